From an optimization exercise on the open Yosys and OpenROAD flow, aimed at small area, a short achievable clock period and few clock cycles; shortcuts taken in it are not production practice.
RTL that was checked went through simulation tests only; none was proved equivalent to the original.
Order is by start time. A run may have started before the one above it ended, and the first run may already hold edits.
Not every run is shown, and edits may drop behaviour that the tests do not exercise.
No functional check of the RTL was part of runs 9, 10, 12 to 18, 24 and 29.

===== design/flow/run.sh =====
#!/bin/bash
# synth_recipe.tcl (not shown) runs the flow's synth.tcl, then flattens the netlist and writes it again
# the make line also repeats each setting of config.mk as NAME=value (left out here)
make -C /OpenROAD-flow-scripts/flow DESIGN_CONFIG=/design/flow/config.mk WORK_HOME=/design/flow/orfs CLKGATE_MAP_FILE= SYNTH_SCRIPT=/design/flow/synth_recipe.tcl finish

===== design/flow/config.mk =====
export PLATFORM = sky130hd
export DESIGN_NAME = huffman
export DESIGN_NICKNAME = huffman
export VERILOG_FILES = /design/flow/design.v
export SDC_FILE = /design/flow/constraint.sdc
export NUM_CORES = 4
export LEC_CHECK = 0
export CAP_MARGIN = 20
export CORE_MARGIN = 2
export CORE_UTILIZATION = 30
export SLEW_MARGIN = 20

===== design/flow/constraint.sdc =====
create_clock -name core_clock -period 7.0 [get_ports {clk}]
set_input_delay 1.4000 -clock core_clock [delete_from_list [all_inputs] [get_ports {clk}]]
set_output_delay 1.4000 -clock core_clock [all_outputs]
set_load 0.01 [all_outputs]

===== design/flow/design.v =====
module huffman(clk, reset, sram_a, sram_d, sram_wen, sram_q, finish);
input            clk;
input            reset;
output reg [9:0] sram_a;
output reg [7:0] sram_d;
output reg       sram_wen;
input  [7:0]     sram_q;
output reg       finish;
reg [7:0] sram_a_r;
wire [9:0] sram_a_w;
wire [7:0] sram_d_w;
wire sram_wen_w;
wire finish_w;
reg [6:0] CNT [0:5];  
reg [6:0] n_CNT [0:5];
reg [5:0] index_value [0:5]; 
reg [5:0] n_index_value [0:5];
reg [2:0] CNT_size;
wire [2:0] CNT_size_w;
wire [12:0] insert_value_w;
wire [5:0] sort_w, insert_w;
reg [4:0] HC [0:5];  
reg [4:0] n_HC [0:5];
reg [4:0] M [0:5];  
reg [4:0] n_M [0:5];
integer i, j;
assign sram_a_w = sram_a_r == 10'd100 ? 8'd128 :
                  sram_a_r == 10'd133 ? 8'd123 :
                  sram_a_r == 10'd127 ? 8'd134 : sram_a_r + 8'd1;
assign sram_d_w = sram_a_r[4:0] == 5'd0 ? {1'd0, n_CNT[0]} :
                  sram_a_r[4:0] == 5'd6 ? {3'd0, n_HC[0]} :
                  sram_a_r[4:0] < 5'd6 ? {1'd0, CNT[sram_a_r[2:0]]} :
                  sram_a_r[4:0] >= 5'd6 && sram_a_r[4:0] < 5'd12 ? {3'd0, HC[sram_a_r[3:0] - 4'd6]} :
                  {3'd0, M[sram_a_r[4:0] - 5'd12]};
assign sram_wen_w = ~sram_a_r[7];
assign finish_w = (sram_a_r == 10'd146);
assign insert_w[0] = sort_w[0];
generate
genvar g;
    for(g = 0; g < 6; g = g +1) assign sort_w[g] = CNT[g] < insert_value_w[12:6];
    for(g = 1; g < 6; g = g +1) assign  insert_w[g] = sort_w[g] && ~sort_w[g-1] && g <= CNT_size;
endgenerate
assign insert_value_w = sram_a_r[7] || sram_a_r == 8'd123 ? {CNT[CNT_size], index_value[CNT_size]} : {CNT[CNT_size] + CNT[CNT_size + 3'd1], index_value[CNT_size] | index_value[CNT_size + 3'd1]};
assign CNT_size_w = (sram_a_r > 128 && sram_a_r <= 133) ? CNT_size + 3'd1 : 
                    (sram_a_r[7:4] == 4'b0111) ? CNT_size - 3'd1 : 
                    CNT_size;
always @(*) begin
    for(i = 0; i < 6; i = i+1)
        n_CNT[i] = CNT[i];
    for(i = 0; i < 6; i = i+1)
        n_index_value[i] = index_value[i];
    if(CNT_size != 3'd0) begin
        for(i = 0; i < 6; i = i+1) begin
            if(i < CNT_size) begin
                if(insert_w[i]) begin
                    n_CNT[i] = insert_value_w[12:6];
                    n_index_value[i] = insert_value_w[5:0];
                end
                else if (sort_w[i]) begin
                    n_CNT[i] = CNT[i-1];
                    n_index_value[i] = index_value[i-1];
                end
            end else if (i == CNT_size && i != 0) begin
                n_CNT[i] = sort_w[i-1] ? CNT[i-1] : insert_value_w[12:6];
                n_index_value[i] = sort_w[i-1] ? index_value[i-1] : insert_value_w[5:0];
            end
        end
    end else begin
        if((sram_a_r < 8'd101 && sram_a_r > 8'd1) || sram_a_r == 8'd128) begin
            for(i = 0; i < 6; i = i+1)n_CNT[i] = sram_q[2:0] == i+1 ? CNT[i] + 7'd1 : CNT[i];
        end
    end
end
always @(*) begin
    for(i = 0; i < 6; i = i+1)n_HC[i] = HC[i];
    for(i = 0; i < 6; i = i+1)n_M[i]  =  M[i];
    if(sram_a_r[7:2] == 6'b011111 || sram_a_r == 8'd134) begin 
        for(i = 0; i < 6; i = i+1)begin
            if(index_value[CNT_size][i] || index_value[CNT_size + 3'd1][i]) n_M[i] = {M[i][3:0], 1'd1};
            if(index_value[CNT_size + 3'd1][i]) begin
                if(M[i][0] ==1) begin
                    n_HC[i][0] = HC[i][0];
                end else begin
                    n_HC[i][0] = 1'b1;
                end
                for(j = 1; j < 5; j = j+1)
                    if(~M[i][j] & M[i][j-1]) begin
                        n_HC[i][j] = 1'b1;
                    end else begin
                        n_HC[i][j] = HC[i][j];
                    end 
            end
        end
    end
end
always @(posedge clk) begin
    if(reset) begin
        sram_a <= 10'h0;
        sram_a_r <= 8'd1;
        sram_d <= 8'd0;
        sram_wen <= 1'd1;
        finish <= 1'd0;
        for (i = 0; i < 6; i = i+1) begin
            CNT[i] <= 7'd0;
            index_value[i] <= 1 << i;
            HC[i] <= 5'd0;
            M[i] <= 5'd0;
        end
        CNT_size <= 3'd0;
    end else begin
        sram_a <= {2'd0, sram_a_r};
        sram_a_r <= sram_a_w;
        sram_d <= sram_d_w;
        sram_wen <= sram_wen_w;
        finish <= finish_w;
        for (i = 0; i < 6; i = i+1) begin
            CNT[i] <= n_CNT[i];
            index_value[i] <= n_index_value[i];
            HC[i] <= n_HC[i];
            M[i] <= n_M[i];
        end
        CNT_size <= CNT_size_w;
    end
end
endmodule

==> results.cfg, run 1 <==
[run_status]
run_status = timing/DRC/antenna clean

[setup_path]
r2r_start = CNT_size[2]$_SDFFE_PP0P_
worstRegToRegCells = 23
sort_of_element_at_the_end_of_the_critical_path = register
worst_r2r_endpoint = sram_d[4]$_SDFF_PP0_
crit_fanout = 20
critical_path_class = reg2reg
crit_path_start_kind = register
critPathRequiredTime_ps = 7300
ff2ff_setup_slack_ps = 750
arrival_ps = 6550

[layout]
finalNetCount = 1534
antenna-diode-count = 0
layout_common_cells = sky130_fd_sc_hd__nor2_1 (210), sky130_fd_sc_hd__dfxtp_1 (165), sky130_fd_sc_hd__nand2_1 (118)
final_layout_size_suffix_gt1_share_pct = 9.60
areaGrowthSynthToFinish_pct = 10.8
final_cells = 1997
leading_cell_type_in_the_layout_fill_and_taps_excluded = sky130_fd_sc_hd__nor2_1

[sta]
setup_viol = 0
worst-slew-pin-transition_ps = 1040
timing.final.crit_period_ps = 6250
clock.fmax_mhz = 160
grt_setup_unrepaired = no
finClkSkew_ps = 18.1
worst_slack_ps = 752
fin_crit_sh_pct = 89.3
hold_slack_ps = 480
slew_violations = 0
finalHoldViolCount = 0
setup_total_negative_slack_ps = 0
slew_headroom_pct = 29.7

[die]
die_h_um = 201
floorplan.io_pins = 30
floorplan.die_area_um2 = 40400
die_x_um = 201
placementRows = 72
effective_utilization_at_floorplan_pct = 30.3
coreArea_um2 = 38500

[grt]
first_pass_grt_wire_length_mm = 63.8
overflow = 0
grt_antenna_before_repair = 0
grt_pass1_vias = 11300
grt_start_max_net_pins = 77
grt_use_total_pct = 19.8

[place]
detailedPlace.worstSlack_ps = 828
dpl.cell_count = 1965
routabilityCongestion = 1.00
place_hpwl_mm = 29.6
number_of_buffers_inserted_by_port_buffering = 21

[synth]
postSynth.asyncResetShare_pct = 0
ys.flop_type = sky130_fd_sc_hd__dfxtp_1
synth_enable_flop_cells = 0
synth.avg_cell_area_um2 = 7.78
post_synth_num_cell_types = 96
synth-seq-cells = 166
synth_seq_area_share_pct = 28.5
synth-warning-count = 11
synth.cell_area_um2 = 11600
postSynthCellCount = 1497

[flow_run]
drv_cap = 0

[min_path]
hold_path.startpoint = HC[1][4]$_SDFFE_PP0P_
min_path_cells = 2
min-delay-path-class = reg2reg
whs_endpoint = HC[1][4]$_SDFFE_PP0P_

[drt]
drt_pass1_iterations = 12
post-route-drc-count = 0
post_drt_wl_per_cell_um = 20.6
route.antenna.remaining_nets = 0
first_iter_violations = 1560
avgViaCountPerCell = 5.97
route.vias.total = 11900
total_length_of_routed_wires_mm = 41.1

[clock_network]
cts_buffer_depth = 2
cts_buffers = 17
numClockSinks = 166
cts-hold-fix-buffers = 0
cts-htree-levels = 4
clock-root-buffer = sky130_fd_sc_hd__clkbuf_16
cts_tree = yes
cts_post_setup_buffers_inserted = 0
clk_pin_slew_worst_paths_ps = 70
worstSkewPairLatency_ps = 450
cts-resized-gates = 0
-- worst max-delay path by stage --
stage	start	end	depth (start not counted)
detailed placement	CNT_size[2]$_SDFFE_PP0P_	sram_d[4]$_SDFF_PP0_	23
finish	CNT_size[2]$_SDFFE_PP0P_	sram_d[4]$_SDFF_PP0_	23
global route	CNT_size[2]$_SDFFE_PP0P_	sram_d[4]$_SDFF_PP0_	23
CTS	CNT_size[2]$_SDFFE_PP0P_	sram_d[4]$_SDFF_PP0_	23
global placement	CNT_size[2]$_SDFFE_PP0P_	sram_d[4]$_SDFF_PP0_	23
floorplan	CNT_size[1]$_SDFFE_PP0P_	sram_d[3]$_SDFF_PP0_	26
-- state kept, by name, indices dropped and copies added (netlist names), 3 cells and up --
name / cells
CNT: 42
index_value: 36
HC: 30
M: 30
sram_a: 8
sram_a_r: 8
sram_d: 7
CNT_size: 3
-- per-layer routing --
layer / wire (um) / up-vias / track usage [%]
met1: 17400 / 5696 / 25.9
li1: - / 5468 / -
met4: 1460 / 0 / 8.73
met2: 18300 / 655 / 31.6
met5: 0 / - / 0
met3: 3820 / 102 / 3.94
-- worst max-delay path: stages (launching register included) --
cell and delay [ps]:
sky130_fd_sc_hd__dfxtp_2 620, sky130_fd_sc_hd__inv_1 120, sky130_fd_sc_hd__ha_1 410, sky130_fd_sc_hd__inv_1 180, sky130_fd_sc_hd__nand2_1 130, sky130_fd_sc_hd__o21ai_0 500
sky130_fd_sc_hd__inv_1 100, sky130_fd_sc_hd__ha_1 330, sky130_fd_sc_hd__a21o_1 160, sky130_fd_sc_hd__a21oi_1 170, sky130_fd_sc_hd__xnor2_1 140, sky130_fd_sc_hd__mux2_2 280
sky130_fd_sc_hd__inv_1 80, sky130_fd_sc_hd__ha_1 300, sky130_fd_sc_hd__o211ai_1 120, sky130_fd_sc_hd__nor2_1 80, sky130_fd_sc_hd__a211oi_1 180, sky130_fd_sc_hd__o21ai_1 120
sky130_fd_sc_hd__maj3_2 330, sky130_fd_sc_hd__maj3_2 320, sky130_fd_sc_hd__maj3_4 460, sky130_fd_sc_hd__or2_0 480, sky130_fd_sc_hd__a31oi_1 360, sky130_fd_sc_hd__a211oi_1 120
-- through the flow --
stage | utilization (%) | cell area (um2)
floorplan | - | 11600
global placement | 31.9 | 12300
detailed placement | 31.9 | 12300
CTS | 33.5 | 12900
global route | 33.5 | 12900
finish | 33.5 | 12900
-- synthesized netlist by cell type (5+ instances only) --
| cell type | instances | share of area (%) |
|---|---|---|
| sky130_fd_sc_hd__a22o_1 | 7 | 0.53 |
| sky130_fd_sc_hd__o32ai_1 | 5 | 0.38 |
| sky130_fd_sc_hd__mux2_2 | 18 | 1.7 |
| sky130_fd_sc_hd__o2111ai_1 | 19 | 1.4 |
| sky130_fd_sc_hd__a31oi_1 | 19 | 1.0 |
| sky130_fd_sc_hd__inv_1 | 47 | 1.5 |
| sky130_fd_sc_hd__maj3_2 | 6 | 0.58 |
| sky130_fd_sc_hd__nand3_1 | 49 | 2.1 |
| sky130_fd_sc_hd__o21ai_0 | 77 | 3.3 |
| sky130_fd_sc_hd__dfxtp_1 | 166 | 29 |
| sky130_fd_sc_hd__buf_2 | 11 | 0.47 |
| sky130_fd_sc_hd__a211o_1 | 5 | 0.38 |
| sky130_fd_sc_hd__a221oi_1 | 14 | 1.1 |
| sky130_fd_sc_hd__nand2_1 | 118 | 3.8 |
| sky130_fd_sc_hd__buf_4 | 6 | 0.39 |
| sky130_fd_sc_hd__o221ai_1 | 12 | 0.90 |
| sky130_fd_sc_hd__or2_1 | 5 | 0.27 |
| sky130_fd_sc_hd__nand4_1 | 10 | 0.54 |
| sky130_fd_sc_hd__a222oi_1 | 21 | 1.8 |
| sky130_fd_sc_hd__a211oi_1 | 34 | 2.2 |
| sky130_fd_sc_hd__o21a_1 | 5 | 0.32 |
| sky130_fd_sc_hd__o22ai_1 | 16 | 0.86 |
| sky130_fd_sc_hd__a21o_1 | 13 | 0.84 |
| sky130_fd_sc_hd__o21ai_1 | 14 | 0.60 |
| sky130_fd_sc_hd__and2_1 | 10 | 0.54 |
| sky130_fd_sc_hd__nor2_1 | 211 | 6.8 |
| sky130_fd_sc_hd__and3_1 | 10 | 0.54 |
| sky130_fd_sc_hd__o31ai_1 | 6 | 0.39 |
| sky130_fd_sc_hd__a22oi_1 | 23 | 1.5 |
| sky130_fd_sc_hd__xnor2_1 | 11 | 0.83 |
| sky130_fd_sc_hd__or2_2 | 13 | 0.70 |
| sky130_fd_sc_hd__a21oi_1 | 111 | 4.8 |
| sky130_fd_sc_hd__nor3_1 | 22 | 0.95 |
| sky130_fd_sc_hd__buf_6 | 10 | 0.97 |
| sky130_fd_sc_hd__or3_1 | 6 | 0.32 |
| sky130_fd_sc_hd__nor3b_1 | 22 | 1.4 |
| sky130_fd_sc_hd__clkbuf_1 | 78 | 2.5 |
| sky130_fd_sc_hd__nor4_1 | 7 | 0.38 |
| sky130_fd_sc_hd__ha_1 | 57 | 6.1 |
| sky130_fd_sc_hd__buf_1 | 9 | 0.29 |
| sky130_fd_sc_hd__nand2b_1 | 9 | 0.48 |
| sky130_fd_sc_hd__o211ai_1 | 22 | 1.4 |
| sky130_fd_sc_hd__mux2i_1 | 60 | 5.2 |
| sky130_fd_sc_hd__nor2b_1 | 12 | 0.64 |
-- layout make-up --
cell class / count / area, um2
Fill cell: 4075 / 25600
Multi-Input combinational cell: 1170 / 7630
Sequential cell: 166 / 3320
Tap cell: 518 / 648
Timing Repair Buffer: 62 / 515
Clock buffer: 19 / 443
Inverter: 49 / 184
Clock inverter: 13 / 161
-- cell families after synthesis --
kind of cell | synth area share (%)
and+or+nand+nor | 21.5
AOI/OAI and AO/OA | 28.2
DFF | 28.5
buffers and inverters | 6.21
muxes | 7.19
adders and majority gates | 7.08
xor gates and xnor gates | 1.19
other | 0.0322
Testbench counts, summed over its fixed seeds: cycles 8,000.
Power of run 1 is not shown: the default activity estimate is doubtful for this run.
==> run 2: changes to the inputs <==
==> design/flow/design.v (replaced) <==
module huffman(clk, reset, sram_a, sram_d, sram_wen, sram_q, finish);
input            clk;
input            reset;
output     [9:0] sram_a;
output     [7:0] sram_d;
output reg       sram_wen;
input      [7:0] sram_q;
output reg       finish;
localparam RD = 2'd0, LF = 2'd1, MG = 2'd2, WR = 2'd3;
reg [7:0] a;           
reg [6:0] X;           
reg [1:0] ph;
reg [2:0] k;           
reg       hm;          
reg       v;           
reg [6:0] cnt [0:5];
reg [2:0] rk  [0:5];
reg [4:0] HC  [0:5];
reg [4:0] M   [0:5];
assign sram_a = {2'b00, a};
assign sram_d = {1'b0, X};
integer s, r;
reg [6:0] n_cnt [0:5];
reg [4:0] n_HC  [0:5];
reg [5:0] lt;
reg [5:0] T;
reg [2:0] Kl, Km;
reg [6:0] selA, selB, selL;
reg [4:0] selH, selM;
always @(*) begin
    for (s = 0; s < 6; s = s + 1) begin
        n_cnt[s] = cnt[s] + {6'd0, v && ph == RD && sram_q[2:0] == s + 1};
        lt[s] = cnt[s] < X;
        for (r = 0; r < 5; r = r + 1)
            n_HC[s][r] = HC[s][r] | (rk[s] == 3'd0 && (r == 0 || M[s][r-1]) && !M[s][r]);
    end
    for (r = 0; r < 6; r = r + 1) begin
        T[r] = 1'b0;
        for (s = 0; s < 6; s = s + 1)
            if (rk[s] == r && lt[s] && (ph != LF || s < k)) T[r] = 1'b1;
    end
    Kl = T[4] ? 3'd5 : T[3] ? 3'd4 : T[2] ? 3'd3 : T[1] ? 3'd2 : T[0] ? 3'd1 : 3'd0;
    Km = T[5] ? 3'd4 : T[4] ? 3'd3 : T[3] ? 3'd2 : T[2] ? 3'd1 : 3'd0;
    selA = 7'd0; selB = 7'd0; selL = 7'd0; selH = 5'd0; selM = 5'd0;
    for (s = 0; s < 6; s = s + 1) begin
        if (rk[s] == 3'd0) selB = selB | cnt[s];
        if (rk[s] == 3'd1) selA = selA | cnt[s];
        if (k == (s + 5) % 6) selL = selL | cnt[s];
        if (k == s) selH = selH | HC[s];
        if (k == s) selM = selM | M[s];
    end
end
always @(posedge clk) begin
    if (reset) begin
        a <= 8'd0;
        sram_wen <= 1'b1;
        finish <= 1'b0;
        ph <= RD;
        v <= 1'b0;
        for (s = 0; s < 6; s = s + 1) begin
            cnt[s] <= 7'd0;
            HC[s] <= 5'd0;
            M[s] <= 5'd0;
        end
    end else begin
        case (ph)
        RD: begin
            v <= 1'b1;
            for (s = 0; s < 6; s = s + 1) cnt[s] <= n_cnt[s];
            if (a == 8'd100) begin
                ph <= LF;
                k <= 3'd1;
                a <= 8'd129;
                sram_wen <= 1'b0;
                X <= n_cnt[1];
                rk[0] <= 3'd0;
            end else begin
                a <= a + 8'd1;
            end
        end
        LF: begin
            for (s = 0; s < 6; s = s + 1) begin
                if (s < k) rk[s] <= rk[s] + {2'd0, !lt[s]};
                else if (s == k) rk[s] <= Kl;
            end
            X <= selL;
            if (k == 3'd5) begin
                ph <= MG;
                k <= 3'd0;
                hm <= 1'b0;
                a <= 8'd128;
            end else begin
                k <= k + 3'd1;
                a <= a + 8'd1;
            end
        end
        MG: begin
            sram_wen <= 1'b1;
            if (!hm) begin
                X <= selA + selB;
                hm <= 1'b1;
            end else begin
                for (s = 0; s < 6; s = s + 1) begin
                    if (rk[s][2:1] == 2'd0) begin
                        cnt[s] <= X;
                        rk[s] <= Km;
                        M[s] <= {M[s][3:0], 1'b1};
                        HC[s] <= n_HC[s];
                    end else begin
                        rk[s] <= rk[s] - (lt[s] ? 3'd2 : 3'd1);
                    end
                end
                if (k == 3'd4) begin
                    ph <= WR;
                    X <= {2'd0, n_HC[0]};
                    a <= 8'd134;
                    sram_wen <= 1'b0;
                    k <= 3'd1;
                    hm <= 1'b0;
                end else begin
                    k <= k + 3'd1;
                    hm <= (k == 3'd3);
                end
            end
        end
        WR: begin
            X <= {2'd0, hm ? selM : selH};
            a <= a + 8'd1;
            if (k == 3'd5) begin
                k <= 3'd0;
                hm <= 1'b1;
            end else begin
                k <= k + 3'd1;
            end
            if (a == 8'd145) finish <= 1'b1;
        end
        endcase
    end
end
endmodule
==> run 2 against run 1 <==
Worst setup slack gained 2400 ps. Final cell count shrank 8.6%. Clock skew shrank 6.6 ps. Flip-flop and latch count shrank 22. Critical endpoint is now X[4]$_DFFE_PP_. Register-to-register slack gained 2400 ps. Sequential share of layout area grew 0.88 points. Final area shrank 7.7%. Via count shrank 12%. Still clean on timing, DRC and antenna. Largest cell class unchanged.
==> results.cfg, run 2 <==
[sta]
fin_crit_sh_pct = 54.6
timing.final.crit_period_ps = 3820
grt_setup_unrepaired = no
clock.fmax_mhz = 262
setup_viol = 0
finalHoldViolCount = 0
worst-slew-pin-transition_ps = 1220
slew_headroom_pct = 18.1
setup_total_negative_slack_ps = 0
hold_slack_ps = 467
slew_violations = 0
finClkSkew_ps = 11.5

[setup_path]
sort_of_element_at_the_end_of_the_critical_path = register
critPathRequiredTime_ps = 7150
crit_fanout = 7
crit_path_start_kind = register
worstRegToRegCells = 15
arrival_ps = 3970
worst_r2r_endpoint = X[4]$_DFFE_PP_
r2r_start = rk[4][0]$_DFFE_PP_
ff2ff_setup_slack_ps = 3180
critical_path_class = reg2reg

[drt]
route.antenna.remaining_nets = 0
first_iter_violations = 971
drt_pass1_iterations = 8
avgViaCountPerCell = 5.77
post-route-drc-count = 0
route.vias.total = 10500
total_length_of_routed_wires_mm = 37.0
post_drt_wl_per_cell_um = 20.3

[synth]
synth.cell_area_um2 = 10600
yosysTopAreaCellShare_pct = 21.6
post_synth_num_cell_types = 77
synth-warning-count = 13
synth-seq-cells = 144
synth_enable_flop_cells = 29
ys.flop_type = sky130_fd_sc_hd__dfxtp_1
ys_top_cells_by_area = sky130_fd_sc_hd__dfxtp_1 (22%), sky130_fd_sc_hd__ha_1 (10%), sky130_fd_sc_hd__edfxtp_1 (8.2%)
synth.avg_cell_area_um2 = 7.78
most_instantiated_cells_after_synthesis = sky130_fd_sc_hd__a21oi_1 (150), sky130_fd_sc_hd__nand2_1 (150), sky130_fd_sc_hd__nor2_1 (141), sky130_fd_sc_hd__dfxtp_1 (115), sky130_fd_sc_hd__o21ai_0 (96)
synth_seq_area_share_pct = 29.8
postSynthCellCount = 1369
postSynth.asyncResetShare_pct = 0
synth.largest_area_cell = sky130_fd_sc_hd__dfxtp_1

[grt]
first_pass_grt_wire_length_mm = 57.6
overflow = 0
grt_pass1_vias = 9843
grt_antenna_before_repair = 0
grt_start_max_net_pins = 87
grt_use_total_pct = 20.3

[layout]
antenna-diode-count = 0
final_cells = 1826
final_core_utilization_pct = 34.3
layout_common_cells = sky130_fd_sc_hd__nand2_1 (150), sky130_fd_sc_hd__a21oi_1 (150), sky130_fd_sc_hd__nor2_1 (141)
finalNetCount = 1460
registers.top_by_ff_count = cnt
areaGrowthSynthToFinish_pct = 11.9
layout_top_registers = cnt x42, HC x30, M x30
largest_register_ff_count = 42
final_layout_size_suffix_gt1_share_pct = 7.59

[die]
effective_utilization_at_floorplan_pct = 30.7
die_x_um = 192
die_h_um = 192
coreArea_um2 = 34700
floorplan.die_area_um2 = 37000
placementRows = 68
floorplan.io_pins = 30

[clock_network]
clock-root-buffer = sky130_fd_sc_hd__clkbuf_16
cts_buffer_depth = 2
cts_post_setup_buffers_inserted = 0
numClockSinks = 144
worstSkewPairLatency_ps = 440
cts_buffers = 17
clk_pin_slew_worst_paths_ps = 70
cts-hold-fix-buffers = 0
cts-htree-levels = 4
cts-resized-gates = 0
cts_tree = yes

[place]
number_of_buffers_inserted_by_port_buffering = 21
dpl.cell_count = 1794
routabilityCongestion = 0.975
place_hpwl_mm = 26.3

[flow_run]
drv_cap = 0

[min_path]
hold_path.startpoint = HC[4][2]$_SDFFE_PP0P_
min_path_cells = 2
whs_endpoint = HC[4][2]$_SDFFE_PP0P_
min-delay-path-class = reg2reg

[run_status]
run_status = timing/DRC/antenna clean
run 2: changes by cell type after synthesis, sizes merged, moves of 18 or more:
cell	change
a21oi	+40
a22oi	+33
a31oi	+18
buf	-21
dfxtp	-51
edfxtp	+29
ha	+28
inv	+24
mux2i	-29
nand2	+32
nor2	-70
o2111ai	-19
o211ai	-19
run 2: worst max-delay path, cell delays in order, from the launching register on:
cell	delay [ps]
sky130_fd_sc_hd__edfxtp_1	550
sky130_fd_sc_hd__inv_1	150
sky130_fd_sc_hd__nor3_1	310
sky130_fd_sc_hd__buf_4	260
sky130_fd_sc_hd__a22oi_1	90
sky130_fd_sc_hd__nand3_1	100
sky130_fd_sc_hd__ha_1	180
sky130_fd_sc_hd__inv_1	70
sky130_fd_sc_hd__fa_1	410
sky130_fd_sc_hd__inv_1	70
sky130_fd_sc_hd__a21oi_1	60
sky130_fd_sc_hd__o21bai_1	220
sky130_fd_sc_hd__xnor2_1	160
sky130_fd_sc_hd__o21ai_0	120
sky130_fd_sc_hd__a2111oi_0	690
sky130_fd_sc_hd__a21oi_1	100
run 2: final cells by class:
class                           instances  area, um2
Tap cell                              455        569
Multi-Input combinational cell       1074       6890
Clock buffer                           22        495
Clock inverter                         10        100
Sequential cell                       144       3170
Inverter                               73        274
Timing Repair Buffer                   48        410
Fill cell                            3686      22800
run 2: stage by stage:
step / instance area (um2) / worst slack, ps
final: 11900 / 3180
after CTS: 11900 / 3320
after global placement: 11300 / 3020
after detailed placement: 11300 / 2950
after floorplan: 10700 / 3760
after global routing: 11900 / 2900
run 2: cells by family after synthesis:
logic type,Yosys count,share of synthesized area (%)
XOR/XNOR,23,1.89
AND/OR/NAND/NOR,468,20.6
other,1,0.0352
adder cells (fa/ha/maj),92,11.3
buffers and inverters,153,5.70
flip-flops,144,29.8
multiplexers,51,5.03
AO/OA/AOI/OAI,437,25.6
run 2: per-layer routing:
| layer | vias up | GRT usage (%) | routed length [um] |
|---|---|---|---|
| met3 | 107 | 3.84 | 2880 |
| met2 | 497 | 31.4 | 16400 |
| met5 | - | 0 | 0 |
| li1 | 4953 | - | - |
| met1 | 4988 | 27.2 | 16100 |
| met4 | 0 | 9.69 | 1580 |
run 2: how the worst max path moves through the flow:
| stage | startpoint | end | cells past startpoint | slack [ps] |
|---|---|---|---|---|
| 2_1_floorplan | rk[0][1]$_DFFE_PP_ | X[4]$_DFFE_PP_ | 14 | 3760 |
| 3_3_place_gp | sram_q[2] | cnt[1][6]$_SDFFE_PP0P_ | 11 | 3020 |
| 3_5_place_dp | sram_q[1] | cnt[1][6]$_SDFFE_PP0P_ | 11 | 2950 |
| 4_1_cts | rk[4][0]$_DFFE_PP_ | X[4]$_DFFE_PP_ | 15 | 3320 |
| 5_1_grt | rk[4][0]$_DFFE_PP_ | X[4]$_DFFE_PP_ | 15 | 2900 |
| 6_report | rk[4][0]$_DFFE_PP_ | X[4]$_DFFE_PP_ | 15 | 3180 |
Testbench counts for the RTL of run 2, summed over its fixed seeds: cycles 8,192.
Power of run 2 is not shown: the default activity estimate is doubtful for this run.
==> run 3: changes to the inputs <==
--- a/design/flow/config.mk
+++ b/design/flow/config.mk
@@ -6,6 +6,8 @@
 export NUM_CORES = 4
 export LEC_CHECK = 0
+export ABC_CLOCK_PERIOD_IN_PS = 3000
 export CAP_MARGIN = 20
 export CORE_MARGIN = 2
 export CORE_UTILIZATION = 30
+export SETUP_SLACK_MARGIN = 4.0
 export SLEW_MARGIN = 20
==> run 3 against run 2 <==
Synthesized cell count did not move. Highest routed layer unchanged. Clock-buffer cell count fell by 4. Worst setup slack improved by 710 ps. First-iteration DRC count rose by 33%. Still clean on timing, DRC and antenna.
==> results.cfg, run 3 <==
[run_status]
run_status = timing/DRC/antenna clean

[synth]
synth.largest_area_cell = sky130_fd_sc_hd__dfxtp_1
synth-seq-cells = 144
synth.cell_area_um2 = 10600
postSynth.asyncResetShare_pct = 0
synth_enable_flop_cells = 29
most_instantiated_cells_after_synthesis = sky130_fd_sc_hd__a21oi_1 (150), sky130_fd_sc_hd__nand2_1 (150), sky130_fd_sc_hd__nor2_1 (141), sky130_fd_sc_hd__dfxtp_1 (115), sky130_fd_sc_hd__o21ai_0 (96)
ys.flop_type = sky130_fd_sc_hd__dfxtp_1
yosysTopAreaCellShare_pct = 21.6
synth-warning-count = 13
synth.avg_cell_area_um2 = 7.78
postSynthCellCount = 1369
ys_top_cells_by_area = sky130_fd_sc_hd__dfxtp_1 (22%), sky130_fd_sc_hd__ha_1 (10%), sky130_fd_sc_hd__edfxtp_1 (8.2%)
synth_seq_area_share_pct = 29.8
post_synth_num_cell_types = 77

[layout]
registers.top_by_ff_count = cnt
layout_common_cells = sky130_fd_sc_hd__nand2_1 (150), sky130_fd_sc_hd__nor2_1 (135), sky130_fd_sc_hd__a21oi_1 (133)
final_layout_size_suffix_gt1_share_pct = 20.3
multi_input_area_um2 = 7460
layout_top_registers = cnt x42, HC x30, M x30
n_fill_cell = 3585
finalNetCount = 1555
leading_cell_type_in_the_layout_fill_and_taps_excluded = sky130_fd_sc_hd__nand2_1
largest_register_ff_count = 42
antenna-diode-count = 0
register_area_um2 = 3180
areaGrowthSynthToFinish_pct = 25.0

[setup_path]
worstRegToRegCells = 13
timing.critical_path.cells = nor3_4 -> a22oi_1 -> nand3_1 -> ha_2 -> inv_2 -> fa_2 -> inv_2 -> a21oi_2 -> o21bai_1 -> xnor2_1 -> o21ai_1 -> a2111oi_2 -> a21oi_1
arrival_ps = 3270
cp.buffers_inverters = 2
crit_fanout = 4
cp_slowest_cell = sky130_fd_sc_hd__edfxtp_1
critical_path_class = reg2reg
ff2ff_setup_slack_ps = 3880
sort_of_element_at_the_end_of_the_critical_path = register
critPathTopFamily = compound AO/OA/AOI/OAI gates
crit_path_start_kind = register
slowest_delay_ps = 510
critPathRequiredTime_ps = 7160
r2r_start = rk[1][1]$_DFFE_PP_
critPathMostFrequentCell = sky130_fd_sc_hd__inv_2
worst_r2r_endpoint = X[4]$_DFFE_PP_

[grt]
grt_start_max_net_pins = 82
overflow = 0
first_pass_grt_wire_length_mm = 58.9
grt_pass1_vias = 10300
grt_use_total_pct = 20.7
grt_antenna_before_repair = 0

[drt]
drt_pass1_iterations = 6
post_drt_wl_per_cell_um = 20.3
first_iter_violations = 1287
total_length_of_routed_wires_mm = 39.0
post-route-drc-count = 0
route.vias.total = 11200
avgViaCountPerCell = 5.82
route.antenna.remaining_nets = 0

[sta]
grt_setup_unrepaired = yes
setup_total_negative_slack_ps = 0
worst-slew-pin-transition_ps = 945
hold_slack_ps = 470
finalHoldViolCount = 0
slew_headroom_pct = 37.0
fin_crit_sh_pct = 44.5
finClkSkew_ps = 19.3
timing.final.crit_period_ps = 3120
slew_violations = 0
setup_viol = 0
clock.fmax_mhz = 321

[die]
placementRows = 68
floorplan.io_pins = 30
die_h_um = 192
coreArea_um2 = 34700
die_x_um = 192
effective_utilization_at_floorplan_pct = 30.7
floorplan.die_area_um2 = 37000

[min_path]
min-delay-path-class = reg2reg
whs_endpoint = HC[2][4]$_SDFFE_PP0P_
hold_path.startpoint = HC[2][4]$_SDFFE_PP0P_
min_path_cells = 2

[place]
number_of_buffers_inserted_by_port_buffering = 21
place_hpwl_mm = 25.8
routabilityCongestion = 0.985

[clock_network]
cts_tree = yes
cts_buffers = 17
clock-root-buffer = sky130_fd_sc_hd__clkbuf_16
cts-htree-levels = 4
numClockSinks = 144
clk_pin_slew_worst_paths_ps = 70
cts_buffer_depth = 2
worstSkewPairLatency_ps = 440

[flow_run]
drv_cap = 0
-- run 3: cell counts after synthesis --
No cell type changed its count.
-- run 3: worst max path at each step --
stage / from / to / slack [ps] / cells after the start
floorplan: rk[0][1]$_DFFE_PP_ / X[4]$_DFFE_PP_ / 4030 / 14
global placement: sram_q[2] / cnt[1][6]$_SDFFE_PP0P_ / 3030 / 11
detailed placement: sram_q[2] / cnt[1][6]$_SDFFE_PP0P_ / 3020 / 11
CTS: rk[5][0]$_DFFE_PP_ / X[4]$_DFFE_PP_ / 3940 / 14
global route: rk[0][0]$_DFFE_PP_ / X[5]$_DFFE_PP_ / 3760 / 13
finish: rk[1][1]$_DFFE_PP_ / X[4]$_DFFE_PP_ / 3880 / 13
-- run 3: area by class of cell --
cell class | count | share of cell area, %
sequential | 144 | 23.9
inverter | 73 | 2.19
multi-input combinational | 1074 | 56.1
timing repair buffer | 143 | 8.81
tap | 455 | 4.28
clock inverter | 14 | 1.35
clock buffer | 18 | 3.39
-- run 3: cells by family (layout without fill, tap and decap cells) --
group / Yosys count / in the layout / share of synthesized area (%)
other: 1 / 3 / 0.0352
AND/OR/NAND/NOR: 468 / 468 / 20.6
multiplexers: 51 / 51 / 5.03
flip-flops: 144 / 144 / 29.8
XOR/XNOR: 23 / 23 / 1.89
buffers and inverters: 153 / 248 / 5.70
adder cells (fa/ha/maj): 92 / 92 / 11.3
AO/OA/AOI/OAI: 437 / 437 / 25.6
-- run 3: routing by layer --
| metal | wire length, um | part of all wire [%] | vias up | global-route usage (%) |
|---|---|---|---|---|
| met2 | 17700 | 45 | 586 | 32.8 |
| met3 | 3610 | 9.2 | 125 | 4.16 |
| met1 | 16200 | 42 | 5292 | 27.4 |
| met4 | 1530 | 3.9 | 0 | 8.63 |
| met5 | 0 | 0 | - | 0 |
| li1 | - | - | 5168 | - |
-- run 3: metrics by stage --
| step | setup slack, ps | util, % | instances | instance area, um2 |
|---|---|---|---|---|
| 2_1_floorplan | 4030 | - | 1371 | 10700 |
| 5_1_grt | 3760 | 38.3 | 1921 | 13300 |
| 6_report | 3880 | 38.3 | 1921 | 13300 |
| 4_1_cts | 3940 | 36.2 | 1867 | 12600 |
| 3_5_place_dp | 3020 | 32.6 | 1785 | 11300 |
| 3_3_place_gp | 3030 | 32.6 | 1785 | 11300 |
-- run 3: worst reg2reg max path, stage by stage, from the launching register on --
cell and delay [ps]:
sky130_fd_sc_hd__edfxtp_1 510, sky130_fd_sc_hd__nor3_4 360, sky130_fd_sc_hd__a22oi_1 140, sky130_fd_sc_hd__nand3_1 110, sky130_fd_sc_hd__ha_2 190, sky130_fd_sc_hd__inv_2 40, sky130_fd_sc_hd__fa_2 370, sky130_fd_sc_hd__inv_2 70
sky130_fd_sc_hd__a21oi_2 50, sky130_fd_sc_hd__o21bai_1 220, sky130_fd_sc_hd__xnor2_1 170, sky130_fd_sc_hd__o21ai_1 120, sky130_fd_sc_hd__a2111oi_2 440, sky130_fd_sc_hd__a21oi_1 80
-- run 3: repair_timing --
item                       in CTS  in global routing
pin swaps                      21                 46
buffers inserted               50                 54
gates cloned                    0                  0
resized for setup              66                 74
setup endpoints to repair      41                 43
hold buffers                    0                  0
Power of run 3 is not shown: the default activity estimate is doubtful for this run.
==> run 4: changes to the inputs <==
==> design/flow/design.v (replaced) <==
module huffman(clk, reset, sram_a, sram_d, sram_wen, sram_q, finish);
input            clk;
input            reset;
output     [9:0] sram_a;
output     [7:0] sram_d;
output reg       sram_wen;
input      [7:0] sram_q;
output reg       finish;
localparam RD = 2'd0, LF = 2'd1, MG = 2'd2, WR = 2'd3;
reg [7:0] a;           
reg [6:0] X;           
reg [1:0] ph;
reg [2:0] k;           
reg       hm;          
reg       v;           
reg [6:0] cnt [0:5];
reg [2:0] rk  [0:5];
reg [5:0] Q   [0:5];
assign sram_a = {2'b00, a};
assign sram_d = {1'b0, X};
integer s, j;
function ge3(input [2:0] x, input integer c);
    begin
        case (c)
        0: ge3 = 1'b1;
        1: ge3 = |x;
        2: ge3 = x[2] | x[1];
        3: ge3 = x[2] | (x[1] & x[0]);
        4: ge3 = x[2];
        5: ge3 = x[2] & (x[1] | x[0]);
        6: ge3 = x[2] & x[1];
        7: ge3 = &x;
        default: ge3 = 1'b0;
        endcase
    end
endfunction
function lt7(input [6:0] x, input [6:0] y);
    integer i;
    begin
        lt7 = 1'b0;
        for (i = 0; i < 7; i = i + 1)
            lt7 = (~x[i] & y[i]) | (~(x[i] & ~y[i]) & lt7);
    end
endfunction
reg [6:0] n_cnt [0:5];
reg [5:0] lt;
reg [5:0] tl, tm;
reg [2:0] Kl, Km;
reg [6:0] selA, selB, selL;
reg [5:0] selQ, W;
reg [4:0] Mo, Ho;
wire      S2 = ph == MG && hm;
always @(*) begin
    for (s = 0; s < 6; s = s + 1) begin
        n_cnt[s] = cnt[s] + {6'd0, v && ph == RD && sram_q[2:0] == s + 1};
        lt[s] = lt7(cnt[s], X);
    end
    for (j = 0; j < 6; j = j + 1) begin
        tl[j] = 1'b0;
        tm[j] = 1'b0;
        for (s = 0; s < 6; s = s + 1) begin
            if (lt[s] && ge3(k, s + 1) && ge3(rk[s], j)) tl[j] = 1'b1;
            if (lt[s] && ge3(rk[s], j + 2)) tm[j] = 1'b1;
        end
    end
    Kl = {tl[3], tl[1] & ~tl[3], (tl[0] & ~tl[1]) | (tl[2] & ~tl[3]) | tl[4]};
    Km = {tm[3], tm[1] & ~tm[3], (tm[0] & ~tm[1]) | (tm[2] & ~tm[3])};
    selA = 7'd0; selB = 7'd0; selL = 7'd0; selQ = 6'd0;
    for (s = 0; s < 6; s = s + 1) begin
        if (rk[s] == 3'd0) selB = selB | cnt[s];
        if (rk[s] == 3'd1) selA = selA | cnt[s];
        if (k == (s + 5) % 6) selL = selL | cnt[s];
        if (k == s) selQ = selQ | Q[s];
    end
    W = ph == MG ? {Q[0][4:0], rk[0] == 3'd0} : selQ;
    for (j = 0; j < 5; j = j + 1) begin
        Mo[j] = |(W >> (j + 1));
        Ho[j] = 1'b0;
        for (s = j + 1; s < 6; s = s + 1)
            if (W[s] && !(|(W >> (s + 1))) && W[s - 1 - j]) Ho[j] = 1'b1;
    end
end
always @(posedge clk) begin
    for (s = 0; s < 6; s = s + 1) begin
        if (reset) cnt[s] <= 7'd0;
        else if (S2 && rk[s][2:1] == 2'd0) cnt[s] <= X;
        else cnt[s] <= n_cnt[s];
        if (reset) Q[s] <= 6'd1;
        else if (S2 && rk[s][2:1] == 2'd0) Q[s] <= {Q[s][4:0], rk[s] == 3'd0};
        if (ph == MG) begin
            if (!hm) rk[s] <= rk[s];
            else if (rk[s][2:1] == 2'd0) rk[s] <= Km;
            else rk[s] <= rk[s] - (lt[s] ? 3'd2 : 3'd1);
        end else begin
            if (ge3(k, s + 1)) rk[s] <= rk[s] + {2'd0, !lt[s]};
            else rk[s] <= Kl;
        end
    end
    if (reset) begin
        a <= 8'd0;
        sram_wen <= 1'b1;
        finish <= 1'b0;
        ph <= RD;
        v <= 1'b0;
        k <= 3'd0;
    end else begin
        case (ph)
        RD: begin
            v <= 1'b1;
            X <= n_cnt[1];
            if (a == 8'd100) begin
                ph <= LF;
                k <= 3'd1;
                a <= 8'd129;
                sram_wen <= 1'b0;
            end else begin
                a <= a + 8'd1;
            end
        end
        LF: begin
            X <= selL;
            if (k == 3'd5) begin
                ph <= MG;
                k <= 3'd0;
                hm <= 1'b0;
                a <= 8'd128;
            end else begin
                k <= k + 3'd1;
                a <= a + 8'd1;
            end
        end
        MG: begin
            sram_wen <= 1'b1;
            a <= 8'd134;
            if (!hm) begin
                X <= selA + selB;
                hm <= 1'b1;
            end else begin
                X <= {2'd0, Ho};
                if (k == 3'd4) begin
                    ph <= WR;
                    sram_wen <= 1'b0;
                    k <= 3'd1;
                    hm <= 1'b0;
                end else begin
                    k <= k + 3'd1;
                    hm <= (k == 3'd3);
                end
            end
        end
        WR: begin
            X <= {2'd0, hm ? Mo : Ho};
            a <= a + 8'd1;
            if (k == 3'd5) begin
                k <= 3'd0;
                hm <= 1'b1;
            end else begin
                k <= k + 3'd1;
            end
            if (a == 8'd145) finish <= 1'b1;
        end
        endcase
    end
end
endmodule
--- a/design/flow/config.mk
+++ b/design/flow/config.mk
@@ -6,8 +6,6 @@
 export NUM_CORES = 4
 export LEC_CHECK = 0
-export ABC_CLOCK_PERIOD_IN_PS = 3000
 export CAP_MARGIN = 20
 export CORE_MARGIN = 2
 export CORE_UTILIZATION = 30
-export SETUP_SLACK_MARGIN = 4.0
 export SLEW_MARGIN = 20
==> run 4 against run 3 <==
Still clean on timing, DRC and antenna. Clock skew is 11 ps lower. Critical path depth is 4 lower. Synthesized cell count fell by 17%. Critical endpoint is now rk[2][0]$_DFFE_PP_. Highest routed layer unchanged.
==> results.cfg, run 4 <==
[grt]
overflow = 0
grt_pass1_vias = 8330
first_pass_grt_wire_length_mm = 47.7
grt_antenna_before_repair = 0
grt_use_total_pct = 19.9
grt_start_max_net_pins = 67

[sta]
hold_slack_ps = 455
worst_slack_ps = 3010
finClkSkew_ps = 8.67
finalHoldViolCount = 0
fin_crit_sh_pct = 57.0
setup_viol = 0
worst-slew-pin-transition_ps = 1110
clock.fmax_mhz = 251
grt_setup_unrepaired = no
slew_headroom_pct = 25.5
slew_violations = 0
setup_total_negative_slack_ps = 0
timing.final.crit_period_ps = 3990

[layout]
n_fill_cell = 3098
layout_top_registers = cnt x42, Q x36, rk x18
largest_register_ff_count = 42
layout_common_cells = sky130_fd_sc_hd__nand2_1 (165), sky130_fd_sc_hd__nor2_1 (104), sky130_fd_sc_hd__dfxtp_1 (94)
registers.top_by_ff_count = cnt
leading_cell_type_in_the_layout_fill_and_taps_excluded = sky130_fd_sc_hd__nand2_1
areaGrowthSynthToFinish_pct = 12.4
antenna-diode-count = 0
fin_area_um2 = 9920
final_layout_size_suffix_gt1_share_pct = 6.33
finalNetCount = 1175

[clock_network]
cts-htree-levels = 4
cts_post_setup_buffers_inserted = 0
cts_tree = yes
clk_pin_slew_worst_paths_ps = 60
cts-resized-gates = 0
numClockSinks = 120
clock-root-buffer = sky130_fd_sc_hd__clkbuf_16
worstSkewPairLatency_ps = 440
cts_buffer_depth = 2
cts_buffers = 17
cts-hold-fix-buffers = 0

[setup_path]
critPathRequiredTime_ps = 7150
slowest_delay_ps = 630
critPathTopFamily = compound AO/OA/AOI/OAI gates
crit_path_start_kind = register
critical_path_class = reg2reg
critPathMostFrequentCell = sky130_fd_sc_hd__a31oi_1
cp.buffers_inverters = 1
crit_fanout = 12
arrival_ps = 4140
sort_of_element_at_the_end_of_the_critical_path = register
cp_slowest_cell = sky130_fd_sc_hd__edfxtp_1
timing.critical_path.cells = clkinv_1 -> a221o_1 -> a31oi_1 -> nand3_1 -> o211ai_1 -> a211o_1 -> a31oi_1 -> a2111oi_4 -> a222oi_1

[drt]
post_drt_wl_per_cell_um = 20.2
detailroute.wirelength.met3_mm = 2.51
dr.max_layer_used = met4
post-route-drc-count = 0
first_iter_violations = 1104
detailroute.wirelength.met2_mm = 13.8
route.antenna.remaining_nets = 0
total_length_of_routed_wires_mm = 30.3
route.vias.total = 8555
avgViaCountPerCell = 5.68
detail_route.wirelength.met1_mm = 12.9
drt_pass1_iterations = 8

[synth]
ys.flop_type = sky130_fd_sc_hd__dfxtp_1
synth-warning-count = 5
synth.cell_area_um2 = 8830
synth-seq-cells = 120
ys_top_cells_by_area = sky130_fd_sc_hd__dfxtp_1 (21%), sky130_fd_sc_hd__edfxtp_1 (8.8%), sky130_fd_sc_hd__ha_1 (7.1%)
yosysTopAreaCellShare_pct = 21.3
synth.avg_cell_area_um2 = 7.81
synth_seq_area_share_pct = 30.2
synth_enable_flop_cells = 26
postSynthCellCount = 1131
postSynth.asyncResetShare_pct = 0
post_synth_num_cell_types = 73
most_instantiated_cells_after_synthesis = sky130_fd_sc_hd__nand2_1 (165), sky130_fd_sc_hd__nor2_1 (104), sky130_fd_sc_hd__dfxtp_1 (94), sky130_fd_sc_hd__a21oi_1 (88)
synth.largest_area_cell = sky130_fd_sc_hd__dfxtp_1
yosys.cell_count.top_type = sky130_fd_sc_hd__nand2_1

[place]
number_of_buffers_inserted_by_port_buffering = 21
detailedPlace.worstSlack_ps = 3130
place_hpwl_mm = 21.0
routabilityCongestion = 0.945
detailed_place.area_um2 = 9310

[die]
die_x_um = 176
effective_utilization_at_floorplan_pct = 30.6
floorplan.die_area_um2 = 30800
placementRows = 62
floorplan.io_pins = 30
die_h_um = 176
coreArea_um2 = 28900

[run_status]
run_status = timing/DRC/antenna clean

[flow_run]
drv_cap = 0

[min_path]
min-delay-path-class = reg2reg
[run 4: cell types whose count changed after synthesis, sizes merged, moves of 21 or more]
cell / delta
mux2i: -23
dfxtp: -21
ha: -35
a31oi: -33
nor2: -37
o21ai: -57
a21oi: -64
nor3: -24
[run 4: metal layers]
metal	GRT usage [%]	vias to the layer above
met4	8.71	0
met5	0	-
met2	32.0	377
li1	-	4041
met3	3.16	92
met1	26.4	4045
[run 4: path summary, 6_finish.rpt]
kind | start | endpoint | slack (ps) | cells after the start
setup / recovery | X[4]$_DFFE_PN_ | rk[2][0]$_DFFE_PP_ | 3010 | 9
hold / removal | Q[5][5]$_SDFFE_PP0P_ | Q[5][5]$_SDFFE_PP0P_ | 450 | 2
setup reg to reg | X[4]$_DFFE_PN_ | rk[2][0]$_DFFE_PP_ | 3010 | 9
hold reg to reg | Q[5][5]$_SDFFE_PP0P_ | Q[5][5]$_SDFFE_PP0P_ | 450 | 2
[run 4: cell type report]
| class | count | area [um2] | area share, % |
|---|---|---|---|
| clock buffer | 23 | 509 | 5.13 |
| multi-input combinational | 870 | 5620 | 56.6 |
| timing repair buffer | 34 | 303 | 3.05 |
| tap | 384 | 480 | 4.84 |
| inverter | 65 | 244 | 2.46 |
| sequential | 120 | 2660 | 26.8 |
| clock inverter | 9 | 109 | 1.10 |
[run 4: worst reg2reg max path: cells and delay by family (launching register included)]
kind | cells | cell delay [ps]
AO/OA/AOI/OAI | 7 | 2410
AND/OR/NAND/NOR | 1 | 180
buffers and inverters | 1 | 500
flip-flops | 1 | 630
[run 4: cells by family after synthesis]
family          synth area share, %
simple gates                   20.4
other cells                  0.0425
buf+inv                        6.40
mux                            1.80
flops                          30.2
xor+xnor                       4.76
fa+ha+maj                      9.63
compound gates                 26.8
[run 4: per-stage QoR]
step / util (%) / instances
2_1_floorplan: - / 1133
3_3_place_gp: 32.2 / 1473
3_5_place_dp: 32.2 / 1473
4_1_cts: 34.4 / 1505
5_1_grt: 34.4 / 1505
6_report: 34.4 / 1505
Testbench counts for the RTL of run 4, summed over its fixed seeds: cycles 8,192.
Power of run 4 is not shown: the default activity estimate is doubtful for this run.
==> run 5: changes to the inputs <==
--- a/design/flow/config.mk
+++ b/design/flow/config.mk
@@ -9,3 +9,4 @@
 export CORE_MARGIN = 2
 export CORE_UTILIZATION = 30
+export SETUP_SLACK_MARGIN = 4.5
 export SLEW_MARGIN = 20
==> run 5 against run 4 <==
Still clean on timing, DRC and antenna. Flip-flop and latch count is the same. Maximum frequency is 26% higher. Final area is 25% higher. Via count grew 13%. Critical path depth stayed put.
==> results.cfg, run 5 <==
[layout]
layout_common_cells = sky130_fd_sc_hd__nand2_1 (156), sky130_fd_sc_hd__buf_4 (142), sky130_fd_sc_hd__dfxtp_1 (81), sky130_fd_sc_hd__a21oi_1 (81), sky130_fd_sc_hd__nor2_1 (76)
registers.top_by_ff_count = cnt
leading_cell_type_in_the_layout_fill_and_taps_excluded = sky130_fd_sc_hd__nand2_1
antenna-diode-count = 0
final_layout_size_suffix_gt1_share_pct = 33.2
largest_register_ff_count = 42
finalNetCount = 1341
areaGrowthSynthToFinish_pct = 40.3
layout_top_registers = cnt x42, Q x36, rk x18

[drt]
post-route-drc-count = 0
total_length_of_routed_wires_mm = 35.2
route.antenna.remaining_nets = 0
route.vias.total = 9708
avgViaCountPerCell = 5.81
first_iter_violations = 1270
post_drt_wl_per_cell_um = 21.1
drt_pass1_iterations = 9

[synth]
most_instantiated_cells_after_synthesis = sky130_fd_sc_hd__nand2_1 (165), sky130_fd_sc_hd__nor2_1 (104), sky130_fd_sc_hd__dfxtp_1 (94), sky130_fd_sc_hd__a21oi_1 (88)
synth_simple_gate_area_share_pct = 20.4
yosysTopAreaCellShare_pct = 21.3
dominant_combinational_cell_family_by_area_after_synthesis = compound AO/OA/AOI/OAI gates
synth.largest_area_cell = sky130_fd_sc_hd__dfxtp_1
ys.flop_type = sky130_fd_sc_hd__dfxtp_1
ys_top_cells_by_area = sky130_fd_sc_hd__dfxtp_1 (21%), sky130_fd_sc_hd__edfxtp_1 (8.8%), sky130_fd_sc_hd__ha_1 (7.1%)
postSynth.asyncResetShare_pct = 0
synth-seq-cells = 120
synth_seq_area_share_pct = 30.2
synth_enable_flop_cells = 26
synth.cell_area_um2 = 8830
synth-compound-area-share_pct = 26.8
synth.avg_cell_area_um2 = 7.81
postSynthCellCount = 1131
synth_xor_xnor_area_share_pct = 4.76
synth_mux_area_share_pct = 1.80
post_synth_num_cell_types = 73
synth-warning-count = 5
yosys.cell_count.top_type = sky130_fd_sc_hd__nand2_1
synth_fa_ha_area_share_pct = 9.63

[run_status]
run_status = timing/DRC/antenna clean

[die]
die_h_um = 176
die_x_um = 176
floorplan.die_area_um2 = 30800
placementRows = 62
effective_utilization_at_floorplan_pct = 30.6
coreArea_um2 = 28900
floorplan.io_pins = 30

[min_path]
whs_endpoint = Q[4][5]$_SDFFE_PP0P_
hold_path.startpoint = Q[4][5]$_SDFFE_PP0P_
min-delay-path-class = reg2reg
min_path_cells = 2

[setup_path]
critical_path_class = reg2reg
worstRegToRegCells = 9
critPathRequiredTime_ps = 7290
sort_of_element_at_the_end_of_the_critical_path = register
crit_path_start_kind = register
r2r_start = X[4]$_DFFE_PN_
worst_r2r_endpoint = rk[4][0]$_DFFE_PP_
ff2ff_setup_slack_ps = 3830
crit_fanout = 6
arrival_ps = 3460

[sta]
grt_setup_unrepaired = yes
slew_violations = 0
fin_crit_sh_pct = 45.4
finClkSkew_ps = 8.94
worst-slew-pin-transition_ps = 963
finalHoldViolCount = 0
setup_total_negative_slack_ps = 0
timing.final.crit_period_ps = 3170
clock.fmax_mhz = 315
setup_viol = 0
slew_headroom_pct = 35.8

[place]
place_hpwl_mm = 21.2
routabilityCongestion = 0.941
number_of_buffers_inserted_by_port_buffering = 21

[clock_network]
cts_buffers = 17
cts-htree-levels = 4
cts_tree = yes
clk_pin_slew_worst_paths_ps = 60
clock-root-buffer = sky130_fd_sc_hd__clkbuf_16
cts_buffer_depth = 2
worstSkewPairLatency_ps = 440
numClockSinks = 120

[flow_run]
drv_cap = 0

[grt]
grt_start_max_net_pins = 84
grt_use_total_pct = 22.5
grt_antenna_before_repair = 0
overflow = 0
grt_pass1_vias = 9267
first_pass_grt_wire_length_mm = 53.6
## run 5: logic make-up after synthesis
group,Yosys count
buffers and inverters,143
adders and majority gates,65
AOI/OAI and AO/OA,338
and+or+nand+nor,401
muxes,15
DFF,120
other,1
xor gates and xnor gates,48
## run 5: routing by layer
| layer | track usage (%) | routed length [um] |
|---|---|---|
| met5 | 0 | 0 |
| met1 | 28.8 | 13800 |
| met4 | 11.1 | 1860 |
| met3 | 5.22 | 3590 |
| met2 | 35.6 | 15900 |
## run 5: stage by stage
step | hold WS [ps] | area [um2] | setup slack [ps] | std cells | utilization (%)
2_1_floorplan | 433 | 9180 | 4130 | 1133 | -
3_3_place_gp | 444 | 9590 | 2990 | 1470 | 33.2
3_5_place_dp | 446 | 9590 | 3010 | 1470 | 33.2
4_1_cts | 454 | 11800 | 3950 | 1638 | 40.9
5_1_grt | 479 | 12400 | 3770 | 1671 | 42.9
6_report | 454 | 12400 | 3830 | 1671 | 42.9
## run 5: cell type report
cell class                 instances  area (um2)
tap                              384         480
sequential                       120        2690
fill                            2821       16500
timing repair inverter             3        20.0
timing repair buffer             197        1710
multi-input combinational        870        6640
clock buffer                      18         450
inverter                          65         272
clock inverter                    14         138
## run 5: what timing repair did
action | 4_1_cts | 5_1_grt
buffers inserted | 132 | 33
resized for setup | 210 | 83
setup endpoints to repair | 122 | 93
gates cloned | 4 | 0
hold buffers | 0 | 0
pin swaps | 52 | 74
## run 5: worst max path at each step
stage                   start                 end  slack, ps  cells past startpoint
6_report       X[4]$_DFFE_PN_  rk[4][0]$_DFFE_PP_       3830                      9
5_1_grt        X[4]$_DFFE_PN_  rk[1][2]$_DFFE_PP_       3770                     10
4_1_cts        X[4]$_DFFE_PN_  rk[2][0]$_DFFE_PP_       3950                     10
3_5_place_dp   X[2]$_DFFE_PN_  rk[2][0]$_DFFE_PP_       3010                      9
3_3_place_gp   X[3]$_DFFE_PN_  rk[2][0]$_DFFE_PP_       2990                      9
2_1_floorplan  X[4]$_DFFE_PN_  rk[5][0]$_DFFE_PP_       4130                     11
## run 5: worst max-delay path, cell delays in order, from the launching register on
cell and delay (ps):
sky130_fd_sc_hd__edfxtp_1 530, sky130_fd_sc_hd__nor2b_4 190, sky130_fd_sc_hd__maj3_2 310, sky130_fd_sc_hd__maj3_2 370, sky130_fd_sc_hd__o21ai_2 200, sky130_fd_sc_hd__o22ai_1 120
sky130_fd_sc_hd__or4_4 610, sky130_fd_sc_hd__o221a_4 350, sky130_fd_sc_hd__a22o_1 240, sky130_fd_sc_hd__a21oi_2 110
Power of run 5 is not shown: the default activity estimate is doubtful for this run.
==> run 6: changes to the inputs <==
--- a/design/flow/design.v
+++ b/design/flow/design.v
@@ -36,9 +36,15 @@
 endfunction
 function lt7(input [6:0] x, input [6:0] y);
-    integer i;
+    reg [6:0] l, g;
+    reg l10, g10, l32, g32, l54, g54, l30, g30, l64, g64;
     begin
-        lt7 = 1'b0;
-        for (i = 0; i < 7; i = i + 1)
-            lt7 = (~x[i] & y[i]) | (~(x[i] & ~y[i]) & lt7);
+        l = ~x & y;
+        g = x & ~y;
+        l10 = l[1] | (~g[1] & l[0]);  g10 = g[1] | (~l[1] & g[0]);
+        l32 = l[3] | (~g[3] & l[2]);  g32 = g[3] | (~l[3] & g[2]);
+        l54 = l[5] | (~g[5] & l[4]);  g54 = g[5] | (~l[5] & g[4]);
+        l30 = l32 | (~g32 & l10);     g30 = g32 | (~l32 & g10);
+        l64 = l[6] | (~g[6] & l54);   g64 = g[6] | (~l[6] & g54);
+        lt7 = l64 | (~g64 & l30);
     end
 endfunction
@@ -50,4 +56,5 @@
 reg [5:0] selQ, W;
 reg [4:0] Mo, Ho;
+reg [6:0] nX;
 wire      S2 = ph == MG && hm;
 always @(*) begin
@@ -80,6 +87,15 @@
             if (W[s] && !(|(W >> (s + 1))) && W[s - 1 - j]) Ho[j] = 1'b1;
     end
+    case (ph)
+    RD: nX = n_cnt[1];
+    LF: nX = selL;
+    MG: nX = hm ? {2'd0, Ho} : selA + selB;
+    default: nX = {2'd0, hm ? Mo : Ho};
+    endcase
 end
 always @(posedge clk) begin
+    X <= nX;
+    sram_wen <= reset || (ph == RD && a != 8'd100) || (ph == MG && !(hm && k == 3'd4));
+    finish <= !reset && ph == WR && a == 8'd145;
     for (s = 0; s < 6; s = s + 1) begin
         if (reset) cnt[s] <= 7'd0;
@@ -99,6 +115,4 @@
     if (reset) begin
         a <= 8'd0;
-        sram_wen <= 1'b1;
-        finish <= 1'b0;
         ph <= RD;
         v <= 1'b0;
@@ -108,10 +122,8 @@
         RD: begin
             v <= 1'b1;
-            X <= n_cnt[1];
             if (a == 8'd100) begin
                 ph <= LF;
                 k <= 3'd1;
                 a <= 8'd129;
-                sram_wen <= 1'b0;
             end else begin
                 a <= a + 8'd1;
@@ -119,5 +131,4 @@
         end
         LF: begin
-            X <= selL;
             if (k == 3'd5) begin
                 ph <= MG;
@@ -131,24 +142,17 @@
         end
         MG: begin
-            sram_wen <= 1'b1;
             a <= 8'd134;
             if (!hm) begin
-                X <= selA + selB;
                 hm <= 1'b1;
+            end else if (k == 3'd4) begin
+                ph <= WR;
+                k <= 3'd1;
+                hm <= 1'b0;
             end else begin
-                X <= {2'd0, Ho};
-                if (k == 3'd4) begin
-                    ph <= WR;
-                    sram_wen <= 1'b0;
-                    k <= 3'd1;
-                    hm <= 1'b0;
-                end else begin
-                    k <= k + 3'd1;
-                    hm <= (k == 3'd3);
-                end
+                k <= k + 3'd1;
+                hm <= (k == 3'd3);
             end
         end
         WR: begin
-            X <= {2'd0, hm ? Mo : Ho};
             a <= a + 8'd1;
             if (k == 3'd5) begin
@@ -158,5 +162,4 @@
                 k <= k + 3'd1;
             end
-            if (a == 8'd145) finish <= 1'b1;
         end
         endcase
--- a/design/flow/config.mk
+++ b/design/flow/config.mk
@@ -9,4 +9,4 @@
 export CORE_MARGIN = 2
 export CORE_UTILIZATION = 30
-export SETUP_SLACK_MARGIN = 4.5
+export SETUP_SLACK_MARGIN = 3.5
 export SLEW_MARGIN = 20
==> run 6 against run 5 <==
Still clean on timing, DRC and antenna. Worst setup slack lost 280 ps. Final area is 14% lower. Via count is 3.9% lower. First-iteration DRC count rose by 1.8%. Critical path depth rose by 2. Synthesized cell count increased by 5.4%. Hold slack improved by 1.6 ps. Critical endpoint is now rk[3][0]$_DFFE_PP_.
==> results.cfg, run 6 <==
[setup_path]
crit_path_start_kind = register
ff2ff_setup_slack_ps = 3540
crit_fanout = 17
slowest_delay_ps = 470
cp_slowest_cell = sky130_fd_sc_hd__a2111oi_0
sort_of_element_at_the_end_of_the_critical_path = register
timing.critical_path.cells = inv_4 -> a222oi_1 -> o2bb2ai_1 -> a221oi_4 -> buf_4 -> buf_4 -> nor2_1 -> a2111oi_0 -> a211oi_2 -> nor3_4 -> a222oi_1
worst_r2r_endpoint = rk[3][0]$_DFFE_PP_
arrival_ps = 3600
worstRegToRegCells = 11
critPathRequiredTime_ps = 7140
r2r_start = X[2]$_DFF_P_
critical_path_class = reg2reg

[place]
routabilityCongestion = 0.900
number_of_buffers_inserted_by_port_buffering = 21
place_hpwl_mm = 21.9

[synth]
synth.avg_cell_area_um2 = 7.83
synth.cell_area_um2 = 9330
synth.largest_area_cell = sky130_fd_sc_hd__dfxtp_1
synth-warning-count = 5
ys_top_cells_by_area = sky130_fd_sc_hd__dfxtp_1 (22%), sky130_fd_sc_hd__ha_1 (6.7%), sky130_fd_sc_hd__nand2_1 (6.6%)
synth_seq_area_share_pct = 27.8
postSynth.asyncResetShare_pct = 0
ys.flop_type = sky130_fd_sc_hd__dfxtp_1
post_synth_num_cell_types = 95
synth_enable_flop_cells = 19
postSynthCellCount = 1192
yosysTopAreaCellShare_pct = 21.7
most_instantiated_cells_after_synthesis = sky130_fd_sc_hd__nand2_1 (165), sky130_fd_sc_hd__nor2_1 (116), sky130_fd_sc_hd__a21oi_1 (103), sky130_fd_sc_hd__dfxtp_1 (101), sky130_fd_sc_hd__clkbuf_1 (60)
yosys.cell_count.top_type = sky130_fd_sc_hd__nand2_1
synth-seq-cells = 120

[clock_network]
cts_buffer_depth = 2
cts-htree-levels = 4
cts_buffers = 17
worstSkewPairLatency_ps = 430
cts-hold-fix-buffers = 0
numClockSinks = 120
cts_tree = yes
clk_pin_slew_worst_paths_ps = 70
clock-root-buffer = sky130_fd_sc_hd__clkbuf_16

[min_path]
min_path_cells = 2
whs_endpoint = Q[0][5]$_SDFFE_PP0P_
hold_path.startpoint = Q[0][5]$_SDFFE_PP0P_
min-delay-path-class = reg2reg

[drt]
post-route-drc-count = 0
first_iter_violations = 1293
post_drt_wl_per_cell_um = 20.2
drt_pass1_iterations = 9
route.vias.total = 9327
route.antenna.remaining_nets = 0
total_length_of_routed_wires_mm = 32.4
avgViaCountPerCell = 5.82

[sta]
slew_headroom_pct = 34.8
grt_setup_unrepaired = yes
finalHoldViolCount = 0
worst-slew-pin-transition_ps = 977
finClkSkew_ps = 15.3
hold_slack_ps = 455
setup_total_negative_slack_ps = 0
setup_viol = 0
slew_violations = 0
fin_crit_sh_pct = 49.4
clock.fmax_mhz = 289
timing.final.crit_period_ps = 3460

[layout]
multi_input_area_um2 = 6110
areaGrowthSynthToFinish_pct = 13.7
antenna-diode-count = 0
largest_register_ff_count = 42
registers.top_by_ff_count = cnt
final_layout_size_suffix_gt1_share_pct = 13.6
register_area_um2 = 2600
finalNetCount = 1261
layout_common_cells = sky130_fd_sc_hd__nand2_1 (165), sky130_fd_sc_hd__nor2_1 (106), sky130_fd_sc_hd__a21oi_1 (103)
leading_cell_type_in_the_layout_fill_and_taps_excluded = sky130_fd_sc_hd__nand2_1
n_fill_cell = 3185
layout_top_registers = cnt x42, Q x36, rk x18

[grt]
grt_pass1_vias = 8499
grt_use_total_pct = 19.1
overflow = 0
first_pass_grt_wire_length_mm = 49.2
grt_start_max_net_pins = 54
grt_antenna_before_repair = 0

[die]
placementRows = 64
coreArea_um2 = 30600
effective_utilization_at_floorplan_pct = 30.5
floorplan.io_pins = 30
die_h_um = 180
floorplan.die_area_um2 = 32500
die_x_um = 180

[run_status]
run_status = timing/DRC/antenna clean

[flow_run]
drv_cap = 0
==> run 6: metrics by stage <==
step	cells	setup WS [ps]	cell area (um2)	utilization [%]
after detailed placement	1533	3100	9640	31.5
after global routing	1603	3460	10600	34.7
after floorplan	1194	3910	9340	-
after CTS	1572	3520	10300	33.7
after global placement	1533	3070	9640	31.5
final	1603	3540	10600	34.7
==> run 6: how the worst max path moves through the flow <==
stage	from	to	slack (ps)	cells after the start
finish	X[2]$_DFF_P_	rk[3][0]$_DFFE_PP_	3540	11
floorplan	rk[5][2]$_DFFE_PP_	X[6]$_DFF_P_	3910	17
global placement	X[3]$_DFF_P_	rk[5][0]$_DFFE_PP_	3070	9
detailed placement	X[3]$_DFF_P_	rk[3][0]$_DFFE_PP_	3100	9
global route	rk[4][2]$_DFFE_PP_	X[6]$_DFF_P_	3460	15
CTS	X[5]$_DFF_P_	rk[3][0]$_DFFE_PP_	3520	9
==> run 6: timing repair <==
item                                    CTS  global route
endpoints found under the setup margin   15            23
resized for setup                        14            15
gates cloned                              0             1
buffers inserted                          7            30
pin swaps                                 2             5
==> run 6: critical path: cells and delay by family, from the launching register on <==
kind                   cells  cell delay, ps
flip-flops                 1             440
AND/OR/NAND/NOR            2             500
AO/OA/AOI/OAI              6            1630
buffers and inverters      3             560
==> run 6: final cells by class <==
cell class	instances	area share, %
timing repair buffer	73	5.62
tap	396	4.67
clock inverter	14	1.32
sequential	120	24.5
multi-input combinational	921	57.6
inverter	61	2.25
clock buffer	18	4.05
==> run 6: cell families after synthesis <==
logic type / synth area share, %
and+or+nand+nor: 19.7
buffers and inverters: 8.06
AOI/OAI and AO/OA: 29.2
DFF: 27.8
xor gates and xnor gates: 4.51
adders and majority gates: 8.53
other: 0.0402
muxes: 2.11
==> run 6: per-layer routing <==
layer	wire, um	global-route usage, %	part of all wire (%)	vias up
li1	-	-	-	4317
met1	14300	26.1	44	4417
met2	14000	29.0	43	490
met3	2640	3.07	8.1	103
met4	1540	9.42	4.7	0
met5	0	0	0	-
Testbench counts for the RTL of run 6, summed over its fixed seeds: cycles 8,192.
Power of run 6 is not shown: the default activity estimate is doubtful for this run.
==> run 7: changes to the inputs <==
--- a/design/flow/config.mk
+++ b/design/flow/config.mk
@@ -9,4 +9,4 @@
 export CORE_MARGIN = 2
 export CORE_UTILIZATION = 30
-export SETUP_SLACK_MARGIN = 3.5
+export SETUP_SLACK_MARGIN = 4.0
 export SLEW_MARGIN = 20
==> run 7 against run 6 <==
Largest cell class unchanged. Core utilization increased by 2.8 points. Clock-buffer cell count decreased by 1. Final cell count increased by 3.5%. Maximum frequency increased by 11%. Flip-flop and latch count unchanged. Routed wire length increased by 7.0%. Sequential share of layout area decreased by 1.6 points. Via count increased by 4.8%. Die area unchanged.
==> results.cfg, run 7 <==
[grt]
grt_antenna_before_repair = 0
grt_start_max_net_pins = 92
first_pass_grt_wire_length_mm = 52.1
overflow = 0
grt_use_total_pct = 20.3
grt_pass1_vias = 8898

[synth]
ys_top_cells_by_area = sky130_fd_sc_hd__dfxtp_1 (22%), sky130_fd_sc_hd__ha_1 (6.7%), sky130_fd_sc_hd__nand2_1 (6.6%)
most_instantiated_cells_after_synthesis = sky130_fd_sc_hd__nand2_1 (165), sky130_fd_sc_hd__nor2_1 (116), sky130_fd_sc_hd__a21oi_1 (103), sky130_fd_sc_hd__dfxtp_1 (101), sky130_fd_sc_hd__clkbuf_1 (60)
yosys.cell_count.top_type = sky130_fd_sc_hd__nand2_1
yosysTopAreaCellShare_pct = 21.7
post_synth_num_cell_types = 95
synth.avg_cell_area_um2 = 7.83
postSynth.asyncResetShare_pct = 0
postSynthCellCount = 1192
synth.largest_area_cell = sky130_fd_sc_hd__dfxtp_1
ys.flop_type = sky130_fd_sc_hd__dfxtp_1
synth_seq_area_share_pct = 27.8
synth_enable_flop_cells = 19
synth.cell_area_um2 = 9330
synth-seq-cells = 120
synth-warning-count = 5

[clock_network]
clock-root-buffer = sky130_fd_sc_hd__clkbuf_16
cts-htree-levels = 4
numClockSinks = 120
worstSkewPairLatency_ps = 430
cts_tree = yes
cts_buffers = 17
clk_pin_slew_worst_paths_ps = 60
cts-hold-fix-buffers = 0
cts_buffer_depth = 2

[layout]
finalNetCount = 1317
registers.top_by_ff_count = cnt
antenna-diode-count = 0
final_layout_size_suffix_gt1_share_pct = 23.3
leading_cell_type_in_the_layout_fill_and_taps_excluded = sky130_fd_sc_hd__nand2_1
layout_top_registers = cnt x42, Q x36, rk x18
layout_common_cells = sky130_fd_sc_hd__nand2_1 (158), sky130_fd_sc_hd__a21oi_1 (101), sky130_fd_sc_hd__nor2_1 (98)
largest_register_ff_count = 42
areaGrowthSynthToFinish_pct = 23.0

[setup_path]
r2r_start = X[3]$_DFF_P_
crit_path_start_kind = register
critPathRequiredTime_ps = 7140
slowest_delay_ps = 480
timing.critical_path.cells = buf_4 -> nor2_1 -> a21o_1 -> a211oi_2 -> a211oi_4 -> o22ai_1 -> a2111oi_0 -> o221ai_1 -> a211oi_4 -> buf_4 -> a221oi_1
worstRegToRegCells = 11
crit_fanout = 6
ff2ff_setup_slack_ps = 3890
critical_path_class = reg2reg
cp.buffers_inverters = 2
sort_of_element_at_the_end_of_the_critical_path = register
worst_setup_path_startpoint = X[3]$_DFF_P_
critPathTopFamily = compound AO/OA/AOI/OAI gates
arrival_ps = 3260
worst_r2r_endpoint = rk[1][0]$_DFFE_PP_
cp_slowest_cell = sky130_fd_sc_hd__a211oi_4

[die]
floorplan.die_area_um2 = 32500
placementRows = 64
floorplan.io_pins = 30
die_h_um = 180
effective_utilization_at_floorplan_pct = 30.5
coreArea_um2 = 30600
die_x_um = 180

[sta]
timing.final.crit_period_ps = 3110
slew_headroom_pct = 31.4
fin_crit_sh_pct = 44.5
slew_violations = 0
worst-slew-pin-transition_ps = 1030
setup_total_negative_slack_ps = 0
grt_setup_unrepaired = yes
clock.fmax_mhz = 321
hold_slack_ps = 465
setup_viol = 0
finClkSkew_ps = 9.29
finalHoldViolCount = 0

[place]
routabilityCongestion = 0.910
number_of_buffers_inserted_by_port_buffering = 21
place_hpwl_mm = 21.8

[drt]
total_length_of_routed_wires_mm = 34.7
route.vias.total = 9778
route.antenna.remaining_nets = 0
avgViaCountPerCell = 5.89
drt_pass1_iterations = 6
post-route-drc-count = 0
post_drt_wl_per_cell_um = 20.9
first_iter_violations = 1136

[run_status]
run_status = timing/DRC/antenna clean

[min_path]
min-delay-path-class = reg2reg
whs_endpoint = Q[4][5]$_SDFFE_PP0P_
hold_path.startpoint = Q[4][5]$_SDFFE_PP0P_
min_path_cells = 2

[flow_run]
drv_cap = 0
==> run 7: metal layers <==
metal  track usage, %  part of all wire [%]  up-vias
li1                 -                     -     4416
met1             27.1                    41     4669
met2             30.9                    43      543
met3             3.98                   9.2      150
met4             10.5                   6.1        0
met5                0                     0        -
==> run 7: final cells by class <==
type	count	area, um2
multi-input combinational	920	6430
sequential	120	2630
tap	396	495
clock inverter	15	153
fill	3095	19100
timing repair inverter	1	7.51
clock buffer	17	425
inverter	61	249
timing repair buffer	129	1090
==> run 7: cell families (layout without fill, tap and decap cells) <==
logic type	count (synthesis)	count (layout)	share of synthesized area [%]
buf+inv	154	223	8.06
simple gates	405	405	19.7
mux	18	18	2.11
xor+xnor	48	48	4.51
flops	120	120	27.8
other cells	1	3	0.0402
compound gates	386	386	29.2
fa+ha+maj	60	60	8.53
==> run 7: worst max path at each step <==
stage / endpoint / slack [ps] / cells after the start
floorplan: X[6]$_DFF_P_ / 3980 / 17
global placement: rk[2][0]$_DFFE_PP_ / 3050 / 9
detailed placement: rk[3][0]$_DFFE_PP_ / 3140 / 9
CTS: rk[2][0]$_DFFE_PP_ / 3990 / 10
global route: X[6]$_DFF_P_ / 3790 / 16
finish: rk[1][0]$_DFFE_PP_ / 3890 / 11
==> run 7: metrics by stage <==
stage          cell area [um2]  worst slack (ps)  std cells  utilization, %
2_1_floorplan             9350              3980       1194               -
3_3_place_gp              9630              3050       1531            31.5
3_5_place_dp              9640              3140       1531            31.5
4_1_cts                  11100              3990       1636            36.1
5_1_grt                  11500              3790       1659            37.5
6_report                 11500              3890       1659            37.5
==> run 7: worst register-to-register path: stages, from the launching register on <==
cell and delay (ps):
sky130_fd_sc_hd__dfxtp_4 380, sky130_fd_sc_hd__buf_4 140, sky130_fd_sc_hd__nor2_1 160, sky130_fd_sc_hd__a21o_1 160, sky130_fd_sc_hd__a211oi_2 130, sky130_fd_sc_hd__a211oi_4 480
sky130_fd_sc_hd__o22ai_1 160, sky130_fd_sc_hd__a2111oi_0 420, sky130_fd_sc_hd__o221ai_1 270, sky130_fd_sc_hd__a211oi_4 260, sky130_fd_sc_hd__buf_4 200, sky130_fd_sc_hd__a221oi_1 90
==> run 7: timing repair <==
action	CTS	global route
endpoints found under the setup margin	88	86
pin swaps	23	18
setup buffers	72	22
gates cloned	1	1
resized for setup	75	74
Power of run 7 is not shown: the default activity estimate is doubtful for this run.
==> run 8: changes to the inputs <==
==> design/flow/flow/run.sh (new file) <==
#!/bin/bash
# Own layout flow: the standard synthesis, then the combinational logic
# re-mapped by ABC with its default (area-recovering) script, keeping every
# register instance of the standard synthesis as it is; then the standard
# layout from floorplan to finish on the re-mapped netlist.
set -euo pipefail
W=$(pwd)
YOSYS=${FLOW_HOME}/../tools/install/yosys/bin/yosys
R=$W/orfs/results/${FLOW_PLATFORM}/huffman/base

bash standard.sh synth > $W/flow_synth.log 2>&1
cp $R/1_2_yosys.v $W/std_synth.v
cd $W
$YOSYS -s $W/flow/remap.ys > $W/flow_remap.log 2>&1
cp $W/remapped.v $R/1_2_yosys.v
rm -f $R/1_synth.odb
bash standard.sh finish > $W/flow_finish.log 2>&1
==> design/flow/flow/remap.ys (new file) <==
read_liberty -ignore_miss_func /OpenROAD-flow-scripts/flow/platforms/sky130hd/lib/sky130_fd_sc_hd__tt_025C_1v80.lib
read_verilog std_synth.v
hierarchy -top huffman
setattr -mod -set keep_hierarchy 1 sky130_fd_sc_hd__df* sky130_fd_sc_hd__edf* sky130_fd_sc_hd__conb_1
flatten
opt_clean
abc -liberty /OpenROAD-flow-scripts/flow/platforms/sky130hd/lib/sky130_fd_sc_hd__tt_025C_1v80.lib -dont_use *lpflow* -dont_use *probe*
opt_clean -purge
setundef -zero
hilomap -singleton -hicell sky130_fd_sc_hd__conb_1 HI -locell sky130_fd_sc_hd__conb_1 LO
splitnets
insbuf -buf sky130_fd_sc_hd__buf_4 A X
opt_clean -purge
select huffman
stat -liberty /OpenROAD-flow-scripts/flow/platforms/sky130hd/lib/sky130_fd_sc_hd__tt_025C_1v80.lib
write_verilog -noattr -selected remapped.v
==> design/flow/standard.sh (new file) <==
#!/bin/bash
# synth_recipe.tcl (not shown) runs the flow's synth.tcl, then flattens the netlist and writes it again
# the make line also repeats each setting of config.mk as NAME=value (left out here)
make -C /OpenROAD-flow-scripts/flow DESIGN_CONFIG=/design/flow/config.mk WORK_HOME=/design/flow/orfs CLKGATE_MAP_FILE= SYNTH_SCRIPT=/design/flow/synth_recipe.tcl "${@:-finish}"
--- a/design/flow/config.mk
+++ b/design/flow/config.mk
@@ -9,4 +9,3 @@
 export CORE_MARGIN = 2
 export CORE_UTILIZATION = 30
-export SETUP_SLACK_MARGIN = 4.0
 export SLEW_MARGIN = 20
removed: design/flow/run.sh
==> run 8 against run 7 <==
Via count down 15%. Worst setup slack worse by 1400 ps. Final area is 21% lower. Clock-buffer cell count grew 4. Flip-flop and latch count unchanged. Hold slack lost 4.1 ps. Critical path depth shrank 1. Sequential share of layout area rose by 5.6 points. Die area shrank 16%.
==> results.cfg, run 8 <==
[clock_network]
clk_pin_slew_worst_paths_ps = 70
numClockSinks = 120
cts_post_setup_buffers_inserted = 0
cts_tree = yes
cts_buffers = 17
cts_buffer_depth = 2
cts-hold-fix-buffers = 0
cts-htree-levels = 4
cts-resized-gates = 0
clock-root-buffer = sky130_fd_sc_hd__clkbuf_16
worstSkewPairLatency_ps = 440

[place]
routabilityCongestion = 0.958
number_of_buffers_inserted_by_port_buffering = 21
place_hpwl_mm = 20.0

[drt]
post-route-drc-count = 0
total_length_of_routed_wires_mm = 28.7
route.antenna.remaining_nets = 0
post_drt_wl_per_cell_um = 20.5
drt_pass1_iterations = 9
detailroute.wirelength.met3_mm = 2.48
dr.max_layer_used = met4
first_iter_violations = 1108
route.vias.total = 8352
detail_route.wirelength.met1_mm = 12.6
avgViaCountPerCell = 5.96
detailroute.wirelength.met2_mm = 12.1

[layout]
layout_common_cells = sky130_fd_sc_hd__nand2_1 (146), sky130_fd_sc_hd__nor2_1 (123), sky130_fd_sc_hd__dfxtp_1 (101)
layout_top_registers = cnt x42, Q x36, rk x18
final_layout_size_suffix_gt1_share_pct = 5.79
finalNetCount = 1068
leading_cell_type_in_the_layout_fill_and_taps_excluded = sky130_fd_sc_hd__nand2_1
multi_input_area_um2 = 4940
largest_register_ff_count = 42
register_area_um2 = 2590
areaGrowthSynthToFinish_pct = 16.9
n_fill_cell = 2716
registers.top_by_ff_count = cnt
antenna-diode-count = 0

[die]
floorplan.die_area_um2 = 27200
die_h_um = 165
floorplan.io_pins = 30
effective_utilization_at_floorplan_pct = 30.7
die_x_um = 165
coreArea_um2 = 25300
placementRows = 58

[grt]
grt_antenna_before_repair = 0
overflow = 0
grt_pass1_vias = 7827
grt_start_max_net_pins = 73
grt_use_total_pct = 21.9
first_pass_grt_wire_length_mm = 45.3

[sta]
setup_viol = 0
clock.fmax_mhz = 221
finalHoldViolCount = 0
slew_violations = 0
slew_headroom_pct = 32.1
timing.final.crit_period_ps = 4520
fin_crit_sh_pct = 64.6
worst-slew-pin-transition_ps = 1010
grt_setup_unrepaired = no
setup_total_negative_slack_ps = 0
finClkSkew_ps = 13.2

[setup_path]
sort_of_element_at_the_end_of_the_critical_path = register
arrival_ps = 4780
crit_path_start_kind = register
critPathRequiredTime_ps = 7260
crit_fanout = 13
critical_path_class = reg2reg

[synth]
synth-warning-count = 5
postSynthCellCount = 1006
synth.cell_area_um2 = 7760
synth.avg_cell_area_um2 = 7.71

[run_status]
run_status = timing/DRC/antenna clean

[min_path]
min-delay-path-class = reg2reg

[flow_run]
drv_cap = 0
-- run 8: cell type report --
type	instances	area share, %
Clock inverter	11	1.08
Tap cell	330	4.55
Sequential cell	120	28.6
Inverter	28	1.16
Timing Repair Buffer	49	4.61
Clock buffer	21	5.55
Multi-Input combinational cell	842	54.5
-- run 8: worst max-delay path: stages, from the launching register on --
cell,delay [ps]
sky130_fd_sc_hd__dfxtp_1,460
sky130_fd_sc_hd__nor2b_1,210
sky130_fd_sc_hd__maj3_1,390
sky130_fd_sc_hd__a21o_1,220
sky130_fd_sc_hd__a31oi_1,720
sky130_fd_sc_hd__or2_0,360
sky130_fd_sc_hd__o2111ai_1,220
sky130_fd_sc_hd__a211oi_1,780
sky130_fd_sc_hd__nand2_1,430
sky130_fd_sc_hd__a32o_1,370
sky130_fd_sc_hd__a211oi_1,170
-- run 8: layer usage --
metal / vias up / global-route usage (%)
met4: 0 / 11.1
met1: 3928 / 29.3
li1: 3923 / -
met2: 405 / 32.6
met5: - / 0
met3: 96 / 5.35
-- run 8: stage by stage --
step                cell area, um2  setup slack [ps]  utilization, %  hold slack, ps  cells
floorplan                     7770              3720               -             430   1008
global placement              8460              2750            33.5             448   1369
detailed placement            8460              2760            33.5             450   1369
CTS                           9060              2720            35.9             459   1401
global route                  9070              2360            35.9             490   1401
finish                        9070              2480            35.9             461   1401
-- run 8: worst paths after layout --
kind	slack [ps]	endpoint	depth (start not counted)	start
setup / recovery	2480	rk[5][1]$_DFFE_PP_	10	X[0]$_DFF_P_
hold / removal	460	Q[1][5]$_SDFFE_PP0P_	2	Q[1][5]$_SDFFE_PP0P_
setup reg to reg	2480	rk[5][1]$_DFFE_PP_	10	X[0]$_DFF_P_
hold reg to reg	460	Q[1][5]$_SDFFE_PP0P_	2	Q[1][5]$_SDFFE_PP0P_
Power of run 8 is not shown: the default activity estimate is doubtful for this run.
==> run 9: changes to the inputs <==
--- a/design/flow/design.v
+++ b/design/flow/design.v
@@ -15,24 +15,9 @@
 reg       v;           
 reg [6:0] cnt [0:5];
-reg [2:0] rk  [0:5];
+reg [4:0] R   [0:5];
 reg [5:0] Q   [0:5];
 assign sram_a = {2'b00, a};
 assign sram_d = {1'b0, X};
 integer s, j;
-function ge3(input [2:0] x, input integer c);
-    begin
-        case (c)
-        0: ge3 = 1'b1;
-        1: ge3 = |x;
-        2: ge3 = x[2] | x[1];
-        3: ge3 = x[2] | (x[1] & x[0]);
-        4: ge3 = x[2];
-        5: ge3 = x[2] & (x[1] | x[0]);
-        6: ge3 = x[2] & x[1];
-        7: ge3 = &x;
-        default: ge3 = 1'b0;
-        endcase
-    end
-endfunction
 function lt7(input [6:0] x, input [6:0] y);
     reg [6:0] l, g;
@@ -51,6 +36,5 @@
 reg [6:0] n_cnt [0:5];
 reg [5:0] lt;
-reg [5:0] tl, tm;
-reg [2:0] Kl, Km;
+reg [4:0] tl, tm;
 reg [6:0] selA, selB, selL;
 reg [5:0] selQ, W;
@@ -63,22 +47,20 @@
         lt[s] = lt7(cnt[s], X);
     end
-    for (j = 0; j < 6; j = j + 1) begin
+    for (j = 0; j < 5; j = j + 1) begin
         tl[j] = 1'b0;
         tm[j] = 1'b0;
         for (s = 0; s < 6; s = s + 1) begin
-            if (lt[s] && ge3(k, s + 1) && ge3(rk[s], j)) tl[j] = 1'b1;
-            if (lt[s] && ge3(rk[s], j + 2)) tm[j] = 1'b1;
+            if (lt[s] && s < k && (j == 0 || R[s][j - 1])) tl[j] = 1'b1;
+            if (lt[s] && j < 4 && R[s][j + 1]) tm[j] = 1'b1;
         end
     end
-    Kl = {tl[3], tl[1] & ~tl[3], (tl[0] & ~tl[1]) | (tl[2] & ~tl[3]) | tl[4]};
-    Km = {tm[3], tm[1] & ~tm[3], (tm[0] & ~tm[1]) | (tm[2] & ~tm[3])};
     selA = 7'd0; selB = 7'd0; selL = 7'd0; selQ = 6'd0;
     for (s = 0; s < 6; s = s + 1) begin
-        if (rk[s] == 3'd0) selB = selB | cnt[s];
-        if (rk[s] == 3'd1) selA = selA | cnt[s];
+        if (!R[s][0]) selB = selB | cnt[s];
+        if (R[s][0] && !R[s][1]) selA = selA | cnt[s];
         if (k == (s + 5) % 6) selL = selL | cnt[s];
         if (k == s) selQ = selQ | Q[s];
     end
-    W = ph == MG ? {Q[0][4:0], rk[0] == 3'd0} : selQ;
+    W = ph == MG ? {Q[0][4:0], !R[0][0]} : selQ;
     for (j = 0; j < 5; j = j + 1) begin
         Mo[j] = |(W >> (j + 1));
@@ -100,15 +82,15 @@
     for (s = 0; s < 6; s = s + 1) begin
         if (reset) cnt[s] <= 7'd0;
-        else if (S2 && rk[s][2:1] == 2'd0) cnt[s] <= X;
+        else if (S2 && !R[s][1]) cnt[s] <= X;
         else cnt[s] <= n_cnt[s];
         if (reset) Q[s] <= 6'd1;
-        else if (S2 && rk[s][2:1] == 2'd0) Q[s] <= {Q[s][4:0], rk[s] == 3'd0};
+        else if (S2 && !R[s][1]) Q[s] <= {Q[s][4:0], !R[s][0]};
         if (ph == MG) begin
-            if (!hm) rk[s] <= rk[s];
-            else if (rk[s][2:1] == 2'd0) rk[s] <= Km;
-            else rk[s] <= rk[s] - (lt[s] ? 3'd2 : 3'd1);
+            if (!hm) R[s] <= R[s];
+            else if (!R[s][1]) R[s] <= tm;
+            else R[s] <= lt[s] ? {2'b00, R[s][4:2]} : {1'b0, R[s][4:1]};
         end else begin
-            if (ge3(k, s + 1)) rk[s] <= rk[s] + {2'd0, !lt[s]};
-            else rk[s] <= Kl;
+            if (s < k) R[s] <= lt[s] ? R[s] : {R[s][3:0], 1'b1};
+            else R[s] <= tl;
         end
     end
==> design/flow/run.sh (new file) <==
#!/bin/bash
# synth_recipe.tcl (not shown) runs the flow's synth.tcl, then flattens the netlist and writes it again
# the make line also repeats each setting of config.mk as NAME=value (left out here)
make -C /OpenROAD-flow-scripts/flow DESIGN_CONFIG=/design/flow/config.mk WORK_HOME=/design/flow/orfs CLKGATE_MAP_FILE= SYNTH_SCRIPT=/design/flow/synth_recipe.tcl finish
--- a/design/flow/config.mk
+++ b/design/flow/config.mk
@@ -9,3 +9,4 @@
 export CORE_MARGIN = 2
 export CORE_UTILIZATION = 30
+export SETUP_SLACK_MARGIN = 4.0
 export SLEW_MARGIN = 20
removed: design/flow/flow/run.sh
removed: design/flow/flow/remap.ys
removed: design/flow/standard.sh
==> run 9 against run 8 <==
Flip-flop and latch count increased by 12. Largest cell class unchanged. Synthesized cell count increased by 18%. Via count increased by 12%. Sequential share of layout area decreased by 1.2 points. Clock skew decreased by 3.2 ps. Core utilization increased by 0.65 points. Global-route usage decreased by 1.2 points. Critical path depth decreased by 9. Area after synthesis increased by 18%. Final cell count increased by 15%. Critical endpoint is now sram_d[0].
==> results.cfg, run 9 <==
[run_status]
run_status = timing/DRC/antenna clean

[sta]
setup_total_negative_slack_ps = 0
fin_crit_sh_pct = 42.0
worst_slack_ps = 4060
clock.fmax_mhz = 340
grt_setup_unrepaired = yes
slew_violations = 0
setup_viol = 0
slew_headroom_pct = 29.4
finalHoldViolCount = 0
timing.final.crit_period_ps = 2940
finClkSkew_ps = 9.94
worst-slew-pin-transition_ps = 1060

[die]
effective_utilization_at_floorplan_pct = 30.7
die_x_um = 178
floorplan.io_pins = 30
coreArea_um2 = 29800
die_h_um = 178
placementRows = 63
floorplan.die_area_um2 = 31900

[clock_network]
numClockSinks = 132
cts_buffers = 17
cts-htree-levels = 4
cts_buffer_depth = 2
cts-hold-fix-buffers = 0
worstSkewPairLatency_ps = 430
clock-root-buffer = sky130_fd_sc_hd__clkbuf_16
cts_tree = yes
clk_pin_slew_worst_paths_ps = 60

[synth]
synth_enable_flop_cells = 31
post_synth_num_cell_types = 71
synth.largest_area_cell = sky130_fd_sc_hd__dfxtp_1
ys_top_cells_by_area = sky130_fd_sc_hd__dfxtp_1 (22%), sky130_fd_sc_hd__edfxtp_1 (10%), sky130_fd_sc_hd__nand2_1 (6.7%)
synth-warning-count = 17
synth-seq-cells = 132
yosys.cell_count.top_type = sky130_fd_sc_hd__nand2_1
synth.cell_area_um2 = 9130
ys.flop_type = sky130_fd_sc_hd__dfxtp_1
yosysTopAreaCellShare_pct = 22.1
postSynth.asyncResetShare_pct = 0
most_instantiated_cells_after_synthesis = sky130_fd_sc_hd__nand2_1 (162), sky130_fd_sc_hd__a21oi_1 (113), sky130_fd_sc_hd__nor2_1 (110), sky130_fd_sc_hd__dfxtp_1 (101), sky130_fd_sc_hd__clkbuf_1 (71)
postSynthCellCount = 1190
synth.avg_cell_area_um2 = 7.68
synth_seq_area_share_pct = 32.3

[drt]
route.vias.total = 9387
first_iter_violations = 1165
avgViaCountPerCell = 5.82
post-route-drc-count = 0
drt_pass1_iterations = 7
total_length_of_routed_wires_mm = 33.4
post_drt_wl_per_cell_um = 20.7
route.antenna.remaining_nets = 0

[grt]
overflow = 0
grt_start_max_net_pins = 93
grt_pass1_vias = 8483
grt_antenna_before_repair = 0
first_pass_grt_wire_length_mm = 50.4
grt_use_total_pct = 20.7

[setup_path]
critPathTopFamily = buffers and inverters
crit_cells = 1
slowest_delay_ps = 600
crit_fanout = 14
cp_slowest_cell = sky130_fd_sc_hd__clkdlybuf4s50_1
critical_path_class = reg2out
timing.critical_path.cells = clkdlybuf4s50_1
cp.buffers_inverters = 1
crit_path_start_kind = register
arrival_ps = 1540
worstRegToRegCells = 11
sort_of_element_at_the_end_of_the_critical_path = output pin
critPathRequiredTime_ps = 5600

[layout]
areaGrowthSynthToFinish_pct = 19.3
registers.top_by_ff_count = cnt
layout_common_cells = sky130_fd_sc_hd__nand2_1 (161), sky130_fd_sc_hd__a21oi_1 (108), sky130_fd_sc_hd__nor2_1 (95)
antenna-diode-count = 0
finalNetCount = 1249
largest_register_ff_count = 42
layout_top_registers = cnt x42, Q x36, R x30
leading_cell_type_in_the_layout_fill_and_taps_excluded = sky130_fd_sc_hd__nand2_1
final_layout_size_suffix_gt1_share_pct = 15.2

[min_path]
min_path_cells = 2
min-delay-path-class = reg2reg

[place]
routabilityCongestion = 0.984
number_of_buffers_inserted_by_port_buffering = 21
detailedPlace.worstSlack_ps = 3120
place_hpwl_mm = 22.5

[flow_run]
drv_cap = 0
==> run 9: worst paths after layout <==
| path | startpoint | to | slack [ps] |
|---|---|---|---|
| worst max-delay path | X[0]$_DFF_P_ | sram_d[0] | 4060 |
| worst min-delay path | Q[5][5]$_SDFFE_PP0P_ | Q[5][5]$_SDFFE_PP0P_ | 450 |
| worst max register to register | X[0]$_DFF_P_ | R[1][0]$_DFFE_PP_ | 4090 |
| worst min register to register | Q[5][5]$_SDFFE_PP0P_ | Q[5][5]$_SDFFE_PP0P_ | 450 |
==> run 9: area by class of cell <==
| type | instances | area [um2] |
|---|---|---|
| clock buffer | 19 | 464 |
| clock inverter | 13 | 148 |
| fill | 3075 | 18900 |
| inverter | 69 | 284 |
| multi-input combinational | 902 | 5820 |
| sequential | 132 | 2980 |
| tap | 390 | 488 |
| timing repair buffer | 87 | 708 |
==> run 9: metal layers <==
layer / vias to the layer above / global-route usage [%] / wire [um]
met1: 4433 / 26.9 / 14100
met3: 99 / 4.24 / 2970
met2: 503 / 33.2 / 14900
met5: - / 0 / 0
li1: 4352 / - / -
met4: 0 / 9.04 / 1480
==> run 9: stage by stage <==
step           std cells  area [um2]  hold WS (ps)  utilization (%)
4_1_cts             1573       10400           457             35.0
5_1_grt             1612       10900           480             36.6
3_5_place_dp        1526        9570           449             32.1
3_3_place_gp        1526        9570           444             32.1
6_report            1612       10900           454             36.6
2_1_floorplan       1192        9140           436                -
==> run 9: cells by family (layout without fill, tap and decap cells) <==
logic type,after synthesis,count (layout),share of synthesized area (%)
AO/OA/AOI/OAI,369,369,28.1
other,1,3,0.0411
buffers and inverters,158,188,6.75
AND/OR/NAND/NOR,427,427,21.2
XOR/XNOR,42,42,4.03
flip-flops,132,132,32.3
multiplexers,23,23,2.53
adder cells (fa/ha/maj),38,38,5.07
==> run 9: timing repair <==
item	in CTS	in global routing
buffers inserted	15	39
endpoints found under the setup margin	53	81
hold endpoints to repair	0	0
pin swaps	7	21
resized for setup	52	44
Power of run 9 is not shown: the default activity estimate is doubtful for this run.
==> run 10: changes to the inputs <==
==> design/flow/flow/run.sh (new file) <==
#!/bin/bash
# Own layout flow: the standard synthesis, then the combinational logic
# re-mapped by ABC with its default (area-recovering) script, keeping every
# register instance of the standard synthesis as it is; then the standard
# layout from floorplan to finish on the re-mapped netlist.
set -euo pipefail
W=$(pwd)
YOSYS=${FLOW_HOME}/../tools/install/yosys/bin/yosys
R=$W/orfs/results/${FLOW_PLATFORM}/huffman/base

bash standard.sh synth > $W/flow_synth.log 2>&1
cp $R/1_2_yosys.v $W/std_synth.v
cd $W
$YOSYS -s $W/flow/remap.ys > $W/flow_remap.log 2>&1
cp $W/remapped.v $R/1_2_yosys.v
rm -f $R/1_synth.odb
bash standard.sh finish > $W/flow_finish.log 2>&1
==> design/flow/flow/remap.ys (new file) <==
read_liberty -ignore_miss_func /OpenROAD-flow-scripts/flow/platforms/sky130hd/lib/sky130_fd_sc_hd__tt_025C_1v80.lib
read_verilog std_synth.v
hierarchy -top huffman
setattr -mod -set keep_hierarchy 1 sky130_fd_sc_hd__df* sky130_fd_sc_hd__edf* sky130_fd_sc_hd__conb_1
flatten
opt_clean
abc -liberty /OpenROAD-flow-scripts/flow/platforms/sky130hd/lib/sky130_fd_sc_hd__tt_025C_1v80.lib -dont_use *lpflow* -dont_use *probe*
opt_clean -purge
setundef -zero
hilomap -singleton -hicell sky130_fd_sc_hd__conb_1 HI -locell sky130_fd_sc_hd__conb_1 LO
splitnets
insbuf -buf sky130_fd_sc_hd__buf_4 A X
opt_clean -purge
select huffman
stat -liberty /OpenROAD-flow-scripts/flow/platforms/sky130hd/lib/sky130_fd_sc_hd__tt_025C_1v80.lib
write_verilog -noattr -selected remapped.v
==> design/flow/standard.sh (new file) <==
#!/bin/bash
# synth_recipe.tcl (not shown) runs the flow's synth.tcl, then flattens the netlist and writes it again
# the make line also repeats each setting of config.mk as NAME=value (left out here)
make -C /OpenROAD-flow-scripts/flow DESIGN_CONFIG=/design/flow/config.mk WORK_HOME=/design/flow/orfs CLKGATE_MAP_FILE= SYNTH_SCRIPT=/design/flow/synth_recipe.tcl "${@:-finish}"
removed: design/flow/run.sh
==> run 10 against run 9 <==
Hold slack improved by 13 ps. Highest routed layer unchanged. Critical path type is now reg2reg. Via count fell by 8.9%. Core utilization barely moved. Sequential share of layout area rose by 3.0 points. Register-to-register slack got worse by 70 ps. Final area fell by 10%. Final cell count fell by 10%. First-iteration DRC count rose by 0.60%. Die area fell by 11%. Flip-flop and latch count did not move. Routed wire length fell by 12%. Synthesized cell count fell by 14%.
==> results.cfg, run 10 <==
[setup_path]
crit_fanout = 35
timing.critical_path.cells = nor2b_2 -> buf_4 -> nand2_1 -> nor2_1 -> a21oi_1 -> a211oi_1
worst_setup_path_startpoint = ph[1]$_SDFFE_PP0P_
arrival_ps = 3320
critPathRequiredTime_ps = 7340
sort_of_element_at_the_end_of_the_critical_path = register
slowest_delay_ps = 950
critical_path_class = reg2reg
r2r_start = ph[1]$_SDFFE_PP0P_
cp_slowest_cell = sky130_fd_sc_hd__nor2_1
crit_path_start_kind = register

[sta]
timing.final.crit_period_ps = 2980
grt_setup_unrepaired = yes
clock.fmax_mhz = 336
slew_violations = 0
finalHoldViolCount = 0
finClkSkew_ps = 11.9
worst_slack_ps = 4020
fin_crit_sh_pct = 42.6
setup_total_negative_slack_ps = 0
slew_headroom_pct = 27.0
setup_viol = 0
worst-slew-pin-transition_ps = 1080

[run_status]
run_status = timing/DRC/antenna clean

[grt]
overflow = 0
first_pass_grt_wire_length_mm = 45.4
grt_start_max_net_pins = 93
grt_antenna_before_repair = 0
grt_pass1_vias = 7804
grt_use_total_pct = 20.4

[clock_network]
clk_pin_slew_worst_paths_ps = 60
cts-hold-fix-buffers = 0
clock-root-buffer = sky130_fd_sc_hd__clkbuf_16
cts_tree = yes
cts_buffers = 17
cts-htree-levels = 4
numClockSinks = 132
worstSkewPairLatency_ps = 430
cts_buffer_depth = 2

[drt]
total_length_of_routed_wires_mm = 29.4
route.antenna.remaining_nets = 0
drt_pass1_iterations = 7
first_iter_violations = 1172
post-route-drc-count = 0
post_drt_wl_per_cell_um = 20.3
route.vias.total = 8551
avgViaCountPerCell = 5.91

[place]
number_of_buffers_inserted_by_port_buffering = 21
routabilityCongestion = 0.919
place_hpwl_mm = 20.2
detailedPlace.worstSlack_ps = 3140

[die]
placementRows = 60
floorplan.io_pins = 30
floorplan.die_area_um2 = 28400
coreArea_um2 = 26700
effective_utilization_at_floorplan_pct = 30.4
die_x_um = 168
die_h_um = 168

[synth]
synth.cell_area_um2 = 8110
synth.avg_cell_area_um2 = 7.92
postSynthCellCount = 1025
synth-warning-count = 17

[layout]
antenna-diode-count = 0
largest_register_ff_count = 42
final_layout_size_suffix_gt1_share_pct = 12.8
finalNetCount = 1103
areaGrowthSynthToFinish_pct = 20.5
registers.top_by_ff_count = cnt
layout_top_registers = cnt x42, Q x36, R x30
layout_common_cells = sky130_fd_sc_hd__nand2_1 (156), sky130_fd_sc_hd__nor2_1 (92), sky130_fd_sc_hd__dfxtp_1 (90)
leading_cell_type_in_the_layout_fill_and_taps_excluded = sky130_fd_sc_hd__nand2_1

[flow_run]
drv_cap = 0

[min_path]
min-delay-path-class = reg2reg
hold_path.startpoint = Q[2][4]$_SDFFE_PP0P_
run 10: layout make-up:
type | count | area [um2]
well taps | 341 | 427
inverters | 48 | 206
clock inverters | 13 | 95.1
repair buffers | 65 | 549
fillers | 2762 | 16900
flip-flops and latches | 132 | 2970
multi-input cells | 829 | 5070
clock buffers | 19 | 464
run 10: critical path, delay by kind of cell, from the launching register on:
family                 cells  cell delay (ps)
buffers and inverters      1              350
AND/OR/NAND/NOR            3             1570
flip-flops                 1              650
AO/OA/AOI/OAI              2              320
run 10: final timing paths:
check                         end  slack (ps)  cells past startpoint
max reg2reg  cnt[5][4]$_SDFF_PP0_        4020                      6
min reg2reg  Q[2][5]$_SDFFE_PP0P_         470                      2
min          Q[2][5]$_SDFFE_PP0P_         470                      2
max          cnt[5][4]$_SDFF_PP0_        4020                      6
run 10: metal layers:
layer,global-route usage (%),wire (um),vias to the layer above
met5,0,0,-
met4,7.61,890,0
met3,4.75,2200,51
met2,31.9,13200,417
met1,27.4,13100,4043
li1,-,-,4040
run 10: what timing repair did:
| item | 4_1_cts | 5_1_grt |
|---|---|---|
| endpoints found under the setup margin | 78 | 68 |
| resized for setup | 48 | 45 |
| pin swaps | 11 | 16 |
| setup buffers | 10 | 24 |
run 10: stage by stage:
step	hold slack, ps	cell area (um2)	cells	util [%]
after global placement	450	8700	1381	32.5
after global routing	482	9780	1447	36.6
after floorplan	430	8120	1027	-
final	467	9780	1447	36.6
after CTS	466	9460	1423	35.4
after detailed placement	456	8700	1381	32.6
Power of run 10 is not shown: the default activity estimate is doubtful for this run.
==> run 11: changes to the inputs <==
==> design/flow/design.v: back to that of run 6 <==
==> run 11 against run 10 <==
Critical path depth increased by 4. Flip-flop and latch count decreased by 12. Global-route usage increased by 2.4 points. Clock-buffer cell count unchanged. First-iteration DRC count increased by 4.0%. Hold slack got worse by 7.8 ps. Register-to-register slack got worse by 20 ps. Sequential share of layout area decreased by 4.4 points. Die area decreased by 4.3%. Clock skew decreased by 0.70 ps. Final cell count increased by 2.1%. Largest cell class unchanged.
==> results.cfg, run 11 <==
[setup_path]
slowest_delay_ps = 490
worstRegToRegCells = 10
cp.buffers_inverters = 0
r2r_start = rk[5][1]$_DFFE_PP_
arrival_ps = 3310
sort_of_element_at_the_end_of_the_critical_path = register
timing.critical_path.cells = nor3b_4 -> a222oi_1 -> nand2_1 -> xnor2_2 -> o31ai_2 -> maj3_2 -> maj3_2 -> maj3_2 -> xnor2_1 -> o22a_1
crit_fanout = 7
ff2ff_setup_slack_ps = 4000
crit_path_start_kind = register
worst_r2r_endpoint = X[6]$_DFF_P_
cp_slowest_cell = sky130_fd_sc_hd__edfxtp_1
critPathTopFamily = adder cells
critPathRequiredTime_ps = 7310
critPathMostFrequentCell = sky130_fd_sc_hd__maj3_2
critical_path_class = reg2reg

[sta]
finClkSkew_ps = 11.2
clock.fmax_mhz = 333
fin_crit_sh_pct = 42.8
grt_setup_unrepaired = yes
setup_viol = 0
setup_total_negative_slack_ps = 0
timing.final.crit_period_ps = 3000
slew_headroom_pct = 37.0
slew_violations = 0
finalHoldViolCount = 0
worst-slew-pin-transition_ps = 945

[layout]
register_area_um2 = 2630
registers.top_by_ff_count = cnt
final_layout_size_suffix_gt1_share_pct = 20.5
finalNetCount = 1144
leading_cell_type_in_the_layout_fill_and_taps_excluded = sky130_fd_sc_hd__nand2_1
areaGrowthSynthToFinish_pct = 30.7
antenna-diode-count = 0
layout_top_registers = cnt x42, Q x36, rk x18
multi_input_area_um2 = 5410
n_fill_cell = 2604
largest_register_ff_count = 42
layout_common_cells = sky130_fd_sc_hd__nand2_1 (143), sky130_fd_sc_hd__nor2_1 (111), sky130_fd_sc_hd__buf_4 (99)

[grt]
grt_antenna_before_repair = 0
grt_pass1_vias = 7955
grt_start_max_net_pins = 50
first_pass_grt_wire_length_mm = 47.0
overflow = 0
grt_use_total_pct = 22.7

[synth]
synth.cell_area_um2 = 7760
postSynthCellCount = 1006
synth-warning-count = 5
synth.avg_cell_area_um2 = 7.71

[die]
die_x_um = 165
floorplan.die_area_um2 = 27200
placementRows = 58
coreArea_um2 = 25300
floorplan.io_pins = 30
die_h_um = 165
effective_utilization_at_floorplan_pct = 30.7

[drt]
first_iter_violations = 1219
route.antenna.remaining_nets = 0
post_drt_wl_per_cell_um = 21.1
total_length_of_routed_wires_mm = 31.1
drt_pass1_iterations = 11
avgViaCountPerCell = 5.95
route.vias.total = 8790
post-route-drc-count = 0

[clock_network]
cts-hold-fix-buffers = 0
cts-htree-levels = 4
clock-root-buffer = sky130_fd_sc_hd__clkbuf_16
worstSkewPairLatency_ps = 430
cts_buffer_depth = 2
cts_buffers = 17
numClockSinks = 120
clk_pin_slew_worst_paths_ps = 60
cts_tree = yes

[place]
number_of_buffers_inserted_by_port_buffering = 21
routabilityCongestion = 0.935
place_hpwl_mm = 20.0

[min_path]
min-delay-path-class = reg2reg
whs_endpoint = Q[4][5]$_SDFFE_PP0P_
hold_path.startpoint = Q[4][5]$_SDFFE_PP0P_
min_path_cells = 2

[run_status]
run_status = timing/DRC/antenna clean

[flow_run]
drv_cap = 0
run 11: per-layer routing:
layer  part of all wire (%)  up-vias  global-route usage (%)
met2                     44      470                    34.7
met1                     42     4132                    30.1
li1                       -     4079                       -
met4                    5.1        0                    11.5
met3                    9.4      109                    5.10
met5                      0        -                       0
run 11: worst max-delay path by stage:
stage / startpoint / endpoint / cells after the start
CTS: X[4]$_DFF_P_ / rk[5][1]$_DFFE_PP_ / 9
global route: rk[2][0]$_DFFE_PP_ / X[6]$_DFF_P_ / 10
detailed placement: X[0]$_DFF_P_ / rk[5][1]$_DFFE_PP_ / 10
finish: rk[5][1]$_DFFE_PP_ / X[6]$_DFF_P_ / 10
global placement: X[0]$_DFF_P_ / rk[5][1]$_DFFE_PP_ / 10
floorplan: k[2]$_SDFFE_PP0P_ / X[0]$_DFF_P_ / 9
run 11: metrics by stage:
step	hold slack (ps)	utilization (%)	setup slack (ps)	cell area, um2	std cells
after floorplan	430	-	4020	7900	1008
after global placement	448	33.7	2640	8510	1357
after detailed placement	452	33.7	2590	8520	1358
after CTS	459	39.0	3960	9840	1457
after global routing	476	40.2	3950	10100	1477
final	459	40.2	4000	10100	1477
run 11: worst register-to-register path: cells and delay by family, from the launching register on:
family                     cells  cell delay, ps
AOI/OAI and AO/OA              3             500
xor gates and xnor gates       2             290
adders and majority gates      3             970
DFF                            1             490
and+or+nand+nor                2             640
run 11: cell type report:
| class | instances | share of cell area [%] |
|---|---|---|
| multi-input combinational | 842 | 53.3 |
| timing repair buffer | 125 | 9.82 |
| clock buffer | 19 | 4.58 |
| sequential | 120 | 25.9 |
| tap | 330 | 4.07 |
| clock inverter | 13 | 1.07 |
| inverter | 28 | 1.21 |
run 11: repair_timing:
action	CTS	global route
gates resized for setup	75	48
pin swaps	26	29
setup buffers	67	20
endpoints found under the setup margin	44	30
endpoints found under the hold margin	0	0
Testbench counts for the RTL of run 11, summed over its fixed seeds: cycles 8,192.
Power of run 11 is not shown: the default activity estimate is doubtful for this run.
==> run 12: changes to the inputs <==
==> design/flow/design.v: back to that of run 9 <==
--- a/design/flow/flow/remap.ys
+++ b/design/flow/flow/remap.ys
@@ -5,5 +5,5 @@
 flatten
 opt_clean
-abc -liberty /OpenROAD-flow-scripts/flow/platforms/sky130hd/lib/sky130_fd_sc_hd__tt_025C_1v80.lib -dont_use *lpflow* -dont_use *probe*
+abc -liberty /OpenROAD-flow-scripts/flow/platforms/sky130hd/lib/sky130_fd_sc_hd__tt_025C_1v80.lib -dont_use *lpflow* -dont_use *probe* -script +strash;dch,-f;map,-a;buffer,-c;upsize,-c;dnsize,-c
 opt_clean -purge
 setundef -zero
==> run 12 against run 11 <==
Core utilization shrank 3.3 points. Still clean on timing, DRC and antenna. Clock-buffer cell count is 2 lower. Non-clock buffer count is 40 lower. Die area rose by 12%. Flip-flop and latch count rose by 12. Sequential share of layout area up 2.2 points. Via count grew 7.6%. Highest routed layer unchanged. Critical path type unchanged. Largest cell class unchanged. Synthesized cell count grew 21%. Worst setup slack better by 40 ps. Register-to-register slack improved by 40 ps. Critical endpoint is now R[5][3]$_DFFE_PP_.
==> results.cfg, run 12 <==
[synth]
synth-warning-count = 17
synth.cell_area_um2 = 8690
synth.avg_cell_area_um2 = 7.15
postSynthCellCount = 1216

[clock_network]
cts_tree = yes
cts_buffers = 17
cts-hold-fix-buffers = 0
cts_buffer_depth = 2
cts-htree-levels = 4
numClockSinks = 132
worstSkewPairLatency_ps = 450
clock-root-buffer = sky130_fd_sc_hd__clkbuf_16
clk_pin_slew_worst_paths_ps = 80

[sta]
setup_viol = 0
finalHoldViolCount = 0
grt_setup_unrepaired = yes
timing.final.crit_period_ps = 2960
setup_total_negative_slack_ps = 0
worst_slack_ps = 4040
slew_headroom_pct = 41.8
finClkSkew_ps = 13.9
slew_violations = 0
fin_crit_sh_pct = 42.3
clock.fmax_mhz = 338
worst-slew-pin-transition_ps = 865

[layout]
largest_register_ff_count = 42
registers.top_by_ff_count = cnt
layout_common_cells = sky130_fd_sc_hd__nor2_1 (159), sky130_fd_sc_hd__inv_1 (155), sky130_fd_sc_hd__nand2_1 (126)
final_layout_size_suffix_gt1_share_pct = 17.8
leading_cell_type_in_the_layout_fill_and_taps_excluded = sky130_fd_sc_hd__nor2_1
fin_area_um2 = 10600
areaGrowthSynthToFinish_pct = 21.4
finalNetCount = 1284
layout_top_registers = cnt x42, Q x36, R x30
n_fill_cell = 3010
antenna-diode-count = 0

[grt]
grt_pass1_vias = 8640
grt_use_total_pct = 23.5
overflow = 0
first_pass_grt_wire_length_mm = 54.1
grt_antenna_before_repair = 0
grt_start_max_net_pins = 57

[flow_run]
drv_cap = 0

[drt]
route.antenna.remaining_nets = 0
avgViaCountPerCell = 5.66
post-route-drc-count = 0
total_length_of_routed_wires_mm = 36.3
post_drt_wl_per_cell_um = 21.7
first_iter_violations = 1121
route.vias.total = 9455
drt_pass1_iterations = 6

[die]
placementRows = 62
die_h_um = 174
floorplan.die_area_um2 = 30400
die_x_um = 174
floorplan.io_pins = 30
effective_utilization_at_floorplan_pct = 30.4
coreArea_um2 = 28600

[run_status]
run_status = timing/DRC/antenna clean

[place]
routabilityCongestion = 0.991
detailedPlace.worstSlack_ps = 3070
number_of_buffers_inserted_by_port_buffering = 21
detailed_place.area_um2 = 9240
place_hpwl_mm = 25.6

[setup_path]
sort_of_element_at_the_end_of_the_critical_path = register
crit_path_start_kind = register
arrival_ps = 3160
critPathRequiredTime_ps = 7200
critical_path_class = reg2reg
crit_fanout = 11

[min_path]
min-delay-path-class = reg2reg
[run 12: worst max-delay path, cell delays in order (launching register included)]
cell and delay, ps:
sky130_fd_sc_hd__dfxtp_1 310, sky130_fd_sc_hd__buf_4 200, sky130_fd_sc_hd__clkinvlp_4 190, sky130_fd_sc_hd__buf_4 130, sky130_fd_sc_hd__a21oi_1 80, sky130_fd_sc_hd__o311ai_2 410, sky130_fd_sc_hd__nand2_2 180, sky130_fd_sc_hd__inv_2 130
sky130_fd_sc_hd__nor2_1 70, sky130_fd_sc_hd__a21oi_1 110, sky130_fd_sc_hd__nand3_1 100, sky130_fd_sc_hd__nor2_1 280, sky130_fd_sc_hd__inv_1 220, sky130_fd_sc_hd__o221a_2 270
[run 12: final cells by class]
type | count | area, um2 | area share [%]
multi-input combinational | 844 | 4940 | 46.8
sequential | 132 | 2970 | 28.2
inverter | 193 | 810 | 7.67
timing repair buffer | 85 | 762 | 7.22
tap | 384 | 480 | 4.55
clock buffer | 17 | 425 | 4.03
clock inverter | 15 | 156 | 1.48
timing repair inverter | 1 | 5.00 | 0.0474
[run 12: metrics by stage]
stage | hold WS [ps] | std cells | utilization [%]
3_5_place_dp | 447 | 1591 | 32.3
3_3_place_gp | 443 | 1590 | 32.2
5_1_grt | 490 | 1671 | 36.9
2_1_floorplan | 429 | 1218 | -
6_report | 458 | 1671 | 36.9
4_1_cts | 458 | 1646 | 35.5
[run 12: what timing repair did]
item,4_1_cts,5_1_grt
gates cloned,0,1
pin swaps,7,11
endpoints found under the hold margin,0,0
gates resized for setup,55,52
buffers inserted,23,24
endpoints found under the setup margin,70,60
[run 12: layer usage]
metal	vias up	track usage [%]	routed length, um
li1	4376	-	-
met4	0	8.82	1300
met2	512	36.4	15900
met5	-	0	0
met3	94	4.22	3190
met1	4473	32.6	15800
[run 12: path summary, 6_finish.rpt]
path                        startpoint                   end  slack (ps)  depth (start not counted)
setup / recovery          X[4]$_DFF_P_     R[5][3]$_DFFE_PP_        4040                         13
hold reg to reg   Q[4][5]$_SDFFE_PP0P_  Q[4][5]$_SDFFE_PP0P_         460                          2
hold / removal    Q[4][5]$_SDFFE_PP0P_  Q[4][5]$_SDFFE_PP0P_         460                          2
setup reg to reg          X[4]$_DFF_P_     R[5][3]$_DFFE_PP_        4040                         13
Power of run 12 is not shown: the default activity estimate is doubtful for this run.
==> run 13: changes to the inputs <==
--- a/design/flow/flow/run.sh
+++ b/design/flow/flow/run.sh
@@ -13,4 +13,5 @@
 cd $W
 $YOSYS -s $W/flow/remap.ys > $W/flow_remap.log 2>&1
+python3 $W/flow/fixports.py $W/remapped0.v $W/remapped.v > $W/flow_fixports.log 2>&1
 cp $W/remapped.v $R/1_2_yosys.v
 rm -f $R/1_synth.odb
==> design/flow/flow/fixports.py (new file) <==
#!/usr/bin/env python3
"""Rewrite 'assign <port bits> = <nets>;' in a flat Yosys netlist so that the
nets take the port names: each net named on the right of such an assign is
renamed to the port bit it drives. A net that drives two ports keeps one and
gets a buffer to the other."""
import re, sys

src, dst = sys.argv[1], sys.argv[2]
text = open(src).read()

def split_concat(s):
    s = s.strip()
    if s.startswith('{'):
        return [x.strip() for x in s[1:-1].split(',')]
    return [s]

def expand(items, widths):
    out = []
    for it in items:
        m = re.fullmatch(r'([A-Za-z_][A-Za-z0-9_$]*)\[(\d+):(\d+)\]', it)
        if m:
            n, hi, lo = m.group(1), int(m.group(2)), int(m.group(3))
            step = -1 if hi >= lo else 1
            out += ['%s[%d]' % (n, i) for i in range(hi, lo + step, step)]
        elif it in widths and widths[it] > 1:
            out += ['%s[%d]' % (it, i) for i in range(widths[it] - 1, -1, -1)]
        else:
            out.append(it)
    return out

widths = {}
for m in re.finditer(r'^\s*(?:wire|input|output)\s*\[(\d+):(\d+)\]\s*([A-Za-z_][A-Za-z0-9_$]*)\s*;', text, re.M):
    widths[m.group(3)] = int(m.group(1)) - int(m.group(2)) + 1

ren = {}
bufs = []
keep = []
for m in re.finditer(r'^\s*assign\s+(.*?)\s*=\s*(.*?)\s*;\s*$', text, re.M):
    lhs = expand(split_concat(m.group(1)), widths)
    rhs = expand(split_concat(m.group(2)), widths)
    assert len(lhs) == len(rhs), m.group(0)
    for l, r in zip(lhs, rhs):
        if re.fullmatch(r'_\d+_', r) and r not in ren:
            ren[r] = l
        else:
            bufs.append((r if r not in ren else ren[r], l))
text = re.sub(r'^\s*assign\s+.*?;\s*$\n', '', text, flags=re.M)
for net in ren:
    text = re.sub(r'^\s*wire\s+%s\s*;\s*$\n' % re.escape(net), '', text, flags=re.M)
def sub(m):
    return ren.get(m.group(0), m.group(0))
text = re.sub(r'\b_\d+_\b', sub, text)
extra = ''
for i, (a, b) in enumerate(bufs):
    extra += '  sky130_fd_sc_hd__buf_2 fixport_%d (\n    .A(%s),\n    .X(%s)\n  );\n' % (i, a, b)
text = text.replace('endmodule', extra + 'endmodule', 1)
open(dst, 'w').write(text)
print('renamed', len(ren), 'nets; buffered', len(bufs))
==> design/flow/flow/remap.ys (replaced) <==
read_liberty -ignore_miss_func /OpenROAD-flow-scripts/flow/platforms/sky130hd/lib/sky130_fd_sc_hd__tt_025C_1v80.lib
read_verilog std_synth.v
hierarchy -top huffman
setattr -mod -set keep_hierarchy 1 sky130_fd_sc_hd__df* sky130_fd_sc_hd__edf* sky130_fd_sc_hd__conb_1
flatten
rename -hide w:*.*
opt_clean
abc -liberty /OpenROAD-flow-scripts/flow/platforms/sky130hd/lib/sky130_fd_sc_hd__tt_025C_1v80.lib -dont_use *lpflow* -dont_use *probe*
opt_clean -purge
setundef -zero
hilomap -hicell sky130_fd_sc_hd__conb_1 HI -locell sky130_fd_sc_hd__conb_1 LO
splitnets
opt_clean -purge
select huffman
stat -liberty /OpenROAD-flow-scripts/flow/platforms/sky130hd/lib/sky130_fd_sc_hd__tt_025C_1v80.lib
write_verilog -noattr -selected remapped0.v
==> run 13 against run 12 <==
Final cell count fell by 14%. Worst setup slack got worse by 31 ps. Clock skew increased by 0.92 ps. Hold slack got worse by 5.2 ps. Flip-flop and latch count stayed put. Core utilization rose by 0.58 points. Non-clock buffer count is 27 lower. Routed wire length down 19%. Sequential share of layout area increased by 2.2 points.
==> results.cfg, run 13 <==
[drt]
route.antenna.remaining_nets = 0
route.vias.total = 8567
total_length_of_routed_wires_mm = 29.5
avgViaCountPerCell = 5.97
first_iter_violations = 1230
drt_pass1_iterations = 19
post-route-drc-count = 0
post_drt_wl_per_cell_um = 20.5

[grt]
grt_start_max_net_pins = 65
grt_antenna_before_repair = 0
grt_use_total_pct = 20.9
first_pass_grt_wire_length_mm = 46.2
overflow = 0
grt_pass1_vias = 7978

[clock_network]
clock-root-buffer = sky130_fd_sc_hd__clkbuf_16
numClockSinks = 132
cts_buffers = 17
clk_pin_slew_worst_paths_ps = 70
cts_tree = yes
cts-htree-levels = 4
cts_buffer_depth = 2
worstSkewPairLatency_ps = 440

[synth]
postSynthCellCount = 1009
synth-warning-count = 17
synth.avg_cell_area_um2 = 7.92
synth.cell_area_um2 = 7990

[layout]
final_layout_size_suffix_gt1_share_pct = 12.5
antenna-diode-count = 0
registers.top_by_ff_count = cnt
areaGrowthSynthToFinish_pct = 22.5
layout_top_registers = cnt x42, Q x36, R x30
largest_register_ff_count = 42
finalNetCount = 1096
leading_cell_type_in_the_layout_fill_and_taps_excluded = sky130_fd_sc_hd__nand2_1
layout_common_cells = sky130_fd_sc_hd__nand2_1 (157), sky130_fd_sc_hd__nor2_1 (89), sky130_fd_sc_hd__dfxtp_1 (88)

[setup_path]
crit_fanout = 13
arrival_ps = 1590
crit_path_start_kind = register
cp_slowest_cell = sky130_fd_sc_hd__clkdlybuf4s50_1
slowest_delay_ps = 610
critPathTopFamily = buffers and inverters
sort_of_element_at_the_end_of_the_critical_path = output pin
cp.buffers_inverters = 1
timing.critical_path.cells = clkdlybuf4s50_1
critPathRequiredTime_ps = 5600
critical_path_class = reg2out

[die]
floorplan.die_area_um2 = 28000
placementRows = 59
coreArea_um2 = 26100
effective_utilization_at_floorplan_pct = 30.6
die_h_um = 167
die_x_um = 167
floorplan.io_pins = 30

[sta]
clock.fmax_mhz = 334
timing.final.crit_period_ps = 2990
finalHoldViolCount = 0
finClkSkew_ps = 14.9
grt_setup_unrepaired = yes
worst-slew-pin-transition_ps = 998
setup_total_negative_slack_ps = 0
hold_slack_ps = 453
setup_viol = 0
slew_headroom_pct = 32.8
slew_violations = 0
fin_crit_sh_pct = 42.7

[place]
number_of_buffers_inserted_by_port_buffering = 21
routabilityCongestion = 0.942
place_hpwl_mm = 20.5

[run_status]
run_status = timing/DRC/antenna clean

[min_path]
min-delay-path-class = reg2reg

[flow_run]
drv_cap = 0
run 13: layer usage:
metal | vias to the layer above | GRT usage (%) | wire length, um
met5 | - | 0 | 0
met4 | 0 | 7.18 | 846
met3 | 75 | 3.97 | 2190
met2 | 400 | 32.6 | 13300
met1 | 4076 | 28.9 | 13100
li1 | 4016 | - | -
run 13: cell type report:
| class | instances | area (um2) |
|---|---|---|
| inverters | 48 | 200 |
| clock inverters | 13 | 116 |
| repair buffers | 58 | 494 |
| flip-flops and latches | 132 | 2980 |
| clock buffers | 19 | 464 |
| well taps | 335 | 419 |
| multi-input cells | 829 | 5110 |
| fillers | 2747 | 16300 |
run 13: stage by stage:
| step | utilization (%) | std cells | setup slack, ps | instance area, um2 |
|---|---|---|---|---|
| after floorplan | - | 1011 | 4080 | 8000 |
| after global placement | 33.3 | 1376 | 3220 | 8700 |
| after detailed placement | 33.3 | 1377 | 3200 | 8710 |
| after CTS | 36.4 | 1421 | 3970 | 9520 |
| after global routing | 37.4 | 1434 | 3890 | 9780 |
| final | 37.4 | 1434 | 4010 | 9780 |
run 13: worst register-to-register path, delay by kind of cell (launching register included):
kind	cells	cell delay (ps)
simple gates	4	990
flops	1	610
compound gates	6	1260
run 13: repair_timing:
item	4_1_cts	5_1_grt
buffers inserted	12	12
pin swaps	4	12
hold buffers	0	0
setup endpoints to repair	77	67
gates resized for setup	47	49
run 13: worst paths after layout:
check	cells after the start	to	from	slack, ps
setup / recovery	1	sram_d[5]	X[5]$_DFF_P_	4010
hold / removal	2	Q[3][2]$_SDFFE_PP0P_	Q[3][1]$_SDFFE_PP0P_	450
setup reg to reg	10	X[6]$_DFF_P_	R[4][1]$_DFFE_PP_	4050
hold reg to reg	2	Q[3][2]$_SDFFE_PP0P_	Q[3][1]$_SDFFE_PP0P_	450
Power of run 13 is not shown: the default activity estimate is doubtful for this run.
==> run 14: changes to the inputs <==
--- a/design/flow/config.mk
+++ b/design/flow/config.mk
@@ -9,4 +9,6 @@
 export CORE_MARGIN = 2
 export CORE_UTILIZATION = 30
+export CTS_BUF_LIST = sky130_fd_sc_hd__clkbuf_4 sky130_fd_sc_hd__clkbuf_8
+export CTS_CLUSTER_SIZE = 30
 export SETUP_SLACK_MARGIN = 4.0
 export SLEW_MARGIN = 20
==> run 14 against run 13 <==
Flip-flop and latch count unchanged. Core utilization down 0.84 points. First-iteration DRC count shrank 1.2%. Sequential share of layout area grew 0.74 points. Final area decreased by 2.3%. Final cell count unchanged. Global-route usage is essentially flat. Clock skew up 1.3 ps. Routed wire length up 0.14%. Via count hardly changed. Worst setup slack improved by 0.92 ps.
==> results.cfg, run 14 <==
[sta]
clock.fmax_mhz = 335
timing.final.crit_period_ps = 2990
setup_viol = 0
finalHoldViolCount = 0
grt_setup_unrepaired = yes
worst-slew-pin-transition_ps = 973
setup_total_negative_slack_ps = 0
finClkSkew_ps = 16.2
slew_violations = 0
fin_crit_sh_pct = 42.7
slew_headroom_pct = 34.5

[setup_path]
r2r_start = X[1]$_DFF_P_
worst_r2r_endpoint = R[4][3]$_DFFE_PP_
crit_fanout = 10
critical_path_class = reg2reg
sort_of_element_at_the_end_of_the_critical_path = register
critPathRequiredTime_ps = 7290
arrival_ps = 3280
crit_path_start_kind = register
ff2ff_setup_slack_ps = 4010
worstRegToRegCells = 10

[drt]
drt_pass1_iterations = 19
first_iter_violations = 1215
route.vias.total = 8573
avgViaCountPerCell = 5.98
post-route-drc-count = 0
total_length_of_routed_wires_mm = 29.5
post_drt_wl_per_cell_um = 20.6
route.antenna.remaining_nets = 0

[grt]
use_met3_pct = 3.50
grt_start_max_net_pins = 65
grt_antenna_before_repair = 0
most_congested_layer_reported_by_global_routing = met2
grtUsageMet1_pct = 29.1
first_pass_grt_wire_length_mm = 46.1
overflow = 0
grt_pass1_vias = 7967
grt_use_total_pct = 20.8
use_met2_pct = 32.8

[flow_run]
drv_cap = 0

[clock_network]
clock-root-buffer = sky130_fd_sc_hd__clkbuf_8
numClockSinks = 132
clk_pin_slew_worst_paths_ps = 90
cts_buffer_depth = 2
worstSkewPairLatency_ps = 470
cts_tree = yes
cts_buffers = 17
cts-htree-levels = 4

[place]
routabilityCongestion = 0.942
place_hpwl_mm = 20.5
number_of_buffers_inserted_by_port_buffering = 21
detailed_place.area_um2 = 8710

[layout]
layout_top_registers = cnt x42, Q x36, R x30
layout_common_cells = sky130_fd_sc_hd__nand2_1 (157), sky130_fd_sc_hd__a21oi_1 (88), sky130_fd_sc_hd__nor2_1 (88)
areaGrowthSynthToFinish_pct = 19.7
fin_area_um2 = 9560
largest_register_ff_count = 42
antenna-diode-count = 0
final_layout_size_suffix_gt1_share_pct = 12.0
finalNetCount = 1096
leading_cell_type_in_the_layout_fill_and_taps_excluded = sky130_fd_sc_hd__nand2_1
n_fill_cell = 2764
registers.top_by_ff_count = cnt

[min_path]
min-delay-path-class = reg2reg
min_path_cells = 2
hold_path.startpoint = Q[3][1]$_SDFFE_PP0P_
whs_endpoint = Q[3][2]$_SDFFE_PP0P_

[synth]
synth-warning-count = 17
synth.cell_area_um2 = 7990
postSynthCellCount = 1009
synth.avg_cell_area_um2 = 7.92

[run_status]
run_status = timing/DRC/antenna clean

[die]
die_h_um = 167
floorplan.io_pins = 30
coreArea_um2 = 26100
floorplan.die_area_um2 = 28000
die_x_um = 167
effective_utilization_at_floorplan_pct = 30.6
placementRows = 59
-- run 14: worst max-delay path: stages (launching register included) --
cell and delay [ps]:
sky130_fd_sc_hd__dfxtp_2 490, sky130_fd_sc_hd__clkinv_2 190, sky130_fd_sc_hd__maj3_1 390, sky130_fd_sc_hd__o221ai_1 230, sky130_fd_sc_hd__a22o_2 320, sky130_fd_sc_hd__and2_1 310
sky130_fd_sc_hd__a22oi_1 130, sky130_fd_sc_hd__o21ai_0 150, sky130_fd_sc_hd__o21bai_2 250, sky130_fd_sc_hd__a21oi_1 110, sky130_fd_sc_hd__a311oi_1 250
-- run 14: layout make-up --
cell class,count,area [um2],area share [%]
sequential,132,2980,31.2
tap,335,419,4.38
timing repair buffer,58,498,5.21
clock buffer,18,248,2.59
inverter,48,193,2.01
clock inverter,14,146,1.53
multi-input combinational,829,5080,53.1
-- run 14: repair_timing --
action,in CTS,in global routing
buffers inserted,11,13
hold endpoints to repair,0,0
hold buffers,0,0
resized for setup,47,41
endpoints found under the setup margin,77,70
pin swaps,4,8
-- run 14: routing by layer --
metal	part of all wire [%]	vias up	wire [um]
met5	0	-	0
met4	2.4	0	695
met3	7.7	69	2270
met2	45	420	13300
met1	45	4067	13200
li1	-	4017	-
-- run 14: through the flow --
step	instances	util (%)	hold slack (ps)	worst slack, ps
6_report	1434	36.6	453	4010
5_1_grt	1434	36.6	481	3850
4_1_cts	1420	35.6	454	3990
3_5_place_dp	1377	33.3	451	3200
3_3_place_gp	1376	33.3	447	3220
2_1_floorplan	1011	-	430	4080
-- run 14: worst max path at each step --
stage	start	endpoint	slack, ps	depth (start not counted)
2_1_floorplan	sram_q[0]	cnt[5][6]$_SDFF_PP0_	4080	6
3_3_place_gp	sram_q[0]	cnt[5][6]$_SDFF_PP0_	3220	7
3_5_place_dp	sram_q[0]	cnt[5][6]$_SDFF_PP0_	3200	7
4_1_cts	sram_q[2]	cnt[4][6]$_SDFF_PP0_	3990	7
5_1_grt	X[1]$_DFF_P_	R[4][3]$_DFFE_PP_	3850	10
6_report	X[1]$_DFF_P_	R[4][3]$_DFFE_PP_	4010	10
Power of run 14 is not shown: the default activity estimate is doubtful for this run.
==> run 15: changes to the inputs <==
--- a/design/flow/design.v
+++ b/design/flow/design.v
@@ -7,8 +7,8 @@
 input      [7:0] sram_q;
 output reg       finish;
-localparam RD = 2'd0, LF = 2'd1, MG = 2'd2, WR = 2'd3;
 reg [7:0] a;           
 reg [6:0] X;           
-reg [1:0] ph;
+reg       rd, lf, mg, wr;   
+reg       s2;          
 reg [2:0] k;           
 reg       hm;          
@@ -41,8 +41,7 @@
 reg [4:0] Mo, Ho;
 reg [6:0] nX;
-wire      S2 = ph == MG && hm;
 always @(*) begin
     for (s = 0; s < 6; s = s + 1) begin
-        n_cnt[s] = cnt[s] + {6'd0, v && ph == RD && sram_q[2:0] == s + 1};
+        n_cnt[s] = cnt[s] + {6'd0, v && rd && sram_q[2:0] == s + 1};
         lt[s] = lt7(cnt[s], X);
     end
@@ -62,5 +61,5 @@
         if (k == s) selQ = selQ | Q[s];
     end
-    W = ph == MG ? {Q[0][4:0], !R[0][0]} : selQ;
+    W = mg ? {Q[0][4:0], !R[0][0]} : selQ;
     for (j = 0; j < 5; j = j + 1) begin
         Mo[j] = |(W >> (j + 1));
@@ -69,23 +68,21 @@
             if (W[s] && !(|(W >> (s + 1))) && W[s - 1 - j]) Ho[j] = 1'b1;
     end
-    case (ph)
-    RD: nX = n_cnt[1];
-    LF: nX = selL;
-    MG: nX = hm ? {2'd0, Ho} : selA + selB;
-    default: nX = {2'd0, hm ? Mo : Ho};
-    endcase
+    if (rd) nX = n_cnt[1];
+    else if (lf) nX = selL;
+    else if (mg) nX = hm ? {2'd0, Ho} : selA + selB;
+    else nX = {2'd0, hm ? Mo : Ho};
 end
 always @(posedge clk) begin
     X <= nX;
-    sram_wen <= reset || (ph == RD && a != 8'd100) || (ph == MG && !(hm && k == 3'd4));
-    finish <= !reset && ph == WR && a == 8'd145;
+    sram_wen <= reset || (rd && a != 8'd100) || (mg && !(hm && k == 3'd4));
+    finish <= !reset && wr && a == 8'd145;
     for (s = 0; s < 6; s = s + 1) begin
         if (reset) cnt[s] <= 7'd0;
-        else if (S2 && !R[s][1]) cnt[s] <= X;
+        else if (s2 && !R[s][1]) cnt[s] <= X;
         else cnt[s] <= n_cnt[s];
         if (reset) Q[s] <= 6'd1;
-        else if (S2 && !R[s][1]) Q[s] <= {Q[s][4:0], !R[s][0]};
-        if (ph == MG) begin
-            if (!hm) R[s] <= R[s];
+        else if (s2 && !R[s][1]) Q[s] <= {Q[s][4:0], !R[s][0]};
+        if (mg) begin
+            if (!s2) R[s] <= R[s];
             else if (!R[s][1]) R[s] <= tm;
             else R[s] <= lt[s] ? {2'b00, R[s][4:2]} : {1'b0, R[s][4:1]};
@@ -97,13 +94,15 @@
     if (reset) begin
         a <= 8'd0;
-        ph <= RD;
+        {rd, lf, mg, wr} <= 4'b1000;
+        s2 <= 1'b0;
         v <= 1'b0;
         k <= 3'd0;
     end else begin
-        case (ph)
-        RD: begin
+        s2 <= mg && (!hm || k == 3'd3);
+        if (rd) begin
             v <= 1'b1;
             if (a == 8'd100) begin
-                ph <= LF;
+                rd <= 1'b0;
+                lf <= 1'b1;
                 k <= 3'd1;
                 a <= 8'd129;
@@ -112,7 +111,8 @@
             end
         end
-        LF: begin
+        if (lf) begin
             if (k == 3'd5) begin
-                ph <= MG;
+                lf <= 1'b0;
+                mg <= 1'b1;
                 k <= 3'd0;
                 hm <= 1'b0;
@@ -123,10 +123,11 @@
             end
         end
-        MG: begin
+        if (mg) begin
             a <= 8'd134;
             if (!hm) begin
                 hm <= 1'b1;
             end else if (k == 3'd4) begin
-                ph <= WR;
+                mg <= 1'b0;
+                wr <= 1'b1;
                 k <= 3'd1;
                 hm <= 1'b0;
@@ -136,5 +137,5 @@
             end
         end
-        WR: begin
+        if (wr) begin
             a <= a + 8'd1;
             if (k == 3'd5) begin
@@ -145,5 +146,4 @@
             end
         end
-        endcase
     end
 end
--- a/design/flow/config.mk
+++ b/design/flow/config.mk
@@ -9,6 +9,4 @@
 export CORE_MARGIN = 2
 export CORE_UTILIZATION = 30
-export CTS_BUF_LIST = sky130_fd_sc_hd__clkbuf_4 sky130_fd_sc_hd__clkbuf_8
-export CTS_CLUSTER_SIZE = 30
 export SETUP_SLACK_MARGIN = 4.0
 export SLEW_MARGIN = 20
==> run 15 against run 14 <==
Final area rose by 5.5%. Routed wire length increased by 3.1%. Still clean. Register-to-register slack got worse by 30 ps. Largest cell class unchanged. Critical endpoint is now X[6]$_DFF_P_. Sequential share of layout area decreased by 1.0 points. Clock-buffer cell count unchanged. Highest routed layer unchanged. Critical path depth is the same. First-iteration DRC count increased by 8.5%. Via count is 3.0% higher. Maximum frequency down 0.96%. Global-route usage is 0.44 points higher.
==> results.cfg, run 15 <==
[run_status]
run_status = timing/DRC/antenna clean

[die]
coreArea_um2 = 26700
floorplan.die_area_um2 = 28200
floorplan.io_pins = 30
die_x_um = 168
die_h_um = 168
placementRows = 60
effective_utilization_at_floorplan_pct = 30.3

[synth]
synth-warning-count = 17
synth.avg_cell_area_um2 = 7.85
synth.cell_area_um2 = 8060
postSynthCellCount = 1027

[grt]
grt_pass1_vias = 7798
grt_antenna_before_repair = 1
most_congested_layer_reported_by_global_routing = met2
first_pass_grt_wire_length_mm = 46.8
overflow = 0
grt_start_max_net_pins = 72
grtUsageMet1_pct = 30.4
use_met2_pct = 32.0
use_met3_pct = 3.29
grt_use_total_pct = 21.3

[layout]
registers.top_by_ff_count = cnt
layout_common_cells = sky130_fd_sc_hd__nor2_1 (133), sky130_fd_sc_hd__o21ai_0 (114), sky130_fd_sc_hd__a21oi_1 (94)
layout_top_registers = cnt x42, Q x36, R x30
leading_cell_type_in_the_layout_fill_and_taps_excluded = sky130_fd_sc_hd__nor2_1
largest_register_ff_count = 42
finalNetCount = 1131
areaGrowthSynthToFinish_pct = 25.1
final_core_utilization_pct = 37.9
final_layout_size_suffix_gt1_share_pct = 15.6
antenna-diode-count = 0
n_fill_cell = 2732

[sta]
worst_slack_ps = 3980
setup_total_negative_slack_ps = 0
hold_slack_ps = 492
finClkSkew_ps = 10.4
finalHoldViolCount = 0
grt_setup_unrepaired = yes
slew_headroom_pct = 40.7
worst-slew-pin-transition_ps = 889
fin_crit_sh_pct = 43.1
setup_viol = 0
clock.fmax_mhz = 331
timing.final.crit_period_ps = 3020
slew_violations = 0

[drt]
post-route-drc-count = 0
drt_pass1_iterations = 7
route.vias.total = 8826
post_drt_wl_per_cell_um = 20.6
total_length_of_routed_wires_mm = 30.4
first_iter_violations = 1318
avgViaCountPerCell = 5.98
route.antenna.remaining_nets = 0

[setup_path]
critPathTopFamily = adder cells
cp.buffers_inverters = 0
timing.critical_path.cells = nor2b_4 -> a222oi_1 -> nand2_1 -> xor2_2 -> a32oi_2 -> maj3_2 -> maj3_2 -> maj3_2 -> xnor2_2 -> o21ai_1
slowest_delay_ps = 480
critPathMostFrequentCell = sky130_fd_sc_hd__maj3_2
critPathRequiredTime_ps = 7370
critical_path_class = reg2reg
worst_setup_path_startpoint = R[4][0]$_DFFE_PP_
cp_slowest_cell = sky130_fd_sc_hd__edfxtp_1
r2r_start = R[4][0]$_DFFE_PP_
crit_path_start_kind = register
sort_of_element_at_the_end_of_the_critical_path = register
arrival_ps = 3380
crit_fanout = 7

[place]
number_of_buffers_inserted_by_port_buffering = 21
routabilityCongestion = 0.929
place_hpwl_mm = 20.5
detailedPlace.worstSlack_ps = 3350

[clock_network]
cts_buffer_depth = 2
clock-root-buffer = sky130_fd_sc_hd__clkbuf_16
cts_tree = yes
cts-htree-levels = 4
cts_buffers = 17
clk_pin_slew_worst_paths_ps = 70
worstSkewPairLatency_ps = 450
numClockSinks = 135

[flow_run]
drv_cap = 0

[min_path]
hold_path.startpoint = Q[2][5]$_SDFFE_PP0P_
min-delay-path-class = reg2reg
-- run 15: stage by stage --
step                cells  area, um2
floorplan            1029       8080
global route         1475      10100
global placement     1403       8810
CTS                  1453       9700
detailed placement   1403       8810
finish               1475      10100
-- run 15: worst min-delay path, cell delays in order, from the launching register on --
cell and delay [ps]:
sky130_fd_sc_hd__dfxtp_1 330, sky130_fd_sc_hd__nor2_1 50, sky130_fd_sc_hd__nor2_1 80
-- run 15: area by class of cell --
class	count	area, um2	area share (%)
Clock inverter	14	129	1.28
Inverter	42	175	1.74
Timing Repair Buffer	75	637	6.31
Tap cell	341	427	4.23
Sequential cell	135	3040	30.2
Clock buffer	18	439	4.35
Multi-Input combinational cell	850	5240	51.9
-- run 15: layer usage --
metal / vias to the layer above / routed length [um]
met4: 0 / 1160
met2: 497 / 13200
met1: 4169 / 13600
li1: 4081 / -
met3: 79 / 2490
met5: - / 0
-- run 15: worst paths after layout --
check                              end  slack, ps  cells past startpoint
setup / recovery          X[6]$_DFF_P_       3980                     10
setup reg to reg          X[6]$_DFF_P_       3980                     10
hold / removal    Q[2][5]$_SDFFE_PP0P_        490                      2
hold reg to reg   Q[2][5]$_SDFFE_PP0P_        490                      2
-- run 15: repair_timing --
| item | CTS | global route |
|---|---|---|
| pin swaps | 9 | 30 |
| resized for setup | 60 | 74 |
| setup buffers | 18 | 22 |
| hold buffers | 0 | 0 |
| endpoints found under the setup margin | 48 | 55 |
Power of run 15 is not shown: the default activity estimate is doubtful for this run.
==> run 16: changes to the inputs <==
--- a/design/flow/design.v
+++ b/design/flow/design.v
@@ -13,5 +13,4 @@
 reg [2:0] k;           
 reg       hm;          
-reg       v;           
 reg [6:0] cnt [0:5];
 reg [4:0] R   [0:5];
@@ -43,5 +42,5 @@
 always @(*) begin
     for (s = 0; s < 6; s = s + 1) begin
-        n_cnt[s] = cnt[s] + {6'd0, v && rd && sram_q[2:0] == s + 1};
+        n_cnt[s] = cnt[s] + {6'd0, rd && a != 8'd0 && sram_q[2:0] == s + 1};
         lt[s] = lt7(cnt[s], X);
     end
@@ -96,10 +95,8 @@
         {rd, lf, mg, wr} <= 4'b1000;
         s2 <= 1'b0;
-        v <= 1'b0;
         k <= 3'd0;
     end else begin
         s2 <= mg && (!hm || k == 3'd3);
         if (rd) begin
-            v <= 1'b1;
             if (a == 8'd100) begin
                 rd <= 1'b0;
--- a/design/flow/config.mk
+++ b/design/flow/config.mk
@@ -9,4 +9,6 @@
 export CORE_MARGIN = 2
 export CORE_UTILIZATION = 30
+export CTS_BUF_LIST = sky130_fd_sc_hd__clkbuf_4 sky130_fd_sc_hd__clkbuf_8
+export CTS_CLUSTER_SIZE = 30
 export SETUP_SLACK_MARGIN = 4.0
 export SLEW_MARGIN = 20
==> run 16 against run 15 <==
Maximum frequency fell by 1.1%. Hold slack got worse by 2.5 ps. Non-clock buffer count fell by 10. Synthesized cell count fell by 3.9%. Die area fell by 1.7%. Sequential share of layout area rose by 1.1 points. Area after synthesis fell by 1.7%. Critical path depth did not move. Critical path type unchanged. Largest cell class unchanged. Highest routed layer unchanged.
==> results.cfg, run 16 <==
[layout]
final_layout_size_suffix_gt1_share_pct = 14.5
largest_register_ff_count = 42
leading_cell_type_in_the_layout_fill_and_taps_excluded = sky130_fd_sc_hd__a21oi_1
final_core_utilization_pct = 37.2
fin_area_um2 = 9660
n_fill_cell = 2716
multi_input_area_um2 = 5090
register_area_um2 = 3010
antenna-diode-count = 0
finalNetCount = 1081
areaGrowthSynthToFinish_pct = 21.9
layout_common_cells = sky130_fd_sc_hd__a21oi_1 (115), sky130_fd_sc_hd__o21ai_0 (111), sky130_fd_sc_hd__nor2_1 (96)
registers.top_by_ff_count = cnt
layout_top_registers = cnt x42, Q x36, R x30

[drt]
post-route-drc-count = 0
drt_pass1_iterations = 12
avgViaCountPerCell = 6.06
post_drt_wl_per_cell_um = 21.5
route.vias.total = 8595
first_iter_violations = 1313
total_length_of_routed_wires_mm = 30.5
route.antenna.remaining_nets = 0

[flow_run]
drv_cap = 0

[setup_path]
worstRegToRegCells = 10
critical_path_class = reg2reg
sort_of_element_at_the_end_of_the_critical_path = register
crit_path_start_kind = register
r2r_start = R[4][0]$_DFFE_PP_
crit_fanout = 7
arrival_ps = 3430
slowest_delay_ps = 500
cp_slowest_cell = sky130_fd_sc_hd__edfxtp_1
ff2ff_setup_slack_ps = 3950
worst_setup_path_startpoint = R[4][0]$_DFFE_PP_
critPathRequiredTime_ps = 7380
timing.critical_path.cells = clkinv_4 -> a222oi_1 -> nand2_1 -> xnor2_4 -> a31oi_4 -> maj3_2 -> maj3_2 -> maj3_2 -> xnor2_2 -> o31ai_2
capture_point_of_the_critical_path = X[6]$_DFF_P_
critPathMostFrequentCell = sky130_fd_sc_hd__maj3_2
worst_r2r_endpoint = X[6]$_DFF_P_

[grt]
first_pass_grt_wire_length_mm = 46.2
most_congested_layer_reported_by_global_routing = met2
overflow = 0
grt_antenna_before_repair = 0
grt_use_total_pct = 21.2
grt_start_max_net_pins = 55
grtUsageMet1_pct = 29.5
use_met3_pct = 4.66
grt_pass1_vias = 7830
use_met2_pct = 31.8

[sta]
setup_total_negative_slack_ps = 0
worst-slew-pin-transition_ps = 1130
worst_slack_ps = 3950
clock.fmax_mhz = 328
grt_setup_unrepaired = yes
slew_violations = 0
slew_headroom_pct = 24.5
finalHoldViolCount = 0
finClkSkew_ps = 21.6
setup_viol = 0
timing.final.crit_period_ps = 3050
fin_crit_sh_pct = 43.6

[clock_network]
cts_buffers = 17
cts_buffer_depth = 2
clock-root-buffer = sky130_fd_sc_hd__clkbuf_8
numClockSinks = 134
cts-htree-levels = 4
clk_pin_slew_worst_paths_ps = 100
cts_tree = yes
worstSkewPairLatency_ps = 490

[place]
detailedPlace.worstSlack_ps = 3130
number_of_buffers_inserted_by_port_buffering = 21
routabilityCongestion = 0.946
detailed_place.area_um2 = 8660
place_hpwl_mm = 20.0

[die]
placementRows = 59
floorplan.io_pins = 30
die_x_um = 167
effective_utilization_at_floorplan_pct = 30.5
die_h_um = 167
floorplan.die_area_um2 = 27700
coreArea_um2 = 26000

[min_path]
min_path_cells = 2
min-delay-path-class = reg2reg

[synth]
synth.cell_area_um2 = 7930
postSynthCellCount = 987
synth-warning-count = 17
synth.avg_cell_area_um2 = 8.03

[run_status]
run_status = timing/DRC/antenna clean
[run 16: stage by stage]
step                cells  hold WS (ps)
floorplan             989           434
global placement     1354           458
detailed placement   1354           460
CTS                  1406           487
global route         1419           507
finish               1419           489
[run 16: cell type report]
class                           count  area share [%]
Clock buffer                       17            2.42
Clock inverter                     15            1.68
Inverter                           39            1.92
Multi-Input combinational cell    814            52.8
Sequential cell                   134            31.2
Tap cell                          335            4.34
Timing Repair Buffer               65            5.66
[run 16: critical path, delay by kind of cell (launching register included)]
family                     cells  cell delay (ps)
adders and majority gates      3             1000
AOI/OAI and AO/OA              3              730
DFF                            1              500
xor gates and xnor gates       2              350
and+or+nand+nor                1              210
buffers and inverters          1              150
[run 16: timing repair]
item,4_1_cts,5_1_grt
setup buffers,20,13
gates resized for setup,66,42
hold buffers,0,0
pin swaps,11,20
endpoints found under the setup margin,94,39
[run 16: worst min path at each step]
stage | to | startpoint
global route | Q[0][5]$_SDFFE_PP0P_ | Q[0][5]$_SDFFE_PP0P_
floorplan | Q[1][4]$_SDFFE_PP0P_ | Q[1][3]$_SDFFE_PP0P_
finish | Q[1][3]$_SDFFE_PP0P_ | Q[1][3]$_SDFFE_PP0P_
global placement | Q[1][3]$_SDFFE_PP0P_ | Q[1][3]$_SDFFE_PP0P_
detailed placement | Q[1][3]$_SDFFE_PP0P_ | Q[1][3]$_SDFFE_PP0P_
CTS | Q[1][3]$_SDFFE_PP0P_ | Q[1][3]$_SDFFE_PP0P_
[run 16: routing by layer]
metal,up-vias,share of wire (%)
li1,3976,-
met4,0,3.2
met2,510,43
met1,4016,44
met5,-,0
met3,93,9.4
Power of run 16 is not shown: the default activity estimate is doubtful for this run.
==> run 17: changes to the inputs <==
--- a/design/flow/flow/run.sh
+++ b/design/flow/flow/run.sh
@@ -3,5 +3,7 @@
 # re-mapped by ABC with its default (area-recovering) script, keeping every
 # register instance of the standard synthesis as it is; then the standard
-# layout from floorplan to finish on the re-mapped netlist.
+# layout from floorplan to finish on the re-mapped netlist, with every input
+# and output port buffered by a plain buffer (sky130_fd_sc_hd__buf_2) rather
+# than the delay cell buffer_ports picks by default.
 set -euo pipefail
 W=$(pwd)
@@ -16,3 +18,3 @@
 cp $W/remapped.v $R/1_2_yosys.v
 rm -f $R/1_synth.odb
-bash standard.sh finish > $W/flow_finish.log 2>&1
+BUFFER_PORTS_ARGS='-buffer_cell sky130_fd_sc_hd__buf_2' bash standard.sh finish > $W/flow_finish.log 2>&1
--- a/design/flow/config.mk
+++ b/design/flow/config.mk
@@ -11,4 +11,4 @@
 export CTS_BUF_LIST = sky130_fd_sc_hd__clkbuf_4 sky130_fd_sc_hd__clkbuf_8
 export CTS_CLUSTER_SIZE = 30
-export SETUP_SLACK_MARGIN = 4.0
+export SETUP_SLACK_MARGIN = 4.3
 export SLEW_MARGIN = 20
==> run 17 against run 16 <==
Still clean on timing, DRC and antenna. Hold slack lost 19 ps. Flip-flop and latch count did not move. Worst setup slack better by 0.71 ps. Area after synthesis stayed put. Final area grew 2.5%. Critical path type unchanged. Largest cell class unchanged.
==> results.cfg, run 17 <==
[clock_network]
numClockSinks = 134
clk_pin_slew_worst_paths_ps = 90
cts-hold-fix-buffers = 0
worstSkewPairLatency_ps = 490
cts_buffer_depth = 2
cts_tree = yes
clock-root-buffer = sky130_fd_sc_hd__clkbuf_8
cts-htree-levels = 4
cts_buffers = 17

[sta]
finalHoldViolCount = 0
hold_slack_ps = 470
fin_crit_sh_pct = 43.6
worst-slew-pin-transition_ps = 1160
setup_total_negative_slack_ps = 0
timing.final.crit_period_ps = 3050
grt_setup_unrepaired = yes
finClkSkew_ps = 23.3
slew_headroom_pct = 22.7
setup_viol = 0
slew_violations = 0
clock.fmax_mhz = 328

[drt]
first_iter_violations = 1426
avgViaCountPerCell = 6.18
total_length_of_routed_wires_mm = 30.7
post-route-drc-count = 0
route.vias.total = 8854
drt_pass1_iterations = 8
post_drt_wl_per_cell_um = 21.4
route.antenna.remaining_nets = 0

[layout]
register_area_um2 = 3060
largest_register_ff_count = 42
registers.top_by_ff_count = cnt
layout_common_cells = sky130_fd_sc_hd__a21oi_1 (112), sky130_fd_sc_hd__o21ai_0 (99), sky130_fd_sc_hd__nor2_1 (95)
antenna-diode-count = 0
multi_input_area_um2 = 5260
finalNetCount = 1094
layout_top_registers = cnt x42, Q x36, R x30
leading_cell_type_in_the_layout_fill_and_taps_excluded = sky130_fd_sc_hd__a21oi_1
areaGrowthSynthToFinish_pct = 24.9
n_fill_cell = 2649
final_layout_size_suffix_gt1_share_pct = 21.2
final_cells = 1432

[synth]
postSynthCellCount = 987
synth.cell_area_um2 = 7930
synth.avg_cell_area_um2 = 8.03
synth-warning-count = 17

[setup_path]
crit_fanout = 3
slowest_delay_ps = 520
crit_path_start_kind = register
sort_of_element_at_the_end_of_the_critical_path = register
cp_slowest_cell = sky130_fd_sc_hd__edfxtp_1
arrival_ps = 3430
critical_path_class = reg2reg
timing.critical_path.cells = clkinv_4 -> a222oi_1 -> nand2_1 -> xnor2_4 -> a31oi_4 -> maj3_2 -> maj3_2 -> maj3_2 -> xnor2_2 -> o31ai_2
critPathRequiredTime_ps = 7380
critPathMostFrequentCell = sky130_fd_sc_hd__maj3_2
ff2ff_setup_slack_ps = 3950

[die]
die_h_um = 167
die_x_um = 167
placementRows = 59
floorplan.io_pins = 30
floorplan.die_area_um2 = 27700
coreArea_um2 = 26000
effective_utilization_at_floorplan_pct = 30.5

[place]
place_hpwl_mm = 19.7
number_of_buffers_inserted_by_port_buffering = 21
routabilityCongestion = 0.919
dpl.cell_count = 1349

[grt]
use_met2_pct = 32.8
use_met3_pct = 4.68
grt_start_max_net_pins = 72
first_pass_grt_wire_length_mm = 47.0
overflow = 0
grtUsageMet1_pct = 29.2
most_congested_layer_reported_by_global_routing = met2
grt_pass1_vias = 7996
grt_use_total_pct = 21.4
grt_antenna_before_repair = 0

[min_path]
min-delay-path-class = reg2reg

[run_status]
run_status = timing/DRC/antenna clean

[flow_run]
drv_cap = 0
run 17: repair_timing:
item / 4_1_cts / 5_1_grt
buffers inserted: 34 / 17
setup endpoints to repair: 138 / 38
pin swaps: 22 / 39
resized for setup: 94 / 71
run 17: worst paths after layout:
kind / startpoint / endpoint / depth (start not counted)
min: Q[1][3]$_SDFFE_PP0P_ / Q[1][3]$_SDFFE_PP0P_ / 2
max reg2reg: R[3][0]$_DFFE_PP_ / X[6]$_DFF_P_ / 10
min reg2reg: Q[1][3]$_SDFFE_PP0P_ / Q[1][3]$_SDFFE_PP0P_ / 2
max: R[3][0]$_DFFE_PP_ / X[6]$_DFF_P_ / 10
run 17: layout make-up:
type,instances,area share (%)
tap,335,4.23
clock buffer,18,2.44
sequential,134,30.9
clock inverter,14,1.40
multi-input combinational,814,53.1
timing repair buffer,78,5.80
inverter,39,2.16
run 17: worst max-delay path, delay by kind of cell, from the launching register on:
kind	cells	cell delay, ps
AOI/OAI and AO/OA	3	740
buffers and inverters	1	120
DFF	1	520
adders and majority gates	3	980
and+or+nand+nor	1	220
xor gates and xnor gates	2	380
run 17: stage by stage:
step	setup slack (ps)	util, %	cell area, um2
global route	3870	38.1	9900
global placement	3500	33.2	8630
floorplan	4310	-	8070
detailed placement	3470	33.2	8640
CTS	4030	36.7	9550
finish	3950	38.1	9900
run 17: per-layer routing:
| metal | routed length [um] | up-vias | share of wire [%] |
|---|---|---|---|
| li1 | - | 4002 | - |
| met1 | 12900 | 4188 | 42 |
| met2 | 13300 | 556 | 43 |
| met3 | 3220 | 108 | 10 |
| met4 | 1260 | 0 | 4.1 |
| met5 | 0 | - | 0 |
Power of run 17 is not shown: the default activity estimate is doubtful for this run.
==> run 18: changes to the inputs <==
--- a/design/flow/design.v
+++ b/design/flow/design.v
@@ -9,6 +9,6 @@
 reg [7:0] a;           
 reg [6:0] X;           
-reg       rd, lf, mg, wr;   
-reg       s2;          
+reg       rd, lf, wr;  
+reg       s1, s2, sf;  
 reg [2:0] k;           
 reg       hm;          
@@ -34,6 +34,6 @@
 endfunction
 reg [6:0] n_cnt [0:5];
-reg [5:0] lt;
-reg [4:0] tl, tm;
+reg [5:0] lt, in, nw;
+reg [4:0] T;
 reg [6:0] selA, selB, selL;
 reg [5:0] selQ, W;
@@ -44,12 +44,11 @@
         n_cnt[s] = cnt[s] + {6'd0, rd && a != 8'd0 && sram_q[2:0] == s + 1};
         lt[s] = lt7(cnt[s], X);
+        in[s] = (rd || lf) ? s < k : !R[s][3];
+        nw[s] = (rd || lf) ? s == k : R[s][3];
     end
     for (j = 0; j < 5; j = j + 1) begin
-        tl[j] = 1'b0;
-        tm[j] = 1'b0;
-        for (s = 0; s < 6; s = s + 1) begin
-            if (lt[s] && s < k && (j == 0 || R[s][j - 1])) tl[j] = 1'b1;
-            if (lt[s] && j < 4 && R[s][j + 1]) tm[j] = 1'b1;
-        end
+        T[j] = 1'b0;
+        for (s = 0; s < 6; s = s + 1)
+            if (in[s] && lt[s] && (j == 0 || R[s][j - 1])) T[j] = 1'b1;
     end
     selA = 7'd0; selB = 7'd0; selL = 7'd0; selQ = 6'd0;
@@ -60,5 +59,5 @@
         if (k == s) selQ = selQ | Q[s];
     end
-    W = mg ? {Q[0][4:0], !R[0][0]} : selQ;
+    W = sf ? {Q[0][4:0], !R[0][0]} : selQ;
     for (j = 0; j < 5; j = j + 1) begin
         Mo[j] = |(W >> (j + 1));
@@ -69,33 +68,34 @@
     if (rd) nX = n_cnt[1];
     else if (lf) nX = selL;
-    else if (mg) nX = hm ? {2'd0, Ho} : selA + selB;
-    else nX = {2'd0, hm ? Mo : Ho};
+    else if (s1) nX = selA + selB;
+    else nX = {2'd0, (wr && hm) ? Mo : Ho};
 end
 always @(posedge clk) begin
     X <= nX;
-    sram_wen <= reset || (rd && a != 8'd100) || (mg && !(hm && k == 3'd4));
+    sram_wen <= reset || (rd && a != 8'd100) || s1 || s2;
     finish <= !reset && wr && a == 8'd145;
     for (s = 0; s < 6; s = s + 1) begin
         if (reset) cnt[s] <= 7'd0;
-        else if (s2 && !R[s][1]) cnt[s] <= X;
+        else if (s2 && R[s][3]) cnt[s] <= X;
         else cnt[s] <= n_cnt[s];
         if (reset) Q[s] <= 6'd1;
-        else if (s2 && !R[s][1]) Q[s] <= {Q[s][4:0], !R[s][0]};
-        if (mg) begin
-            if (!s2) R[s] <= R[s];
-            else if (!R[s][1]) R[s] <= tm;
-            else R[s] <= lt[s] ? {2'b00, R[s][4:2]} : {1'b0, R[s][4:1]};
+        else if (s2 && R[s][3]) Q[s] <= {Q[s][4:0], R[s][4]};
+        else if (sf) Q[s] <= {Q[s][4:0], !R[s][0]};
+        if (s1) begin
+            if (!R[s][1]) R[s] <= {!R[s][0], 4'b1111};
+            else R[s] <= {2'b00, R[s][4:2]};
         end else begin
-            if (s < k) R[s] <= lt[s] ? R[s] : {R[s][3:0], 1'b1};
-            else R[s] <= tl;
+            if (nw[s]) R[s] <= T;
+            else if (!lt[s]) R[s] <= {R[s][3:0], 1'b1};
         end
     end
     if (reset) begin
         a <= 8'd0;
-        {rd, lf, mg, wr} <= 4'b1000;
-        s2 <= 1'b0;
+        {rd, lf, wr, s1, s2, sf} <= 6'b100000;
         k <= 3'd0;
     end else begin
-        s2 <= mg && (!hm || k == 3'd3);
+        s2 <= s1;
+        sf <= s2 && k == 3'd3;
+        s1 <= (lf && k == 3'd5) || (s2 && k != 3'd3);
         if (rd) begin
             if (a == 8'd100) begin
@@ -111,7 +111,5 @@
             if (k == 3'd5) begin
                 lf <= 1'b0;
-                mg <= 1'b1;
                 k <= 3'd0;
-                hm <= 1'b0;
                 a <= 8'd128;
             end else begin
@@ -120,17 +118,11 @@
             end
         end
-        if (mg) begin
+        if (s1 || s2) a <= 8'd134;
+        if (s2) k <= k + 3'd1;
+        if (sf) begin
+            wr <= 1'b1;
+            k <= 3'd1;
+            hm <= 1'b0;
             a <= 8'd134;
-            if (!hm) begin
-                hm <= 1'b1;
-            end else if (k == 3'd4) begin
-                mg <= 1'b0;
-                wr <= 1'b1;
-                k <= 3'd1;
-                hm <= 1'b0;
-            end else begin
-                k <= k + 3'd1;
-                hm <= (k == 3'd3);
-            end
         end
         if (wr) begin
==> run 18 against run 17 <==
Still clean on timing, DRC and antenna. Routed wire length decreased by 4.3%. Area after synthesis shrank 2.2%. Final cell count down 1.7%. Flip-flop and latch count grew 1. Highest routed layer unchanged. Via count decreased by 5.5%. Critical path type unchanged. Worst setup slack improved by 130 ps. Synthesized cell count is 5.0% lower. Final area shrank 0.58%.
==> results.cfg, run 18 <==
[drt]
total_length_of_routed_wires_mm = 29.4
drt_pass1_iterations = 6
post-route-drc-count = 0
route.antenna.remaining_nets = 0
route.vias.total = 8368
avgViaCountPerCell = 5.95
post_drt_wl_per_cell_um = 20.9
first_iter_violations = 1007

[layout]
areaGrowthSynthToFinish_pct = 27.0
multi_input_area_um2 = 4970
n_fill_cell = 2595
final_layout_size_suffix_gt1_share_pct = 22.7
largest_register_ff_count = 42
leading_cell_type_in_the_layout_fill_and_taps_excluded = sky130_fd_sc_hd__nand2_1
registers.top_by_ff_count = cnt
register_area_um2 = 3060
antenna-diode-count = 0
finalNetCount = 1074
layout_common_cells = sky130_fd_sc_hd__nand2_1 (91), sky130_fd_sc_hd__nor2_1 (89), sky130_fd_sc_hd__dfxtp_1 (83)
layout_top_registers = cnt x42, Q x36, R x30

[sta]
timing.final.crit_period_ps = 2920
finalHoldViolCount = 0
fin_crit_sh_pct = 41.7
clock.fmax_mhz = 343
finClkSkew_ps = 20.2
worst-slew-pin-transition_ps = 844
setup_total_negative_slack_ps = 0
slew_violations = 0
slew_headroom_pct = 43.2
grt_setup_unrepaired = yes
setup_viol = 0

[place]
number_of_buffers_inserted_by_port_buffering = 21
routabilityCongestion = 0.955
place_hpwl_mm = 19.3

[clock_network]
cts_buffers = 17
numClockSinks = 135
worstSkewPairLatency_ps = 490
cts_buffer_depth = 2
cts-htree-levels = 4
clk_pin_slew_worst_paths_ps = 90
cts_tree = yes
cts-hold-fix-buffers = 0
clock-root-buffer = sky130_fd_sc_hd__clkbuf_8

[setup_path]
ff2ff_setup_slack_ps = 4080
sort_of_element_at_the_end_of_the_critical_path = register
crit_path_start_kind = register
critPathRequiredTime_ps = 7230
crit_fanout = 6
arrival_ps = 3150
critical_path_class = reg2reg

[die]
effective_utilization_at_floorplan_pct = 30.7
placementRows = 58
coreArea_um2 = 25300
die_x_um = 165
floorplan.die_area_um2 = 27100
die_h_um = 165
floorplan.io_pins = 30

[grt]
first_pass_grt_wire_length_mm = 44.8
grt_antenna_before_repair = 0
overflow = 0
grt_use_total_pct = 21.7
grt_start_max_net_pins = 50
grt_pass1_vias = 7698

[min_path]
min-delay-path-class = reg2reg

[synth]
postSynthCellCount = 938
synth-warning-count = 11
synth.cell_area_um2 = 7750
synth.avg_cell_area_um2 = 8.26

[flow_run]
drv_cap = 0

[run_status]
run_status = timing/DRC/antenna clean
## run 18: changes by cell type in the layout (fill, tap and decap cells not counted), moves of 11 or more
cell,before,now
sky130_fd_sc_hd__o21ai_0,99,81
sky130_fd_sc_hd__buf_4,47,77
sky130_fd_sc_hd__clkinv_1,24,35
sky130_fd_sc_hd__mux2i_1,2,31
sky130_fd_sc_hd__a21oi_1,112,80
sky130_fd_sc_hd__o211ai_1,16,2
## run 18: area by class of cell
cell class | count | area share, %
clock buffer | 19 | 2.59
clock inverter | 13 | 1.58
inverter | 45 | 2.02
multi-input combinational | 758 | 50.5
sequential | 135 | 31.1
tap | 330 | 4.20
timing repair buffer | 107 | 8.00
## run 18: path summary, 6_finish.rpt
path / from / endpoint / cells after the start
min reg2reg: Q[0][5]$_SDFFE_PP0P_ / Q[0][5]$_SDFFE_PP0P_ / 2
min: Q[0][5]$_SDFFE_PP0P_ / Q[0][5]$_SDFFE_PP0P_ / 2
max reg2reg: cnt[2][0]$_SDFF_PP0_ / R[5][1]$_DFFE_PP_ / 12
max: cnt[2][0]$_SDFF_PP0_ / R[5][1]$_DFFE_PP_ / 12
## run 18: critical path, cell delays in order (launching register included)
cell                       delay [ps]
sky130_fd_sc_hd__dfxtp_4          380
sky130_fd_sc_hd__nand2b_4         120
sky130_fd_sc_hd__o221ai_2         100
sky130_fd_sc_hd__a222oi_1         360
sky130_fd_sc_hd__o22ai_1          190
sky130_fd_sc_hd__maj3_2           390
sky130_fd_sc_hd__o211a_1          170
sky130_fd_sc_hd__buf_6            130
sky130_fd_sc_hd__a222oi_1         280
sky130_fd_sc_hd__nand2_1          170
sky130_fd_sc_hd__a21oi_4          200
sky130_fd_sc_hd__buf_6            140
sky130_fd_sc_hd__a21oi_2           50
## run 18: per-stage QoR
| step | worst slack (ps) | std cells | util, % | hold slack (ps) | instance area, um2 |
|---|---|---|---|---|---|
| after floorplan | 4270 | 940 | - | 451 | 7840 |
| after global placement | 3070 | 1297 | 33.3 | 480 | 8400 |
| after detailed placement | 3110 | 1297 | 33.3 | 486 | 8400 |
| after CTS | 4130 | 1389 | 37.6 | 508 | 9500 |
| after global routing | 3950 | 1407 | 39.0 | 535 | 9840 |
| final | 4080 | 1407 | 39.0 | 504 | 9840 |
## run 18: repair_timing
action                                  4_1_cts  5_1_grt
pin swaps                                    31       21
endpoints found under the setup margin       87       81
setup buffers                                60       18
cloned                                        0        0
resized for setup                            75       63
## run 18: metal layers
metal  GRT usage [%]  vias up  wire, um
met5               0        -         0
li1                -     3838         -
met2            33.5      482     13200
met1            29.5     3934     11900
met4            9.53        0      1220
met3            4.34      114      3030
Power of run 18 is not shown: the default activity estimate is doubtful for this run.
==> run 19: changes to the inputs <==
--- a/design/flow/design.v
+++ b/design/flow/design.v
@@ -87,5 +87,5 @@
         end else begin
             if (nw[s]) R[s] <= T;
-            else if (!lt[s]) R[s] <= {R[s][3:0], 1'b1};
+            else R[s] <= R[s] | ({R[s][3:0], 1'b1} & {5{!lt[s]}});
         end
     end
--- a/design/flow/config.mk
+++ b/design/flow/config.mk
@@ -8,7 +8,7 @@
 export CAP_MARGIN = 20
 export CORE_MARGIN = 2
-export CORE_UTILIZATION = 30
+export CORE_UTILIZATION = 50
 export CTS_BUF_LIST = sky130_fd_sc_hd__clkbuf_4 sky130_fd_sc_hd__clkbuf_8
 export CTS_CLUSTER_SIZE = 30
-export SETUP_SLACK_MARGIN = 4.3
+export SETUP_SLACK_MARGIN = 4.0
 export SLEW_MARGIN = 20
==> run 19 against run 18 <==
Still clean on timing, DRC and antenna. First-iteration DRC count rose by 14%. Critical path depth fell by 3. Sequential share of layout area fell by 0.32 points. Flip-flop and latch count did not move. Maximum frequency fell by 1.4%. Die area fell by 40%. Core utilization rose by 20 points. Clock skew fell by 4.5 ps. Non-clock buffer count fell by 58. Critical path type unchanged.
==> results.cfg, run 19 <==
[die]
placementRows = 45
floorplan.die_area_um2 = 16400
floorplan.io_pins = 30
die_x_um = 128
effective_utilization_at_floorplan_pct = 50.9
die_h_um = 128
coreArea_um2 = 15100

[layout]
registers.top_by_ff_count = cnt
register_area_um2 = 2750
layout_top_registers = cnt x42, Q x36, R x30
largest_register_ff_count = 42
final_layout_size_suffix_gt1_share_pct = 12.4
multi_input_area_um2 = 5040
areaGrowthSynthToFinish_pct = 15.7
n_fill_cell = 1407
leading_cell_type_in_the_layout_fill_and_taps_excluded = sky130_fd_sc_hd__dfxtp_1
antenna-diode-count = 0
final_core_utilization_pct = 58.8
finalNetCount = 1049
layout_common_cells = sky130_fd_sc_hd__dfxtp_1 (119), sky130_fd_sc_hd__a21oi_1 (104), sky130_fd_sc_hd__nor2_1 (102)

[sta]
fin_crit_sh_pct = 42.3
finClkSkew_ps = 15.7
finalHoldViolCount = 0
worst-slew-pin-transition_ps = 958
slew_violations = 0
slew_headroom_pct = 36.1
timing.final.crit_period_ps = 2960
grt_setup_unrepaired = yes
setup_viol = 0
hold_slack_ps = 469
setup_total_negative_slack_ps = 0
clock.fmax_mhz = 338

[drt]
route.antenna.remaining_nets = 0
route.vias.total = 8341
post_drt_wl_per_cell_um = 21.6
dr.max_layer_used = met4
detailroute.wirelength.met3_mm = 2.45
drt_pass1_iterations = 8
detail_route.wirelength.met1_mm = 11.1
first_iter_violations = 1146
avgViaCountPerCell = 6.73
detailroute.wirelength.met2_mm = 12.0
total_length_of_routed_wires_mm = 26.7
post-route-drc-count = 0

[flow_run]
drv_cap = 0

[grt]
grt_use_total_pct = 32.6
grt_antenna_before_repair = 0
first_pass_grt_wire_length_mm = 41.6
grt_start_max_net_pins = 58
grt_pass1_vias = 7570
overflow = 0

[setup_path]
arrival_ps = 3300
crit_fanout = 20
sort_of_element_at_the_end_of_the_critical_path = register
critPathRequiredTime_ps = 7340
crit_path_start_kind = register
critical_path_class = reg2reg

[clock_network]
numClockSinks = 135
cts_tree = yes
cts_buffer_depth = 2
cts-hold-fix-buffers = 0
worstSkewPairLatency_ps = 480
cts_buffers = 17
cts-htree-levels = 4
clk_pin_slew_worst_paths_ps = 90
clock-root-buffer = sky130_fd_sc_hd__clkbuf_8

[place]
routabilityCongestion = 0.942
number_of_buffers_inserted_by_port_buffering = 21
place_hpwl_mm = 18.5

[synth]
synth-warning-count = 11
synth.avg_cell_area_um2 = 7.93
synth.cell_area_um2 = 7700
postSynthCellCount = 971

[min_path]
min-delay-path-class = reg2reg

[run_status]
run_status = timing/DRC/antenna clean
==> run 19: cell types whose count changed in the layout (fill, tap and decap cells not counted), moves of 8 or more <==
cell | previous run | this run
sky130_fd_sc_hd__nand2b_1 | 7 | 23
sky130_fd_sc_hd__a2111oi_0 | 0 | 9
sky130_fd_sc_hd__nor2_1 | 89 | 102
sky130_fd_sc_hd__a22o_1 | 3 | 14
sky130_fd_sc_hd__edfxtp_1 | 31 | 1
sky130_fd_sc_hd__nor2b_1 | 6 | 14
sky130_fd_sc_hd__a211oi_1 | 4 | 14
sky130_fd_sc_hd__a21oi_1 | 80 | 104
sky130_fd_sc_hd__nand3_1 | 22 | 14
sky130_fd_sc_hd__dfxtp_1 | 83 | 119
sky130_fd_sc_hd__buf_4 | 77 | 27
==> run 19: repair_timing <==
action / CTS / global route
gates cloned: 0 / 0
buffers inserted: 9 / 4
endpoints found under the setup margin: 35 / 29
pin swaps: 1 / 4
resized for setup: 40 / 30
==> run 19: area by class of cell <==
class                      instances  share of cell area, %
tap                              188                   2.64
clock buffer                      17                   2.63
multi-input combinational        794                   56.6
clock inverter                    15                   1.91
sequential                       135                   30.8
timing repair buffer              49                   3.58
inverter                          42                   1.84
==> run 19: final timing paths <==
kind	start	end	slack, ps	depth (start not counted)
min reg2reg	Q[2][4]$_SDFFE_PP0P_	Q[2][4]$_SDFFE_PP0P_	470	2
max	lf$_SDFF_PP0_	R[5][0]$_DFF_P_	4040	9
min	Q[2][4]$_SDFFE_PP0P_	Q[2][4]$_SDFFE_PP0P_	470	2
max reg2reg	lf$_SDFF_PP0_	R[5][0]$_DFF_P_	4040	9
==> run 19: worst max-delay path: stages (launching register included) <==
cell and delay, ps:
sky130_fd_sc_hd__dfxtp_2 540, sky130_fd_sc_hd__nor2_1 200, sky130_fd_sc_hd__buf_4 270, sky130_fd_sc_hd__nor2_1 430, sky130_fd_sc_hd__a2111oi_0 140, sky130_fd_sc_hd__buf_4 180, sky130_fd_sc_hd__or4_1 530, sky130_fd_sc_hd__nor3_4 280
sky130_fd_sc_hd__buf_4 190, sky130_fd_sc_hd__a21oi_1 70
==> run 19: metrics by stage <==
| step | std cells | cell area [um2] | worst slack [ps] |
|---|---|---|---|
| finish | 1240 | 8910 | 4040 |
| CTS | 1236 | 8750 | 4010 |
| detailed placement | 1195 | 8150 | 3160 |
| global placement | 1195 | 8150 | 3190 |
| global route | 1240 | 8910 | 3950 |
| floorplan | 973 | 7710 | 4100 |
==> run 19: layer usage <==
layer	up-vias	GRT usage (%)
met5	-	0
met2	443	50.6
met3	85	6.51
li1	3866	-
met1	3947	43.6
met4	0	15.7
Testbench counts for the RTL of run 19, summed over its fixed seeds: cycles 8,192.
Power of run 19 is not shown: the default activity estimate is doubtful for this run.
==> run 20: changes to the inputs <==
--- a/design/flow/design.v
+++ b/design/flow/design.v
@@ -33,4 +33,15 @@
     end
 endfunction
+function [6:0] inc7(input [6:0] x, input e);
+    integer i;
+    reg p;
+    begin
+        p = 1'b1;
+        for (i = 0; i < 7; i = i + 1) begin
+            inc7[i] = x[i] ^ (e & p);
+            p = p & x[i];
+        end
+    end
+endfunction
 reg [6:0] n_cnt [0:5];
 reg [5:0] lt, in, nw;
@@ -42,5 +53,5 @@
 always @(*) begin
     for (s = 0; s < 6; s = s + 1) begin
-        n_cnt[s] = cnt[s] + {6'd0, rd && a != 8'd0 && sram_q[2:0] == s + 1};
+        n_cnt[s] = inc7(cnt[s], rd && a != 8'd0 && sram_q[2:0] == s + 1);
         lt[s] = lt7(cnt[s], X);
         in[s] = (rd || lf) ? s < k : !R[s][3];
--- a/design/flow/flow/remap.ys
+++ b/design/flow/flow/remap.ys
@@ -6,5 +6,5 @@
 rename -hide w:*.*
 opt_clean
-abc -liberty /OpenROAD-flow-scripts/flow/platforms/sky130hd/lib/sky130_fd_sc_hd__tt_025C_1v80.lib -dont_use *lpflow* -dont_use *probe*
+abc -liberty /OpenROAD-flow-scripts/flow/platforms/sky130hd/lib/sky130_fd_sc_hd__tt_025C_1v80.lib -dont_use *lpflow* -dont_use *probe* -script +strash;dch,-f;map,-D,2500;topo
 opt_clean -purge
 setundef -zero
--- a/design/flow/config.mk
+++ b/design/flow/config.mk
@@ -8,5 +8,5 @@
 export CAP_MARGIN = 20
 export CORE_MARGIN = 2
-export CORE_UTILIZATION = 50
+export CORE_UTILIZATION = 30
 export CTS_BUF_LIST = sky130_fd_sc_hd__clkbuf_4 sky130_fd_sc_hd__clkbuf_8
 export CTS_CLUSTER_SIZE = 30
==> run 20 against run 19 <==
Still clean. Final area increased by 3.2%. Largest cell class unchanged. Worst setup slack improved by 12 ps. First-iteration DRC count decreased by 18%. Area after synthesis increased by 0.73%. Die area increased by 66%. Flip-flop and latch count unchanged.
==> results.cfg, run 20 <==
[setup_path]
worstRegToRegCells = 11
crit_fanout = 12
ff2ff_setup_slack_ps = 4050
cp.buffers_inverters = 3
worst_r2r_endpoint = R[1][2]$_DFF_P_
critical_path_class = reg2reg
r2r_start = X[3]$_DFF_P_
slowest_delay_ps = 560
critPathRequiredTime_ps = 7380
cp_slowest_cell = sky130_fd_sc_hd__dfxtp_2
crit_path_start_kind = register
critPathTopFamily = compound AO/OA/AOI/OAI gates
arrival_ps = 3330
sort_of_element_at_the_end_of_the_critical_path = register
timing.critical_path.cells = clkinv_2 -> a22oi_1 -> nand2_1 -> a211o_2 -> o21ai_1 -> nand2_1 -> clkinv_1 -> a21oi_1 -> nand3_1 -> clkinv_1 -> a221oi_1

[sta]
slew_violations = 0
finalHoldViolCount = 0
finClkSkew_ps = 16.6
setup_viol = 0
fin_crit_sh_pct = 42.1
worst-slew-pin-transition_ps = 732
timing.final.crit_period_ps = 2950
grt_setup_unrepaired = yes
setup_total_negative_slack_ps = 0
slew_headroom_pct = 51.0
clock.fmax_mhz = 339

[run_status]
run_status = timing/DRC/antenna clean

[drt]
drt_pass1_iterations = 5
route.antenna.remaining_nets = 0
route.vias.total = 8910
avgViaCountPerCell = 5.72
post_drt_wl_per_cell_um = 19.2
first_iter_violations = 935
post-route-drc-count = 0
total_length_of_routed_wires_mm = 29.9

[grt]
grt_antenna_before_repair = 0
overflow = 0
first_pass_grt_wire_length_mm = 46.0
grt_use_total_pct = 22.2
grt_pass1_vias = 8111
grt_start_max_net_pins = 39

[place]
routabilityCongestion = 0.978
place_hpwl_mm = 21.6
number_of_buffers_inserted_by_port_buffering = 21

[layout]
largest_register_ff_count = 42
final_core_utilization_pct = 36.4
layout_common_cells = sky130_fd_sc_hd__clkinv_1 (162), sky130_fd_sc_hd__nor2_1 (145), sky130_fd_sc_hd__a21oi_1 (133)
finalNetCount = 1226
registers.top_by_ff_count = cnt
final_layout_size_suffix_gt1_share_pct = 15.1
leading_cell_type_in_the_layout_fill_and_taps_excluded = sky130_fd_sc_hd__clkinv_1
layout_top_registers = cnt x42, Q x36, R x30
areaGrowthSynthToFinish_pct = 18.5
antenna-diode-count = 0

[synth]
synth.avg_cell_area_um2 = 6.74
synth.cell_area_um2 = 7760
postSynthCellCount = 1151
synth-warning-count = 11

[clock_network]
cts-htree-levels = 4
cts_tree = yes
cts_buffers = 17
clk_pin_slew_worst_paths_ps = 90
cts-hold-fix-buffers = 0
numClockSinks = 135
cts_buffer_depth = 2
clock-root-buffer = sky130_fd_sc_hd__clkbuf_8
worstSkewPairLatency_ps = 480

[die]
coreArea_um2 = 25300
die_x_um = 165
placementRows = 58
effective_utilization_at_floorplan_pct = 30.7
floorplan.die_area_um2 = 27200
die_h_um = 165
floorplan.io_pins = 30

[flow_run]
drv_cap = 0

[min_path]
whs_endpoint = Q[5][2]$_SDFFE_PP0P_
min_path_cells = 2
hold_path.startpoint = Q[5][1]$_SDFFE_PP0P_
min-delay-path-class = reg2reg
-- run 20: through the flow --
| stage | cells | setup slack (ps) | cell area (um2) | hold slack (ps) |
|---|---|---|---|---|
| 6_report | 1559 | 4050 | 9200 | 462 |
| 2_1_floorplan | 1153 | 3950 | 7790 | 431 |
| 3_5_place_dp | 1513 | 3090 | 8380 | 444 |
| 4_1_cts | 1545 | 3890 | 8940 | 465 |
| 3_3_place_gp | 1513 | 3120 | 8380 | 447 |
| 5_1_grt | 1559 | 3950 | 9200 | 479 |
-- run 20: worst max-delay path by stage --
stage	slack (ps)	from	depth (start not counted)	to
after global placement	3120	k[2]$_SDFFE_PP0P_	14	X[2]$_DFF_P_
final	4050	X[3]$_DFF_P_	11	R[1][2]$_DFF_P_
after detailed placement	3090	k[2]$_SDFFE_PP0P_	14	X[2]$_DFF_P_
after global routing	3950	X[6]$_DFF_P_	12	R[1][2]$_DFF_P_
after CTS	3890	k[2]$_SDFFE_PP0P_	14	X[2]$_DFF_P_
after floorplan	3950	sram_q[2]	14	cnt[0][6]$_SDFF_PP0_
-- run 20: final cells by class --
class,instances,area (um2)
clock buffers,17,234
repair buffers,46,293
fillers,2779,16100
inverters,199,787
well taps,330,413
flip-flops and latches,135,2760
multi-input cells,817,4530
clock inverters,15,185
-- run 20: per-layer routing --
| layer | track usage [%] | vias to the layer above | part of all wire (%) |
|---|---|---|---|
| met2 | 34.7 | 388 | 44 |
| met4 | 8.42 | 0 | 3.7 |
| met3 | 5.22 | 82 | 8.6 |
| met5 | 0 | - | 0 |
| li1 | - | 4261 | - |
| met1 | 29.6 | 4179 | 43 |
-- run 20: what timing repair did --
action                                  CTS  global route
resized for setup                        63            62
endpoints found under the setup margin   45            42
pin swaps                                 0             7
setup buffers                             0            14
hold endpoints to repair                  0             0
-- run 20: worst register-to-register path, cell delays in order, from the launching register on --
cell,delay [ps]
sky130_fd_sc_hd__dfxtp_2,560
sky130_fd_sc_hd__clkinv_2,290
sky130_fd_sc_hd__a22oi_1,220
sky130_fd_sc_hd__nand2_1,120
sky130_fd_sc_hd__a211o_2,330
sky130_fd_sc_hd__o21ai_1,240
sky130_fd_sc_hd__nand2_1,200
sky130_fd_sc_hd__clkinv_1,120
sky130_fd_sc_hd__a21oi_1,70
sky130_fd_sc_hd__nand3_1,120
sky130_fd_sc_hd__clkinv_1,250
sky130_fd_sc_hd__a221oi_1,330
Testbench counts for the RTL of run 20, summed over its fixed seeds: cycles 8,192.
Power of run 20 is not shown: the default activity estimate is doubtful for this run.
==> run 21: changes to the inputs <==
--- a/design/flow/config.mk
+++ b/design/flow/config.mk
@@ -8,5 +8,5 @@
 export CAP_MARGIN = 20
 export CORE_MARGIN = 2
-export CORE_UTILIZATION = 30
+export CORE_UTILIZATION = 50
 export CTS_BUF_LIST = sky130_fd_sc_hd__clkbuf_4 sky130_fd_sc_hd__clkbuf_8
 export CTS_CLUSTER_SIZE = 30
==> run 21 against run 20 <==
Final cell count fell by 8.9%. Core utilization is 23 points higher. Clock skew barely moved. Die area fell by 39%. Routed wire length shrank 5.3%. First-iteration DRC count grew 5.9%. Final area down 1.5%.
==> results.cfg, run 21 <==
[setup_path]
crit_cells = 10
worstRegToRegCells = 10
critPathTopFamily = compound AO/OA/AOI/OAI gates
crit_path_start_kind = register
timing.critical_path.cells = clkinv_2 -> a22oi_1 -> o211ai_1 -> nand3_1 -> clkinv_1 -> a211oi_4 -> nand2_1 -> nand3_1 -> clkinv_1 -> a221oi_1
sort_of_element_at_the_end_of_the_critical_path = register
critical_path_class = reg2reg
arrival_ps = 3290
crit_fanout = 12
slowest_delay_ps = 490
cp_slowest_cell = sky130_fd_sc_hd__dfxtp_2
cp.buffers_inverters = 3
critPathRequiredTime_ps = 7370

[grt]
first_pass_grt_wire_length_mm = 43.3
grt_antenna_before_repair = 0
grt_pass1_vias = 7947
overflow = 0
grt_start_max_net_pins = 39
grt_use_total_pct = 34.3

[sta]
finClkSkew_ps = 16.6
worst-slew-pin-transition_ps = 732
slew_violations = 0
slew_headroom_pct = 50.0
setup_total_negative_slack_ps = 0
clock.fmax_mhz = 343
setup_viol = 0
hold_slack_ps = 472
fin_crit_sh_pct = 41.7
finalHoldViolCount = 0
timing.final.crit_period_ps = 2920
grt_setup_unrepaired = no

[clock_network]
cts_buffer_depth = 2
cts_tree = yes
worstSkewPairLatency_ps = 460
clk_pin_slew_worst_paths_ps = 90
cts_buffers = 17
cts-htree-levels = 4
numClockSinks = 135
clock-root-buffer = sky130_fd_sc_hd__clkbuf_8

[layout]
layout_common_cells = sky130_fd_sc_hd__clkinv_1 (165), sky130_fd_sc_hd__nor2_1 (143), sky130_fd_sc_hd__a21oi_1 (133)
registers.top_by_ff_count = cnt
areaGrowthSynthToFinish_pct = 16.8
largest_register_ff_count = 42
multi_input_area_um2 = 4530
final_layout_size_suffix_gt1_share_pct = 15.0
leading_cell_type_in_the_layout_fill_and_taps_excluded = sky130_fd_sc_hd__clkinv_1
layout_top_registers = cnt x42, Q x36, R x30
antenna-diode-count = 0
register_area_um2 = 2750
n_fill_cell = 1481
finalNetCount = 1230

[die]
effective_utilization_at_floorplan_pct = 51.0
floorplan.die_area_um2 = 16500
floorplan.io_pins = 30
die_x_um = 129
placementRows = 45
die_h_um = 129
coreArea_um2 = 15200

[drt]
first_iter_violations = 990
route.antenna.remaining_nets = 0
drt_pass1_iterations = 5
post_drt_wl_per_cell_um = 19.9
post-route-drc-count = 0
avgViaCountPerCell = 6.26
total_length_of_routed_wires_mm = 28.3
route.vias.total = 8896

[run_status]
run_status = timing/DRC/antenna clean

[synth]
synth-warning-count = 11
postSynthCellCount = 1151
synth.cell_area_um2 = 7760
synth.avg_cell_area_um2 = 6.74

[place]
number_of_buffers_inserted_by_port_buffering = 21
place_hpwl_mm = 20.8
routabilityCongestion = 0.972

[min_path]
min-delay-path-class = reg2reg
min_path_cells = 2

[flow_run]
drv_cap = 0
run 21: through the flow:
stage,area (um2),util [%],setup WS (ps),cells
finish,9060,59.6,4080,1421
global route,9060,59.6,3940,1421
CTS,8800,57.9,3950,1405
detailed placement,8210,54.0,2970,1372
global placement,8210,54.0,2960,1372
floorplan,7790,-,3950,1153
run 21: layout make-up:
cell class / count / area share (%)
tap: 188 / 2.59
multi-input combinational: 817 / 50.0
clock buffer: 19 / 2.88
clock inverter: 13 / 1.78
inverter: 199 / 8.81
sequential: 135 / 30.3
timing repair buffer: 50 / 3.60
run 21: tightest hold or removal path: stages (launching register included):
cell,delay (ps)
sky130_fd_sc_hd__dfxtp_1,310
sky130_fd_sc_hd__clkinv_1,60
sky130_fd_sc_hd__a21oi_1,60
run 21: path summary, 6_finish.rpt:
kind	from	end	slack (ps)
setup / recovery	X[5]$_DFF_P_	R[1][2]$_DFF_P_	4080
hold / removal	Q[3][3]$_SDFFE_PP0P_	Q[3][4]$_SDFFE_PP0P_	470
setup reg to reg	X[5]$_DFF_P_	R[1][2]$_DFF_P_	4080
hold reg to reg	Q[3][3]$_SDFFE_PP0P_	Q[3][4]$_SDFFE_PP0P_	470
run 21: what timing repair did:
item	4_1_cts	5_1_grt
endpoints found under the setup margin	43	42
pin swaps	0	9
gates resized for setup	64	55
buffers inserted	1	16
hold buffers	0	0
run 21: metal layers:
metal | part of all wire, % | up-vias | GRT usage, %
met4 | 3.9 | 0 | 14.0
met1 | 43 | 4057 | 46.6
li1 | - | 4260 | -
met5 | 0 | - | 0
met2 | 43 | 486 | 53.8
met3 | 10 | 93 | 6.53
Power of run 21 is not shown: the default activity estimate is doubtful for this run.
==> run 22: changes to the inputs <==
--- a/design/flow/design.v
+++ b/design/flow/design.v
@@ -33,15 +33,4 @@
     end
 endfunction
-function [6:0] inc7(input [6:0] x, input e);
-    integer i;
-    reg p;
-    begin
-        p = 1'b1;
-        for (i = 0; i < 7; i = i + 1) begin
-            inc7[i] = x[i] ^ (e & p);
-            p = p & x[i];
-        end
-    end
-endfunction
 reg [6:0] n_cnt [0:5];
 reg [5:0] lt, in, nw;
@@ -53,5 +42,5 @@
 always @(*) begin
     for (s = 0; s < 6; s = s + 1) begin
-        n_cnt[s] = inc7(cnt[s], rd && a != 8'd0 && sram_q[2:0] == s + 1);
+        n_cnt[s] = cnt[s] + {6'd0, rd && a != 8'd0 && sram_q[2:0] == s + 1};
         lt[s] = lt7(cnt[s], X);
         in[s] = (rd || lf) ? s < k : !R[s][3];
--- a/design/flow/flow/remap.ys
+++ b/design/flow/flow/remap.ys
@@ -6,5 +6,5 @@
 rename -hide w:*.*
 opt_clean
-abc -liberty /OpenROAD-flow-scripts/flow/platforms/sky130hd/lib/sky130_fd_sc_hd__tt_025C_1v80.lib -dont_use *lpflow* -dont_use *probe* -script +strash;dch,-f;map,-D,2500;topo
+abc -liberty /OpenROAD-flow-scripts/flow/platforms/sky130hd/lib/sky130_fd_sc_hd__tt_025C_1v80.lib -dont_use *lpflow* -dont_use *probe*
 opt_clean -purge
 setundef -zero
--- a/design/flow/config.mk
+++ b/design/flow/config.mk
@@ -11,4 +11,4 @@
 export CTS_BUF_LIST = sky130_fd_sc_hd__clkbuf_4 sky130_fd_sc_hd__clkbuf_8
 export CTS_CLUSTER_SIZE = 30
-export SETUP_SLACK_MARGIN = 4.0
+export SETUP_SLACK_MARGIN = 4.5
 export SLEW_MARGIN = 20
==> run 22 against run 21 <==
Routed wire length is 6.4% higher. Worst setup slack improved by 200 ps. Core utilization is 8.4 points higher. Critical endpoint is now X[6]$_DFF_P_. Highest routed layer unchanged.
==> results.cfg, run 22 <==
[drt]
post-route-drc-count = 0
detail_route.wirelength.met1_mm = 11.7
post_drt_wl_per_cell_um = 23.0
total_length_of_routed_wires_mm = 30.2
avgViaCountPerCell = 6.86
route.vias.total = 8986
detailroute.wirelength.met2_mm = 13.7
detailroute.wirelength.met3_mm = 3.04
dr.max_layer_used = met4
drt_pass1_iterations = 9
first_iter_violations = 1251
route.antenna.remaining_nets = 0

[layout]
leading_cell_type_in_the_layout_fill_and_taps_excluded = sky130_fd_sc_hd__a21oi_1
largest_register_ff_count = 42
finalNetCount = 1118
antenna-diode-count = 0
layout_top_registers = cnt x42, Q x36, R x30
areaGrowthSynthToFinish_pct = 33.7
n_fill_cell = 1230
final_layout_size_suffix_gt1_share_pct = 29.2
registers.top_by_ff_count = cnt
layout_common_cells = sky130_fd_sc_hd__a21oi_1 (93), sky130_fd_sc_hd__dfxtp_1 (92), sky130_fd_sc_hd__nor2_1 (92)

[die]
effective_utilization_at_floorplan_pct = 50.9
die_x_um = 128
die_h_um = 128
floorplan.die_area_um2 = 16400
placementRows = 45
coreArea_um2 = 15100
floorplan.io_pins = 30

[grt]
grt_pass1_vias = 8288
overflow = 0
first_pass_grt_wire_length_mm = 46.0
grt_use_total_pct = 36.4
grt_antenna_before_repair = 0
grt_start_max_net_pins = 58

[place]
number_of_buffers_inserted_by_port_buffering = 21
detailedPlace.worstSlack_ps = 3640
place_hpwl_mm = 19.1
routabilityCongestion = 0.966

[setup_path]
timing.critical_path.cells = nor2b_4 -> buf_6 -> a222oi_1 -> and2_1 -> nand4_1 -> a31oi_4 -> maj3_2 -> maj3_2 -> maj3_2 -> xnor2_2 -> o21ai_1
sort_of_element_at_the_end_of_the_critical_path = register
slowest_delay_ps = 370
critical_path_class = reg2reg
critPathRequiredTime_ps = 7400
worstRegToRegCells = 11
crit_fanout = 4
cp_slowest_cell = sky130_fd_sc_hd__dfxtp_4
critPathMostFrequentCell = sky130_fd_sc_hd__maj3_2
crit_path_start_kind = register
arrival_ps = 3110

[sta]
grt_setup_unrepaired = yes
slew_headroom_pct = 39.7
finClkSkew_ps = 13.7
finalHoldViolCount = 0
fin_crit_sh_pct = 38.8
slew_violations = 0
timing.final.crit_period_ps = 2710
setup_total_negative_slack_ps = 0
clock.fmax_mhz = 368
worst_slack_ps = 4290
setup_viol = 0
worst-slew-pin-transition_ps = 901

[clock_network]
cts_buffers = 17
numClockSinks = 135
worstSkewPairLatency_ps = 480
clk_pin_slew_worst_paths_ps = 100
cts_tree = yes
cts_buffer_depth = 2
cts-htree-levels = 4
clock-root-buffer = sky130_fd_sc_hd__clkbuf_8

[flow_run]
drv_cap = 0

[synth]
synth.cell_area_um2 = 7700
synth-warning-count = 11
synth.avg_cell_area_um2 = 7.93
postSynthCellCount = 971

[run_status]
run_status = timing/DRC/antenna clean

[min_path]
min-delay-path-class = reg2reg
min_path_cells = 2
-- run 22: timing repair --
item                       in CTS  in global routing
gates cloned                    1                  0
setup endpoints to repair      83                 75
pin swaps                      40                 56
buffers inserted               52                 35
resized for setup             126                108
hold buffers                    0                  0
-- run 22: critical path, delay by kind of cell (launching register included) --
kind,cells,cell delay (ps)
buf+inv,1,140
simple gates,3,650
fa+ha+maj,3,1020
xor+xnor,1,140
compound gates,3,320
flops,1,370
-- run 22: path summary, 6_finish.rpt --
check	endpoint	slack, ps	start
setup reg to reg	X[6]$_DFF_P_	4290	R[4][0]$_DFF_P_
hold / removal	Q[2][4]$_SDFFE_PP0P_	480	Q[2][4]$_SDFFE_PP0P_
setup / recovery	X[6]$_DFF_P_	4290	R[4][0]$_DFF_P_
hold reg to reg	Q[2][4]$_SDFFE_PP0P_	480	Q[2][4]$_SDFFE_PP0P_
-- run 22: cell type report --
type	instances	area, um2	area share, %
sequential	135	2830	27.4
tap	188	235	2.28
clock buffer	18	248	2.41
inverter	42	178	1.73
timing repair buffer	118	992	9.64
multi-input combinational	794	5640	54.7
clock inverter	14	183	1.77
-- run 22: through the flow --
stage               hold slack, ps  util, %  std cells  area [um2]
floorplan                      434        -        973        7890
global placement               455     54.7       1189        8290
detailed placement             457     54.7       1189        8290
CTS                            473     63.3       1274        9590
global route                   516     68.0       1309       10300
finish                         480     68.0       1309       10300
-- run 22: layer usage --
| layer | GRT usage [%] | vias up |
|---|---|---|
| li1 | - | 4010 |
| met3 | 9.39 | 153 |
| met2 | 57.4 | 590 |
| met4 | 18.9 | 0 |
| met5 | 0 | - |
| met1 | 45.8 | 4233 |
Testbench counts for the RTL of run 22, summed over its fixed seeds: cycles 8,192.
Power of run 22 is not shown: the default activity estimate is doubtful for this run.
==> run 23: changes to the inputs <==
--- a/design/flow/design.v
+++ b/design/flow/design.v
@@ -33,4 +33,15 @@
     end
 endfunction
+function [6:0] inc7(input [6:0] x, input e);
+    integer i;
+    reg p;
+    begin
+        p = 1'b1;
+        for (i = 0; i < 7; i = i + 1) begin
+            inc7[i] = x[i] ^ (e & p);
+            p = p & x[i];
+        end
+    end
+endfunction
 reg [6:0] n_cnt [0:5];
 reg [5:0] lt, in, nw;
@@ -42,5 +53,5 @@
 always @(*) begin
     for (s = 0; s < 6; s = s + 1) begin
-        n_cnt[s] = cnt[s] + {6'd0, rd && a != 8'd0 && sram_q[2:0] == s + 1};
+        n_cnt[s] = inc7(cnt[s], rd && a != 8'd0 && sram_q[2:0] == s + 1);
         lt[s] = lt7(cnt[s], X);
         in[s] = (rd || lf) ? s < k : !R[s][3];
==> run 23 against run 22 <==
Critical path depth unchanged. Die area decreased by 2.4%. Maximum frequency decreased by 0.69%. Area after synthesis decreased by 2.5%. Sequential share of layout area increased by 1.1 points. Still clean. Highest routed layer unchanged. Worst setup slack got worse by 19 ps. Final area decreased by 4.7%. Global-route usage decreased by 2.0 points. Non-clock buffer count decreased by 9. Final cell count decreased by 5.2%.
==> results.cfg, run 23 <==
[run_status]
run_status = timing/DRC/antenna clean

[layout]
largest_register_ff_count = 42
register_area_um2 = 2800
multi_input_area_um2 = 5320
n_fill_cell = 1212
layout_common_cells = sky130_fd_sc_hd__dfxtp_1 (97), sky130_fd_sc_hd__a21oi_1 (87), sky130_fd_sc_hd__nor2_1 (78)
final_layout_size_suffix_gt1_share_pct = 28.9
layout_top_registers = cnt x42, Q x36, R x30
leading_cell_type_in_the_layout_fill_and_taps_excluded = sky130_fd_sc_hd__dfxtp_1
registers.top_by_ff_count = cnt
areaGrowthSynthToFinish_pct = 30.6
antenna-diode-count = 0
finalNetCount = 1054

[drt]
post-route-drc-count = 0
first_iter_violations = 1046
post_drt_wl_per_cell_um = 22.9
drt_pass1_iterations = 9
avgViaCountPerCell = 6.82
route.antenna.remaining_nets = 0
route.vias.total = 8465
total_length_of_routed_wires_mm = 28.4

[setup_path]
crit_fanout = 6
worst_setup_path_startpoint = R[4][0]$_DFF_P_
arrival_ps = 3100
sort_of_element_at_the_end_of_the_critical_path = register
ff2ff_setup_slack_ps = 4270
worstRegToRegCells = 11
crit_path_start_kind = register
capture_point_of_the_critical_path = X[6]$_DFF_P_
critical_path_class = reg2reg
worst_r2r_endpoint = X[6]$_DFF_P_
r2r_start = R[4][0]$_DFF_P_
critPathRequiredTime_ps = 7370

[sta]
worst-slew-pin-transition_ps = 744
slew_headroom_pct = 49.1
setup_total_negative_slack_ps = 0
timing.final.crit_period_ps = 2730
finalHoldViolCount = 0
finClkSkew_ps = 19.1
hold_slack_ps = 513
fin_crit_sh_pct = 39.0
setup_viol = 0
clock.fmax_mhz = 366
slew_violations = 0
grt_setup_unrepaired = yes

[clock_network]
cts-htree-levels = 4
cts_buffers = 17
clock-root-buffer = sky130_fd_sc_hd__clkbuf_8
cts_tree = yes
cts-hold-fix-buffers = 0
cts_buffer_depth = 2
clk_pin_slew_worst_paths_ps = 80
numClockSinks = 135
worstSkewPairLatency_ps = 470

[die]
placementRows = 44
coreArea_um2 = 14600
die_h_um = 127
floorplan.die_area_um2 = 16000
floorplan.io_pins = 30
die_x_um = 127
effective_utilization_at_floorplan_pct = 51.5

[synth]
postSynthCellCount = 916
synth.avg_cell_area_um2 = 8.20
synth-warning-count = 11
synth.cell_area_um2 = 7510

[grt]
overflow = 0
grt_start_max_net_pins = 52
grt_use_total_pct = 34.4
grt_pass1_vias = 7794
grt_antenna_before_repair = 0
first_pass_grt_wire_length_mm = 43.5

[place]
number_of_buffers_inserted_by_port_buffering = 21
routabilityCongestion = 0.989
place_hpwl_mm = 18.4

[min_path]
min-delay-path-class = reg2reg
min_path_cells = 2

[flow_run]
drv_cap = 0
[run 23: final cells by class]
cell class / count / share of cell area [%]
clock inverters: 13 / 1.47
clock buffers: 19 / 2.54
repair buffers: 109 / 9.00
well taps: 184 / 2.35
flip-flops and latches: 135 / 28.5
inverters: 38 / 1.94
multi-input cells: 743 / 54.2
[run 23: per-stage QoR]
step           instance area (um2)  setup WS (ps)  cells  util (%)
6_report                      9810           4270   1241      67.3
5_1_grt                       9810           4200   1241      67.3
4_1_cts                       9330           4280   1207      63.9
3_5_place_dp                  8090           3330   1129      55.5
3_3_place_gp                  8090           3460   1129      55.5
2_1_floorplan                 7710           4260    918         -
[run 23: per-layer routing]
layer,up-vias,share of wire (%),track usage (%)
li1,3829,-,-
met4,0,2.4,9.89
met2,499,47,54.2
met1,4065,41,47.3
met3,72,10,7.80
met5,-,0,0
[run 23: repair_timing]
item / in CTS / in global routing
setup endpoints to repair: 57 / 90
setup buffers: 46 / 34
cloned: 0 / 0
pin swaps: 53 / 51
resized for setup: 130 / 67
[run 23: worst min-delay path by stage]
| stage | start | to |
|---|---|---|
| after CTS | Q[4][5]$_SDFFE_PP0P_ | Q[4][5]$_SDFFE_PP0P_ |
| after detailed placement | Q[4][5]$_SDFFE_PP0P_ | Q[4][5]$_SDFFE_PP0P_ |
| after floorplan | R[0][4]$_DFF_P_ | Q[0][0]$_SDFFE_PP1P_ |
| final | Q[1][5]$_SDFFE_PP0P_ | Q[1][5]$_SDFFE_PP0P_ |
| after global placement | Q[5][5]$_SDFFE_PP0P_ | Q[5][5]$_SDFFE_PP0P_ |
| after global routing | R[3][1]$_DFF_P_ | R[3][4]$_DFF_P_ |
[run 23: worst max-delay path: stages, from the launching register on]
cell	delay [ps]
sky130_fd_sc_hd__dfxtp_4	380
sky130_fd_sc_hd__nor2b_4	160
sky130_fd_sc_hd__a222oi_1	340
sky130_fd_sc_hd__and2_4	230
sky130_fd_sc_hd__nor3_2	60
sky130_fd_sc_hd__o211ai_1	220
sky130_fd_sc_hd__a21o_1	190
sky130_fd_sc_hd__nand2_2	60
sky130_fd_sc_hd__maj3_2	320
sky130_fd_sc_hd__maj3_2	340
sky130_fd_sc_hd__xnor2_1	130
sky130_fd_sc_hd__o31ai_1	200
Testbench counts for the RTL of run 23, summed over its fixed seeds: cycles 8,192.
Power of run 23 is not shown: the default activity estimate is doubtful for this run.
==> run 24: changes to the inputs <==
--- a/design/flow/design.v
+++ b/design/flow/design.v
@@ -13,4 +13,5 @@
 reg [2:0] k;           
 reg       hm;          
+reg [2:0] qr;          
 reg [6:0] cnt [0:5];
 reg [4:0] R   [0:5];
@@ -53,5 +54,5 @@
 always @(*) begin
     for (s = 0; s < 6; s = s + 1) begin
-        n_cnt[s] = inc7(cnt[s], rd && a != 8'd0 && sram_q[2:0] == s + 1);
+        n_cnt[s] = inc7(cnt[s], rd && a[7:1] != 7'd0 && qr == s + 1);
         lt[s] = lt7(cnt[s], X);
         in[s] = (rd || lf) ? s < k : !R[s][3];
@@ -83,6 +84,7 @@
 end
 always @(posedge clk) begin
+    qr <= sram_q[2:0];
     X <= nX;
-    sram_wen <= reset || (rd && a != 8'd100) || s1 || s2;
+    sram_wen <= reset || (rd && a != 8'd101) || s1 || s2;
     finish <= !reset && wr && a == 8'd145;
     for (s = 0; s < 6; s = s + 1) begin
@@ -110,5 +112,5 @@
         s1 <= (lf && k == 3'd5) || (s2 && k != 3'd3);
         if (rd) begin
-            if (a == 8'd100) begin
+            if (a == 8'd101) begin
                 rd <= 1'b0;
                 lf <= 1'b1;
--- a/design/flow/config.mk
+++ b/design/flow/config.mk
@@ -11,4 +11,4 @@
 export CTS_BUF_LIST = sky130_fd_sc_hd__clkbuf_4 sky130_fd_sc_hd__clkbuf_8
 export CTS_CLUSTER_SIZE = 30
-export SETUP_SLACK_MARGIN = 4.5
+export SETUP_SLACK_MARGIN = 4.6
 export SLEW_MARGIN = 20
==> run 24 against run 23 <==
Non-clock buffer count increased by 7. Maximum frequency shrank 7.8%. Via count grew 3.8%. Critical path depth rose by 1. Highest routed layer unchanged. Still clean. Routed wire length rose by 7.2%. Register-to-register slack worse by 230 ps. Hold slack got worse by 5.3 ps. Critical endpoint is now R[5][1]$_DFF_P_. Final cell count is 3.8% higher. Critical path type unchanged.
==> results.cfg, run 24 <==
[layout]
antenna-diode-count = 0
registers.top_by_ff_count = cnt
leading_cell_type_in_the_layout_fill_and_taps_excluded = sky130_fd_sc_hd__dfxtp_1
largest_register_ff_count = 42
register_area_um2 = 2860
areaGrowthSynthToFinish_pct = 34.7
n_fill_cell = 1203
final_layout_size_suffix_gt1_share_pct = 30.8
multi_input_area_um2 = 5550
layout_top_registers = cnt x42, Q x36, R x30
layout_common_cells = sky130_fd_sc_hd__dfxtp_1 (101), sky130_fd_sc_hd__a21oi_1 (95), sky130_fd_sc_hd__nor2_1 (94)
finalNetCount = 1097

[die]
floorplan.die_area_um2 = 16300
coreArea_um2 = 15100
floorplan.io_pins = 30
die_h_um = 128
effective_utilization_at_floorplan_pct = 50.7
placementRows = 45
die_x_um = 128

[sta]
slew_violations = 0
setup_total_negative_slack_ps = 0
clock.fmax_mhz = 337
fin_crit_sh_pct = 42.3
worst-slew-pin-transition_ps = 680
finalHoldViolCount = 0
finClkSkew_ps = 10.1
setup_viol = 0
hold_slack_ps = 508
timing.final.crit_period_ps = 2960
grt_setup_unrepaired = yes
slew_headroom_pct = 54.2

[drt]
total_length_of_routed_wires_mm = 30.4
post-route-drc-count = 0
first_iter_violations = 1283
route.antenna.remaining_nets = 0
avgViaCountPerCell = 6.82
drt_pass1_iterations = 10
post_drt_wl_per_cell_um = 23.6
route.vias.total = 8790

[grt]
grt_start_max_net_pins = 51
grt_antenna_before_repair = 0
grt_use_total_pct = 36.3
first_pass_grt_wire_length_mm = 45.6
overflow = 0
grt_pass1_vias = 8056

[place]
routabilityCongestion = 0.926
number_of_buffers_inserted_by_port_buffering = 21
place_hpwl_mm = 19.3

[setup_path]
arrival_ps = 3350
worst_r2r_endpoint = R[5][1]$_DFF_P_
critPathMostFrequentCell = sky130_fd_sc_hd__maj3_2
timing.critical_path.cells = nand2b_4 -> maj3_2 -> maj3_2 -> maj3_2 -> maj3_2 -> a21oi_4 -> o22ai_4 -> a211oi_4 -> buf_4 -> a222oi_1 -> and2_4 -> a211oi_2
sort_of_element_at_the_end_of_the_critical_path = register
r2r_start = X[0]$_DFF_P_
crit_fanout = 7
ff2ff_setup_slack_ps = 4040
critical_path_class = reg2reg
cp_slowest_cell = sky130_fd_sc_hd__dfxtp_4
crit_path_start_kind = register
critPathRequiredTime_ps = 7380
slowest_delay_ps = 430
worstRegToRegCells = 12

[clock_network]
numClockSinks = 138
cts_buffers = 17
worstSkewPairLatency_ps = 470
clock-root-buffer = sky130_fd_sc_hd__clkbuf_8
clk_pin_slew_worst_paths_ps = 90
cts_tree = yes
cts-htree-levels = 4
cts_buffer_depth = 2

[synth]
synth.avg_cell_area_um2 = 8.05
postSynthCellCount = 951
synth-warning-count = 11
synth.cell_area_um2 = 7650

[min_path]
whs_endpoint = Q[0][5]$_SDFFE_PP0P_
hold_path.startpoint = Q[0][5]$_SDFFE_PP0P_
min-delay-path-class = reg2reg
min_path_cells = 2

[flow_run]
drv_cap = 0

[run_status]
run_status = timing/DRC/antenna clean
run 24: cell types whose count changed in the layout (fill, tap and decap cells not counted), sizes merged, moves of 6 or more:
cell,before,now
a21oi,113,127
nand2,79,72
a221oi,21,10
o21ai,81,95
a22oi,20,4
clkinv,38,44
buf,109,116
o22ai,16,22
nor2,87,103
run 24: how the worst max path moves through the flow:
stage,endpoint,start,slack (ps),cells after the start
final,R[5][1]$_DFF_P_,X[0]$_DFF_P_,4040,12
after global routing,R[2][3]$_DFF_P_,cnt[3][0]$_SDFF_PP0_,3960,11
after CTS,R[2][3]$_DFF_P_,cnt[3][0]$_SDFF_PP0_,4110,11
after detailed placement,R[2][0]$_DFF_P_,cnt[5][1]$_SDFF_PP0_,3280,11
after global placement,R[2][0]$_DFF_P_,cnt[1][1]$_SDFF_PP0_,3350,9
after floorplan,R[2][3]$_DFF_P_,X[1]$_DFF_P_,4210,11
run 24: final cells by class:
type                       count  area share (%)
inverter                      42            1.99
tap                          188            2.28
multi-input combinational    771            53.9
timing repair buffer         116            9.54
clock inverter                15            2.19
clock buffer                  17            2.27
timing repair inverter         1          0.0850
sequential                   138            27.8
run 24: metal layers:
layer / GRT usage, % / part of all wire (%) / vias up
met5: 0 / 0 / -
met4: 17.3 / 4.4 / 0
met3: 7.10 / 10 / 108
met2: 56.5 / 46 / 564
met1: 48.6 / 40 / 4171
li1: - / - / 3947
run 24: metrics by stage:
step | cell area (um2) | std cells | util, % | setup WS [ps]
floorplan | 7760 | 953 | - | 4210
global placement | 8150 | 1168 | 54.0 | 3350
detailed placement | 8150 | 1168 | 54.0 | 3280
CTS | 9780 | 1270 | 64.8 | 4110
global route | 10300 | 1288 | 68.3 | 3960
finish | 10300 | 1288 | 68.3 | 4040
run 24: what timing repair did:
action	4_1_cts	5_1_grt
setup endpoints to repair	78	83
setup buffers	69	18
gates cloned	1	0
resized for setup	185	86
pin swaps	53	38
hold buffers	0	0
run 24: worst max-delay path, delay by kind of cell, from the launching register on:
kind | cells | cell delay (ps)
AO/OA/AOI/OAI | 5 | 740
flip-flops | 1 | 430
AND/OR/NAND/NOR | 2 | 300
buffers and inverters | 1 | 170
adder cells (fa/ha/maj) | 4 | 1250
Power of run 24 is not shown: the default activity estimate is doubtful for this run.
==> run 25: changes to the inputs <==
--- a/design/flow/design.v
+++ b/design/flow/design.v
@@ -13,5 +13,4 @@
 reg [2:0] k;           
 reg       hm;          
-reg [2:0] qr;          
 reg [6:0] cnt [0:5];
 reg [4:0] R   [0:5];
@@ -34,15 +33,4 @@
     end
 endfunction
-function [6:0] inc7(input [6:0] x, input e);
-    integer i;
-    reg p;
-    begin
-        p = 1'b1;
-        for (i = 0; i < 7; i = i + 1) begin
-            inc7[i] = x[i] ^ (e & p);
-            p = p & x[i];
-        end
-    end
-endfunction
 reg [6:0] n_cnt [0:5];
 reg [5:0] lt, in, nw;
@@ -54,5 +42,5 @@
 always @(*) begin
     for (s = 0; s < 6; s = s + 1) begin
-        n_cnt[s] = inc7(cnt[s], rd && a[7:1] != 7'd0 && qr == s + 1);
+        n_cnt[s] = cnt[s] + {6'd0, rd && a != 8'd0 && sram_q[2:0] == s + 1};
         lt[s] = lt7(cnt[s], X);
         in[s] = (rd || lf) ? s < k : !R[s][3];
@@ -84,7 +72,6 @@
 end
 always @(posedge clk) begin
-    qr <= sram_q[2:0];
     X <= nX;
-    sram_wen <= reset || (rd && a != 8'd101) || s1 || s2;
+    sram_wen <= reset || (rd && a != 8'd100) || s1 || s2;
     finish <= !reset && wr && a == 8'd145;
     for (s = 0; s < 6; s = s + 1) begin
@@ -112,5 +99,5 @@
         s1 <= (lf && k == 3'd5) || (s2 && k != 3'd3);
         if (rd) begin
-            if (a == 8'd101) begin
+            if (a == 8'd100) begin
                 rd <= 1'b0;
                 lf <= 1'b1;
--- a/design/flow/config.mk
+++ b/design/flow/config.mk
@@ -8,7 +8,7 @@
 export CAP_MARGIN = 20
 export CORE_MARGIN = 2
-export CORE_UTILIZATION = 50
+export CORE_UTILIZATION = 30
 export CTS_BUF_LIST = sky130_fd_sc_hd__clkbuf_4 sky130_fd_sc_hd__clkbuf_8
 export CTS_CLUSTER_SIZE = 30
-export SETUP_SLACK_MARGIN = 4.6
+export SETUP_SLACK_MARGIN = 4.3
 export SLEW_MARGIN = 20
==> run 25 against run 24 <==
Non-clock buffer count down 36. Worst setup slack better by 300 ps. Core utilization down 30 points. Area after synthesis up 0.69%. Hold slack worse by 39 ps. Sequential share of layout area up 1.3 points. Routed wire length down 7.5%. Via count down 4.5%. Critical endpoint is now R[0][2]$_DFF_P_.
==> results.cfg, run 25 <==
[grt]
overflow = 0
grt_antenna_before_repair = 0
grtUsageMet1_pct = 27.6
grt_start_max_net_pins = 58
grt_pass1_vias = 7599
use_met3_pct = 6.06
grt_use_total_pct = 20.6
use_met2_pct = 31.5
first_pass_grt_wire_length_mm = 43.2
most_congested_layer_reported_by_global_routing = met2

[sta]
setup_viol = 0
finalHoldViolCount = 0
grt_setup_unrepaired = yes
worst-slew-pin-transition_ps = 1020
slew_violations = 0
finClkSkew_ps = 11.3
clock.fmax_mhz = 376
fin_crit_sh_pct = 38.0
slew_headroom_pct = 32.1
setup_total_negative_slack_ps = 0
timing.final.crit_period_ps = 2660

[die]
die_x_um = 164
die_h_um = 164
floorplan.die_area_um2 = 27000
effective_utilization_at_floorplan_pct = 30.6
floorplan.io_pins = 30
coreArea_um2 = 25200
placementRows = 58

[synth]
synth-warning-count = 11
postSynthCellCount = 971
synth.avg_cell_area_um2 = 7.93
synth.cell_area_um2 = 7700

[layout]
largest_register_ff_count = 42
antenna-diode-count = 0
finalNetCount = 1080
register_area_um2 = 2790
multi_input_area_um2 = 5300
final_layout_size_suffix_gt1_share_pct = 20.5
layout_common_cells = sky130_fd_sc_hd__a21oi_1 (103), sky130_fd_sc_hd__dfxtp_1 (101), sky130_fd_sc_hd__nor2_1 (95)
leading_cell_type_in_the_layout_fill_and_taps_excluded = sky130_fd_sc_hd__a21oi_1
registers.top_by_ff_count = cnt
layout_top_registers = cnt x42, Q x36, R x30
n_fill_cell = 2573
areaGrowthSynthToFinish_pct = 24.6

[min_path]
min-delay-path-class = reg2reg
hold_path.startpoint = Q[2][4]$_SDFFE_PP0P_
min_path_cells = 2

[clock_network]
clock-root-buffer = sky130_fd_sc_hd__clkbuf_8
cts_tree = yes
numClockSinks = 135
clk_pin_slew_worst_paths_ps = 90
worstSkewPairLatency_ps = 460
cts-htree-levels = 4
cts_buffers = 17
cts-hold-fix-buffers = 0
cts_buffer_depth = 2

[drt]
total_length_of_routed_wires_mm = 28.1
drt_pass1_iterations = 8
route.vias.total = 8391
avgViaCountPerCell = 5.94
post-route-drc-count = 0
route.antenna.remaining_nets = 0
post_drt_wl_per_cell_um = 19.9
first_iter_violations = 1167

[setup_path]
arrival_ps = 3010
crit_path_start_kind = register
critPathRequiredTime_ps = 7350
crit_fanout = 16
r2r_start = lf$_SDFF_PP0_
critical_path_class = reg2reg
sort_of_element_at_the_end_of_the_critical_path = register
worst_setup_path_startpoint = lf$_SDFF_PP0_
worstRegToRegCells = 10

[place]
routabilityCongestion = 0.921
number_of_buffers_inserted_by_port_buffering = 21
place_hpwl_mm = 18.5

[flow_run]
drv_cap = 0

[run_status]
run_status = timing/DRC/antenna clean
-- run 25: cell count changes in the layout (fill, tap and decap cells not counted), moves of 9 or more --
cell / change
sky130_fd_sc_hd__nor3_1: +13
sky130_fd_sc_hd__nand2b_1: +13
sky130_fd_sc_hd__nor2b_1: +9
sky130_fd_sc_hd__a22o_1: +13
sky130_fd_sc_hd__o21ai_0: -13
sky130_fd_sc_hd__buf_6: -30
sky130_fd_sc_hd__buf_4: -12
sky130_fd_sc_hd__a21oi_2: -28
sky130_fd_sc_hd__xnor2_1: +14
sky130_fd_sc_hd__xnor2_2: -13
sky130_fd_sc_hd__nand2_1: +29
sky130_fd_sc_hd__a22oi_1: +17
-- run 25: path summary, 6_finish.rpt --
kind	end	slack, ps
worst max-delay path	R[0][2]$_DFF_P_	4340
worst min-delay path	Q[2][4]$_SDFFE_PP0P_	470
worst max register to register	R[0][2]$_DFF_P_	4340
worst min register to register	Q[2][4]$_SDFFE_PP0P_	470
-- run 25: routing by layer --
metal  wire length, um  vias to the layer above
met3              2470                       83
met4               933                        0
met2             12500                      390
li1                  -                     3913
met5                 0                        -
met1             12300                     4005
-- run 25: stage by stage --
stage / util (%) / std cells / hold WS, ps / worst slack (ps) / cell area, um2
after floorplan: - / 973 / 434 / 4240 / 7810
after global placement: 33.4 / 1333 / 457 / 3430 / 8400
after detailed placement: 33.4 / 1333 / 460 / 3380 / 8400
after CTS: 36.7 / 1394 / 473 / 4290 / 9250
after global routing: 38.1 / 1412 / 504 / 4200 / 9600
final: 38.1 / 1412 / 469 / 4340 / 9600
-- run 25: worst max-delay path: stages, from the launching register on --
cell and delay (ps):
sky130_fd_sc_hd__dfxtp_2 550, sky130_fd_sc_hd__clkinv_1 290, sky130_fd_sc_hd__nand2_1 290, sky130_fd_sc_hd__nor2_1 70
sky130_fd_sc_hd__nor2_1 170, sky130_fd_sc_hd__nor3_2 90, sky130_fd_sc_hd__buf_4 170, sky130_fd_sc_hd__a22o_1 190
sky130_fd_sc_hd__or3_4 420, sky130_fd_sc_hd__o32ai_1 250, sky130_fd_sc_hd__nor2_1 60
-- run 25: cell type report --
type	instances	share of cell area [%]
multi-input combinational	794	55.2
sequential	135	29.0
clock buffer	18	2.52
inverter	42	1.79
timing repair buffer	80	6.10
clock inverter	13	1.07
tap	330	4.30
-- run 25: repair_timing --
action	4_1_cts	5_1_grt
gates resized for setup	85	55
pin swaps	11	27
buffers inserted	30	18
endpoints found under the setup margin	42	40
Testbench counts for the RTL of run 25, summed over its fixed seeds: cycles 8,192.
Power of run 25 is not shown: the default activity estimate is doubtful for this run.
==> run 26: changes to the inputs <==
--- a/design/flow/design.v
+++ b/design/flow/design.v
@@ -33,4 +33,15 @@
     end
 endfunction
+function [6:0] inc7(input [6:0] x, input e);
+    integer i;
+    reg p;
+    begin
+        p = 1'b1;
+        for (i = 0; i < 7; i = i + 1) begin
+            inc7[i] = x[i] ^ (e & p);
+            p = p & x[i];
+        end
+    end
+endfunction
 reg [6:0] n_cnt [0:5];
 reg [5:0] lt, in, nw;
@@ -42,5 +53,5 @@
 always @(*) begin
     for (s = 0; s < 6; s = s + 1) begin
-        n_cnt[s] = cnt[s] + {6'd0, rd && a != 8'd0 && sram_q[2:0] == s + 1};
+        n_cnt[s] = inc7(cnt[s], rd && a != 8'd0 && sram_q[2:0] == s + 1);
         lt[s] = lt7(cnt[s], X);
         in[s] = (rd || lf) ? s < k : !R[s][3];
==> run 26 against run 25 <==
Via count decreased by 4.1%. Clock skew rose by 4.0 ps. Area after synthesis decreased by 2.5%. Flip-flop and latch count unchanged. Critical path depth up 1. Global-route usage down 0.69 points. Die area fell by 2.4%. Maximum frequency shrank 5.0%. Non-clock buffer count fell by 5. Critical path type unchanged.
==> results.cfg, run 26 <==
[grt]
overflow = 0
use_met2_pct = 31.3
grtUsageMet1_pct = 27.0
use_met3_pct = 3.70
most_congested_layer_reported_by_global_routing = met2
grt_pass1_vias = 7357
grt_start_max_net_pins = 52
grt_antenna_before_repair = 0
first_pass_grt_wire_length_mm = 41.3
grt_use_total_pct = 19.9

[setup_path]
slowest_delay_ps = 370
critPathTopFamily = compound AO/OA/AOI/OAI gates
arrival_ps = 3170
cp.buffers_inverters = 1
critical_path_class = reg2reg
timing.critical_path.cells = nor2b_4 -> buf_4 -> a222oi_1 -> nand2_1 -> o211ai_1 -> a21o_1 -> nand2_2 -> maj3_2 -> maj3_2 -> xnor2_2 -> o31ai_2
cp_slowest_cell = sky130_fd_sc_hd__dfxtp_4
crit_fanout = 5
critPathRequiredTime_ps = 7370
crit_path_start_kind = register
critPathMostFrequentCell = sky130_fd_sc_hd__maj3_2
sort_of_element_at_the_end_of_the_critical_path = register

[die]
coreArea_um2 = 24500
effective_utilization_at_floorplan_pct = 30.7
placementRows = 57
die_x_um = 162
floorplan.die_area_um2 = 26300
die_h_um = 162
floorplan.io_pins = 30

[run_status]
run_status = timing/DRC/antenna clean

[layout]
layout_common_cells = sky130_fd_sc_hd__dfxtp_1 (107), sky130_fd_sc_hd__a21oi_1 (103), sky130_fd_sc_hd__nor2_1 (81)
finalNetCount = 1020
final_layout_size_suffix_gt1_share_pct = 21.8
multi_input_area_um2 = 5120
registers.top_by_ff_count = cnt
register_area_um2 = 2780
layout_top_registers = cnt x42, Q x36, R x30
areaGrowthSynthToFinish_pct = 25.7
leading_cell_type_in_the_layout_fill_and_taps_excluded = sky130_fd_sc_hd__dfxtp_1
final_core_utilization_pct = 38.6
antenna-diode-count = 0
largest_register_ff_count = 42
n_fill_cell = 2475
fin_area_um2 = 9450

[sta]
worst-slew-pin-transition_ps = 776
slew_violations = 0
slew_headroom_pct = 48.2
setup_total_negative_slack_ps = 0
clock.fmax_mhz = 357
grt_setup_unrepaired = yes
fin_crit_sh_pct = 40.1
timing.final.crit_period_ps = 2800
setup_viol = 0
finalHoldViolCount = 0
finClkSkew_ps = 15.3

[drt]
total_length_of_routed_wires_mm = 26.6
route.vias.total = 8046
route.antenna.remaining_nets = 0
first_iter_violations = 954
post_drt_wl_per_cell_um = 19.8
post-route-drc-count = 0
drt_pass1_iterations = 12
avgViaCountPerCell = 5.98

[synth]
synth-warning-count = 11
synth.cell_area_um2 = 7510
synth.avg_cell_area_um2 = 8.20
postSynthCellCount = 916

[clock_network]
worstSkewPairLatency_ps = 470
clock-root-buffer = sky130_fd_sc_hd__clkbuf_8
clk_pin_slew_worst_paths_ps = 80
cts_tree = yes
cts-hold-fix-buffers = 0
cts-htree-levels = 4
numClockSinks = 135
cts_buffer_depth = 2
cts_buffers = 17

[flow_run]
drv_cap = 0

[place]
routabilityCongestion = 0.931
place_hpwl_mm = 17.8
number_of_buffers_inserted_by_port_buffering = 21
detailed_place.area_um2 = 8130

[min_path]
min-delay-path-class = reg2reg
## run 26: cell types whose count changed in the layout (fill, tap and decap cells not counted), moves of 10 or more
cell                       previous run  this run
sky130_fd_sc_hd__a22o_1              14         3
sky130_fd_sc_hd__nand2b_1            21         7
sky130_fd_sc_hd__clkinv_1            36        26
sky130_fd_sc_hd__nand2_1             92        78
sky130_fd_sc_hd__nor3_1              23         9
sky130_fd_sc_hd__nor2_1              95        81
sky130_fd_sc_hd__mux2i_1             26        36
## run 26: what timing repair did
action / in CTS / in global routing
gates resized for setup: 102 / 59
pin swaps: 23 / 30
endpoints found under the setup margin: 41 / 47
setup buffers: 36 / 10
cloned: 0 / 0
## run 26: metrics by stage
stage          cells  hold WS, ps  worst slack, ps
6_report        1346          501             4200
4_1_cts         1336          507             4280
3_5_place_dp    1269          488             3300
3_3_place_gp    1269          480             3270
5_1_grt         1346          542             4010
2_1_floorplan    918          449             4250
## run 26: layer usage
layer | share of wire, % | vias up
met3 | 7.3 | 79
li1 | - | 3746
met1 | 44 | 3867
met4 | 3.3 | 0
met2 | 45 | 354
met5 | 0 | -
## run 26: area by class of cell
type | count | area share [%]
well taps | 324 | 4.29
multi-input cells | 743 | 54.2
clock buffers | 23 | 3.09
flip-flops and latches | 135 | 29.4
inverters | 38 | 1.97
repair buffers | 75 | 5.70
clock inverters | 8 | 1.30
## run 26: path summary, 6_finish.rpt
| check | start | cells after the start | endpoint | slack (ps) |
|---|---|---|---|---|
| worst max register to register | R[2][0]$_DFF_P_ | 11 | X[6]$_DFF_P_ | 4200 |
| worst min-delay path | Q[4][5]$_SDFFE_PP0P_ | 2 | Q[4][5]$_SDFFE_PP0P_ | 500 |
| worst min register to register | Q[4][5]$_SDFFE_PP0P_ | 2 | Q[4][5]$_SDFFE_PP0P_ | 500 |
| worst max-delay path | R[2][0]$_DFF_P_ | 11 | X[6]$_DFF_P_ | 4200 |
## run 26: worst register-to-register path, cell delays in order, from the launching register on
cell	delay (ps)
sky130_fd_sc_hd__dfxtp_4	370
sky130_fd_sc_hd__nor2b_4	160
sky130_fd_sc_hd__buf_4	140
sky130_fd_sc_hd__a222oi_1	310
sky130_fd_sc_hd__nand2_1	150
sky130_fd_sc_hd__o211ai_1	260
sky130_fd_sc_hd__a21o_1	180
sky130_fd_sc_hd__nand2_2	70
sky130_fd_sc_hd__maj3_2	330
sky130_fd_sc_hd__maj3_2	350
sky130_fd_sc_hd__xnor2_2	150
sky130_fd_sc_hd__o31ai_2	220
Testbench counts for the RTL of run 26, summed over its fixed seeds: cycles 8,192.
Power of run 26 is not shown: the default activity estimate is doubtful for this run.
==> run 27: changes to the inputs <==
--- a/design/flow/design.v
+++ b/design/flow/design.v
@@ -33,15 +33,4 @@
     end
 endfunction
-function [6:0] inc7(input [6:0] x, input e);
-    integer i;
-    reg p;
-    begin
-        p = 1'b1;
-        for (i = 0; i < 7; i = i + 1) begin
-            inc7[i] = x[i] ^ (e & p);
-            p = p & x[i];
-        end
-    end
-endfunction
 reg [6:0] n_cnt [0:5];
 reg [5:0] lt, in, nw;
@@ -53,5 +42,5 @@
 always @(*) begin
     for (s = 0; s < 6; s = s + 1) begin
-        n_cnt[s] = inc7(cnt[s], rd && a != 8'd0 && sram_q[2:0] == s + 1);
+        n_cnt[s] = cnt[s] + {6'd0, rd && a != 8'd0 && sram_q[2:0] == s + 1};
         lt[s] = lt7(cnt[s], X);
         in[s] = (rd || lf) ? s < k : !R[s][3];
--- a/design/flow/config.mk
+++ b/design/flow/config.mk
@@ -8,7 +8,7 @@
 export CAP_MARGIN = 20
 export CORE_MARGIN = 2
-export CORE_UTILIZATION = 30
+export CORE_UTILIZATION = 40
 export CTS_BUF_LIST = sky130_fd_sc_hd__clkbuf_4 sky130_fd_sc_hd__clkbuf_8
 export CTS_CLUSTER_SIZE = 30
-export SETUP_SLACK_MARGIN = 4.3
+export SETUP_SLACK_MARGIN = 4.2
 export SLEW_MARGIN = 20
==> run 27 against run 26 <==
Largest cell class unchanged. First-iteration DRC count rose by 2.4%. Hold slack worse by 34 ps. Worst setup slack gained 35 ps. Still clean on timing, DRC and antenna. Global-route usage rose by 6.3 points. Highest routed layer unchanged. Final area decreased by 2.3%. Critical path type is now in2reg.
==> results.cfg, run 27 <==
[grt]
grt_pass1_vias = 7428
grt_use_total_pct = 26.3
grt_antenna_before_repair = 0
grt_start_max_net_pins = 58
first_pass_grt_wire_length_mm = 41.5
overflow = 0

[place]
routabilityCongestion = 0.937
number_of_buffers_inserted_by_port_buffering = 21
detailedPlace.worstSlack_ps = 3190
dpl.cell_count = 1259
place_hpwl_mm = 18.3

[sta]
clock.fmax_mhz = 361
worst-slew-pin-transition_ps = 997
hold_slack_ps = 467
finClkSkew_ps = 12.3
slew_violations = 0
slew_headroom_pct = 33.5
worst_slack_ps = 4230
fin_crit_sh_pct = 39.6
grt_setup_unrepaired = yes
setup_viol = 0
setup_total_negative_slack_ps = 0
finalHoldViolCount = 0
timing.final.crit_period_ps = 2770

[clock_network]
cts_buffers = 17
clock-root-buffer = sky130_fd_sc_hd__clkbuf_8
numClockSinks = 135
cts_tree = yes
cts-htree-levels = 4
clk_pin_slew_worst_paths_ps = 90
worstSkewPairLatency_ps = 480
cts_buffer_depth = 2

[drt]
total_length_of_routed_wires_mm = 26.8
avgViaCountPerCell = 6.25
first_iter_violations = 977
route.vias.total = 8279
route.antenna.remaining_nets = 0
post-route-drc-count = 0
drt_pass1_iterations = 12
post_drt_wl_per_cell_um = 20.2

[layout]
final_cells = 1324
layout_top_registers = cnt x42, Q x36, R x30
registers.top_by_ff_count = cnt
areaGrowthSynthToFinish_pct = 19.8
antenna-diode-count = 0
n_fill_cell = 1861
final_layout_size_suffix_gt1_share_pct = 16.7
largest_register_ff_count = 42
layout_common_cells = sky130_fd_sc_hd__dfxtp_1 (108), sky130_fd_sc_hd__a21oi_1 (104), sky130_fd_sc_hd__nor2_1 (97)
finalNetCount = 1061
leading_cell_type_in_the_layout_fill_and_taps_excluded = sky130_fd_sc_hd__dfxtp_1

[run_status]
run_status = timing/DRC/antenna clean

[die]
floorplan.io_pins = 30
floorplan.die_area_um2 = 20400
placementRows = 50
die_x_um = 143
die_h_um = 143
effective_utilization_at_floorplan_pct = 40.9
coreArea_um2 = 18800

[setup_path]
critical_path_class = in2reg
sort_of_element_at_the_end_of_the_critical_path = register
crit_fanout = 5
arrival_ps = 3130
critPathRequiredTime_ps = 7360
crit_path_start_kind = primary input

[synth]
synth.cell_area_um2 = 7700
synth.avg_cell_area_um2 = 7.93
synth-warning-count = 11
postSynthCellCount = 971

[flow_run]
drv_cap = 0

[min_path]
min-delay-path-class = reg2reg
[run 27: path summary, 6_finish.rpt]
kind                   startpoint                   end  slack, ps  depth (start not counted)
max                     sram_q[1]          X[6]$_DFF_P_       4230                          9
min          Q[2][4]$_SDFFE_PP0P_  Q[2][4]$_SDFFE_PP0P_        470                          2
min reg2reg  Q[2][4]$_SDFFE_PP0P_  Q[2][4]$_SDFFE_PP0P_        470                          2
max reg2reg  cnt[2][1]$_SDFF_PP0_       R[2][0]$_DFF_P_       4240                         10
[run 27: metal layers]
layer	wire length [um]	global-route usage (%)
met2	11600	39.5
met3	2090	5.13
met1	12200	37.1
met5	0	0
met4	837	9.80
[run 27: through the flow]
stage / area, um2 / utilization, %
6_report: 9230 / 49.0
5_1_grt: 9230 / 49.0
4_1_cts: 8920 / 47.4
3_5_place_dp: 8230 / 43.7
3_3_place_gp: 8230 / 43.7
2_1_floorplan: 7750 / -
[run 27: timing repair]
| action | CTS | global route |
|---|---|---|
| setup buffers | 17 | 16 |
| pin swaps | 4 | 14 |
| endpoints found under the setup margin | 40 | 36 |
| gates resized for setup | 63 | 48 |
| hold buffers | 0 | 0 |
[run 27: final cells by class]
class                           instances  area, um2  share of cell area [%]
Timing Repair Buffer                   61        425                    4.61
Clock inverter                         15        135                    1.46
Multi-Input combinational cell        794       5160                    55.9
Sequential cell                       135       2780                    30.1
Inverter                               42        176                    1.91
Tap cell                              260        325                    3.52
Clock buffer                           17        234                    2.53
[run 27: worst max-delay path, cell delays in order]
cell                       delay, ps
sky130_fd_sc_hd__buf_2           110
sky130_fd_sc_hd__o211ai_1        170
sky130_fd_sc_hd__nor4_2          470
sky130_fd_sc_hd__and3_4          290
sky130_fd_sc_hd__nand3_1         150
sky130_fd_sc_hd__nor2_1          150
sky130_fd_sc_hd__xnor2_1         170
sky130_fd_sc_hd__o22a_1          150
sky130_fd_sc_hd__o21ai_0          60
Testbench counts for the RTL of run 27, summed over its fixed seeds: cycles 8,192.
Power of run 27 is not shown: the default activity estimate is doubtful for this run.
==> run 28: changes to the inputs <==
--- a/design/flow/config.mk
+++ b/design/flow/config.mk
@@ -8,7 +8,7 @@
 export CAP_MARGIN = 20
 export CORE_MARGIN = 2
-export CORE_UTILIZATION = 40
+export CORE_UTILIZATION = 30
 export CTS_BUF_LIST = sky130_fd_sc_hd__clkbuf_4 sky130_fd_sc_hd__clkbuf_8
 export CTS_CLUSTER_SIZE = 30
-export SETUP_SLACK_MARGIN = 4.2
+export SETUP_SLACK_MARGIN = 4.4
 export SLEW_MARGIN = 20
==> run 28 against run 27 <==
Final area is 6.2% higher. First-iteration DRC count is 2.1% higher. Global-route usage is 5.5 points lower. Final cell count is 7.0% higher. Clock skew is 0.57 ps higher. Critical path depth is 2 higher. Register-to-register slack better by 90 ps. Largest cell class unchanged. Highest routed layer unchanged.
==> results.cfg, run 28 <==
[run_status]
run_status = timing/DRC/antenna clean

[drt]
drt_pass1_iterations = 10
route.antenna.remaining_nets = 0
route.vias.total = 8431
post-route-drc-count = 0
first_iter_violations = 998
total_length_of_routed_wires_mm = 28.3
avgViaCountPerCell = 5.95
post_drt_wl_per_cell_um = 19.9

[die]
die_h_um = 164
effective_utilization_at_floorplan_pct = 30.6
placementRows = 58
die_x_um = 164
floorplan.io_pins = 30
floorplan.die_area_um2 = 27000
coreArea_um2 = 25200

[sta]
setup_viol = 0
grt_setup_unrepaired = yes
slew_headroom_pct = 50.0
timing.final.crit_period_ps = 2670
slew_violations = 0
clock.fmax_mhz = 375
worst-slew-pin-transition_ps = 750
fin_crit_sh_pct = 38.1
finClkSkew_ps = 12.9
finalHoldViolCount = 0
setup_total_negative_slack_ps = 0

[layout]
layout_top_registers = cnt x42, Q x36, R x30
leading_cell_type_in_the_layout_fill_and_taps_excluded = sky130_fd_sc_hd__dfxtp_1
n_fill_cell = 2560
antenna-diode-count = 0
largest_register_ff_count = 42
registers.top_by_ff_count = cnt
finalNetCount = 1085
final_layout_size_suffix_gt1_share_pct = 22.6
areaGrowthSynthToFinish_pct = 27.3
layout_common_cells = sky130_fd_sc_hd__dfxtp_1 (100), sky130_fd_sc_hd__a21oi_1 (97), sky130_fd_sc_hd__nor2_1 (95)

[setup_path]
sort_of_element_at_the_end_of_the_critical_path = register
cp.buffers_inverters = 1
critPathRequiredTime_ps = 7360
critical_path_class = reg2reg
slowest_delay_ps = 540
cp_slowest_cell = sky130_fd_sc_hd__or4_4
crit_fanout = 6
timing.critical_path.cells = buf_6 -> nor2b_1 -> o221ai_1 -> a22oi_1 -> o221ai_2 -> a2bb2oi_4 -> a2111oi_4 -> or4_4 -> nor3_4 -> a211o_1 -> nand3_1
arrival_ps = 3030
critPathTopFamily = compound AO/OA/AOI/OAI gates
crit_path_start_kind = register

[grt]
grt_use_total_pct = 20.7
overflow = 0
grt_start_max_net_pins = 58
first_pass_grt_wire_length_mm = 43.3
grt_antenna_before_repair = 0
grt_pass1_vias = 7669

[flow_run]
drv_cap = 0

[clock_network]
cts_buffers = 17
numClockSinks = 135
clk_pin_slew_worst_paths_ps = 80
cts-htree-levels = 4
cts_buffer_depth = 2
clock-root-buffer = sky130_fd_sc_hd__clkbuf_8
worstSkewPairLatency_ps = 470
cts_tree = yes
cts-hold-fix-buffers = 0

[synth]
synth.avg_cell_area_um2 = 7.93
synth.cell_area_um2 = 7700
postSynthCellCount = 971
synth-warning-count = 11

[min_path]
min-delay-path-class = reg2reg

[place]
place_hpwl_mm = 18.5
routabilityCongestion = 0.928
number_of_buffers_inserted_by_port_buffering = 21
run 28: worst reg2reg max path: stages, from the launching register on:
cell and delay (ps):
sky130_fd_sc_hd__dfxtp_4 370, sky130_fd_sc_hd__buf_6 130, sky130_fd_sc_hd__nor2b_1 100, sky130_fd_sc_hd__o221ai_1 130, sky130_fd_sc_hd__a22oi_1 240, sky130_fd_sc_hd__o221ai_2 160
sky130_fd_sc_hd__a2bb2oi_4 270, sky130_fd_sc_hd__a2111oi_4 100, sky130_fd_sc_hd__or4_4 540, sky130_fd_sc_hd__nor3_4 280, sky130_fd_sc_hd__a211o_1 180, sky130_fd_sc_hd__nand3_1 70
run 28: what timing repair did:
action / 4_1_cts / 5_1_grt
buffers inserted: 33 / 22
gates resized for setup: 91 / 66
pin swaps: 19 / 17
endpoints found under the setup margin: 52 / 46
run 28: through the flow:
step                      utilization (%)  hold WS, ps  std cells  cell area (um2)  setup WS (ps)
after floorplan                         -          434        973             7850           4280
after global routing                 38.9          491       1417             9800           4230
after detailed placement             33.5          458       1331             8430           3560
after CTS                            37.3          470       1395             9400           4380
final                                38.9          469       1417             9800           4330
after global placement               33.5          459       1331             8430           3560
run 28: worst paths after layout:
path	start	end	slack (ps)	depth (start not counted)
setup / recovery	X[1]$_DFF_P_	R[1][0]$_DFF_P_	4330	11
hold / removal	Q[2][4]$_SDFFE_PP0P_	Q[2][4]$_SDFFE_PP0P_	470	2
setup reg to reg	X[1]$_DFF_P_	R[1][0]$_DFF_P_	4330	11
hold reg to reg	Q[2][4]$_SDFFE_PP0P_	Q[2][4]$_SDFFE_PP0P_	470	2
run 28: per-layer routing:
metal	vias to the layer above	routed length [um]	global-route usage [%]
met1	4049	11900	27.2
met4	0	922	8.09
li1	3939	-	-
met2	369	12700	31.8
met3	74	2730	6.11
met5	-	0	0
run 28: area by class of cell:
| class | instances | area [um2] | area share [%] |
|---|---|---|---|
| Tap cell | 330 | 413 | 4.21 |
| Multi-Input combinational cell | 794 | 5350 | 54.6 |
| Inverter | 42 | 189 | 1.93 |
| Clock buffer | 23 | 310 | 3.16 |
| Sequential cell | 135 | 2800 | 28.6 |
| Timing Repair Buffer | 85 | 621 | 6.33 |
| Clock inverter | 8 | 119 | 1.21 |
Power of run 28 is not shown: the default activity estimate is doubtful for this run.
==> run 29: changes to the inputs <==
--- a/design/flow/design.v
+++ b/design/flow/design.v
@@ -13,4 +13,5 @@
 reg [2:0] k;           
 reg       hm;          
+reg [2:0] qr;          
 reg [6:0] cnt [0:5];
 reg [4:0] R   [0:5];
@@ -33,4 +34,15 @@
     end
 endfunction
+function [6:0] inc7(input [6:0] x, input e);
+    integer i;
+    reg p;
+    begin
+        p = 1'b1;
+        for (i = 0; i < 7; i = i + 1) begin
+            inc7[i] = x[i] ^ (e & p);
+            p = p & x[i];
+        end
+    end
+endfunction
 reg [6:0] n_cnt [0:5];
 reg [5:0] lt, in, nw;
@@ -42,5 +54,5 @@
 always @(*) begin
     for (s = 0; s < 6; s = s + 1) begin
-        n_cnt[s] = cnt[s] + {6'd0, rd && a != 8'd0 && sram_q[2:0] == s + 1};
+        n_cnt[s] = inc7(cnt[s], rd && a[7:1] != 7'd0 && qr == s + 1);
         lt[s] = lt7(cnt[s], X);
         in[s] = (rd || lf) ? s < k : !R[s][3];
@@ -72,6 +84,7 @@
 end
 always @(posedge clk) begin
+    qr <= sram_q[2:0];
     X <= nX;
-    sram_wen <= reset || (rd && a != 8'd100) || s1 || s2;
+    sram_wen <= reset || (rd && a != 8'd101) || s1 || s2;
     finish <= !reset && wr && a == 8'd145;
     for (s = 0; s < 6; s = s + 1) begin
@@ -99,5 +112,5 @@
         s1 <= (lf && k == 3'd5) || (s2 && k != 3'd3);
         if (rd) begin
-            if (a == 8'd100) begin
+            if (a == 8'd101) begin
                 rd <= 1'b0;
                 lf <= 1'b1;
==> run 29 against run 28 <==
Still clean on timing, DRC and antenna. Core utilization is 0.73 points higher. Die area is 0.66% lower. Maximum frequency is 11% lower. Critical path depth is 1 higher. Worst setup slack worse by 340 ps. Register-to-register slack worse by 340 ps. Highest routed layer unchanged.
==> results.cfg, run 29 <==
[run_status]
run_status = timing/DRC/antenna clean

[layout]
registers.top_by_ff_count = cnt
final_core_utilization_pct = 39.7
largest_register_ff_count = 42
final_layout_size_suffix_gt1_share_pct = 25.9
layout_common_cells = sky130_fd_sc_hd__dfxtp_1 (104), sky130_fd_sc_hd__a21oi_1 (100), sky130_fd_sc_hd__nor2_1 (96)
leading_cell_type_in_the_layout_fill_and_taps_excluded = sky130_fd_sc_hd__dfxtp_1
areaGrowthSynthToFinish_pct = 30.2
layout_top_registers = cnt x42, Q x36, R x30
antenna-diode-count = 0
finalNetCount = 1074

[synth]
postSynthCellCount = 951
synth.cell_area_um2 = 7650
synth.avg_cell_area_um2 = 8.05
synth-warning-count = 11

[setup_path]
r2r_start = cnt[3][0]$_SDFF_PP0_
critPathRequiredTime_ps = 7390
worst_r2r_endpoint = R[4][3]$_DFF_P_
worstRegToRegCells = 12
timing.critical_path.cells = nand2b_4 -> maj3_2 -> maj3_2 -> maj3_2 -> maj3_2 -> a21oi_2 -> o22ai_4 -> a211oi_4 -> a222oi_1 -> and2_4 -> buf_4 -> a221oi_2
sort_of_element_at_the_end_of_the_critical_path = register
arrival_ps = 3390
crit_fanout = 6
slowest_delay_ps = 350
critPathMostFrequentCell = sky130_fd_sc_hd__maj3_2
ff2ff_setup_slack_ps = 4000
cp_slowest_cell = sky130_fd_sc_hd__dfxtp_4
crit_path_start_kind = register
critical_path_class = reg2reg

[sta]
timing.final.crit_period_ps = 3000
finClkSkew_ps = 17.0
grt_setup_unrepaired = yes
setup_total_negative_slack_ps = 0
slew_headroom_pct = 43.9
worst-slew-pin-transition_ps = 834
hold_slack_ps = 493
finalHoldViolCount = 0
fin_crit_sh_pct = 42.9
clock.fmax_mhz = 333
slew_violations = 0
setup_viol = 0

[min_path]
hold_path.startpoint = Q[4][5]$_SDFFE_PP0P_
min_path_cells = 2
min-delay-path-class = reg2reg
whs_endpoint = Q[4][5]$_SDFFE_PP0P_

[clock_network]
worstSkewPairLatency_ps = 470
clock-root-buffer = sky130_fd_sc_hd__clkbuf_8
cts-hold-fix-buffers = 0
clk_pin_slew_worst_paths_ps = 90
cts_buffer_depth = 2
cts_buffers = 17
cts-htree-levels = 4
numClockSinks = 138
cts_tree = yes

[drt]
avgViaCountPerCell = 5.93
post-route-drc-count = 0
first_iter_violations = 1204
drt_pass1_iterations = 10
route.antenna.remaining_nets = 0
route.vias.total = 8338
post_drt_wl_per_cell_um = 20.3
total_length_of_routed_wires_mm = 28.6

[flow_run]
drv_cap = 0

[die]
placementRows = 58
coreArea_um2 = 25100
die_x_um = 164
die_h_um = 164
floorplan.io_pins = 30
effective_utilization_at_floorplan_pct = 30.5
floorplan.die_area_um2 = 26800

[grt]
overflow = 0
grt_antenna_before_repair = 0
grt_use_total_pct = 20.8
first_pass_grt_wire_length_mm = 43.2
grt_pass1_vias = 7606
grt_start_max_net_pins = 50

[place]
number_of_buffers_inserted_by_port_buffering = 21
routabilityCongestion = 0.936
place_hpwl_mm = 18.9
[run 29: cell types whose count changed in the layout (fill, tap and decap cells not counted), sizes merged, moves of 8 or more]
cell	change
nand2b	-11
a22oi	-18
a21oi	+23
buf	+9
nor2b	-10
mux2i	+8
a22o	-13
nand2	-21
nor3	-12
o21ai	+17
[run 29: layout make-up]
class | instances | area, um2
tap | 330 | 413
timing repair buffer | 94 | 739
clock inverter | 14 | 209
multi-input combinational | 771 | 5330
inverter | 42 | 179
sequential | 138 | 2840
clock buffer | 18 | 248
fill | 2600 | 15200
[run 29: how the worst max path moves through the flow]
stage	from	endpoint	slack, ps
after floorplan	X[1]$_DFF_P_	R[2][3]$_DFF_P_	4200
after global placement	cnt[5][1]$_SDFF_PP0_	R[2][0]$_DFF_P_	3160
after detailed placement	cnt[5][1]$_SDFF_PP0_	R[2][0]$_DFF_P_	3170
after CTS	cnt[3][0]$_SDFF_PP0_	R[2][3]$_DFF_P_	4100
after global routing	cnt[3][0]$_SDFF_PP0_	R[2][3]$_DFF_P_	3930
final	cnt[3][0]$_SDFF_PP0_	R[4][3]$_DFF_P_	4000
[run 29: timing repair]
item | CTS | global route
gates resized for setup | 146 | 67
endpoints found under the setup margin | 62 | 55
pin swaps | 39 | 32
setup buffers | 43 | 22
[run 29: stage by stage]
stage,setup WS [ps],cells,cell area [um2]
4_1_cts,4100,1385,9540
3_5_place_dp,3170,1310,8280
3_3_place_gp,3160,1310,8280
2_1_floorplan,4200,953,7710
6_report,4000,1407,9960
5_1_grt,3930,1407,9960
[run 29: worst max-delay path: cells and delay by family, from the launching register on]
family                   cells  cell delay [ps]
flip-flops                   1              350
buffers and inverters        1              140
AO/OA/AOI/OAI                5              840
AND/OR/NAND/NOR              2              350
adder cells (fa/ha/maj)      4             1240
[run 29: layer usage]
layer | vias to the layer above | global-route usage [%] | share of wire, %
li1 | 3883 | - | -
met1 | 3939 | 28.4 | 43
met2 | 434 | 31.3 | 44
met3 | 82 | 4.60 | 9.0
met4 | 0 | 9.25 | 3.5
met5 | - | 0 | 0
Power of run 29 is not shown: the default activity estimate is doubtful for this run.

## separate check: timing with driven ports
The flow's constraints put no driver on any port. The routed layouts listed below were extracted and timed again, unchanged, in two steps. Step 1 assumes that a clkbuf_16 drives the clock port and a buf_2 every other input. Step 2 moves the port delays by t, midway between the first and last clock arrival at a register: inputs arrive t later, outputs are due t later. That takes back most of the time a late clock gives input paths. Slacks: ideal / step 1 / step 2; pairs: ideal / step 1.
| run | shift t [ns] | slack for setup (ns) | hold WS [ns] | worst setup path at the end | worst data-port slew with drivers (ns) |
|---|---|---|---|---|---|
| run 1 | 0.492 | 0.752 / 0.752 / 0.752 | 0.480 / 0.480 / 0.480 | register to register | 0.04 |
| run 2 | 0.484 | 3.176 / 3.176 / 2.920 | 0.467 / 0.467 / 0.467 | input to register | 0.03 |
| run 3 | 0.479 | 3.884 / 3.884 / 3.594 | 0.470 / 0.470 / 0.470 | input to register | 0.03 |
| run 4 | 0.482 | 3.010 / 3.010 / 3.010 | 0.455 / 0.455 / 0.455 | register to register | 0.03 |
| run 5 | 0.481 | 3.825 / 3.825 / 3.825 | 0.454 / 0.454 / 0.454 | register to register | 0.04 |
| run 6 | 0.471 | 3.543 / 3.543 / 3.278 | 0.455 / 0.455 / 0.455 | input to register | 0.04 |
| run 7 | 0.474 | 3.885 / 3.885 / 3.660 | 0.465 / 0.465 / 0.465 | input to register | 0.04 |
| run 8 | 0.482 | 2.479 / 2.479 / 2.479 | 0.461 / 0.461 / 0.461 | register to register | 0.03 |
| run 9 | 0.470 | 4.059 / 4.013 / 3.644 | 0.454 / 0.454 / 0.454 | input to register | 0.03 |
| run 10 | 0.473 | 4.020 / 4.018 / 3.718 | 0.467 / 0.467 / 0.467 | input to register | 0.03 |
| run 11 | 0.475 | 4.001 / 4.001 / 3.686 | 0.459 / 0.459 / 0.459 | input to register | 0.03 |
| run 12 | 0.491 | 4.041 / 4.027 / 3.668 | 0.458 / 0.458 / 0.458 | input to register | 0.04 |
| run 13 | 0.480 | 4.010 / 3.962 / 3.611 | 0.453 / 0.453 / 0.453 | input to register | 0.03 |
| run 14 | 0.502 | 4.011 / 3.972 / 3.622 | 0.453 / 0.453 / 0.453 | input to register | 0.03 |
| run 15 | 0.487 | 3.982 / 3.973 / 3.780 | 0.492 / 0.492 / 0.492 | input to register | 0.03 |
| run 16 | 0.515 | 3.948 / 3.948 / 3.561 | 0.489 / 0.489 / 0.489 | input to register | 0.03 |
| run 17 | 0.514 | 3.949 / 3.949 / 3.916 | 0.470 / 0.470 / 0.470 | input to register | 0.03 |
| run 18 | 0.518 | 4.082 / 4.082 / 3.924 | 0.504 / 0.504 / 0.504 | input to register | 0.03 |
| run 19 | 0.506 | 4.041 / 4.041 / 3.702 | 0.469 / 0.469 / 0.469 | input to register | 0.03 |
| run 20 | 0.519 | 4.052 / 4.052 / 3.708 | 0.462 / 0.462 / 0.462 | input to register | 0.04 |
| run 21 | 0.494 | 4.082 / 4.082 / 3.739 | 0.472 / 0.472 / 0.472 | input to register | 0.03 |
| run 22 | 0.509 | 4.286 / 4.286 / 4.006 | 0.480 / 0.480 / 0.480 | input to register | 0.05 |
| run 23 | 0.500 | 4.267 / 4.267 / 4.009 | 0.513 / 0.513 / 0.513 | input to register | 0.05 |
| run 24 | 0.502 | 4.036 / 4.036 / 4.036 | 0.508 / 0.508 / 0.508 | register to register | 0.03 |
| run 25 | 0.500 | 4.337 / 4.337 / 3.854 | 0.469 / 0.469 / 0.469 | input to register | 0.05 |
| run 26 | 0.508 | 4.196 / 4.184 / 3.922 | 0.501 / 0.501 / 0.501 | input to register | 0.03 |
| run 27 | 0.514 | 4.231 / 4.238 / 3.731 | 0.467 / 0.467 / 0.467 | input to register | 0.03 |
| run 28 | 0.510 | 4.331 / 4.331 / 3.923 | 0.469 / 0.469 / 0.469 | input to register | 0.03 |
| run 29 | 0.506 | 3.995 / 3.995 / 3.995 | 0.493 / 0.493 / 0.493 | register to register | 0.03 |
After both steps every run listed still meets setup and hold. For run 27, which loses most, drivers alone change the setup slack by +0.007 ns; drivers and shift together by -0.500 ns.
